This design comes from an exercise in tuning for small area on the open sky130 flow, not from production work. Function was checked by simulation only, so behaviour that the tests miss may differ from the original. Runs are listed by start time; runs that overlapped did not see each other's results, and the first one shown may already differ from the original design. Not every run is shown, and edits may drop behaviour that the tests do not exercise.

==> design/flow/design.v <==
module IG(
	clk,
	rst,
	mode_w,
	datain,
	dataout,
	DCT_out,
	IDCT_out,
	state
);
input clk,rst,mode_w;
input [21:0] datain;
output [21:0] dataout;
output [11:0] DCT_out;
output [7:0] IDCT_out;
output [5:0] state;
wire [5:0] state_trans;      
wire [21:0] dataout_trans;   
wire [22:0] add_dru,sub_dru,MUXC_dru,MUXD_dru;  
wire [21:0] acfout,bdegout;   
wire [21:0] idruout,dataout_temp;  
reg mode;
assign state=state_trans;
assign dataout=dataout_temp;
assign DCT_out=dataout_temp[20:9]+dataout_temp[8];
assign IDCT_out=dataout_temp[13:6]+dataout_temp[5];
dru mydru(
	datain,
	dataout_trans,
	rst,
	clk,
	state_trans[2:0],
	add_dru,
	sub_dru,
	MUXC_dru,
	MUXD_dru
);
acf myacf(
	MUXC_dru,
	add_dru,
	clk,
	rst,
	mode,  
	state_trans[2:0],
	acfout
);
bdeg mybdeg(
	MUXD_dru,
	sub_dru,
	clk,
	rst,
	mode,  
	state_trans[2:0],
	bdegout
);
idru myidru(
	acfout,
	bdegout,
	rst,
	clk,
	mode,  
	state_trans[2:0],
	idruout,
	dataout_temp
);
transpose mytrans(
	clk,
	rst,
	state_trans,
	idruout,
	dataout_trans
);
state_counter mystate_counter(
	clk,
	rst,
	state_trans
);
always@(posedge clk or negedge rst)begin
	if (!rst)begin
		mode<=0;
	end
	else begin
		mode<=mode_w;
	end
end
endmodule
module state_counter(
	clk,
	rst,
	state
);
input clk,rst;
output [5:0] state;
reg [5:0] state;
wire [5:0] state_w;
assign state_w=state+6'b000001;
always@(posedge clk or negedge rst)begin
	if(!rst)begin
		state<=6'b000000;
	end
	else begin
		state<=state_w;
	end
end
endmodule
module transpose(
	clk,
	rst,
	state,
	datain,
	dataout
);
input clk,rst;
input [5:0] state;
input [21:0] datain;
output [21:0]dataout;
reg [21:0] dataout;
reg mode_in_w,mode_in_r,mode_out_w,mode_out_r;
wire [2:0] index_x_in,index_y_in,index_x_out,index_y_out;
wire [5:0] innum,outnum;
reg [21:0] register_w [7:0][7:0];
reg [21:0] register_r [7:0][7:0];
integer i,j;
assign innum=state-6'b001011;
assign outnum=state-6'b000011;
assign index_x_in=mode_in_r?innum[5:3]:innum[2:0];
assign index_y_in=mode_in_r?innum[2:0]:innum[5:3];
assign index_x_out=mode_out_r?outnum[5:3]:outnum[2:0];
assign index_y_out=mode_out_r?outnum[2:0]:outnum[5:3];
always@(*)begin
	mode_in_w=(state==6'b001011)?!mode_in_r:mode_in_r;
	mode_out_w=(state==6'b000011)?!mode_out_r:mode_out_r;
	for(i=0;i<8;i=i+1)begin
		for(j=0;j<8;j=j+1)begin
			register_w[i][j]=register_r[i][j];
		end
	end
	register_w[index_x_in][index_y_in]=datain;
end
always@ (posedge clk or negedge rst)begin
	if(!rst)begin
		for(i=0;i<8;i=i+1)begin
			for(j=0;j<8;j=j+1)begin
				register_r[i][j]<=22'b0000000000000000000000;
			end
		end
		mode_in_r<=1'b1;
		mode_out_r<=1'b1;
		dataout<=22'b0000000000000000000000;
	end
	else begin
		for(i=0;i<8;i=i+1)begin
			for(j=0;j<8;j=j+1)begin
				register_r[i][j]<=register_w[i][j];
			end
		end
		mode_in_r<=mode_in_w;
		mode_out_r<=mode_out_w;
		dataout<=register_r[index_x_out][index_y_out];
	end
end
endmodule
module idru(
	MUXA,
	MUXB,
	rst,
	clk,
	mode,  
	state,
	out_2_trans,
	out_2_port
);
input [21:0] MUXA,MUXB;
input clk,rst,mode;
input [2:0] state;
output [21:0] out_2_trans,out_2_port;
reg [21:0] out_2_trans,out_2_port;
reg [21:0] temp_w [7:0];
reg [21:0] temp_r [7:0];
wire [21:0] add,sub;
wire [2:0] state_fit;
assign state_fit=state-3'b011;
assign add=MUXA+MUXB;
assign sub=MUXA-MUXB;
parameter n0=3'b000;
parameter n1=3'b001;
parameter n2=3'b010;
parameter n3=3'b011;
parameter n4=3'b100;
parameter n5=3'b101;
parameter n6=3'b110;
parameter n7=3'b111;
always@(*)begin
	if(mode)begin
		out_2_trans=(state_fit==3'b000)?temp_w[0]:
						 (state_fit==3'b001)?temp_w[1]:
						 (state_fit==3'b010)?temp_w[2]:
						 (state_fit==3'b011)?temp_w[3]:
						 (state_fit==3'b100)?temp_r[4]:
						 (state_fit==3'b101)?temp_r[5]:
						 (state_fit==3'b110)?temp_r[6]:
						 temp_r[7];
		out_2_port=(state_fit==3'b100)?temp_w[3]:
						(state_fit==3'b101)?temp_w[2]:
						(state_fit==3'b110)?temp_w[1]:
						(state_fit==3'b111)?temp_w[0]:
						(state_fit==3'b000)?temp_r[7]:
						(state_fit==3'b001)?temp_r[6]:
						(state_fit==3'b010)?temp_r[5]:
						temp_r[4];
	end
	else begin
		out_2_trans=(state_fit==3'b000)?temp_w[0]:
						 (state_fit==3'b001)?temp_r[1]:
						 (state_fit==3'b010)?temp_r[2]:
						 (state_fit==3'b011)?temp_r[3]:
						 (state_fit==3'b100)?temp_r[4]:
						 (state_fit==3'b101)?temp_r[5]:
						 (state_fit==3'b110)?temp_r[6]:
						 temp_r[7];
		out_2_port=(state_fit==3'b100)?temp_w[0]:
						(state_fit==3'b101)?temp_r[1]:
						(state_fit==3'b110)?temp_r[2]:
						(state_fit==3'b111)?temp_r[3]:
						(state_fit==3'b000)?temp_r[4]:
						(state_fit==3'b001)?temp_r[5]:
						(state_fit==3'b010)?temp_r[6]:
						temp_r[7];
	end
end
always@(*)begin
	temp_w[0]=temp_r[0];
	temp_w[1]=temp_r[1];
	temp_w[2]=temp_r[2];
	temp_w[3]=temp_r[3];
	temp_w[4]=temp_r[4];
	temp_w[5]=temp_r[5];
	temp_w[6]=temp_r[6];
	temp_w[7]=temp_r[7];
	if(mode)begin
		case(state_fit)
			n0:begin
				temp_w[0]=add;
				temp_w[7]=sub;
			end
			n1:begin
				temp_w[1]=add;
				temp_w[6]=sub;
			end
			n2:begin
				temp_w[2]=add;
				temp_w[5]=sub;
			end
			n3:begin
				temp_w[3]=add;
				temp_w[4]=sub;
			end
			n4:begin
				temp_w[3]=add;
				temp_w[4]=sub;
			end
			n5:begin
				temp_w[2]=add;
				temp_w[5]=sub;
			end
			n6:begin
				temp_w[1]=add;
				temp_w[6]=sub;
			end
			n7:begin
				temp_w[0]=add;
				temp_w[7]=sub;
			end
		endcase
	end
	else begin
		case(state_fit)
			n0:begin
				temp_w[0]=MUXA;
				temp_w[1]=MUXB;
			end
			n1:begin
				temp_w[2]=MUXA;
				temp_w[3]=MUXB;
			end
			n2:begin
				temp_w[4]=MUXA;
				temp_w[5]=MUXB;
			end
			n3:begin
				temp_w[6]=MUXA;
				temp_w[7]=MUXB;
			end
			n4:begin
				temp_w[0]=MUXA;
				temp_w[1]=MUXB;
			end
			n5:begin
				temp_w[2]=MUXA;
				temp_w[3]=MUXB;
			end
			n6:begin
				temp_w[4]=MUXA;
				temp_w[5]=MUXB;
			end
			n7:begin
				temp_w[6]=MUXA;
				temp_w[7]=MUXB;
			end
		endcase
	end
end
always@(posedge clk or negedge rst)begin
	if(!rst)begin
		temp_r[0]<=22'b0000000000000000000000;
		temp_r[1]<=22'b0000000000000000000000;
		temp_r[2]<=22'b0000000000000000000000;
		temp_r[3]<=22'b0000000000000000000000;
		temp_r[4]<=22'b0000000000000000000000;
		temp_r[5]<=22'b0000000000000000000000;
		temp_r[6]<=22'b0000000000000000000000;
		temp_r[7]<=22'b0000000000000000000000;
	end
	else begin
		temp_r[0]<=temp_w[0];
		temp_r[1]<=temp_w[1];
		temp_r[2]<=temp_w[2];
		temp_r[3]<=temp_w[3];
		temp_r[4]<=temp_w[4];
		temp_r[5]<=temp_w[5];
		temp_r[6]<=temp_w[6];
		temp_r[7]<=temp_w[7];
	end
end
endmodule
module dru(
	datain,
	datain_trans,
	rst,
	clk,
	state,
	add,
	sub,
	MUXC,
	MUXD
);
input [21:0] datain,datain_trans;
input clk,rst;
input [2:0] state;
output [22:0] add,sub;
output [22:0] MUXC,MUXD;
reg [21:0] datain_r,datain_trans_r;
reg [22:0] add_w,sub_w,add_r,sub_r;
reg [22:0] MUXC_w,MUXD_w,MUXC_r,MUXD_r;
reg [21:0] lifo_w [3:0];
reg [21:0] lifo_r [3:0];
wire [2:0] state_fit;
wire [21:0] MUXA,MUXB;
wire [22:0] lifo_out_sign_ext, MUXB_ext;
assign state_fit=state-1;
assign MUXA=state_fit[2]?datain_trans_r:datain_r;
assign MUXB=state_fit[2]?datain_r:datain_trans_r;
assign lifo_out_sign_ext={lifo_r[3][21],lifo_r[3]};
assign MUXB_ext={MUXB[21],MUXB};
assign add=add_r;
assign sub=sub_r;
assign MUXC=MUXC_r;
assign MUXD=MUXD_r;
always@(*)begin
	case(state_fit[1:0])
		2'b00: begin
			lifo_w[0]=MUXA;
			lifo_w[1]=lifo_r[0];
			lifo_w[2]=lifo_r[1];
			lifo_w[3]=lifo_r[2];
		end
		2'b01: begin
			lifo_w[0]=lifo_r[0];
			lifo_w[1]=MUXA;
			lifo_w[2]=lifo_r[1];
			lifo_w[3]=lifo_r[2];
		end
		2'b10: begin
			lifo_w[0]=lifo_r[0];
			lifo_w[1]=lifo_r[1];
			lifo_w[2]=MUXA;
			lifo_w[3]=lifo_r[2];
		end
		2'b11: begin
			lifo_w[0]=lifo_r[0];
			lifo_w[1]=lifo_r[1];
			lifo_w[2]=lifo_r[2];
			lifo_w[3]=MUXA;
		end
	endcase
	MUXC_w=state_fit[0]? {{lifo_r[3][21]},lifo_r[3]}:{{MUXB[21]},MUXB};
	MUXD_w=state_fit[0]? {{MUXB[21]},MUXB}:{{lifo_r[3][21]},lifo_r[3]};
	add_w=lifo_out_sign_ext+MUXB_ext;
	sub_w=lifo_out_sign_ext-MUXB_ext;
end
always@(posedge clk or negedge rst)begin
	if(!rst)begin
		lifo_r[0]<=22'b0000000000000000000000;
		lifo_r[1]<=22'b0000000000000000000000;
		lifo_r[2]<=22'b0000000000000000000000;
		lifo_r[3]<=22'b0000000000000000000000;
		add_r<=23'b00000000000000000000000;
		sub_r<=23'b00000000000000000000000;
		MUXC_r<=23'b00000000000000000000000;
		MUXD_r<=23'b00000000000000000000000;
		datain_r<=22'b0000000000000000000000;
		datain_trans_r<=22'b0000000000000000000000;
	end
	else begin
		lifo_r[0]<=lifo_w[0];
		lifo_r[1]<=lifo_w[1];
		lifo_r[2]<=lifo_w[2];
		lifo_r[3]<=lifo_w[3];
		add_r<=add_w;
		sub_r<=sub_w;
		MUXC_r<=MUXC_w;
		MUXD_r<=MUXD_w;
		datain_r<=datain;
		datain_trans_r<=datain_trans;
	end
end
endmodule
module acf(
	MUXC_in,
	add_in,
	clk,
	rst,
	mode,  
	state,
	dataout
);
input [22:0] MUXC_in,add_in;
input clk,rst,mode;
input [2:0] state;
output [21:0] dataout;
wire [23:0] a,c,f;
acf_mult mymult(
	.rst(rst),
	.clk(clk),
	.mode(mode),
	.add_in(add_in),
	.MUXC_in(MUXC_in),
	.multa(a),
	.multc(c),
	.multf(f)
);
acf_acc myacc(
	.axdata(a),
	.cxdata(c),
	.fxdata(f),
	.clk(clk),
	.rst(rst),
	.mode(mode),  
	.state(state),
	.dataout(dataout)
);
endmodule
module acf_acc(
	axdata,
	cxdata,
	fxdata,
	clk,
	rst,
	mode,  
	state,
	dataout
);
input [23:0] axdata,cxdata,fxdata;
input clk,rst,mode;
input[2:0] state;
output [21:0] dataout;
wire [2:0] state_fit;
reg [21:0] datastore_w [3:0];
reg [21:0] datastore_r [3:0];
reg [23:0] acc0_w,acc0_r,acc1_w,acc1_r, acc2_w,acc2_r, acc3_w,acc3_r;
reg [23:0] acc0_out_temp,acc1_out_temp,acc2_out_temp,acc3_out_temp;
assign state_fit=state-3'b011;
assign dataout=datastore_r[state_fit[1:0]];
always@(*)begin
	datastore_w[0]=datastore_r[0];
	datastore_w[1]=datastore_r[1];
	datastore_w[2]=datastore_r[2];
	datastore_w[3]=datastore_r[3];
	acc0_out_temp=mode?(acc0_r+axdata):(acc0_r+axdata);
	acc1_out_temp=mode?(acc1_r+axdata):(acc1_r+cxdata);
	acc2_out_temp=mode?(acc2_r+axdata):(acc2_r+axdata);
	acc3_out_temp=mode?(acc3_r+axdata):(acc3_r+fxdata);
	if (mode) begin
		case(state_fit)
			3'b000:begin
				acc0_w=acc0_r+axdata;
				acc1_w=acc1_r-axdata;
				acc2_w=acc2_r-axdata;
				acc3_w=acc3_r+axdata;
			end
			3'b001:begin
				acc0_w=acc0_r+cxdata;
				acc1_w=acc1_r+fxdata;
				acc2_w=acc2_r-fxdata;
				acc3_w=acc3_r-cxdata;
			end
			3'b010:begin
				acc0_w=acc0_r+fxdata;
				acc1_w=acc1_r-cxdata;
				acc2_w=acc2_r+cxdata;
				acc3_w=acc3_r-fxdata;
			end
			3'b011:begin
				acc0_w=24'h00;
				acc1_w=24'h00;
				acc2_w=24'h00;
				acc3_w=24'h00;
				datastore_w[0]=(acc0_out_temp>>>2)+acc0_out_temp[1];
				datastore_w[1]=(acc1_out_temp>>>2)+acc1_out_temp[1];
				datastore_w[2]=(acc2_out_temp>>>2)+acc2_out_temp[1];
				datastore_w[3]=(acc3_out_temp>>>2)+acc3_out_temp[1];
			end
			3'b100:begin
				acc0_w=acc0_r+axdata;
				acc1_w=acc1_r-axdata;
				acc2_w=acc2_r-axdata;
				acc3_w=acc3_r+axdata;
			end
			3'b101:begin
				acc0_w=acc0_r+cxdata;
				acc1_w=acc1_r+fxdata;
				acc2_w=acc2_r-fxdata;
				acc3_w=acc3_r-cxdata;
			end
			3'b110:begin
				acc0_w=acc0_r+fxdata;
				acc1_w=acc1_r-cxdata;
				acc2_w=acc2_r+cxdata;
				acc3_w=acc3_r-fxdata;
			end
			3'b111:begin
				acc0_w=24'h00;
				acc1_w=24'h00;
				acc2_w=24'h00;
				acc3_w=24'h00;
				datastore_w[0]=(acc0_out_temp>>>2)+acc0_out_temp[1];
				datastore_w[1]=(acc1_out_temp>>>2)+acc1_out_temp[1];
				datastore_w[2]=(acc2_out_temp>>>2)+acc2_out_temp[1];
				datastore_w[3]=(acc3_out_temp>>>2)+acc3_out_temp[1];
			end
		endcase
	end
	else begin
		case(state_fit)
			3'b000:begin
				acc0_w=acc0_r+axdata;
				acc1_w=acc1_r-cxdata;
				acc2_w=acc2_r+axdata;
				acc3_w=acc3_r-fxdata;
			end
			3'b001:begin
				acc0_w=acc0_r+axdata;
				acc1_w=acc1_r-fxdata;
				acc2_w=acc2_r-axdata;
				acc3_w=acc3_r+cxdata;
			end
			3'b010:begin
				acc0_w=acc0_r+axdata;
				acc1_w=acc1_r+fxdata;
				acc2_w=acc2_r-axdata;
				acc3_w=acc3_r-cxdata;
			end
			3'b011:begin
				acc0_w=24'h00;
				acc1_w=24'h00;
				acc2_w=24'h00;
				acc3_w=24'h00;
				datastore_w[0]=(acc0_out_temp>>>2)+acc0_out_temp[1];
				datastore_w[1]=(acc1_out_temp>>>2)+acc1_out_temp[1];
				datastore_w[2]=(acc2_out_temp>>>2)+acc2_out_temp[1];
				datastore_w[3]=(acc3_out_temp>>>2)+acc3_out_temp[1];
			end
			3'b100:begin
				acc0_w=acc0_r+axdata;
				acc1_w=acc1_r-cxdata;
				acc2_w=acc2_r+axdata;
				acc3_w=acc3_r-fxdata;
			end
			3'b101:begin
				acc0_w=acc0_r+axdata;
				acc1_w=acc1_r-fxdata;
				acc2_w=acc2_r-axdata;
				acc3_w=acc3_r+cxdata;
			end
			3'b110:begin
				acc0_w=acc0_r+axdata;
				acc1_w=acc1_r+fxdata;
				acc2_w=acc2_r-axdata;
				acc3_w=acc3_r-cxdata;
			end
			3'b111:begin
				acc0_w=24'h00;
				acc1_w=24'h00;
				acc2_w=24'h00;
				acc3_w=24'h00;
				datastore_w[0]=(acc0_out_temp>>>2)+acc0_out_temp[1];
				datastore_w[1]=(acc1_out_temp>>>2)+acc1_out_temp[1];
				datastore_w[2]=(acc2_out_temp>>>2)+acc2_out_temp[1];
				datastore_w[3]=(acc3_out_temp>>>2)+acc3_out_temp[1];
			end
		endcase
	end
end
always@(posedge clk or negedge rst)begin
	if(!rst)begin
		datastore_r[0]<=22'h00;
		datastore_r[1]<=22'h00;
		datastore_r[2]<=22'h00;
		datastore_r[3]<=22'h00;
		acc0_r<=24'h00;
		acc1_r<=24'h00;
		acc2_r<=24'h00;
		acc3_r<=24'h00;
	end
	else begin
		acc0_r<=acc0_w;
		acc1_r<=acc1_w;
		acc2_r<=acc2_w;
		acc3_r<=acc3_w;
		datastore_r[0]<=datastore_w[0];
		datastore_r[1]<=datastore_w[1];
		datastore_r[2]<=datastore_w[2];
		datastore_r[3]<=datastore_w[3];
	end
end
endmodule
module acf_mult(
	rst,
	clk,
	mode,
	add_in,
	MUXC_in,
	multa,
	multc,
	multf
);
input rst,clk,mode;
input [22:0] add_in,MUXC_in;
output [23:0] multa,multc,multf;
wire [22:0] datain;
wire [23:0] temp1,temp2,temp3,temp4,temp5,temp7,temp8,temp9,temp10,temp14;
wire [23:0] multa_w,multc_w,multf_w;
reg [23:0] multa,multc,multf;
assign datain=mode?MUXC_in:add_in;
assign temp1={{2{datain[22]}},datain[22:1]};
assign temp2={{3{datain[22]}},datain[22:2]};
assign temp3={{4{datain[22]}},datain[22:3]};
assign temp4={{5{datain[22]}},datain[22:4]};
assign temp5={{6{datain[22]}},datain[22:5]};
assign temp7={{8{datain[22]}},datain[22:7]};
assign temp8={{9{datain[22]}},datain[22:8]};
assign temp9={{10{datain[22]}},datain[22:9]};
assign temp10={{11{datain[22]}},datain[22:10]};
assign temp14={{15{datain[22]}},datain[22:14]};
assign multa_w=temp2+temp4+temp5+temp7+temp9;
assign multc_w=temp1-temp5-temp7+temp10;
assign multf_w=temp3+temp4+temp8-temp14;
always@(posedge clk or negedge rst)begin
	if(!rst)begin
		multa<=24'h00;
		multc<=24'h00;
		multf<=24'h00;
	end
	else begin
		multa<=multa_w;
		multc<=multc_w;
		multf<=multf_w;
	end
end
endmodule
module bdeg(
	MUXD_in,
	sub_in,
	clk,
	rst,
	mode,  
	state,
	dataout
);
input [22:0] MUXD_in,sub_in;
input clk,rst,mode;
input [2:0] state;
output [21:0] dataout;
wire [23:0] b,d,e,g;
bdeg_mult mymult(
	.MUXD_in(MUXD_in),
	.sub_in(sub_in),
	.clk(clk),
	.rst(rst),
	.mode(mode),
	.multb(b),
	.multd(d),
	.multe(e),
	.multg(g)
);
bdeg_acc myacc(
	.bxdata(b),
	.dxdata(d),
	.exdata(e),
	.gxdata(g),
	.clk(clk),
	.rst(rst),
	.mode(mode),  
	.state(state),
	.dataout(dataout)
);
endmodule
module bdeg_acc(
	bxdata,
	dxdata,
	exdata,
	gxdata,
	clk,
	rst,
	mode,  
	state,
	dataout
);
input [23:0] bxdata,dxdata,exdata,gxdata;
input clk,rst,mode;
output [21:0] dataout;
input [2:0] state;
wire [2:0] state_fit;
reg [21:0] datastore_w [3:0];
reg [21:0] datastore_r [3:0];
reg [23:0] acc0_w,acc0_r,acc1_w,acc1_r, acc2_w,acc2_r, acc3_w,acc3_r;
reg [23:0] acc0_out_temp,acc1_out_temp,acc2_out_temp,acc3_out_temp;
assign state_fit=state-3'b011;
assign dataout=datastore_r[state_fit[1:0]];
always@(*)begin
	datastore_w[0]=datastore_r[0];
	datastore_w[1]=datastore_r[1];
	datastore_w[2]=datastore_r[2];
	datastore_w[3]=datastore_r[3];
	acc0_out_temp=mode?(acc0_r+gxdata):(acc0_r+bxdata);
	acc1_out_temp=mode?(acc1_r-exdata):(acc1_r+dxdata);
	acc2_out_temp=mode?(acc2_r+dxdata):(acc2_r+exdata);
	acc3_out_temp=mode?(acc3_r-bxdata):(acc3_r+gxdata);
	if (mode) begin
		case(state_fit)
			3'b000:begin
				acc0_w=acc0_r+dxdata;
				acc1_w=acc1_r-gxdata;
				acc2_w=acc2_r-bxdata;
				acc3_w=acc3_r-exdata;
			end
			3'b001:begin
				acc0_w=acc0_r+exdata;
				acc1_w=acc1_r-bxdata;
				acc2_w=acc2_r+gxdata;
				acc3_w=acc3_r+dxdata;
			end
			3'b010:begin
				acc0_w=acc0_r+bxdata;
				acc1_w=acc1_r+dxdata;
				acc2_w=acc2_r+exdata;
				acc3_w=acc3_r+gxdata;
			end
			3'b011:begin
				acc0_w=24'h00;
				acc1_w=24'h00;
				acc2_w=24'h00;
				acc3_w=24'h00;
				datastore_w[0]=(acc0_out_temp>>>2)+acc0_out_temp[1];
				datastore_w[1]=(acc1_out_temp>>>2)+acc1_out_temp[1];
				datastore_w[2]=(acc2_out_temp>>>2)+acc2_out_temp[1];
				datastore_w[3]=(acc3_out_temp>>>2)+acc3_out_temp[1];
			end
			3'b100:begin
				acc0_w=acc0_r+dxdata;
				acc1_w=acc1_r-gxdata;
				acc2_w=acc2_r-bxdata;
				acc3_w=acc3_r-exdata;
			end
			3'b101:begin
				acc0_w=acc0_r+exdata;
				acc1_w=acc1_r-bxdata;
				acc2_w=acc2_r+gxdata;
				acc3_w=acc3_r+dxdata;
			end
			3'b110:begin
				acc0_w=acc0_r+bxdata;
				acc1_w=acc1_r+dxdata;
				acc2_w=acc2_r+exdata;
				acc3_w=acc3_r+gxdata;
			end
			3'b111:begin
				acc0_w=24'h00;
				acc1_w=24'h00;
				acc2_w=24'h00;
				acc3_w=24'h00;
				datastore_w[0]=(acc0_out_temp>>>2)+acc0_out_temp[1];
				datastore_w[1]=(acc1_out_temp>>>2)+acc1_out_temp[1];
				datastore_w[2]=(acc2_out_temp>>>2)+acc2_out_temp[1];
				datastore_w[3]=(acc3_out_temp>>>2)+acc3_out_temp[1];
			end
		endcase
	end
	else begin
		case(state_fit)
			3'b000:begin
				acc0_w=acc0_r+gxdata;
				acc1_w=acc1_r-exdata;
				acc2_w=acc2_r+dxdata;
				acc3_w=acc3_r-bxdata;
			end
			3'b001:begin
				acc0_w=acc0_r+exdata;
				acc1_w=acc1_r-bxdata;
				acc2_w=acc2_r+gxdata;
				acc3_w=acc3_r+dxdata;
			end
			3'b010:begin
				acc0_w=acc0_r+dxdata;
				acc1_w=acc1_r-gxdata;
				acc2_w=acc2_r-bxdata;
				acc3_w=acc3_r-exdata;
			end
			3'b011:begin
				acc0_w=24'h00;
				acc1_w=24'h00;
				acc2_w=24'h00;
				acc3_w=24'h00;
				datastore_w[0]=(acc0_out_temp>>>2)+acc0_out_temp[1];
				datastore_w[1]=(acc1_out_temp>>>2)+acc1_out_temp[1];
				datastore_w[2]=(acc2_out_temp>>>2)+acc2_out_temp[1];
				datastore_w[3]=(acc3_out_temp>>>2)+acc3_out_temp[1];
			end
			3'b100:begin
				acc0_w=acc0_r+gxdata;
				acc1_w=acc1_r-exdata;
				acc2_w=acc2_r+dxdata;
				acc3_w=acc3_r-bxdata;
			end
			3'b101:begin
				acc0_w=acc0_r+exdata;
				acc1_w=acc1_r-bxdata;
				acc2_w=acc2_r+gxdata;
				acc3_w=acc3_r+dxdata;
			end
			3'b110:begin
				acc0_w=acc0_r+dxdata;
				acc1_w=acc1_r-gxdata;
				acc2_w=acc2_r-bxdata;
				acc3_w=acc3_r-exdata;
			end
			3'b111:begin
				acc0_w=24'h00;
				acc1_w=24'h00;
				acc2_w=24'h00;
				acc3_w=24'h00;
				datastore_w[0]=(acc0_out_temp>>>2)+acc0_out_temp[1];
				datastore_w[1]=(acc1_out_temp>>>2)+acc1_out_temp[1];
				datastore_w[2]=(acc2_out_temp>>>2)+acc2_out_temp[1];
				datastore_w[3]=(acc3_out_temp>>>2)+acc3_out_temp[1];
			end
		endcase
	end
end
always@(posedge clk or negedge rst)begin
	if(!rst)begin
		datastore_r[0]<=22'h00;
		datastore_r[1]<=22'h00;
		datastore_r[2]<=22'h00;
		datastore_r[3]<=22'h00;
		acc0_r<=24'h00;
		acc1_r<=24'h00;
		acc2_r<=24'h00;
		acc3_r<=24'h00;
	end
	else begin
		acc0_r<=acc0_w;
		acc1_r<=acc1_w;
		acc2_r<=acc2_w;
		acc3_r<=acc3_w;
		datastore_r[0]<=datastore_w[0];
		datastore_r[1]<=datastore_w[1];
		datastore_r[2]<=datastore_w[2];
		datastore_r[3]<=datastore_w[3];
	end
end
endmodule
module bdeg_mult(
	MUXD_in,
	sub_in,
	clk,
	rst,
	mode,
	multb,
	multd,
	multe,
	multg
);
input clk,rst,mode;
input [22:0] MUXD_in,sub_in;
output [23:0] multb,multd,multe,multg;
wire [22:0] datain;
wire [23:0] temp1,temp2,temp3,temp4,temp5,temp7,temp8,temp9,temp11,temp12,temp13;
wire [23:0] multb_w,multd_w,multe_w,multg_w;
reg [23:0] multb,multd,multe,multg;
assign datain=mode?MUXD_in:sub_in;
assign temp1={{2{datain[22]}},datain[22:1]};
assign temp2={{3{datain[22]}},datain[22:2]};
assign temp3={{4{datain[22]}},datain[22:3]};
assign temp4={{5{datain[22]}},datain[22:4]};
assign temp5={{6{datain[22]}},datain[22:5]};
assign temp7={{8{datain[22]}},datain[22:7]};
assign temp8={{9{datain[22]}},datain[22:8]};
assign temp9={{10{datain[22]}},datain[22:9]};
assign temp11={{12{datain[22]}},datain[22:11]};
assign temp12={{13{datain[22]}},datain[22:12]};
assign temp13={{14{datain[22]}},datain[22:13]};
assign multb_w=temp1-temp7-temp9+temp13;
assign multd_w=temp2+temp3+temp5+temp7+temp9-temp12;
assign multe_w=temp2+temp5-temp8+temp11;
assign multg_w=temp4+temp5+temp8-temp13;
always@(posedge clk or negedge rst)begin
	if(!rst)begin
		multb<=24'h00;
		multd<=24'h00;
		multe<=24'h00;
		multg<=24'h00;
	end
	else begin
		multb<=multb_w;
		multd<=multd_w;
		multe<=multe_w;
		multg<=multg_w;
	end
end
endmodule
==> design/flow/run.sh <==
#!/bin/bash
# synth_recipe.tcl (not shown) runs the flow's synth.tcl, then flattens the netlist and writes it again
# the make line also repeats each setting of config.mk as NAME=value (left out here)
make -C /OpenROAD-flow-scripts/flow DESIGN_CONFIG=/design/flow/config.mk WORK_HOME=/design/flow/orfs CLKGATE_MAP_FILE= SYNTH_SCRIPT=/design/flow/synth_recipe.tcl finish
==> design/flow/config.mk <==
export PLATFORM = sky130hd
export DESIGN_NAME = IG
export DESIGN_NICKNAME = IG
export VERILOG_FILES = /design/flow/design.v
export SDC_FILE = /design/flow/constraint.sdc
export NUM_CORES = 4
export LEC_CHECK = 0
export CAP_MARGIN = 20
export CORE_MARGIN = 2
export CORE_UTILIZATION = 30
export SLEW_MARGIN = 20
==> design/flow/constraint.sdc <==
create_clock -name core_clock -period 10.0 [get_ports {clk}]
set_input_delay 2.0000 -clock core_clock [delete_from_list [all_inputs] [get_ports {clk}]]
set_output_delay 2.0000 -clock core_clock [all_outputs]
set_load 0.01 [all_outputs]
==> results.ini, run 1 <==
[floorplanning]
core_um2 = 525500
die_area_um2 = 534100
num_rows = 266
initial_core_util_pct = 30.16
die_y_um = 730.8
die_w_um = 730.8
ios = 73

[timing]
skew_ps = 83.91
hold_violations = 0
fmax_ghz = 0.1039
hold_ws_ps = 348.6
finalSetupViolations = 0
slew_headroom_pct = 5.677
drv_slew = 0
fin_crit_sh_pct = 96.25
fin_crit_ps = 9625
setup_ws_ps = 375.1
worst_slew_pin_slew_ps = 1415

[logic_synthesis]
synth.area.top_cells = dfrtp_1 (37%), ha_1 (7.9%), o21ai_0 (6.0%)
syn-cell-area_um2 = 158500
ys_async_sr_fraction_pct = 100.0
ys_ff_latch = 2366
seq_area_frac_synth_pct = 37.36
syn_inst = 17950
synth_most_common_cell = nand2_1
netlist.top_cell.by_area = dfrtp_1
synth_commonest_cells = nand2_1 (2379), dfrtp_1 (2364), o21ai_0 (1904)
ys_types = 109
yosysTopAreaCellShare_pct = 37.33
synth_warnings = 19
synth_flop_cell = dfrtp_1
synth-edff-count = 0
syn_area_per_cell_um2 = 8.829

[setup_path]
required_ps = 8000
cp_data_arrival_time_ps = 7620
worstSetupPathType = register to primary output
slowest_delay_ps = 640
crit_buf_inv = 5
cp_top_family = buffers and inverters
crit_path_end_kind = primary output
crit_chain = buf_4 > ha_4 > inv_8 > buf_6 > mux2i_1 > inv_1 > ha_1 > nor2b_1 > nand3_1 > nor3_1 > a21oi_1 > nand2_1 > or4b_1 > nand2_1 > o221ai_1 > o221a_2 > o21ai_0 > nor2b_1 > nand3_1 > xnor2_1 > clkdlybuf4s50_1
cp-start-kind = register
crit_fanout = 87
slowest_stage = mux2i_1

[cells_and_area]
drive_above_1_share_pct = 8.168
nets = 18920
area_growth_pct = 12.02
fillCellCount = 53750
design_area_um2 = 177500

[min_path]
hold_path_class = register to register

[clocking]
clockBufferDepth = 4
ctsRootBufferMaster = clkbuf_16
hold_buffers = 0
cts.htree.levels = 5
clkTransAtPathRegs_ps = 60
cts_buffers = 278
clock_sinks = 2366
clock_latency_ps = 980
tritoncts = done

[place]
port_buffers = 72
hpwlAfterDp_um = 440200
place_area_um2 = 167600
place_ws_ps = 822.4
place_congestion = 0.9718

[global_routing]
grt_pass1_vias = 132900
grt_max_degree = 179
grt_pass1_wl_um = 933000
antenna_found_initial = 32
grt_overflow = 0
gr-usage-all-layers_pct = 23.33

[routing]
num_vias = 140900
ant_nets = 0
drc = 0
drtIter0Drc = 16580
routed_wl_um = 642700
via_per_inst = 5.684
dr.pass1.iters = 10
wl_per_cell_um = 25.93

[run_status]
status = complete, no violations

[run]
cap_violations = 0

cell type report:
class	instances	area, um2	share of cell area, %
antenna	27	67.56	0.03806
clock buffer	390	8018	4.517
clock inverter	101	1649	0.9290
inverter	784	2959	1.667
multi-input combinational	13690	92980	52.37
sequential	2366	59210	33.36
tap	6968	8718	4.911
timing repair buffer	455	3918	2.207
layout by cell type (no fill, tap or decap), drive strengths merged, types with 142 or more instances in the layout:
cell | synthesis | layout
mux2 | 280 | 280
buf | 244 | 383
nand3 | 277 | 277
mux2i | 193 | 193
o21a | 151 | 151
xor2 | 307 | 307
a21o | 244 | 244
inv | 780 | 793
a22o | 169 | 169
ha | 998 | 998
a21oi | 1232 | 1232
a211oi | 160 | 160
nor2 | 1322 | 1322
nor3 | 264 | 264
a22oi | 382 | 382
o21ai | 2078 | 2078
nor2b | 142 | 142
fa | 316 | 316
a221oi | 321 | 321
nand2 | 2380 | 2380
xnor2 | 682 | 682
dfrtp | 2364 | 2364
clkbuf | 863 | 391
worst paths after layout:
| check | from | endpoint | slack (ps) | depth (start not counted) |
|---|---|---|---|---|
| worst max-delay path | mystate_counter.state[1]$_DFF_PN0_ | DCT_out[11] | 380 | 21 |
| worst min register to register | mytrans.dataout[8]$_DFF_PN0_ | mydru.datain_trans_r[8]$_DFF_PN0_ | 350 | 0 |
| max in group asynchronous | rst | mytrans.register_r[23][20]$_DFFE_PN0N_ | 6720 | 3 |
| worst min-delay path | mytrans.dataout[8]$_DFF_PN0_ | mydru.datain_trans_r[8]$_DFF_PN0_ | 350 | 0 |
| min in group asynchronous | rst | mybdeg.mymult.multd[1]$_DFF_PN0_ | 980 | 1 |
| worst max register to register | mode$_DFF_PN0_ | myacf.mymult.multa[21]$_DFF_PN0_ | 2200 | 20 |
sequential cells by signal (all words and copies together), names as in the netlist, 88 cells and up:
register / flops
myacf.myacc.datastore_r: 88
mybdeg.myacc.datastore_r: 88
mydru.lifo_r: 88
myidru.temp_r: 176
mytrans.register_r: 1408
routing by layer:
metal  track usage, %  up-vias  wire [um]
met5                0        -         72
met3            4.496     1536      57600
met1            30.99    69410     266500
met4            12.11       10      40820
met2            35.99     6527     277700
li1                 -    63380          -
metrics by stage:
step | util, % | cells | TNS, ps
CTS | 33.73 | 24750 | 0
global route | 33.77 | 24770 | -16.25
global placement | 31.88 | 24260 | 0
floorplan | - | 17950 | 0
detailed placement | 31.89 | 24260 | 0
finish | 33.78 | 24780 | 0
repair_timing:
action | 4_1_cts | 5_1_grt
pin swaps | 0 | 3
endpoints found under the setup margin | 2 | 13
buffers inserted | 0 | 5
gates resized for setup | 2 | 11
logic make-up after synthesis:
group                    after synthesis  share of synthesized area, %
AO/OA/AOI/OAI                       5840                         23.38
XOR/XNOR                             989                         5.475
adder cells (fa/ha/maj)             1314                         11.87
buffers and inverters               1891                         4.605
flip-flops                          2366                         37.36
multiplexers                         493                         3.493
AND/OR/NAND/NOR                     5056                         13.81
Power of run 1 is not shown: the default activity estimate is doubtful for this run.
==> inputs of run 2 (changes only) <==
==> design/flow/design.v (replaced) <==
module IG(
	clk,
	rst,
	mode_w,
	datain,
	dataout,
	DCT_out,
	IDCT_out,
	state
);
input clk,rst,mode_w;
input [21:0] datain;
output [21:0] dataout;
output [11:0] DCT_out;
output [7:0] IDCT_out;
output [5:0] state;
wire [5:0] state_trans;      
wire [21:0] dataout_trans;   
wire [22:0] even_dru,odd_dru;  
wire [21:0] acfout,bdegout;   
wire [21:0] idruout,dataout_temp;  
reg mode;
assign state=state_trans;
assign dataout=dataout_temp;
assign DCT_out=dataout_temp[20:9]+dataout_temp[8];
assign IDCT_out=dataout_temp[13:6]+dataout_temp[5];
dru mydru(
	.datain(datain[21:10]),
	.datain_trans(dataout_trans),
	.rst(rst),
	.clk(clk),
	.mode(mode),
	.state(state_trans[2:0]),
	.even(even_dru),
	.odd(odd_dru)
);
acf myacf(
	.datain(even_dru),
	.clk(clk),
	.rst(rst),
	.mode(mode),
	.state(state_trans[2:0]),
	.dataout(acfout)
);
bdeg mybdeg(
	.datain(odd_dru),
	.clk(clk),
	.rst(rst),
	.mode(mode),
	.state(state_trans[2:0]),
	.dataout(bdegout)
);
idru myidru(
	.MUXA(acfout),
	.MUXB(bdegout),
	.rst(rst),
	.clk(clk),
	.mode(mode),
	.state(state_trans[2:0]),
	.out_2_trans(idruout),
	.out_2_port(dataout_temp)
);
transpose mytrans(
	clk,
	rst,
	state_trans,
	idruout,
	dataout_trans
);
state_counter mystate_counter(
	clk,
	rst,
	state_trans
);
always@(posedge clk or negedge rst)begin
	if (!rst)begin
		mode<=0;
	end
	else begin
		mode<=mode_w;
	end
end
endmodule
module state_counter(
	clk,
	rst,
	state
);
input clk,rst;
output [5:0] state;
reg [5:0] state;
wire [5:0] state_w;
assign state_w=state+6'b000001;
always@(posedge clk or negedge rst)begin
	if(!rst)begin
		state<=6'b000000;
	end
	else begin
		state<=state_w;
	end
end
endmodule
module transpose(
	clk,
	rst,
	state,
	datain,
	dataout
);
input clk,rst;
input [5:0] state;
input [21:0] datain;
output [21:0] dataout;
reg [21:0] dataout;
reg [21:0] pre [6:0];
reg [21:0] dl1 [6:0];
reg [21:0] dl2 [13:0];
reg [21:0] dl3 [27:0];
reg f64,f128;
wire [5:0] p1,p2,p3,ko,ki;
wire s1,s2,s3;
wire [21:0] x1,y1,y2,y3;
wire [6:0] d;
wire valid;
integer i;
assign p1=state-6'd18;
assign p2=state-6'd25;
assign p3=state-6'd39;
assign s1=!p1[0]&p1[3];
assign s2=!p2[1]&p2[4];
assign s3=!p3[2]&p3[5];
assign x1=pre[6];
assign y1=s1?x1:dl1[6];
assign y2=s2?y1:dl2[13];
assign y3=s3?y2:dl3[27];
assign ko=state-6'd3;
assign ki={ko[2:0],ko[5:3]};
assign d=7'd56+{1'b0,ko}-{1'b0,ki};
assign valid=f128|(f64?({1'b1,state}>=d):({1'b0,state}>=d));
always@(posedge clk)begin
	pre[0]<=datain;
	for(i=1;i<7;i=i+1) pre[i]<=pre[i-1];
	dl1[0]<=s1?dl1[6]:x1;
	for(i=1;i<7;i=i+1) dl1[i]<=dl1[i-1];
	dl2[0]<=s2?dl2[13]:y1;
	for(i=1;i<14;i=i+1) dl2[i]<=dl2[i-1];
	dl3[0]<=s3?dl3[27]:y2;
	for(i=1;i<28;i=i+1) dl3[i]<=dl3[i-1];
end
always@(posedge clk or negedge rst)begin
	if(!rst)begin
		f64<=1'b0;
		f128<=1'b0;
		dataout<=22'b0;
	end
	else begin
		f64<=f64|(state==6'd63);
		f128<=f128|(f64&(state==6'd63));
		dataout<=valid?y3:22'b0;
	end
end
endmodule
module dru(
	datain,
	datain_trans,
	rst,
	clk,
	mode,
	state,
	even,
	odd
);
input [11:0] datain;
input [21:0] datain_trans;
input clk,rst,mode;
input [2:0] state;
output [22:0] even,odd;
reg [11:0] datain_r;
reg [21:0] datain_trans_r;
reg [22:0] even,odd;
reg [21:0] lifo0,lifo1,lifo2,lifo3;
wire [2:0] state_fit;
wire [21:0] din,MUXA,MUXB;
wire [22:0] l3,mb,add,sub;
assign state_fit=state-3'b001;
assign din={datain_r,10'b0};
assign MUXA=state_fit[2]?datain_trans_r:din;
assign MUXB=state_fit[2]?din:datain_trans_r;
assign l3={lifo3[21],lifo3};
assign mb={MUXB[21],MUXB};
assign add=l3+mb;
assign sub=l3-mb;
always@(posedge clk or negedge rst)begin
	if(!rst)begin
		lifo0<=22'b0;
		lifo1<=22'b0;
		lifo2<=22'b0;
		lifo3<=22'b0;
		even<=23'b0;
		odd<=23'b0;
		datain_r<=12'b0;
		datain_trans_r<=22'b0;
	end
	else begin
		if(state_fit[1:0]==2'b00) lifo0<=MUXA;
		case(state_fit[1:0])
			2'b00: lifo1<=lifo0;
			2'b01: lifo1<=MUXA;
			default: ;
		endcase
		case(state_fit[1:0])
			2'b10: lifo2<=MUXA;
			2'b11: ;
			default: lifo2<=lifo1;
		endcase
		lifo3<=(state_fit[1:0]==2'b11)?MUXA:lifo2;
		if(mode)begin
			even<=state_fit[0]?l3:mb;
			odd<=state_fit[0]?mb:l3;
		end
		else begin
			even<=add;
			odd<=sub;
		end
		datain_r<=datain;
		datain_trans_r<=datain_trans;
	end
end
endmodule
module acf(
	datain,
	clk,
	rst,
	mode,  
	state,
	dataout
);
input [22:0] datain;
input clk,rst,mode;
input [2:0] state;
output [21:0] dataout;
wire [23:0] temp1,temp2,temp3,temp4,temp5,temp7,temp8,temp9,temp10,temp14;
reg [23:0] multa,multc,multf;
wire [2:0] state_fit;
wire [1:0] g;
reg [23:0] acc0_r,acc1_r,acc2_r,acc3_r;
reg [22:0] ds0,ds1,ds2,ds3;
reg [1:0] s0,s1,s2,s3;
reg n0,n1,n2,n3;
reg [23:0] o0,o1,o2,o3;
wire [23:0] sum0,sum1,sum2,sum3;
assign temp1={{2{datain[22]}},datain[22:1]};
assign temp2={{3{datain[22]}},datain[22:2]};
assign temp3={{4{datain[22]}},datain[22:3]};
assign temp4={{5{datain[22]}},datain[22:4]};
assign temp5={{6{datain[22]}},datain[22:5]};
assign temp7={{8{datain[22]}},datain[22:7]};
assign temp8={{9{datain[22]}},datain[22:8]};
assign temp9={{10{datain[22]}},datain[22:9]};
assign temp10={{11{datain[22]}},datain[22:10]};
assign temp14={{15{datain[22]}},datain[22:14]};
assign state_fit=state-3'b011;
assign g=state_fit[1:0];
always@(*)begin
	if(mode)begin
		case(g)
			2'd0: begin s0=0;n0=0; s1=0;n1=1; s2=0;n2=1; s3=0;n3=0; end
			2'd1: begin s0=1;n0=0; s1=2;n1=0; s2=2;n2=1; s3=1;n3=1; end
			2'd2: begin s0=2;n0=0; s1=1;n1=1; s2=1;n2=0; s3=2;n3=1; end
			default: begin s0=0;n0=0; s1=0;n1=0; s2=0;n2=0; s3=0;n3=0; end
		endcase
	end
	else begin
		case(g)
			2'd0: begin s0=0;n0=0; s1=1;n1=1; s2=0;n2=0; s3=2;n3=1; end
			2'd1: begin s0=0;n0=0; s1=2;n1=1; s2=0;n2=1; s3=1;n3=0; end
			2'd2: begin s0=0;n0=0; s1=2;n1=0; s2=0;n2=1; s3=1;n3=1; end
			default: begin s0=0;n0=0; s1=1;n1=0; s2=0;n2=0; s3=2;n3=0; end
		endcase
	end
	o0=(s0==2'd0)?multa:(s0==2'd1)?multc:multf;
	o1=(s1==2'd0)?multa:(s1==2'd1)?multc:multf;
	o2=(s2==2'd0)?multa:(s2==2'd1)?multc:multf;
	o3=(s3==2'd0)?multa:(s3==2'd1)?multc:multf;
end
assign sum0=acc0_r+(o0^{24{n0}})+n0;
assign sum1=acc1_r+(o1^{24{n1}})+n1;
assign sum2=acc2_r+(o2^{24{n2}})+n2;
assign sum3=acc3_r+(o3^{24{n3}})+n3;
assign dataout=ds0[22:1]+ds0[0];
always@(posedge clk or negedge rst)begin
	if(!rst)begin
		multa<=24'h0;
		multc<=24'h0;
		multf<=24'h0;
		acc0_r<=24'h0;
		acc1_r<=24'h0;
		acc2_r<=24'h0;
		acc3_r<=24'h0;
		ds0<=23'h0;
		ds1<=23'h0;
		ds2<=23'h0;
	end
	else begin
		multa<=temp2+temp4+temp5+temp7+temp9;
		multc<=temp1-temp5-temp7+temp10;
		multf<=temp3+temp4+temp8-temp14;
		if(g==2'd3)begin
			acc0_r<=24'h0;
			acc1_r<=24'h0;
			acc2_r<=24'h0;
			acc3_r<=24'h0;
			ds0<=sum0[23:1];
			ds1<=sum1[23:1];
			ds2<=sum2[23:1];
		end
		else begin
			acc0_r<=sum0;
			acc1_r<=sum1;
			acc2_r<=sum2;
			acc3_r<=sum3;
			ds0<=ds1;
			ds1<=ds2;
			ds2<=ds3;
		end
	end
end
always@(posedge clk)begin
	ds3<=sum3[23:1];
end
endmodule
module bdeg(
	datain,
	clk,
	rst,
	mode,  
	state,
	dataout
);
input [22:0] datain;
input clk,rst,mode;
input [2:0] state;
output [21:0] dataout;
wire [23:0] temp1,temp2,temp3,temp4,temp5,temp7,temp8,temp9,temp11,temp12,temp13;
reg [23:0] multb,multd,multe,multg;
wire [2:0] state_fit;
wire [1:0] g;
reg [23:0] acc0_r,acc1_r,acc2_r,acc3_r;
reg [22:0] ds0,ds1,ds2,ds3;
reg [1:0] s0,s1,s2,s3;
reg n0,n1,n2,n3;
reg [23:0] o0,o1,o2,o3;
wire [23:0] sum0,sum1,sum2,sum3;
assign temp1={{2{datain[22]}},datain[22:1]};
assign temp2={{3{datain[22]}},datain[22:2]};
assign temp3={{4{datain[22]}},datain[22:3]};
assign temp4={{5{datain[22]}},datain[22:4]};
assign temp5={{6{datain[22]}},datain[22:5]};
assign temp7={{8{datain[22]}},datain[22:7]};
assign temp8={{9{datain[22]}},datain[22:8]};
assign temp9={{10{datain[22]}},datain[22:9]};
assign temp11={{12{datain[22]}},datain[22:11]};
assign temp12={{13{datain[22]}},datain[22:12]};
assign temp13={{14{datain[22]}},datain[22:13]};
assign state_fit=state-3'b011;
assign g=state_fit[1:0];
always@(*)begin
	if(mode)begin
		case(g)
			2'd0: begin s0=1;n0=0; s1=3;n1=1; s2=0;n2=1; s3=2;n3=1; end
			2'd1: begin s0=2;n0=0; s1=0;n1=1; s2=3;n2=0; s3=1;n3=0; end
			2'd2: begin s0=0;n0=0; s1=1;n1=0; s2=2;n2=0; s3=3;n3=0; end
			default: begin s0=3;n0=0; s1=2;n1=1; s2=1;n2=0; s3=0;n3=1; end
		endcase
	end
	else begin
		case(g)
			2'd0: begin s0=3;n0=0; s1=2;n1=1; s2=1;n2=0; s3=0;n3=1; end
			2'd1: begin s0=2;n0=0; s1=0;n1=1; s2=3;n2=0; s3=1;n3=0; end
			2'd2: begin s0=1;n0=0; s1=3;n1=1; s2=0;n2=1; s3=2;n3=1; end
			default: begin s0=0;n0=0; s1=1;n1=0; s2=2;n2=0; s3=3;n3=0; end
		endcase
	end
	o0=(s0==2'd0)?multb:(s0==2'd1)?multd:(s0==2'd2)?multe:multg;
	o1=(s1==2'd0)?multb:(s1==2'd1)?multd:(s1==2'd2)?multe:multg;
	o2=(s2==2'd0)?multb:(s2==2'd1)?multd:(s2==2'd2)?multe:multg;
	o3=(s3==2'd0)?multb:(s3==2'd1)?multd:(s3==2'd2)?multe:multg;
end
assign sum0=acc0_r+(o0^{24{n0}})+n0;
assign sum1=acc1_r+(o1^{24{n1}})+n1;
assign sum2=acc2_r+(o2^{24{n2}})+n2;
assign sum3=acc3_r+(o3^{24{n3}})+n3;
assign dataout=ds0[22:1]+ds0[0];
always@(posedge clk or negedge rst)begin
	if(!rst)begin
		multb<=24'h0;
		multd<=24'h0;
		multe<=24'h0;
		multg<=24'h0;
		acc0_r<=24'h0;
		acc1_r<=24'h0;
		acc2_r<=24'h0;
		acc3_r<=24'h0;
		ds0<=23'h0;
		ds1<=23'h0;
		ds2<=23'h0;
	end
	else begin
		multb<=temp1-temp7-temp9+temp13;
		multd<=temp2+temp3+temp5+temp7+temp9-temp12;
		multe<=temp2+temp5-temp8+temp11;
		multg<=temp4+temp5+temp8-temp13;
		if(g==2'd3)begin
			acc0_r<=24'h0;
			acc1_r<=24'h0;
			acc2_r<=24'h0;
			acc3_r<=24'h0;
			ds0<=sum0[23:1];
			ds1<=sum1[23:1];
			ds2<=sum2[23:1];
		end
		else begin
			acc0_r<=sum0;
			acc1_r<=sum1;
			acc2_r<=sum2;
			acc3_r<=sum3;
			ds0<=ds1;
			ds1<=ds2;
			ds2<=ds3;
		end
	end
end
always@(posedge clk)begin
	ds3<=sum3[23:1];
end
endmodule
module idru(
	MUXA,
	MUXB,
	rst,
	clk,
	mode,  
	state,
	out_2_trans,
	out_2_port
);
input [21:0] MUXA,MUXB;
input clk,rst,mode;
input [2:0] state;
output [21:0] out_2_trans,out_2_port;
reg [21:0] q0,q1,q2,q3;
wire [21:0] add,sub,v,w,outnew;
wire [2:0] state_fit;
wire [1:0] g;
assign state_fit=state-3'b011;
assign g=state_fit[1:0];
assign add=MUXA+MUXB;
assign sub=MUXA-MUXB;
assign v=mode?sub:MUXA;
assign w=mode?sub:MUXB;
assign outnew=mode?add:(g==2'd0)?MUXA:(g==2'd2)?q1:q0;
assign out_2_trans=state_fit[2]?q3:outnew;
assign out_2_port=state_fit[2]?outnew:q3;
always@(posedge clk or negedge rst)begin
	if(!rst)begin
		q0<=22'b0;
		q1<=22'b0;
		q2<=22'b0;
		q3<=22'b0;
	end
	else begin
		q3<=(mode&&g==2'd3)?v:q2;
		if(g==2'd2) q2<=v;
		else if(!(mode&&g==2'd3)) q2<=q1;
		if(mode)begin
			if(g==2'd0) q1<=q0;
			else if(g==2'd1) q1<=v;
		end
		else begin
			case(g)
				2'd0: q1<=q0;
				2'd2: q1<=w;
				default: q1<=v;
			endcase
		end
		if(mode?(g==2'd0):(g!=2'd2)) q0<=w;
	end
end
endmodule
==> results.ini, run 2 <==
[run_status]
status = complete, no violations

[place]
place_ws_ps = 2577
place_area_um2 = 93620
port_buffers = 62
hpwlAfterDp_um = 151500
place_congestion = 0.8941

[setup_path]
slowest_delay_ps = 640
crit_chain = ha_1 > ha_1 > nand2_1 > nor2_1 > xor2_1 > ha_1 > inv_1 > nor2_1 > nor2_1 > a2111oi_4 > o211ai_2 > a211oi_2 > o21ai_1 > a22oi_1 > a21oi_1 > or4_1 > and3_1 > o21ai_1 > clkdlybuf4s50_1
cp_data_arrival_time_ps = 6360
cp-start-kind = register
worstSetupPathType = register to primary output
required_ps = 8000
crit_fanout = 4
slowest_stage = clkdlybuf4s50_1
crit_path_end_kind = primary output

[cells_and_area]
design_area_um2 = 100800
drive_above_1_share_pct = 8.116
area_growth_pct = 13.91
top_regs = mytrans.dl3 x616, mytrans.dl2 x308
layout_common_cells = dfxtp_1 (1278), dfrtp_1 (776), nand2_1 (699), nor2_1 (560), inv_1 (541)
largest_register_ffs = 616
layout_commonest_cell = dfxtp_1
final_core_utilization_pct = 34.32
max_flop_register = mytrans.dl3
nets = 9127

[logic_synthesis]
seq_area_frac_synth_pct = 50.99
synth_most_common_cell = dfxtp_1
synth_flop_cell = dfxtp_1
syn-cell-area_um2 = 88450
ys_ff_latch = 2058
syn_inst = 8293
yosysTopAreaCellShare_pct = 28.93
syn_area_per_cell_um2 = 10.67
synth_commonest_cells = dfxtp_1 (1278), dfrtp_1 (780), nand2_1 (701)
synth-edff-count = 0
synth.area.top_cells = dfxtp_1 (29%), dfrtp_1 (22%), ha_1 (6.8%)
ys_types = 97
netlist.top_cell.by_area = dfxtp_1
ys_async_sr_fraction_pct = 37.90
synth_warnings = 11

[timing]
fmax_ghz = 0.1196
finalSetupViolations = 0
drv_slew = 0
setup_ws_ps = 1642
slew_headroom_pct = 25.69
fin_crit_ps = 8358
hold_violations = 0
rsz0062_at_grt = false
skew_ps = 98.54
fin_tns_setup_ps = 0
fin_crit_sh_pct = 83.58
worst_slew_pin_slew_ps = 1112

[clocking]
clock_latency_ps = 880
cts.htree.levels = 4
ctsRootBufferMaster = clkbuf_16
clockBufferDepth = 4
hold_buffers = 0
cts_setup_buffers = 0
ctsResizeCount = 0
cts_buffers = 204
tritoncts = done
clkTransAtPathRegs_ps = 70
clock_sinks = 2058

[routing]
via_per_inst = 4.733
top_layer = met5
drtIter0Drc = 4446
wl_met1_um = 99300
wl_per_cell_um = 17.16
dr.pass1.iters = 6
drc = 0
wl_met2_um = 97420
met3_length_um = 8828
routed_wl_um = 213000
ant_nets = 0
num_vias = 58740

[floorplanning]
num_rows = 199
die_y_um = 547.0
core_um2 = 293600
die_w_um = 547.0
initial_core_util_pct = 30.13
die_area_um2 = 299200
ios = 73

[run]
cap_violations = 0

[global_routing]
grt_max_degree = 176
grt_pass1_vias = 59080
gr-usage-all-layers_pct = 14.06
grt_overflow = 0
grt_pass1_wl_um = 337100
antenna_found_initial = 7

[min_path]
hold_path_class = register to register

## run 2: worst max-delay path, delay by kind of cell (launching register included)
family / cells / cell delay (ps)
XOR/XNOR: 1 / 450
flip-flops: 1 / 370
AND/OR/NAND/NOR: 6 / 1120
AO/OA/AOI/OAI: 7 / 2150
adder cells (fa/ha/maj): 3 / 710
buffers and inverters: 2 / 740
## run 2: layout make-up
class                           count  area, um2
Fill cell                       28780     192800
Sequential cell                  2058      45110
Multi-Input combinational cell   5380      40310
Clock buffer                      287       6047
Tap cell                         3919       4903
Inverter                          548       2059
Timing Repair Buffer              135       1236
Clock inverter                     81       1071
Antenna cell                        3      7.507
## run 2: worst paths after layout
path / startpoint / endpoint / slack (ps) / cells after the start
worst max register to register: mystate_counter.state[1]$_DFF_PN0_ / mybdeg.ds1[21]$_DFF_PN0_ / 2870 / 24
worst min-delay path: mytrans.pre[3][5]$_DFF_P_ / mytrans.pre[4][5]$_DFF_P_ / 270 / 0
worst max-delay path: mybdeg.ds0[0]$_DFF_PN0_ / dataout[21] / 1640 / 19
worst min register to register: mytrans.pre[3][5]$_DFF_P_ / mytrans.pre[4][5]$_DFF_P_ / 270 / 0
min in group asynchronous: rst / mydru.datain_trans_r[19]$_DFF_PN0_ / 1100 / 1
max in group asynchronous: rst / myacf.multa[8]$_DFF_PN0_ / 6710 / 3
## run 2: metal layers
metal,track usage (%),up-vias
met4,5.006,2
li1,-,28060
met1,19.30,28900
met3,1.737,346
met2,22.73,1436
met5,0,-
## run 2: metrics by stage
stage | hold slack, ps | instances
2_1_floorplan | 309.6 | 8293
3_3_place_gp | 310.0 | 12040
3_5_place_dp | 312.1 | 12040
4_1_cts | 260.1 | 12410
5_1_grt | 268.1 | 12410
6_report | 272.8 | 12410
## run 2: kinds of logic after synthesis
group | count (synthesis) | share of synthesized area (%)
buf+inv | 855 | 3.644
compound gates | 1700 | 11.97
fa+ha+maj | 775 | 13.46
simple gates | 2051 | 10.72
flops | 2058 | 50.99
xor+xnor | 525 | 5.216
mux | 329 | 4.003
Power of run 2 is not shown: the default activity estimate is doubtful for this run.
==> inputs of run 3 (changes only) <==
--- a/design/flow/design.v
+++ b/design/flow/design.v
@@ -188,8 +188,8 @@
 assign MUXB=state_fit[2]?din:datain_trans_r;
 assign l3={lifo3[21],lifo3};
 assign mb={MUXB[21],MUXB};
-assign add=l3+mb;
-assign sub=l3-mb;
+cia #(.W(23),.B(8)) uadd(.a(l3),.b(mb),.ci(1'b0),.s(add));
+cia #(.W(23),.B(8)) usub(.a(l3),.b(~mb),.ci(1'b1),.s(sub));
 always@(posedge clk or negedge rst)begin
 	if(!rst)begin
 		lifo0<=22'b0;
@@ -244,7 +244,7 @@
 wire [2:0] state_fit;
 wire [1:0] g;
 reg [23:0] acc0_r,acc1_r,acc2_r,acc3_r;
-reg [22:0] ds0,ds1,ds2,ds3;
+reg [21:0] ds0,ds1,ds2,ds3;
 reg [1:0] s0,s1,s2,s3;
 reg n0,n1,n2,n3;
 reg [23:0] o0,o1,o2,o3;
@@ -259,6 +259,17 @@
 assign temp9={{10{datain[22]}},datain[22:9]};
 assign temp10={{11{datain[22]}},datain[22:10]};
 assign temp14={{15{datain[22]}},datain[22:14]};
+wire [23:0] ma,mc,mf,as1,ac1,as2,ac2,as3,ac3,cs1,cc1,cs2,cc2,fs1,fc1,fs2,fc2;
+csa ua1(.x(temp2),.y(temp4),.z(temp5),.cin(1'b0),.s(as1),.c(ac1));
+csa ua2(.x(as1),.y(ac1),.z(temp7),.cin(1'b0),.s(as2),.c(ac2));
+csa ua3(.x(as2),.y(ac2),.z(temp9),.cin(1'b0),.s(as3),.c(ac3));
+cia #(.W(24),.B(8)) uma(.a(as3),.b(ac3),.ci(1'b0),.s(ma));
+csa uc1(.x(temp1),.y(~temp5),.z(~temp7),.cin(1'b1),.s(cs1),.c(cc1));
+csa uc2(.x(cs1),.y(cc1),.z(temp10),.cin(1'b0),.s(cs2),.c(cc2));
+cia #(.W(24),.B(8)) umc(.a(cs2),.b(cc2),.ci(1'b1),.s(mc));
+csa uf1(.x(temp3),.y(temp4),.z(temp8),.cin(1'b0),.s(fs1),.c(fc1));
+csa uf2(.x(fs1),.y(fc1),.z(~temp14),.cin(1'b0),.s(fs2),.c(fc2));
+cia #(.W(24),.B(8)) umf(.a(fs2),.b(fc2),.ci(1'b1),.s(mf));
 assign state_fit=state-3'b011;
 assign g=state_fit[1:0];
 always@(*)begin
@@ -283,36 +294,36 @@
 	o2=(s2==2'd0)?multa:(s2==2'd1)?multc:multf;
 	o3=(s3==2'd0)?multa:(s3==2'd1)?multc:multf;
 end
-assign sum0=acc0_r+(o0^{24{n0}})+n0;
-assign sum1=acc1_r+(o1^{24{n1}})+n1;
-assign sum2=acc2_r+(o2^{24{n2}})+n2;
-assign sum3=acc3_r+(o3^{24{n3}})+n3;
-assign dataout=ds0[22:1]+ds0[0];
+cia #(.W(24),.B(6)) uacc0(.a(acc0_r),.b(o0^{24{n0}}),.ci(n0),.s(sum0));
+cia #(.W(24),.B(6)) uacc1(.a(acc1_r),.b(o1^{24{n1}}),.ci(n1),.s(sum1));
+cia #(.W(24),.B(6)) uacc2(.a(acc2_r),.b(o2^{24{n2}}),.ci(n2),.s(sum2));
+cia #(.W(24),.B(6)) uacc3(.a(acc3_r),.b(o3^{24{n3}}),.ci(n3),.s(sum3));
+assign dataout=ds0;
 always@(posedge clk or negedge rst)begin
 	if(!rst)begin
 		multa<=24'h0;
 		multc<=24'h0;
 		multf<=24'h0;
-		acc0_r<=24'h0;
-		acc1_r<=24'h0;
-		acc2_r<=24'h0;
-		acc3_r<=24'h0;
-		ds0<=23'h0;
-		ds1<=23'h0;
-		ds2<=23'h0;
+		acc0_r<=24'h2;
+		acc1_r<=24'h2;
+		acc2_r<=24'h2;
+		acc3_r<=24'h2;
+		ds0<=22'h0;
+		ds1<=22'h0;
+		ds2<=22'h0;
 	end
 	else begin
-		multa<=temp2+temp4+temp5+temp7+temp9;
-		multc<=temp1-temp5-temp7+temp10;
-		multf<=temp3+temp4+temp8-temp14;
+		multa<=ma;
+		multc<=mc;
+		multf<=mf;
 		if(g==2'd3)begin
-			acc0_r<=24'h0;
-			acc1_r<=24'h0;
-			acc2_r<=24'h0;
-			acc3_r<=24'h0;
-			ds0<=sum0[23:1];
-			ds1<=sum1[23:1];
-			ds2<=sum2[23:1];
+			acc0_r<=24'h2;
+			acc1_r<=24'h2;
+			acc2_r<=24'h2;
+			acc3_r<=24'h2;
+			ds0<=sum0[23:2];
+			ds1<=sum1[23:2];
+			ds2<=sum2[23:2];
 		end
 		else begin
 			acc0_r<=sum0;
@@ -326,7 +337,7 @@
 	end
 end
 always@(posedge clk)begin
-	ds3<=sum3[23:1];
+	ds3<=sum3[23:2];
 end
 endmodule
 module bdeg(
@@ -346,7 +357,7 @@
 wire [2:0] state_fit;
 wire [1:0] g;
 reg [23:0] acc0_r,acc1_r,acc2_r,acc3_r;
-reg [22:0] ds0,ds1,ds2,ds3;
+reg [21:0] ds0,ds1,ds2,ds3;
 reg [1:0] s0,s1,s2,s3;
 reg n0,n1,n2,n3;
 reg [23:0] o0,o1,o2,o3;
@@ -362,6 +373,21 @@
 assign temp11={{12{datain[22]}},datain[22:11]};
 assign temp12={{13{datain[22]}},datain[22:12]};
 assign temp13={{14{datain[22]}},datain[22:13]};
+wire [23:0] mb,md,me,mg,bs1,bc1,bs2,bc2,ds1_,dc1_,ds2_,dc2_,ds3_,dc3_,ds4_,dc4_,es1,ec1,es2,ec2,gs1,gc1,gs2,gc2;
+csa ub1(.x(temp1),.y(~temp7),.z(~temp9),.cin(1'b1),.s(bs1),.c(bc1));
+csa ub2(.x(bs1),.y(bc1),.z(temp13),.cin(1'b0),.s(bs2),.c(bc2));
+cia #(.W(24),.B(8)) umb(.a(bs2),.b(bc2),.ci(1'b1),.s(mb));
+csa ud1(.x(temp2),.y(temp3),.z(temp5),.cin(1'b0),.s(ds1_),.c(dc1_));
+csa ud2(.x(temp7),.y(temp9),.z(~temp12),.cin(1'b0),.s(ds2_),.c(dc2_));
+csa ud3(.x(ds1_),.y(dc1_),.z(ds2_),.cin(1'b0),.s(ds3_),.c(dc3_));
+csa ud4(.x(ds3_),.y(dc3_),.z(dc2_),.cin(1'b0),.s(ds4_),.c(dc4_));
+cia #(.W(24),.B(8)) umd(.a(ds4_),.b(dc4_),.ci(1'b1),.s(md));
+csa ue1(.x(temp2),.y(temp5),.z(~temp8),.cin(1'b0),.s(es1),.c(ec1));
+csa ue2(.x(es1),.y(ec1),.z(temp11),.cin(1'b0),.s(es2),.c(ec2));
+cia #(.W(24),.B(8)) ume(.a(es2),.b(ec2),.ci(1'b1),.s(me));
+csa ug1(.x(temp4),.y(temp5),.z(temp8),.cin(1'b0),.s(gs1),.c(gc1));
+csa ug2(.x(gs1),.y(gc1),.z(~temp13),.cin(1'b0),.s(gs2),.c(gc2));
+cia #(.W(24),.B(8)) umg(.a(gs2),.b(gc2),.ci(1'b1),.s(mg));
 assign state_fit=state-3'b011;
 assign g=state_fit[1:0];
 always@(*)begin
@@ -386,38 +412,38 @@
 	o2=(s2==2'd0)?multb:(s2==2'd1)?multd:(s2==2'd2)?multe:multg;
 	o3=(s3==2'd0)?multb:(s3==2'd1)?multd:(s3==2'd2)?multe:multg;
 end
-assign sum0=acc0_r+(o0^{24{n0}})+n0;
-assign sum1=acc1_r+(o1^{24{n1}})+n1;
-assign sum2=acc2_r+(o2^{24{n2}})+n2;
-assign sum3=acc3_r+(o3^{24{n3}})+n3;
-assign dataout=ds0[22:1]+ds0[0];
+cia #(.W(24),.B(6)) uacc0(.a(acc0_r),.b(o0^{24{n0}}),.ci(n0),.s(sum0));
+cia #(.W(24),.B(6)) uacc1(.a(acc1_r),.b(o1^{24{n1}}),.ci(n1),.s(sum1));
+cia #(.W(24),.B(6)) uacc2(.a(acc2_r),.b(o2^{24{n2}}),.ci(n2),.s(sum2));
+cia #(.W(24),.B(6)) uacc3(.a(acc3_r),.b(o3^{24{n3}}),.ci(n3),.s(sum3));
+assign dataout=ds0;
 always@(posedge clk or negedge rst)begin
 	if(!rst)begin
 		multb<=24'h0;
 		multd<=24'h0;
 		multe<=24'h0;
 		multg<=24'h0;
-		acc0_r<=24'h0;
-		acc1_r<=24'h0;
-		acc2_r<=24'h0;
-		acc3_r<=24'h0;
-		ds0<=23'h0;
-		ds1<=23'h0;
-		ds2<=23'h0;
+		acc0_r<=24'h2;
+		acc1_r<=24'h2;
+		acc2_r<=24'h2;
+		acc3_r<=24'h2;
+		ds0<=22'h0;
+		ds1<=22'h0;
+		ds2<=22'h0;
 	end
 	else begin
-		multb<=temp1-temp7-temp9+temp13;
-		multd<=temp2+temp3+temp5+temp7+temp9-temp12;
-		multe<=temp2+temp5-temp8+temp11;
-		multg<=temp4+temp5+temp8-temp13;
+		multb<=mb;
+		multd<=md;
+		multe<=me;
+		multg<=mg;
 		if(g==2'd3)begin
-			acc0_r<=24'h0;
-			acc1_r<=24'h0;
-			acc2_r<=24'h0;
-			acc3_r<=24'h0;
-			ds0<=sum0[23:1];
-			ds1<=sum1[23:1];
-			ds2<=sum2[23:1];
+			acc0_r<=24'h2;
+			acc1_r<=24'h2;
+			acc2_r<=24'h2;
+			acc3_r<=24'h2;
+			ds0<=sum0[23:2];
+			ds1<=sum1[23:2];
+			ds2<=sum2[23:2];
 		end
 		else begin
 			acc0_r<=sum0;
@@ -431,7 +457,7 @@
 	end
 end
 always@(posedge clk)begin
-	ds3<=sum3[23:1];
+	ds3<=sum3[23:2];
 end
 endmodule
 module idru(
@@ -487,3 +513,60 @@
 	end
 end
 endmodule
+module cia #(parameter W=24, parameter B=6) (
+	input [W-1:0] a,
+	input [W-1:0] b,
+	input ci,
+	output [W-1:0] s
+);
+localparam N=(W+B-1)/B;
+wire [W-1:0] t;
+wire [W-1:0] cin;    
+wire [W-1:0] cout;
+wire [W-1:0] iin;    
+wire [N:0] cb;       
+genvar i,k;
+generate
+	for(i=0;i<W;i=i+1)begin: bits
+		if(i==0) begin: b0
+			assign cin[i]=ci;
+			assign iin[i]=1'b0;
+		end
+		else if(i%B==0) begin: first
+			assign cin[i]=1'b0;
+			assign iin[i]=cb[i/B];
+		end
+		else begin: rest
+			assign cin[i]=cout[i-1];
+			assign iin[i]=iin[i-1]&t[i-1];
+		end
+		assign t[i]=a[i]^b[i]^cin[i];
+		assign cout[i]=(a[i]&b[i])|(cin[i]&(a[i]^b[i]));
+		assign s[i]=t[i]^iin[i];
+	end
+	assign cb[0]=ci;
+	for(k=0;k<N;k=k+1)begin: blocks
+		localparam LO=k*B;
+		localparam HI=(k*B+B>W)?W:k*B+B;
+		if(k==0) begin: bk0
+			assign cb[1]=cout[HI-1];
+		end
+		else begin: bk
+			assign cb[k+1]=cout[HI-1]|(cb[k]&(&t[HI-1:LO]));
+		end
+	end
+endgenerate
+endmodule
+module csa #(parameter W=24) (
+	input [W-1:0] x,
+	input [W-1:0] y,
+	input [W-1:0] z,
+	input cin,
+	output [W-1:0] s,
+	output [W-1:0] c
+);
+wire [W-1:0] m;
+assign s=x^y^z;
+assign m=(x&y)|(x&z)|(y&z);
+assign c={m[W-2:0],cin};
+endmodule
==> results.ini, run 3 <==
[logic_synthesis]
syn-cell-area_um2 = 84480
netlist.top_cell.by_area = dfxtp_1
synth.area.top_cells = dfxtp_1 (30%), dfrtp_1 (23%), fa_1 (14%)
ys_types = 93
synth_flop_cell = dfxtp_1
seq_area_frac_synth_pct = 53.18
ys_async_sr_fraction_pct = 37.76
syn_area_per_cell_um2 = 11.97
synth-edff-count = 0
synth_most_common_cell = dfxtp_1
syn_inst = 7057
synth_commonest_cells = dfxtp_1 (1276), dfrtp_1 (766), fa_1 (580)
synth_warnings = 11
yosysTopAreaCellShare_pct = 30.24
ys_ff_latch = 2050

[global_routing]
grt_max_degree = 182
grt_pass1_wl_um = 304100
antenna_found_initial = 7
gr-usage-all-layers_pct = 13.50
grt_overflow = 0
grt_pass1_vias = 51920

[timing]
fin_crit_sh_pct = 82.96
drv_slew = 0
rsz0062_at_grt = false
skew_ps = 104.7
worst_slew_pin_slew_ps = 1033
hold_violations = 0
fmax_ghz = 0.1205
fin_tns_setup_ps = 0
finalSetupViolations = 0
slew_headroom_pct = 30.37
fin_crit_ps = 8296
setup_ws_ps = 1704

[place]
hpwlAfterDp_um = 134700
place_ws_ps = 1675
place_congestion = 0.8960
port_buffers = 62

[routing]
routed_wl_um = 191400
ant_nets = 0
dr.pass1.iters = 8
num_vias = 49710
drtIter0Drc = 3685
via_per_inst = 4.522
wl_per_cell_um = 17.41
drc = 0

[setup_path]
crit_fanout = 9
crit_path_end_kind = register
slowest_delay_ps = 670
required_ps = 10760
cp-start-kind = register
rrSetupSlack_ps = 1700
rr_worst_depth = 27
cp_data_arrival_time_ps = 9060
timing.rr.end = mybdeg.multd[23]$_DFF_PN0_
reg2reg_from = mydru.odd[11]$_DFF_PN0_
crit_path_end = mybdeg.multd[23]$_DFF_PN0_
path_common_cell = fa_1
worstSetupPathType = register to register
crit_start = mydru.odd[11]$_DFF_PN0_
slowest_stage = dfrtp_1

[cells_and_area]
top_regs = mytrans.dl3 x616, mytrans.dl2 x308
nets = 8107
layout_commonest_cell = dfxtp_1
fillCellCount = 27220
layout_common_cells = dfxtp_1 (1276), dfrtp_1 (762), fa_1 (580), inv_1 (573), nand2_1 (504)
area_growth_pct = 14.30
drive_above_1_share_pct = 9.828
largest_register_ffs = 616
max_flop_register = mytrans.dl3

[clocking]
tritoncts = done
hold_buffers = 0
clkTransAtPathRegs_ps = 60
cts_buffers = 195
ctsRootBufferMaster = clkbuf_16
clockBufferDepth = 3
clock_sinks = 2050
ctsResizeCount = 0
cts_setup_buffers = 0
clock_latency_ps = 870
cts.htree.levels = 4

[floorplanning]
ios = 73
die_y_um = 534.7
die_w_um = 534.7
initial_core_util_pct = 30.21
num_rows = 194
core_um2 = 279600
die_area_um2 = 285900

[min_path]
hold_path_class = register to register
hold_depth = 0

[run_status]
status = complete, no violations

[run]
cap_violations = 0

run 3: changes by cell type in the layout (fill, tap and decap cells not counted), sizes merged, moves of 50 or more:
cell | previous run | this run
o21a | 55 | 4
xnor2 | 384 | 225
a31oi | 123 | 73
and2 | 197 | 22
fa | 294 | 580
a21oi | 517 | 391
xor2 | 141 | 71
nand2 | 701 | 508
a21o | 112 | 22
ha | 481 | 409
nor3 | 124 | 48
o21ai | 386 | 272
nor2b | 78 | 197
nor2 | 563 | 371
run 3: cell families (layout without fill, tap and decap cells):
family | Yosys count | count (layout) | synth area share, %
adder cells (fa/ha/maj) | 989 | 989 | 19.80
AO/OA/AOI/OAI | 1055 | 1055 | 7.367
multiplexers | 410 | 410 | 5.212
other | 2 | 6 | 0.008890
XOR/XNOR | 296 | 296 | 3.069
buffers and inverters | 904 | 1111 | 4.060
AND/OR/NAND/NOR | 1351 | 1351 | 7.306
flip-flops | 2050 | 2050 | 53.18
run 3: worst max-delay path, delay by kind of cell (launching register included):
| family | cells | cell delay (ps) |
|---|---|---|
| adders and majority gates | 18 | 5850 |
| buffers and inverters | 5 | 740 |
| DFF | 1 | 670 |
| and+or+nand+nor | 2 | 430 |
| AOI/OAI and AO/OA | 1 | 370 |
| xor gates and xnor gates | 1 | 160 |
run 3: per-layer routing:
metal / GRT usage [%] / routed length, um / share of wire [%]
met1: 18.63 / 87680 / 46
met2: 21.54 / 88190 / 46
met3: 2.062 / 9219 / 4.8
met4: 4.656 / 6295 / 3.3
met5: 0 / 13 / 0.0068
run 3: cell type report:
class                   count  area (um2)  share of cell area [%]
multi-input cells        4104       36290                   37.58
clock inverters            91        1351                   1.399
well taps                3724        4659                   4.825
clock buffers             278        5717                   5.920
flip-flops and latches   2050       44930                   46.53
inverters                 582        2186                   2.264
diodes                      3       7.507                0.007775
repair buffers            160        1415                   1.466
run 3: metrics by stage:
step | hold slack, ps | utilization (%) | instances | instance area [um2]
after floorplan | 309.6 | - | 7058 | 84480
after global placement | 309.8 | 32.00 | 10620 | 89480
after detailed placement | 312.1 | 32.00 | 10620 | 89480
after CTS | 250.5 | 34.53 | 10990 | 96550
after global routing | 253.5 | 34.53 | 10990 | 96550
final | 260.6 | 34.53 | 10990 | 96560
run 3: worst min path at each step:
stage / from / end / slack [ps]
2_1_floorplan: mytrans.dl1[0][0]$_DFF_P_ / mytrans.dl1[1][0]$_DFF_P_ / 310
3_5_place_dp: mytrans.dl1[5][20]$_DFF_P_ / mytrans.dl1[6][20]$_DFF_P_ / 310
3_3_place_gp: mytrans.dl3[25][2]$_DFF_P_ / mytrans.dl3[26][2]$_DFF_P_ / 310
6_report: mytrans.dl3[15][2]$_DFF_P_ / mytrans.dl3[16][2]$_DFF_P_ / 260
4_1_cts: mytrans.dl3[15][2]$_DFF_P_ / mytrans.dl3[16][2]$_DFF_P_ / 250
5_1_grt: mytrans.dl3[15][2]$_DFF_P_ / mytrans.dl3[16][2]$_DFF_P_ / 250
Power of run 3 is not shown: the default activity estimate is doubtful for this run.
==> inputs of run 4 (changes only) <==
--- a/design/flow/config.mk
+++ b/design/flow/config.mk
@@ -7,5 +7,7 @@
 export LEC_CHECK = 0
 export CAP_MARGIN = 20
 export CORE_MARGIN = 2
-export CORE_UTILIZATION = 30
+export CORE_UTILIZATION = 45
+export CTS_BUF_LIST = sky130_fd_sc_hd__clkbuf_8
+export CTS_CLUSTER_SIZE = 30
 export SLEW_MARGIN = 20
==> results.ini, run 4 <==
[run_status]
status = complete, no violations

[cells_and_area]
largest_register_ffs = 616
top_regs = mytrans.dl3 x616, mytrans.dl2 x308
area_growth_pct = 12.21
drive_above_1_share_pct = 11.35
nets = 8238
layout_common_cells = dfxtp_1 (1276), dfrtp_1 (763), inv_1 (678), fa_1 (580), nand2_1 (504)
layout_commonest_cell = dfxtp_1
max_flop_register = mytrans.dl3

[global_routing]
antenna_found_initial = 12
grt_pass1_wl_um = 305400
grt_max_degree = 162
gr-usage-all-layers_pct = 20.72
grt_overflow = 0
grt_pass1_vias = 50960

[timing]
fin_crit_sh_pct = 88.04
finalSetupViolations = 0
fin_crit_ps = 8804
slew_headroom_pct = 20.92
hold_violations = 0
fmax_ghz = 0.1136
rsz0062_at_grt = false
worst_slew_pin_slew_ps = 1183
fin_tns_setup_ps = 0
drv_slew = 0
hold_ws_ps = 253.4
skew_ps = 112.1

[setup_path]
cp-start-kind = register
timing.rr.end = myacf.ds1[21]$_DFF_PN0_
worstSetupPathType = register to primary output
rr_worst_depth = 28
rrSetupSlack_ps = 1270
crit_fanout = 64
required_ps = 8000
reg2reg_from = mystate_counter.state[0]$_DFF_PN0_
cp_data_arrival_time_ps = 6800
crit_path_end_kind = primary output

[clocking]
hold_buffers = 0
cts_buffers = 333
clkTransAtPathRegs_ps = 60
ctsResizeCount = 0
clock_sinks = 2050
clockBufferDepth = 4
clock_latency_ps = 1020
tritoncts = done
ctsRootBufferMaster = clkbuf_8
cts_setup_buffers = 0
cts.htree.levels = 5

[logic_synthesis]
syn_inst = 7057
synth_commonest_cells = dfxtp_1 (1276), dfrtp_1 (766), fa_1 (580)
synth_warnings = 11
synth.area.top_cells = dfxtp_1 (30%), dfrtp_1 (23%), fa_1 (14%)
ys_types = 93
synth_most_common_cell = dfxtp_1
ys_async_sr_fraction_pct = 37.76
seq_area_frac_synth_pct = 53.18
syn-cell-area_um2 = 84480
syn_area_per_cell_um2 = 11.97
synth_flop_cell = dfxtp_1
netlist.top_cell.by_area = dfxtp_1
ys_ff_latch = 2050
synth-edff-count = 0
yosysTopAreaCellShare_pct = 30.24

[min_path]
hold_path_class = register to register
hp-start = mytrans.dl1[5][10]$_DFF_P_
hold_depth = 0
hold_end = mytrans.dl1[6][10]$_DFF_P_

[routing]
wl_per_cell_um = 19.58
num_vias = 50050
via_per_inst = 5.017
dr.pass1.iters = 6
drtIter0Drc = 3763
drc = 0
ant_nets = 0
routed_wl_um = 195300

[floorplanning]
die_y_um = 437.3
ios = 73
die_w_um = 437.3
die_area_um2 = 191200
num_rows = 159
initial_core_util_pct = 45.13
core_um2 = 187200

[place]
place_congestion = 0.8958
port_buffers = 62
hpwlAfterDp_um = 138200

[run]
cap_violations = 0

==> run 4: cell counts after synthesis <==
Identical to the previous run, type by type.
==> run 4: critical path: stages, from the launching register on <==
cell and delay (ps):
dfrtp_2 550, buf_4 640, ha_2 340, xnor2_2 230, buf_4 310, inv_2 80
buf_4 540, a221o_1 440, ha_1 250, ha_1 190, nor3b_1 670, nand3_1 480
nand4b_1 350, xnor2_1 150, clkdlybuf4s50_1 550
==> run 4: through the flow <==
stage	worst slack (ps)	cells	util, %	area [um2]
CTS	913.6	9965	50.62	94770
global placement	1382	9384	46.95	87890
floorplan	2354	7058	-	84480
detailed placement	1372	9384	46.95	87890
finish	1196	9975	50.64	94800
global route	803.9	9968	50.63	94780
==> run 4: kinds of logic (layout without fill, tap and decap cells) <==
kind of cell | Yosys count | count (layout) | synth area share, %
adder cells (fa/ha/maj) | 989 | 989 | 19.80
other | 2 | 13 | 0.008890
AO/OA/AOI/OAI | 1055 | 1055 | 7.367
AND/OR/NAND/NOR | 1351 | 1351 | 7.306
flip-flops | 2050 | 2050 | 53.18
multiplexers | 410 | 410 | 5.212
buffers and inverters | 904 | 1316 | 4.060
XOR/XNOR | 296 | 296 | 3.069
==> run 4: final cells by class <==
| cell class | instances | area [um2] |
|---|---|---|
| Tap cell | 2495 | 3122 |
| Clock buffer | 418 | 5753 |
| Sequential cell | 2050 | 44930 |
| Inverter | 582 | 2187 |
| Timing Repair Buffer | 153 | 1363 |
| Fill cell | 16280 | 92400 |
| Antenna cell | 10 | 25.02 |
| Multi-Input combinational cell | 4104 | 36290 |
| Clock inverter | 163 | 1130 |
==> run 4: routing by layer <==
layer  up-vias  global-route usage, %  routed length, um
li1      23480                      -                  -
met1     25010                  29.92              91300
met2      1247                  32.03              89420
met3       305                  3.592               9709
met4         6                  6.051               4829
met5         -                      0                 41
==> run 4: how the worst max path moves through the flow <==
stage,from,to,cells past startpoint
after floorplan,mystate_counter.state[0]$_DFF_PN0_,mybdeg.ds2[21]$_DFF_PN0_,32
after global placement,mystate_counter.state[0]$_DFF_PN0_,myacf.ds1[21]$_DFF_PN0_,28
after detailed placement,mystate_counter.state[0]$_DFF_PN0_,myacf.ds1[21]$_DFF_PN0_,28
after CTS,mystate_counter.state[0]$_DFF_PN0_,DCT_out[10],14
after global routing,mystate_counter.state[0]$_DFF_PN0_,DCT_out[10],14
final,mystate_counter.state[0]$_DFF_PN0_,DCT_out[10],14
Power of run 4 is not shown: the default activity estimate is doubtful for this run.
==> inputs of run 5 (changes only) <==
--- a/design/flow/design.v
+++ b/design/flow/design.v
@@ -19,12 +19,17 @@
 wire [22:0] even_dru,odd_dru;  
 wire [21:0] acfout,bdegout;   
 wire [21:0] idruout,dataout_temp;  
+wire [21:0] addsum,subsum;   
 reg mode;
 assign state=state_trans;
 assign dataout=dataout_temp;
 assign DCT_out=dataout_temp[20:9]+dataout_temp[8];
 assign IDCT_out=dataout_temp[13:6]+dataout_temp[5];
 dru mydru(
+	.opa(acfout),
+	.opb(bdegout),
+	.addsum(addsum),
+	.subsum(subsum),
 	.datain(datain[21:10]),
 	.datain_trans(dataout_trans),
 	.rst(rst),
@@ -53,6 +58,8 @@
 idru myidru(
 	.MUXA(acfout),
 	.MUXB(bdegout),
+	.add(addsum),
+	.sub(subsum),
 	.rst(rst),
 	.clk(clk),
 	.mode(mode),
@@ -161,6 +168,10 @@
 end
 endmodule
 module dru(
+	opa,
+	opb,
+	addsum,
+	subsum,
 	datain,
 	datain_trans,
 	rst,
@@ -170,6 +181,8 @@
 	even,
 	odd
 );
+input [21:0] opa,opb;
+output [21:0] addsum,subsum;
 input [11:0] datain;
 input [21:0] datain_trans;
 input clk,rst,mode;
@@ -181,15 +194,19 @@
 reg [21:0] lifo0,lifo1,lifo2,lifo3;
 wire [2:0] state_fit;
 wire [21:0] din,MUXA,MUXB;
-wire [22:0] l3,mb,add,sub;
+wire [22:0] l3,mb,add,sub,x,y;
 assign state_fit=state-3'b001;
 assign din={datain_r,10'b0};
 assign MUXA=state_fit[2]?datain_trans_r:din;
 assign MUXB=state_fit[2]?din:datain_trans_r;
 assign l3={lifo3[21],lifo3};
 assign mb={MUXB[21],MUXB};
-cia #(.W(23),.B(8)) uadd(.a(l3),.b(mb),.ci(1'b0),.s(add));
-cia #(.W(23),.B(8)) usub(.a(l3),.b(~mb),.ci(1'b1),.s(sub));
+assign x=mode?{opa[21],opa}:l3;
+assign y=mode?{opb[21],opb}:mb;
+cia #(.W(23),.B(6)) uadd(.a(x),.b(y),.ci(1'b0),.s(add));
+cia #(.W(23),.B(6)) usub(.a(x),.b(~y),.ci(1'b1),.s(sub));
+assign addsum=add[21:0];
+assign subsum=sub[21:0];
 always@(posedge clk or negedge rst)begin
 	if(!rst)begin
 		lifo0<=22'b0;
@@ -199,7 +216,6 @@
 		even<=23'b0;
 		odd<=23'b0;
 		datain_r<=12'b0;
-		datain_trans_r<=22'b0;
 	end
 	else begin
 		if(state_fit[1:0]==2'b00) lifo0<=MUXA;
@@ -223,9 +239,11 @@
 			odd<=sub;
 		end
 		datain_r<=datain;
-		datain_trans_r<=datain_trans;
 	end
 end
+always@(posedge clk)begin
+	datain_trans_r<=datain_trans;
+end
 endmodule
 module acf(
 	datain,
@@ -245,9 +263,7 @@
 wire [1:0] g;
 reg [23:0] acc0_r,acc1_r,acc2_r,acc3_r;
 reg [21:0] ds0,ds1,ds2,ds3;
-reg [1:0] s0,s1,s2,s3;
-reg n0,n1,n2,n3;
-reg [23:0] o0,o1,o2,o3;
+wire [23:0] o0,o1,o2,o3;
 wire [23:0] sum0,sum1,sum2,sum3;
 assign temp1={{2{datain[22]}},datain[22:1]};
 assign temp2={{3{datain[22]}},datain[22:2]};
@@ -272,27 +288,35 @@
 cia #(.W(24),.B(8)) umf(.a(fs2),.b(fc2),.ci(1'b1),.s(mf));
 assign state_fit=state-3'b011;
 assign g=state_fit[1:0];
+reg n0,n1,n2,n3;
+wire swap,sa0,sa1;
+wire [23:0] x,y;
+assign swap=mode?(g==2'd2):(g==2'd0||g==2'd3);
+assign x=swap?multf:multc;
+assign y=swap?multc:multf;
+assign sa0=!(mode&&(g==2'd1||g==2'd2));
+assign sa1=mode&&(g==2'd0||g==2'd3);
+assign o0=sa0?multa:x;
+assign o1=sa1?multa:y;
+assign o2=sa0?multa:y;
+assign o3=sa1?multa:x;
 always@(*)begin
 	if(mode)begin
 		case(g)
-			2'd0: begin s0=0;n0=0; s1=0;n1=1; s2=0;n2=1; s3=0;n3=0; end
-			2'd1: begin s0=1;n0=0; s1=2;n1=0; s2=2;n2=1; s3=1;n3=1; end
-			2'd2: begin s0=2;n0=0; s1=1;n1=1; s2=1;n2=0; s3=2;n3=1; end
-			default: begin s0=0;n0=0; s1=0;n1=0; s2=0;n2=0; s3=0;n3=0; end
+			2'd0: begin n0=0; n1=1; n2=1; n3=0; end
+			2'd1: begin n0=0; n1=0; n2=1; n3=1; end
+			2'd2: begin n0=0; n1=1; n2=0; n3=1; end
+			default: begin n0=0; n1=0; n2=0; n3=0; end
 		endcase
 	end
 	else begin
 		case(g)
-			2'd0: begin s0=0;n0=0; s1=1;n1=1; s2=0;n2=0; s3=2;n3=1; end
-			2'd1: begin s0=0;n0=0; s1=2;n1=1; s2=0;n2=1; s3=1;n3=0; end
-			2'd2: begin s0=0;n0=0; s1=2;n1=0; s2=0;n2=1; s3=1;n3=1; end
-			default: begin s0=0;n0=0; s1=1;n1=0; s2=0;n2=0; s3=2;n3=0; end
+			2'd0: begin n0=0; n1=1; n2=0; n3=1; end
+			2'd1: begin n0=0; n1=1; n2=1; n3=0; end
+			2'd2: begin n0=0; n1=0; n2=1; n3=1; end
+			default: begin n0=0; n1=0; n2=0; n3=0; end
 		endcase
 	end
-	o0=(s0==2'd0)?multa:(s0==2'd1)?multc:multf;
-	o1=(s1==2'd0)?multa:(s1==2'd1)?multc:multf;
-	o2=(s2==2'd0)?multa:(s2==2'd1)?multc:multf;
-	o3=(s3==2'd0)?multa:(s3==2'd1)?multc:multf;
 end
 cia #(.W(24),.B(6)) uacc0(.a(acc0_r),.b(o0^{24{n0}}),.ci(n0),.s(sum0));
 cia #(.W(24),.B(6)) uacc1(.a(acc1_r),.b(o1^{24{n1}}),.ci(n1),.s(sum1));
@@ -301,9 +325,6 @@
 assign dataout=ds0;
 always@(posedge clk or negedge rst)begin
 	if(!rst)begin
-		multa<=24'h0;
-		multc<=24'h0;
-		multf<=24'h0;
 		acc0_r<=24'h2;
 		acc1_r<=24'h2;
 		acc2_r<=24'h2;
@@ -313,9 +334,6 @@
 		ds2<=22'h0;
 	end
 	else begin
-		multa<=ma;
-		multc<=mc;
-		multf<=mf;
 		if(g==2'd3)begin
 			acc0_r<=24'h2;
 			acc1_r<=24'h2;
@@ -338,6 +356,9 @@
 end
 always@(posedge clk)begin
 	ds3<=sum3[23:2];
+	multa<=ma;
+	multc<=mc;
+	multf<=mf;
 end
 endmodule
 module bdeg(
@@ -358,9 +379,7 @@
 wire [1:0] g;
 reg [23:0] acc0_r,acc1_r,acc2_r,acc3_r;
 reg [21:0] ds0,ds1,ds2,ds3;
-reg [1:0] s0,s1,s2,s3;
-reg n0,n1,n2,n3;
-reg [23:0] o0,o1,o2,o3;
+wire [23:0] o0,o1,o2,o3;
 wire [23:0] sum0,sum1,sum2,sum3;
 assign temp1={{2{datain[22]}},datain[22:1]};
 assign temp2={{3{datain[22]}},datain[22:2]};
@@ -390,27 +409,38 @@
 cia #(.W(24),.B(8)) umg(.a(gs2),.b(gc2),.ci(1'b1),.s(mg));
 assign state_fit=state-3'b011;
 assign g=state_fit[1:0];
+reg n0,n1,n2,n3;
+reg [1:0] k;
+wire [23:0] u0,u1,u2,u3,r0,r1,r2,r3;
+assign u0=k[1]?multg:multb;
+assign u1=k[1]?multd:multe;
+assign u2=k[1]?multb:multg;
+assign u3=k[1]?multe:multd;
+assign r0=k[0]?u1:u0;
+assign r1=k[0]?u2:u1;
+assign r2=k[0]?u3:u2;
+assign r3=k[0]?u0:u3;
+assign o0=r0;
+assign o1=r3;
+assign o2=r1;
+assign o3=r2;
 always@(*)begin
 	if(mode)begin
 		case(g)
-			2'd0: begin s0=1;n0=0; s1=3;n1=1; s2=0;n2=1; s3=2;n3=1; end
-			2'd1: begin s0=2;n0=0; s1=0;n1=1; s2=3;n2=0; s3=1;n3=0; end
-			2'd2: begin s0=0;n0=0; s1=1;n1=0; s2=2;n2=0; s3=3;n3=0; end
-			default: begin s0=3;n0=0; s1=2;n1=1; s2=1;n2=0; s3=0;n3=1; end
+			2'd0: begin k=2'd3; n0=0; n1=1; n2=1; n3=1; end
+			2'd1: begin k=2'd1; n0=0; n1=1; n2=0; n3=0; end
+			2'd2: begin k=2'd0; n0=0; n1=0; n2=0; n3=0; end
+			default: begin k=2'd2; n0=0; n1=1; n2=0; n3=1; end
 		endcase
 	end
 	else begin
 		case(g)
-			2'd0: begin s0=3;n0=0; s1=2;n1=1; s2=1;n2=0; s3=0;n3=1; end
-			2'd1: begin s0=2;n0=0; s1=0;n1=1; s2=3;n2=0; s3=1;n3=0; end
-			2'd2: begin s0=1;n0=0; s1=3;n1=1; s2=0;n2=1; s3=2;n3=1; end
-			default: begin s0=0;n0=0; s1=1;n1=0; s2=2;n2=0; s3=3;n3=0; end
+			2'd0: begin k=2'd2; n0=0; n1=1; n2=0; n3=1; end
+			2'd1: begin k=2'd1; n0=0; n1=1; n2=0; n3=0; end
+			2'd2: begin k=2'd3; n0=0; n1=1; n2=1; n3=1; end
+			default: begin k=2'd0; n0=0; n1=0; n2=0; n3=0; end
 		endcase
 	end
-	o0=(s0==2'd0)?multb:(s0==2'd1)?multd:(s0==2'd2)?multe:multg;
-	o1=(s1==2'd0)?multb:(s1==2'd1)?multd:(s1==2'd2)?multe:multg;
-	o2=(s2==2'd0)?multb:(s2==2'd1)?multd:(s2==2'd2)?multe:multg;
-	o3=(s3==2'd0)?multb:(s3==2'd1)?multd:(s3==2'd2)?multe:multg;
 end
 cia #(.W(24),.B(6)) uacc0(.a(acc0_r),.b(o0^{24{n0}}),.ci(n0),.s(sum0));
 cia #(.W(24),.B(6)) uacc1(.a(acc1_r),.b(o1^{24{n1}}),.ci(n1),.s(sum1));
@@ -419,10 +449,6 @@
 assign dataout=ds0;
 always@(posedge clk or negedge rst)begin
 	if(!rst)begin
-		multb<=24'h0;
-		multd<=24'h0;
-		multe<=24'h0;
-		multg<=24'h0;
 		acc0_r<=24'h2;
 		acc1_r<=24'h2;
 		acc2_r<=24'h2;
@@ -432,10 +458,6 @@
 		ds2<=22'h0;
 	end
 	else begin
-		multb<=mb;
-		multd<=md;
-		multe<=me;
-		multg<=mg;
 		if(g==2'd3)begin
 			acc0_r<=24'h2;
 			acc1_r<=24'h2;
@@ -458,11 +480,17 @@
 end
 always@(posedge clk)begin
 	ds3<=sum3[23:2];
+	multb<=mb;
+	multd<=md;
+	multe<=me;
+	multg<=mg;
 end
 endmodule
 module idru(
 	MUXA,
 	MUXB,
+	add,
+	sub,
 	rst,
 	clk,
 	mode,  
@@ -470,18 +498,16 @@
 	out_2_trans,
 	out_2_port
 );
-input [21:0] MUXA,MUXB;
+input [21:0] MUXA,MUXB,add,sub;
 input clk,rst,mode;
 input [2:0] state;
 output [21:0] out_2_trans,out_2_port;
 reg [21:0] q0,q1,q2,q3;
-wire [21:0] add,sub,v,w,outnew;
+wire [21:0] v,w,outnew;
 wire [2:0] state_fit;
 wire [1:0] g;
 assign state_fit=state-3'b011;
 assign g=state_fit[1:0];
-assign add=MUXA+MUXB;
-assign sub=MUXA-MUXB;
 assign v=mode?sub:MUXA;
 assign w=mode?sub:MUXB;
 assign outnew=mode?add:(g==2'd0)?MUXA:(g==2'd2)?q1:q0;
--- a/design/flow/config.mk
+++ b/design/flow/config.mk
@@ -8,6 +8,7 @@
 export CAP_MARGIN = 20
 export CORE_MARGIN = 2
 export CORE_UTILIZATION = 45
-export CTS_BUF_LIST = sky130_fd_sc_hd__clkbuf_8
-export CTS_CLUSTER_SIZE = 30
+export CTS_BUF_LIST = sky130_fd_sc_hd__clkbuf_16
+export CTS_CLUSTER_DIAMETER = 100
+export CTS_CLUSTER_SIZE = 25
 export SLEW_MARGIN = 20
==> results.ini, run 5 <==
[clocking]
clock_latency_ps = 790
ctsRootBufferMaster = clkbuf_16
clock_sinks = 2050
tritoncts = done
clockBufferDepth = 3
cts.htree.levels = 3
hold_buffers = 0
clkTransAtPathRegs_ps = 100
cts_buffers = 95

[setup_path]
path_common_cell = ha_1
timing.rr.end = mybdeg.multd[23]$_DFF_P_
crit_fanout = 4
crit_path_end_kind = primary output
slowest_stage = clkdlybuf4s50_1
worstSetupPathType = register to primary output
cp_data_arrival_time_ps = 7550
cp-start-kind = register
rrSetupSlack_ps = 1800
rr_worst_depth = 27
reg2reg_from = mydru.odd[11]$_DFF_PN0_
slowest_delay_ps = 550
crit_start = mystate_counter.state[0]$_DFF_PN0_
required_ps = 8000

[timing]
fin_tns_setup_ps = 0
hold_violations = 0
fin_crit_ps = 9548
rsz0062_at_grt = false
finalSetupViolations = 0
skew_ps = 73.96
worst_slew_pin_slew_ps = 1165
fmax_ghz = 0.1047
fin_crit_sh_pct = 95.48
drv_slew = 0
slew_headroom_pct = 22.17

[cells_and_area]
drive_above_1_share_pct = 8.317
top_regs = mytrans.dl3 x616, mytrans.dl2 x308
layout_commonest_cell = dfxtp_1
area_growth_pct = 7.758
layout_common_cells = dfxtp_1 (1463), dfrtp_1 (576), fa_1 (575), inv_1 (534), ha_1 (367)
multiInputGateArea_um2 = 33400
fillCellCount = 15450
regArea_um2 = 43990
max_flop_register = mytrans.dl3
largest_register_ffs = 616
nets = 7222

[logic_synthesis]
netlist.top_cell.by_area = dfxtp_1
syn_area_per_cell_um2 = 12.86
synth_commonest_cells = dfxtp_1 (1463), dfrtp_1 (579), fa_1 (575)
syn_inst = 6242
synth.area.top_cells = dfxtp_1 (36%), dfrtp_1 (18%), fa_1 (14%)
synth_most_common_cell = dfxtp_1
syn-cell-area_um2 = 80250
synth-edff-count = 0
seq_area_frac_synth_pct = 54.81
yosysTopAreaCellShare_pct = 36.49
ys_async_sr_fraction_pct = 28.63
synth_flop_cell = dfxtp_1
synth_warnings = 11
ys_ff_latch = 2050
ys_types = 80

[routing]
routed_wl_um = 169300
drc = 0
drtIter0Drc = 2806
ant_nets = 0
dr.pass1.iters = 8
via_per_inst = 4.913
num_vias = 42460
wl_per_cell_um = 19.59

[floorplanning]
die_w_um = 426.3
die_y_um = 426.3
core_um2 = 176700
num_rows = 154
ios = 73
die_area_um2 = 181700
initial_core_util_pct = 45.42

[min_path]
hold_depth = 0
hp-start = mytrans.dl1[4][12]$_DFF_P_
hold_end = mytrans.dl1[5][12]$_DFF_P_
hold_path_class = register to register

[global_routing]
gr-usage-all-layers_pct = 19.13
grt_max_degree = 134
grt_pass1_wl_um = 264700
antenna_found_initial = 10
grt_overflow = 0
grt_pass1_vias = 44140

[place]
place_congestion = 0.9342
port_buffers = 62
hpwlAfterDp_um = 122900

[run]
cap_violations = 0

[run_status]
status = complete, no violations

==> run 5: routing by layer <==
metal / part of all wire [%] / vias up / wire (um) / GRT usage, %
met3: 3.8 / 222 / 6365 / 2.457
met2: 46 / 670 / 78300 / 30.54
met5: 0.014 / - / 23 / 0
met4: 3.3 / 4 / 5601 / 6.278
met1: 47 / 21340 / 79030 / 27.04
li1: - / 20220 / - / -
==> run 5: worst max-delay path by stage <==
stage                     cells after the start     endpoint
final                                        28  DCT_out[11]
after global routing                         28  DCT_out[11]
after CTS                                    25  DCT_out[11]
after detailed placement                     24  DCT_out[11]
after global placement                       29  DCT_out[11]
after floorplan                              28  DCT_out[11]
==> run 5: final cells by class <==
| type | instances | area share [%] |
|---|---|---|
| Antenna cell | 2 | 0.005787 |
| Clock buffer | 96 | 2.778 |
| Timing Repair Buffer | 160 | 1.646 |
| Inverter | 507 | 2.202 |
| Sequential cell | 2050 | 50.87 |
| Clock inverter | 52 | 0.4847 |
| Tap cell | 2340 | 3.386 |
| Multi-Input combinational cell | 3435 | 38.63 |
==> run 5: per-stage QoR <==
| step | util [%] | setup WS, ps | cell area (um2) | cells | hold WS, ps |
|---|---|---|---|---|---|
| after global routing | 48.94 | 1.926 | 86480 | 8640 | 283.0 |
| after floorplan | - | 828.7 | 80260 | 6243 | 309.6 |
| after CTS | 48.90 | 35.75 | 86410 | 8636 | 271.1 |
| after global placement | 47.30 | 894.5 | 83580 | 8488 | 309.6 |
| after detailed placement | 47.30 | 832.4 | 83580 | 8488 | 312.1 |
| final | 48.94 | 452.1 | 86480 | 8642 | 288.0 |
==> run 5: cell families after synthesis <==
kind of cell             after synthesis  share of synthesized area (%)
AO/OA/AOI/OAI                        756                          5.650
XOR/XNOR                             263                          2.880
adder cells (fa/ha/maj)              948                          20.16
buffers and inverters                758                          3.827
flip-flops                          2050                          54.81
multiplexers                         503                          7.011
other                                  2                       0.009358
AND/OR/NAND/NOR                      962                          5.655
==> run 5: timing repair <==
action,CTS,global route
pin swaps,0,2
endpoints found under the setup margin,1,5
gates resized for setup,1,4
setup buffers,0,4
endpoints found under the hold margin,0,0
gates cloned,0,0
==> run 5: critical path: cells and delay by family, from the launching register on <==
| kind | cells | cell delay, ps |
|---|---|---|
| AOI/OAI and AO/OA | 4 | 1040 |
| xor gates and xnor gates | 3 | 660 |
| buffers and inverters | 6 | 1070 |
| and+or+nand+nor | 3 | 550 |
| DFF | 1 | 370 |
| adders and majority gates | 12 | 3090 |
Power of run 5 is not shown: default switching activity piles up to over one toggle a cycle in this logic, so the estimate is an artifact.
==> inputs of run 6 (changes only) <==
--- a/design/flow/design.v
+++ b/design/flow/design.v
@@ -258,12 +258,13 @@
 input [2:0] state;
 output [21:0] dataout;
 wire [23:0] temp1,temp2,temp3,temp4,temp5,temp7,temp8,temp9,temp10,temp14;
-reg [23:0] multa,multc,multf;
+reg [21:0] multa,multc,multf;
 wire [2:0] state_fit;
 wire [1:0] g;
 reg [23:0] acc0_r,acc1_r,acc2_r,acc3_r;
 reg [21:0] ds0,ds1,ds2,ds3;
 wire [23:0] o0,o1,o2,o3;
+wire [21:0] p0,p1,p2,p3;
 wire [23:0] sum0,sum1,sum2,sum3;
 assign temp1={{2{datain[22]}},datain[22:1]};
 assign temp2={{3{datain[22]}},datain[22:2]};
@@ -275,31 +276,35 @@
 assign temp9={{10{datain[22]}},datain[22:9]};
 assign temp10={{11{datain[22]}},datain[22:10]};
 assign temp14={{15{datain[22]}},datain[22:14]};
-wire [23:0] ma,mc,mf,as1,ac1,as2,ac2,as3,ac3,cs1,cc1,cs2,cc2,fs1,fc1,fs2,fc2;
-csa ua1(.x(temp2),.y(temp4),.z(temp5),.cin(1'b0),.s(as1),.c(ac1));
-csa ua2(.x(as1),.y(ac1),.z(temp7),.cin(1'b0),.s(as2),.c(ac2));
-csa ua3(.x(as2),.y(ac2),.z(temp9),.cin(1'b0),.s(as3),.c(ac3));
-cia #(.W(24),.B(8)) uma(.a(as3),.b(ac3),.ci(1'b0),.s(ma));
-csa uc1(.x(temp1),.y(~temp5),.z(~temp7),.cin(1'b1),.s(cs1),.c(cc1));
-csa uc2(.x(cs1),.y(cc1),.z(temp10),.cin(1'b0),.s(cs2),.c(cc2));
-cia #(.W(24),.B(8)) umc(.a(cs2),.b(cc2),.ci(1'b1),.s(mc));
-csa uf1(.x(temp3),.y(temp4),.z(temp8),.cin(1'b0),.s(fs1),.c(fc1));
-csa uf2(.x(fs1),.y(fc1),.z(~temp14),.cin(1'b0),.s(fs2),.c(fc2));
-cia #(.W(24),.B(8)) umf(.a(fs2),.b(fc2),.ci(1'b1),.s(mf));
+wire [21:0] ma,mc,mf,as1,ac1,as2,ac2,as3,ac3,cs1,cc1,cs2,cc2,fs1,fc1,fs2,fc2;
+csa #(.W(22)) ua1(.x(temp2[21:0]),.y(temp4[21:0]),.z(temp5[21:0]),.cin(1'b0),.s(as1),.c(ac1));
+csa #(.W(22)) ua2(.x(as1),.y(ac1),.z(temp7[21:0]),.cin(1'b0),.s(as2),.c(ac2));
+csa #(.W(22)) ua3(.x(as2),.y(ac2),.z(temp9[21:0]),.cin(1'b0),.s(as3),.c(ac3));
+cia #(.W(22),.B(8)) uma(.a(as3),.b(ac3),.ci(1'b0),.s(ma));
+csa #(.W(22)) uc1(.x(temp1[21:0]),.y(~temp5[21:0]),.z(~temp7[21:0]),.cin(1'b1),.s(cs1),.c(cc1));
+csa #(.W(22)) uc2(.x(cs1),.y(cc1),.z(temp10[21:0]),.cin(1'b0),.s(cs2),.c(cc2));
+cia #(.W(22),.B(8)) umc(.a(cs2),.b(cc2),.ci(1'b1),.s(mc));
+csa #(.W(22)) uf1(.x(temp3[21:0]),.y(temp4[21:0]),.z(temp8[21:0]),.cin(1'b0),.s(fs1),.c(fc1));
+csa #(.W(22)) uf2(.x(fs1),.y(fc1),.z(~temp14[21:0]),.cin(1'b0),.s(fs2),.c(fc2));
+cia #(.W(22),.B(8)) umf(.a(fs2),.b(fc2),.ci(1'b1),.s(mf));
 assign state_fit=state-3'b011;
 assign g=state_fit[1:0];
 reg n0,n1,n2,n3;
 wire swap,sa0,sa1;
-wire [23:0] x,y;
+wire [21:0] x,y;
 assign swap=mode?(g==2'd2):(g==2'd0||g==2'd3);
 assign x=swap?multf:multc;
 assign y=swap?multc:multf;
 assign sa0=!(mode&&(g==2'd1||g==2'd2));
 assign sa1=mode&&(g==2'd0||g==2'd3);
-assign o0=sa0?multa:x;
-assign o1=sa1?multa:y;
-assign o2=sa0?multa:y;
-assign o3=sa1?multa:x;
+assign o0={{2{p0[21]}},p0};
+assign p0=sa0?multa:x;
+assign o1={{2{p1[21]}},p1};
+assign p1=sa1?multa:y;
+assign o2={{2{p2[21]}},p2};
+assign p2=sa0?multa:y;
+assign o3={{2{p3[21]}},p3};
+assign p3=sa1?multa:x;
 always@(*)begin
 	if(mode)begin
 		case(g)
@@ -374,7 +379,7 @@
 input [2:0] state;
 output [21:0] dataout;
 wire [23:0] temp1,temp2,temp3,temp4,temp5,temp7,temp8,temp9,temp11,temp12,temp13;
-reg [23:0] multb,multd,multe,multg;
+reg [21:0] multb,multd,multe,multg;
 wire [2:0] state_fit;
 wire [1:0] g;
 reg [23:0] acc0_r,acc1_r,acc2_r,acc3_r;
@@ -392,26 +397,26 @@
 assign temp11={{12{datain[22]}},datain[22:11]};
 assign temp12={{13{datain[22]}},datain[22:12]};
 assign temp13={{14{datain[22]}},datain[22:13]};
-wire [23:0] mb,md,me,mg,bs1,bc1,bs2,bc2,ds1_,dc1_,ds2_,dc2_,ds3_,dc3_,ds4_,dc4_,es1,ec1,es2,ec2,gs1,gc1,gs2,gc2;
-csa ub1(.x(temp1),.y(~temp7),.z(~temp9),.cin(1'b1),.s(bs1),.c(bc1));
-csa ub2(.x(bs1),.y(bc1),.z(temp13),.cin(1'b0),.s(bs2),.c(bc2));
-cia #(.W(24),.B(8)) umb(.a(bs2),.b(bc2),.ci(1'b1),.s(mb));
-csa ud1(.x(temp2),.y(temp3),.z(temp5),.cin(1'b0),.s(ds1_),.c(dc1_));
-csa ud2(.x(temp7),.y(temp9),.z(~temp12),.cin(1'b0),.s(ds2_),.c(dc2_));
-csa ud3(.x(ds1_),.y(dc1_),.z(ds2_),.cin(1'b0),.s(ds3_),.c(dc3_));
-csa ud4(.x(ds3_),.y(dc3_),.z(dc2_),.cin(1'b0),.s(ds4_),.c(dc4_));
-cia #(.W(24),.B(8)) umd(.a(ds4_),.b(dc4_),.ci(1'b1),.s(md));
-csa ue1(.x(temp2),.y(temp5),.z(~temp8),.cin(1'b0),.s(es1),.c(ec1));
-csa ue2(.x(es1),.y(ec1),.z(temp11),.cin(1'b0),.s(es2),.c(ec2));
-cia #(.W(24),.B(8)) ume(.a(es2),.b(ec2),.ci(1'b1),.s(me));
-csa ug1(.x(temp4),.y(temp5),.z(temp8),.cin(1'b0),.s(gs1),.c(gc1));
-csa ug2(.x(gs1),.y(gc1),.z(~temp13),.cin(1'b0),.s(gs2),.c(gc2));
-cia #(.W(24),.B(8)) umg(.a(gs2),.b(gc2),.ci(1'b1),.s(mg));
+wire [21:0] mb,md,me,mg,bs1,bc1,bs2,bc2,ds1_,dc1_,ds2_,dc2_,ds3_,dc3_,ds4_,dc4_,es1,ec1,es2,ec2,gs1,gc1,gs2,gc2;
+csa #(.W(22)) ub1(.x(temp1[21:0]),.y(~temp7[21:0]),.z(~temp9[21:0]),.cin(1'b1),.s(bs1),.c(bc1));
+csa #(.W(22)) ub2(.x(bs1),.y(bc1),.z(temp13[21:0]),.cin(1'b0),.s(bs2),.c(bc2));
+cia #(.W(22),.B(8)) umb(.a(bs2),.b(bc2),.ci(1'b1),.s(mb));
+csa #(.W(22)) ud1(.x(temp2[21:0]),.y(temp3[21:0]),.z(temp5[21:0]),.cin(1'b0),.s(ds1_),.c(dc1_));
+csa #(.W(22)) ud2(.x(temp7[21:0]),.y(temp9[21:0]),.z(~temp12[21:0]),.cin(1'b0),.s(ds2_),.c(dc2_));
+csa #(.W(22)) ud3(.x(ds1_),.y(dc1_),.z(ds2_),.cin(1'b0),.s(ds3_),.c(dc3_));
+csa #(.W(22)) ud4(.x(ds3_),.y(dc3_),.z(dc2_),.cin(1'b0),.s(ds4_),.c(dc4_));
+cia #(.W(22),.B(8)) umd(.a(ds4_),.b(dc4_),.ci(1'b1),.s(md));
+csa #(.W(22)) ue1(.x(temp2[21:0]),.y(temp5[21:0]),.z(~temp8[21:0]),.cin(1'b0),.s(es1),.c(ec1));
+csa #(.W(22)) ue2(.x(es1),.y(ec1),.z(temp11[21:0]),.cin(1'b0),.s(es2),.c(ec2));
+cia #(.W(22),.B(8)) ume(.a(es2),.b(ec2),.ci(1'b1),.s(me));
+csa #(.W(22)) ug1(.x(temp4[21:0]),.y(temp5[21:0]),.z(temp8[21:0]),.cin(1'b0),.s(gs1),.c(gc1));
+csa #(.W(22)) ug2(.x(gs1),.y(gc1),.z(~temp13[21:0]),.cin(1'b0),.s(gs2),.c(gc2));
+cia #(.W(22),.B(8)) umg(.a(gs2),.b(gc2),.ci(1'b1),.s(mg));
 assign state_fit=state-3'b011;
 assign g=state_fit[1:0];
 reg n0,n1,n2,n3;
 reg [1:0] k;
-wire [23:0] u0,u1,u2,u3,r0,r1,r2,r3;
+wire [21:0] u0,u1,u2,u3,r0,r1,r2,r3;
 assign u0=k[1]?multg:multb;
 assign u1=k[1]?multd:multe;
 assign u2=k[1]?multb:multg;
@@ -420,10 +425,10 @@
 assign r1=k[0]?u2:u1;
 assign r2=k[0]?u3:u2;
 assign r3=k[0]?u0:u3;
-assign o0=r0;
-assign o1=r3;
-assign o2=r1;
-assign o3=r2;
+assign o0={{2{r0[21]}},r0};
+assign o1={{2{r3[21]}},r3};
+assign o2={{2{r1[21]}},r1};
+assign o3={{2{r2[21]}},r2};
 always@(*)begin
 	if(mode)begin
 		case(g)
==> results.ini, run 6 <==
[logic_synthesis]
yosysTopAreaCellShare_pct = 36.77
seq_area_frac_synth_pct = 55.36
synth_warnings = 11
ys_types = 60
synth_most_common_cell = dfxtp_1
synth-edff-count = 0
synth.area.top_cells = dfxtp_1 (37%), dfrtp_1 (18%), fa_1 (14%)
ys_async_sr_fraction_pct = 28.79
ys_ff_latch = 2039
syn_inst = 6183
syn-cell-area_um2 = 79050
netlist.top_cell.by_area = dfxtp_1
syn_area_per_cell_um2 = 12.79
synth_flop_cell = dfxtp_1
synth_commonest_cells = dfxtp_1 (1452), dfrtp_1 (579), fa_1 (572)

[setup_path]
rr_worst_depth = 26
crit_path_end_kind = primary output
reg2reg_from = mydru.odd[15]$_DFF_PN0_
rrSetupSlack_ps = 1810
worstSetupPathType = register to primary output
crit_fanout = 17
cp-start-kind = register
required_ps = 8000
cp_data_arrival_time_ps = 7590
timing.rr.end = mybdeg.multd[21]$_DFF_P_

[routing]
wl_per_cell_um = 19.28
drc = 0
ant_nets = 0
dr.pass1.iters = 6
routed_wl_um = 165200
drtIter0Drc = 2547
num_vias = 41700
via_per_inst = 4.866

[cells_and_area]
area_growth_pct = 7.906
largest_register_ffs = 616
fillCellCount = 15320
drive_above_1_share_pct = 7.956
max_flop_register = mytrans.dl3
design_area_um2 = 85300
nets = 7132
top_regs = mytrans.dl3 x616, mytrans.dl2 x308
layout_commonest_cell = dfxtp_1
layout_common_cells = dfxtp_1 (1452), dfrtp_1 (575), fa_1 (572), inv_1 (542), ha_1 (348)

[clocking]
clkTransAtPathRegs_ps = 100
hold_buffers = 0
clock_sinks = 2039
ctsRootBufferMaster = clkbuf_16
clockBufferDepth = 3
cts.htree.levels = 3
cts_buffers = 94
tritoncts = done
clock_latency_ps = 770

[floorplanning]
die_area_um2 = 179000
die_w_um = 423.1
die_y_um = 423.1
core_um2 = 174200
initial_core_util_pct = 45.38
num_rows = 153
ios = 73

[timing]
fin_tns_setup_ps = 0
skew_ps = 45.41
hold_ws_ps = 306.8
fmax_ghz = 0.1043
drv_slew = 0
finalSetupViolations = 0
fin_crit_sh_pct = 95.91
hold_violations = 0
slew_headroom_pct = 24.07
rsz0062_at_grt = false
worst_slew_pin_slew_ps = 1127
fin_crit_ps = 9591

[min_path]
hold_end = mytrans.pre[2][13]$_DFF_P_
hold_depth = 0
hold_path_class = register to register
hp-start = mytrans.pre[1][13]$_DFF_P_

[global_routing]
grt_pass1_vias = 42920
antenna_found_initial = 9
gr-usage-all-layers_pct = 18.73
grt_overflow = 0
grt_pass1_wl_um = 257600
grt_max_degree = 169

[place]
port_buffers = 62
hpwlAfterDp_um = 119500
place_area_um2 = 82380
place_congestion = 0.9108

[run_status]
status = complete, no violations

[run]
cap_violations = 0

run 6: per-layer routing:
metal,global-route usage (%),up-vias,wire length (um)
li1,-,19870,-
met1,26.81,20910,78200
met2,29.36,701,75750
met3,2.091,218,5294
met4,6.999,0,5994
met5,0,-,0
run 6: metrics by stage:
| step | utilization (%) | setup slack, ps | cells |
|---|---|---|---|
| after floorplan | - | 475.8 | 6183 |
| after global placement | 47.29 | 537.1 | 8401 |
| after detailed placement | 47.29 | 475.7 | 8401 |
| after CTS | 48.91 | 55.68 | 8556 |
| after global routing | 48.96 | 8.481 | 8565 |
| final | 48.97 | 408.7 | 8569 |
run 6: cell type report:
cell class / instances / area (um2) / area share (%)
flip-flops and latches: 2039 / 43770 / 51.32
multi-input cells: 3388 / 32540 / 38.15
well taps: 2325 / 2909 / 3.410
clock buffers: 96 / 2402 / 2.816
inverters: 510 / 1914 / 2.244
repair buffers: 148 / 1373 / 1.609
clock inverters: 53 / 366.6 / 0.4298
diodes: 10 / 25.02 / 0.02933
run 6: worst max path at each step:
stage	to	cells past startpoint	startpoint	slack, ps
after floorplan	DCT_out[11]	29	mystate_counter.state[0]$_DFF_PN0_	480
after global placement	DCT_out[11]	27	mystate_counter.state[1]$_DFF_PN0_	540
after detailed placement	DCT_out[11]	27	mystate_counter.state[1]$_DFF_PN0_	480
after CTS	DCT_out[10]	28	mystate_counter.state[1]$_DFF_PN0_	60
after global routing	DCT_out[10]	33	mystate_counter.state[0]$_DFF_PN0_	8
final	dataout[21]	24	mystate_counter.state[0]$_DFF_PN0_	410
run 6: logic make-up after synthesis:
family	synth area share, %
xor gates and xnor gates	2.906
DFF	55.36
adders and majority gates	20.09
buffers and inverters	3.718
and+or+nand+nor	5.739
AOI/OAI and AO/OA	5.179
muxes	7.008
run 6: what timing repair did:
item                       4_1_cts  5_1_grt
pin swaps                        1        3
buffers inserted                 6        2
resized for setup                3       10
setup endpoints to repair        7       11
run 6: worst max-delay path, cell delays in order, from the launching register on:
cell	delay, ps
dfrtp_2	420
inv_1	110
ha_4	180
xnor2_4	140
buf_12	140
buf_4	120
buf_4	150
buf_4	290
mux2i_1	580
a21oi_1	250
fa_1	460
fa_1	420
inv_1	80
fa_1	200
fa_1	180
inv_1	60
fa_1	500
a41o_1	240
ha_1	190
ha_1	220
ha_1	210
ha_1	290
a21oi_1	100
o21ai_0	590
clkdlybuf4s50_1	680
Power of run 6 is left out for the same reason.
==> inputs of run 7 (changes only) <==
--- a/design/flow/design.v
+++ b/design/flow/design.v
@@ -258,7 +258,9 @@
 input [2:0] state;
 output [21:0] dataout;
 wire [23:0] temp1,temp2,temp3,temp4,temp5,temp7,temp8,temp9,temp10,temp14;
-reg [21:0] multa,multc,multf;
+reg [21:0] multa,multc;
+reg [20:0] multf_r;
+wire [21:0] multf={multf_r[20],multf_r};
 wire [2:0] state_fit;
 wire [1:0] g;
 reg [23:0] acc0_r,acc1_r,acc2_r,acc3_r;
@@ -276,17 +278,18 @@
 assign temp9={{10{datain[22]}},datain[22:9]};
 assign temp10={{11{datain[22]}},datain[22:10]};
 assign temp14={{15{datain[22]}},datain[22:14]};
-wire [21:0] ma,mc,mf,as1,ac1,as2,ac2,as3,ac3,cs1,cc1,cs2,cc2,fs1,fc1,fs2,fc2;
+wire [21:0] ma,mc,as1,ac1,as2,ac2,as3,ac3,cs1,cc1,cs2,cc2;
+wire [20:0] mf_n,fs1,fc1,fs2,fc2;
 csa #(.W(22)) ua1(.x(temp2[21:0]),.y(temp4[21:0]),.z(temp5[21:0]),.cin(1'b0),.s(as1),.c(ac1));
 csa #(.W(22)) ua2(.x(as1),.y(ac1),.z(temp7[21:0]),.cin(1'b0),.s(as2),.c(ac2));
 csa #(.W(22)) ua3(.x(as2),.y(ac2),.z(temp9[21:0]),.cin(1'b0),.s(as3),.c(ac3));
-cia #(.W(22),.B(8)) uma(.a(as3),.b(ac3),.ci(1'b0),.s(ma));
+cia #(.W(22),.B(11)) uma(.a(as3),.b(ac3),.ci(1'b0),.s(ma));
 csa #(.W(22)) uc1(.x(temp1[21:0]),.y(~temp5[21:0]),.z(~temp7[21:0]),.cin(1'b1),.s(cs1),.c(cc1));
 csa #(.W(22)) uc2(.x(cs1),.y(cc1),.z(temp10[21:0]),.cin(1'b0),.s(cs2),.c(cc2));
-cia #(.W(22),.B(8)) umc(.a(cs2),.b(cc2),.ci(1'b1),.s(mc));
-csa #(.W(22)) uf1(.x(temp3[21:0]),.y(temp4[21:0]),.z(temp8[21:0]),.cin(1'b0),.s(fs1),.c(fc1));
-csa #(.W(22)) uf2(.x(fs1),.y(fc1),.z(~temp14[21:0]),.cin(1'b0),.s(fs2),.c(fc2));
-cia #(.W(22),.B(8)) umf(.a(fs2),.b(fc2),.ci(1'b1),.s(mf));
+cia #(.W(22),.B(11)) umc(.a(cs2),.b(cc2),.ci(1'b1),.s(mc));
+csa #(.W(21)) uf1(.x(temp3[20:0]),.y(temp4[20:0]),.z(temp8[20:0]),.cin(1'b0),.s(fs1),.c(fc1));
+csa #(.W(21)) uf2(.x(fs1),.y(fc1),.z(~temp14[20:0]),.cin(1'b0),.s(fs2),.c(fc2));
+cia #(.W(21),.B(11)) umf(.a(fs2),.b(fc2),.ci(1'b1),.s(mf_n));
 assign state_fit=state-3'b011;
 assign g=state_fit[1:0];
 reg n0,n1,n2,n3;
@@ -323,10 +326,10 @@
 		endcase
 	end
 end
-cia #(.W(24),.B(6)) uacc0(.a(acc0_r),.b(o0^{24{n0}}),.ci(n0),.s(sum0));
-cia #(.W(24),.B(6)) uacc1(.a(acc1_r),.b(o1^{24{n1}}),.ci(n1),.s(sum1));
-cia #(.W(24),.B(6)) uacc2(.a(acc2_r),.b(o2^{24{n2}}),.ci(n2),.s(sum2));
-cia #(.W(24),.B(6)) uacc3(.a(acc3_r),.b(o3^{24{n3}}),.ci(n3),.s(sum3));
+cia #(.W(24),.B(8)) uacc0(.a(acc0_r),.b(o0^{24{n0}}),.ci(n0),.s(sum0));
+cia #(.W(24),.B(8)) uacc1(.a(acc1_r),.b(o1^{24{n1}}),.ci(n1),.s(sum1));
+cia #(.W(24),.B(8)) uacc2(.a(acc2_r),.b(o2^{24{n2}}),.ci(n2),.s(sum2));
+cia #(.W(24),.B(8)) uacc3(.a(acc3_r),.b(o3^{24{n3}}),.ci(n3),.s(sum3));
 assign dataout=ds0;
 always@(posedge clk or negedge rst)begin
 	if(!rst)begin
@@ -363,7 +366,7 @@
 	ds3<=sum3[23:2];
 	multa<=ma;
 	multc<=mc;
-	multf<=mf;
+	multf_r<=mf_n;
 end
 endmodule
 module bdeg(
@@ -379,7 +382,9 @@
 input [2:0] state;
 output [21:0] dataout;
 wire [23:0] temp1,temp2,temp3,temp4,temp5,temp7,temp8,temp9,temp11,temp12,temp13;
-reg [21:0] multb,multd,multe,multg;
+reg [21:0] multb,multd,multe;
+reg [19:0] multg_r;
+wire [21:0] multg={{2{multg_r[19]}},multg_r};
 wire [2:0] state_fit;
 wire [1:0] g;
 reg [23:0] acc0_r,acc1_r,acc2_r,acc3_r;
@@ -397,21 +402,22 @@
 assign temp11={{12{datain[22]}},datain[22:11]};
 assign temp12={{13{datain[22]}},datain[22:12]};
 assign temp13={{14{datain[22]}},datain[22:13]};
-wire [21:0] mb,md,me,mg,bs1,bc1,bs2,bc2,ds1_,dc1_,ds2_,dc2_,ds3_,dc3_,ds4_,dc4_,es1,ec1,es2,ec2,gs1,gc1,gs2,gc2;
+wire [21:0] mb,md,me,bs1,bc1,bs2,bc2,ds1_,dc1_,ds2_,dc2_,ds3_,dc3_,ds4_,dc4_,es1,ec1,es2,ec2;
+wire [19:0] mg_n,gs1,gc1,gs2,gc2;
 csa #(.W(22)) ub1(.x(temp1[21:0]),.y(~temp7[21:0]),.z(~temp9[21:0]),.cin(1'b1),.s(bs1),.c(bc1));
 csa #(.W(22)) ub2(.x(bs1),.y(bc1),.z(temp13[21:0]),.cin(1'b0),.s(bs2),.c(bc2));
-cia #(.W(22),.B(8)) umb(.a(bs2),.b(bc2),.ci(1'b1),.s(mb));
+cia #(.W(22),.B(11)) umb(.a(bs2),.b(bc2),.ci(1'b1),.s(mb));
 csa #(.W(22)) ud1(.x(temp2[21:0]),.y(temp3[21:0]),.z(temp5[21:0]),.cin(1'b0),.s(ds1_),.c(dc1_));
 csa #(.W(22)) ud2(.x(temp7[21:0]),.y(temp9[21:0]),.z(~temp12[21:0]),.cin(1'b0),.s(ds2_),.c(dc2_));
 csa #(.W(22)) ud3(.x(ds1_),.y(dc1_),.z(ds2_),.cin(1'b0),.s(ds3_),.c(dc3_));
 csa #(.W(22)) ud4(.x(ds3_),.y(dc3_),.z(dc2_),.cin(1'b0),.s(ds4_),.c(dc4_));
-cia #(.W(22),.B(8)) umd(.a(ds4_),.b(dc4_),.ci(1'b1),.s(md));
+cia #(.W(22),.B(11)) umd(.a(ds4_),.b(dc4_),.ci(1'b1),.s(md));
 csa #(.W(22)) ue1(.x(temp2[21:0]),.y(temp5[21:0]),.z(~temp8[21:0]),.cin(1'b0),.s(es1),.c(ec1));
 csa #(.W(22)) ue2(.x(es1),.y(ec1),.z(temp11[21:0]),.cin(1'b0),.s(es2),.c(ec2));
-cia #(.W(22),.B(8)) ume(.a(es2),.b(ec2),.ci(1'b1),.s(me));
-csa #(.W(22)) ug1(.x(temp4[21:0]),.y(temp5[21:0]),.z(temp8[21:0]),.cin(1'b0),.s(gs1),.c(gc1));
-csa #(.W(22)) ug2(.x(gs1),.y(gc1),.z(~temp13[21:0]),.cin(1'b0),.s(gs2),.c(gc2));
-cia #(.W(22),.B(8)) umg(.a(gs2),.b(gc2),.ci(1'b1),.s(mg));
+cia #(.W(22),.B(11)) ume(.a(es2),.b(ec2),.ci(1'b1),.s(me));
+csa #(.W(20)) ug1(.x(temp4[19:0]),.y(temp5[19:0]),.z(temp8[19:0]),.cin(1'b0),.s(gs1),.c(gc1));
+csa #(.W(20)) ug2(.x(gs1),.y(gc1),.z(~temp13[19:0]),.cin(1'b0),.s(gs2),.c(gc2));
+cia #(.W(20),.B(11)) umg(.a(gs2),.b(gc2),.ci(1'b1),.s(mg_n));
 assign state_fit=state-3'b011;
 assign g=state_fit[1:0];
 reg n0,n1,n2,n3;
@@ -447,10 +453,10 @@
 		endcase
 	end
 end
-cia #(.W(24),.B(6)) uacc0(.a(acc0_r),.b(o0^{24{n0}}),.ci(n0),.s(sum0));
-cia #(.W(24),.B(6)) uacc1(.a(acc1_r),.b(o1^{24{n1}}),.ci(n1),.s(sum1));
-cia #(.W(24),.B(6)) uacc2(.a(acc2_r),.b(o2^{24{n2}}),.ci(n2),.s(sum2));
-cia #(.W(24),.B(6)) uacc3(.a(acc3_r),.b(o3^{24{n3}}),.ci(n3),.s(sum3));
+cia #(.W(24),.B(8)) uacc0(.a(acc0_r),.b(o0^{24{n0}}),.ci(n0),.s(sum0));
+cia #(.W(24),.B(8)) uacc1(.a(acc1_r),.b(o1^{24{n1}}),.ci(n1),.s(sum1));
+cia #(.W(24),.B(8)) uacc2(.a(acc2_r),.b(o2^{24{n2}}),.ci(n2),.s(sum2));
+cia #(.W(24),.B(8)) uacc3(.a(acc3_r),.b(o3^{24{n3}}),.ci(n3),.s(sum3));
 assign dataout=ds0;
 always@(posedge clk or negedge rst)begin
 	if(!rst)begin
@@ -488,7 +494,7 @@
 	multb<=mb;
 	multd<=md;
 	multe<=me;
-	multg<=mg;
+	multg_r<=mg_n;
 end
 endmodule
 module idru(
==> results.ini, run 7 <==
[run_status]
status = complete, no violations

[timing]
worst_slew_pin_slew_ps = 1092
fin_crit_sh_pct = 94.82
fin_tns_setup_ps = 0
finalSetupViolations = 0
fmax_ghz = 0.1055
hold_violations = 0
skew_ps = 79.61
drv_slew = 0
fin_crit_ps = 9482
slew_headroom_pct = 26.43
rsz0062_at_grt = false
hold_ws_ps = 295.3

[global_routing]
gr-usage-all-layers_pct = 18.27
antenna_found_initial = 5
grt_pass1_vias = 41640
grt_max_degree = 160
grt_pass1_wl_um = 250500
grt_overflow = 0

[floorplanning]
num_rows = 153
die_w_um = 421.1
ios = 73
die_y_um = 421.1
die_area_um2 = 177300
core_um2 = 173400
initial_core_util_pct = 45.14

[cells_and_area]
stdcell_count = 8281
nets = 6830
drive_above_1_share_pct = 9.355
layout_commonest_cell = dfxtp_1
fillCellCount = 15320
top_regs = mytrans.dl3 x616, mytrans.dl2 x308
largest_register_ffs = 616
multiInputGateArea_um2 = 32160
regArea_um2 = 43710
max_flop_register = mytrans.dl3
final_core_utilization_pct = 48.83
layout_common_cells = dfxtp_1 (1449), fa_1 (587), dfrtp_1 (576), inv_1 (479), mux2i_1 (342)
area_growth_pct = 8.193

[place]
port_buffers = 62
place_congestion = 0.8976
hpwlAfterDp_um = 114700
placed_cells = 8129

[clocking]
clockBufferDepth = 3
ctsRootBufferMaster = clkbuf_16
tritoncts = done
clock_latency_ps = 790
hold_buffers = 0
clkTransAtPathRegs_ps = 110
cts.htree.levels = 3
clock_sinks = 2036
cts_buffers = 95

[logic_synthesis]
synth_most_common_cell = dfxtp_1
yosysTopAreaCellShare_pct = 37.05
synth.area.top_cells = dfxtp_1 (37%), dfrtp_1 (19%), fa_1 (15%)
seq_area_frac_synth_pct = 55.83
syn_area_per_cell_um2 = 13.29
syn-cell-area_um2 = 78280
netlist.top_cell.by_area = dfxtp_1
ys_types = 61
synth_warnings = 11
ys_async_sr_fraction_pct = 28.83
syn_inst = 5891
synth_commonest_cells = dfxtp_1 (1449), fa_1 (587), dfrtp_1 (579)
synth-edff-count = 0
synth_flop_cell = dfxtp_1
ys_ff_latch = 2036

[setup_path]
rr_worst_depth = 27
rrSetupSlack_ps = 1190
path_common_cell = ha_1
crit_path_end_kind = primary output
slowest_delay_ps = 550
worstSetupPathType = register to primary output
crit_buf_inv = 9
required_ps = 8000
cp_data_arrival_time_ps = 7480
crit_fanout = 7
cp.depth = 32
slowest_stage = clkdlybuf4s50_1
cp-start-kind = register
cp_top_family = adder cells

[routing]
dr.pass1.iters = 6
drc = 0
wl_per_cell_um = 19.22
ant_nets = 0
drtIter0Drc = 2458
routed_wl_um = 159100
num_vias = 40020
via_per_inst = 4.833

[run]
cap_violations = 0

[min_path]
hold_path_class = register to register
hold_depth = 0

## run 7: cell families after synthesis
group / Yosys count / share of synthesized area [%]
AOI/OAI and AO/OA: 598 / 4.504
xor gates and xnor gates: 249 / 2.855
and+or+nand+nor: 776 / 4.677
DFF: 2036 / 55.83
buffers and inverters: 687 / 3.392
adders and majority gates: 899 / 20.00
muxes: 646 / 8.744
## run 7: routing by layer
| metal | track usage, % | wire length [um] |
|---|---|---|
| met1 | 26.20 | 74800 |
| met3 | 2.107 | 5536 |
| met5 | 0 | 13 |
| met4 | 4.086 | 3477 |
| met2 | 29.84 | 75310 |
## run 7: worst reg2reg max path: cells and delay by family, from the launching register on
family / cells / cell delay (ps)
flip-flops: 1 / 410
XOR/XNOR: 5 / 1480
adder cells (fa/ha/maj): 14 / 4360
multiplexers: 3 / 730
AO/OA/AOI/OAI: 1 / 440
buffers and inverters: 4 / 1230
## run 7: final timing paths
path / startpoint / endpoint
min in group asynchronous: rst / myacf.acc3_r[6]$_DFF_PN0_
hold / removal: mytrans.dl3[7][12]$_DFF_P_ / mytrans.dl3[8][12]$_DFF_P_
hold reg to reg: mytrans.dl3[7][12]$_DFF_P_ / mytrans.dl3[8][12]$_DFF_P_
max in group asynchronous: rst / mybdeg.ds0[18]$_DFF_PN0_
setup reg to reg: mystate_counter.state[0]$_DFF_PN0_ / mybdeg.ds1[21]$_DFF_PN0_
setup / recovery: mystate_counter.state[0]$_DFF_PN0_ / DCT_out[8]
## run 7: through the flow
step	area [um2]	setup slack [ps]
after floorplan	78280	783.0
after global placement	81730	943.5
after detailed placement	81730	896.4
after CTS	84580	105.6
after global routing	84690	44.46
final	84700	517.8
## run 7: layout make-up
type                            count  area share, %
Antenna cell                        2       0.005909
Clock buffer                       95          2.807
Clock inverter                     50         0.5599
Inverter                          450          1.994
Multi-Input combinational cell   3168          37.97
Sequential cell                  2036          51.61
Tap cell                         2325          3.435
Timing Repair Buffer              155          1.622
## run 7: repair_timing
| action | in CTS | in global routing |
|---|---|---|
| setup buffers | 0 | 4 |
| setup endpoints to repair | 1 | 6 |
| pin swaps | 0 | 4 |
| gates cloned | 0 | 1 |
| gates resized for setup | 1 | 15 |
| hold endpoints to repair | 0 | 0 |
Power of run 7 is left out for the same reason.
==> inputs of run 8 (changes only) <==
==> design/flow/config.mk (replaced) <==
export PLATFORM = sky130hd
export DESIGN_NAME = IG
export DESIGN_NICKNAME = IG
export VERILOG_FILES = /design/flow/design.v
export SDC_FILE = /design/flow/constraint.sdc
export NUM_CORES = 4
export LEC_CHECK = 0
export CAP_MARGIN = 10
export CORE_MARGIN = 2
export CORE_UTILIZATION = 45
export CTS_BUF_LIST = sky130_fd_sc_hd__clkbuf_16
export CTS_CLUSTER_DIAMETER = 100
export CTS_CLUSTER_SIZE = 25
export SLEW_MARGIN = 10
==> results.ini, run 8 <==
[timing]
fin_tns_setup_ps = 0
fmax_ghz = 0.1055
worst_slew_pin_slew_ps = 1092
fin_crit_sh_pct = 94.82
slew_headroom_pct = 26.43
fin_crit_ps = 9482
setup_ws_ps = 517.8
hold_violations = 0
rsz0062_at_grt = false
drv_slew = 0
finalSetupViolations = 0
skew_ps = 79.61

[logic_synthesis]
ys_ff_latch = 2036
synth.area.top_cells = dfxtp_1 (37%), dfrtp_1 (19%), fa_1 (15%)
synth_warnings = 11
syn-cell-area_um2 = 78280
seq_area_frac_synth_pct = 55.83
synth_commonest_cells = dfxtp_1 (1449), fa_1 (587), dfrtp_1 (579)
syn_inst = 5891
synth_most_common_cell = dfxtp_1
syn_area_per_cell_um2 = 13.29
synthXorXnorAreaFrac_pct = 2.855
yosys.area_share.simple_pct = 4.677
synth-edff-count = 0
synth_top_family_by_area = adder cells
synth_flop_cell = dfxtp_1
ys_types = 61
yosysTopAreaCellShare_pct = 37.05
synth_compound_area_share_pct = 4.504
synthAdderAreaFrac_pct = 20.00
netlist.top_cell.by_area = dfxtp_1
ys_async_sr_fraction_pct = 28.83
synthMuxAreaShare_pct = 8.744

[place]
place_ws_ps = 896.4
port_buffers = 62
place_area_um2 = 81730
placed_cells = 8129
hpwlAfterDp_um = 114700
place_congestion = 0.8976

[cells_and_area]
design_area_um2 = 84700
largest_register_ffs = 616
layout_commonest_cell = dfxtp_1
max_flop_register = mytrans.dl3
top_regs = mytrans.dl3 x616, mytrans.dl2 x308
layout_common_cells = dfxtp_1 (1449), fa_1 (587), dfrtp_1 (576), inv_1 (479), mux2i_1 (342)
fillCellCount = 15320
nets = 6830
stdcell_count = 8281
drive_above_1_share_pct = 9.355
area_growth_pct = 8.193

[routing]
num_vias = 40020
dr.pass1.iters = 6
wl_met2_um = 75310
ant_nets = 0
met3_length_um = 5536
wl_met1_um = 74800
wl_per_cell_um = 19.22
drc = 0
via_per_inst = 4.833
top_layer = met5
drtIter0Drc = 2458
routed_wl_um = 159100

[clocking]
tritoncts = done
clkTransAtPathRegs_ps = 110
cts_buffers = 95
hold_buffers = 0
clock_latency_ps = 790
clockBufferDepth = 3
ctsRootBufferMaster = clkbuf_16
cts.htree.levels = 3
clock_sinks = 2036

[run]
cap_violations = 0

[run_status]
status = complete, no violations

[min_path]
hold_path_class = register to register

[setup_path]
worstSetupPathType = register to primary output
cp_data_arrival_time_ps = 7480
cp-start-kind = register
slowest_stage = clkdlybuf4s50_1
path_common_cell = ha_1
crit_path_end_kind = primary output
crit_fanout = 7
slowest_delay_ps = 550
required_ps = 8000

[floorplanning]
die_area_um2 = 177300
initial_core_util_pct = 45.14
die_y_um = 421.1
num_rows = 153
die_w_um = 421.1
ios = 73
core_um2 = 173400

[global_routing]
gr-usage-all-layers_pct = 18.27
grt_overflow = 0
grt_pass1_vias = 41640
grt_max_degree = 160
antenna_found_initial = 5
grt_pass1_wl_um = 250500

run 8: cell counts after synthesis:
Identical to the previous run, type by type.
run 8: cells by family after synthesis:
family / after synthesis
AO/OA/AOI/OAI: 598
XOR/XNOR: 249
adder cells (fa/ha/maj): 899
buffers and inverters: 687
flip-flops: 2036
multiplexers: 646
AND/OR/NAND/NOR: 776
run 8: final cells by class:
| type | count | area [um2] | area share, % |
|---|---|---|---|
| antenna | 2 | 5.005 | 0.005909 |
| clock buffer | 95 | 2377 | 2.807 |
| clock inverter | 50 | 474.2 | 0.5599 |
| inverter | 450 | 1689 | 1.994 |
| multi-input combinational | 3168 | 32160 | 37.97 |
| sequential | 2036 | 43710 | 51.61 |
| tap | 2325 | 2909 | 3.435 |
| timing repair buffer | 155 | 1374 | 1.622 |
run 8: repair_timing:
item                                    CTS  global route
gates cloned                              0             1
buffers inserted                          0             4
endpoints found under the setup margin    1             6
gates resized for setup                   1            15
pin swaps                                 0             4
endpoints found under the hold margin     0             0
run 8: layer usage:
layer	global-route usage, %	vias to the layer above
li1	-	19020
met1	26.20	20210
met2	29.84	621
met3	2.107	166
met4	4.086	2
met5	0	-
run 8: critical path: cells and delay by family (launching register included):
| family | cells | cell delay, ps |
|---|---|---|
| adder cells (fa/ha/maj) | 12 | 2930 |
| buffers and inverters | 9 | 1530 |
| XOR/XNOR | 2 | 280 |
| AND/OR/NAND/NOR | 5 | 610 |
| AO/OA/AOI/OAI | 4 | 920 |
| flip-flops | 1 | 410 |
run 8: path summary, 6_finish.rpt:
kind                                                     from  depth (start not counted)  slack [ps]                         end
max                        mystate_counter.state[0]$_DFF_PN0_                         32         520                  DCT_out[8]
min reg2reg                        mytrans.dl3[7][12]$_DFF_P_                          0         300  mytrans.dl3[8][12]$_DFF_P_
min                                mytrans.dl3[7][12]$_DFF_P_                          0         300  mytrans.dl3[8][12]$_DFF_P_
max in group asynchronous                                 rst                          3        6520    mybdeg.ds0[18]$_DFF_PN0_
min in group asynchronous                                 rst                          1        1260   myacf.acc3_r[6]$_DFF_PN0_
max reg2reg                mystate_counter.state[0]$_DFF_PN0_                         27        1190    mybdeg.ds1[21]$_DFF_PN0_
run 8: through the flow:
step / util (%) / hold WS (ps)
5_1_grt: 48.83 / 308.7
2_1_floorplan: - / 309.6
3_5_place_dp: 47.12 / 312.1
6_report: 48.83 / 295.3
4_1_cts: 48.77 / 295.9
3_3_place_gp: 47.12 / 309.6
Power of run 8 is left out for the same reason.
==> inputs of run 9 (changes only) <==
==> design/flow/config.mk (replaced) <==
export PLATFORM = sky130hd
export DESIGN_NAME = IG
export DESIGN_NICKNAME = IG
export VERILOG_FILES = /design/flow/design.v
export SDC_FILE = /design/flow/constraint.sdc
export NUM_CORES = 4
export LEC_CHECK = 0
export CAP_MARGIN = 20
export CORE_MARGIN = 2
export CORE_UTILIZATION = 45
export CTS_BUF_LIST = sky130_fd_sc_hd__clkbuf_16
export CTS_CLUSTER_DIAMETER = 80
export CTS_CLUSTER_SIZE = 25
export GPL_TIMING_DRIVEN = 0
export PLACE_DENSITY = 0.7
export SLEW_MARGIN = 20
==> results.ini, run 9 <==
[run_status]
status = complete, no violations

[clocking]
clkTransAtPathRegs_ps = 100
hold_buffers = 0
tritoncts = done
ctsRootBufferMaster = clkbuf_16
clock_latency_ps = 790
clockBufferDepth = 3
cts.htree.levels = 3
clock_sinks = 2036
cts_buffers = 103

[logic_synthesis]
yosysTopAreaCellShare_pct = 37.05
ys_ff_latch = 2036
ys_types = 61
syn_area_per_cell_um2 = 13.29
synth_flop_cell = dfxtp_1
synth.area.top_cells = dfxtp_1 (37%), dfrtp_1 (19%), fa_1 (15%)
netlist.top_cell.by_area = dfxtp_1
syn-cell-area_um2 = 78280
syn_inst = 5891
ys_async_sr_fraction_pct = 28.83
seq_area_frac_synth_pct = 55.83
synth-edff-count = 0
synth_commonest_cells = dfxtp_1 (1449), fa_1 (587), dfrtp_1 (579)
synth_most_common_cell = dfxtp_1
synth_warnings = 11

[timing]
fin_tns_setup_ps = 0
setup_ws_ps = 185.5
rsz0062_at_grt = false
drv_slew = 0
fin_crit_ps = 9815
fin_crit_sh_pct = 98.15
hold_violations = 0
slew_headroom_pct = 16.26
skew_ps = 65.23
finalSetupViolations = 0
worst_slew_pin_slew_ps = 1243
hold_ws_ps = 312.5
fmax_ghz = 0.1019

[setup_path]
crit_path_end_kind = primary output
crit_start = mystate_counter.state[0]$_DFF_PN0_
cp_top_family = adder cells
slowest_delay_ps = 840
cp_data_arrival_time_ps = 7810
path_common_cell = fa_1
crit_buf_inv = 10
required_ps = 8000
worstSetupPathType = register to primary output
slowest_stage = o21ai_0
cp-start-kind = register
crit_fanout = 15
reg2reg_from = mystate_counter.state[0]$_DFF_PN0_

[global_routing]
gr-usage-all-layers_pct = 21.85
grt_max_degree = 101
grt_pass1_vias = 45220
grt_overflow = 0
antenna_found_initial = 7
grt_pass1_wl_um = 290600

[routing]
routed_wl_um = 192400
drtIter0Drc = 3486
num_vias = 42930
drc = 0
wl_per_cell_um = 22.74
dr.pass1.iters = 6
ant_nets = 0
via_per_inst = 5.074

[cells_and_area]
final_core_utilization_pct = 49.39
nets = 6999
area_growth_pct = 9.428
max_flop_register = mytrans.dl3
layout_common_cells = dfxtp_1 (1449), fa_1 (586), dfrtp_1 (576), inv_1 (465), mux2i_1 (341)
layout_commonest_cell = dfxtp_1
top_regs = mytrans.dl3 x616, mytrans.dl2 x308
largest_register_ffs = 616
drive_above_1_share_pct = 9.442

[min_path]
hold_path_class = register to register
hp-start = mytrans.dl3[13][19]$_DFF_P_

[place]
place_congestion = 0.9786
port_buffers = 62
place_ws_ps = -1967
hpwlAfterDp_um = 147300

[floorplanning]
die_w_um = 421.1
ios = 73
initial_core_util_pct = 45.14
core_um2 = 173400
die_y_um = 421.1
num_rows = 153
die_area_um2 = 177300

[run]
cap_violations = 0

[run 9: cell types whose count changed in the layout (fill, tap and decap cells not counted), moves of 7 or more]
cell       delta
clkbuf_16     +9
clkinv_8      +7
buf_4        -70
clkbuf_1    +132
inv_6         +7
inv_1        -14
buf_2        +48
buf_1        +28
clkbuf_2      +7
[run 9: cells by family after synthesis]
| kind of cell | synth area share [%] |
|---|---|
| xor+xnor | 2.855 |
| compound gates | 4.504 |
| buf+inv | 3.392 |
| simple gates | 4.677 |
| flops | 55.83 |
| fa+ha+maj | 20.00 |
| mux | 8.744 |
[run 9: area by class of cell]
type	instances	area, um2
diodes	4	10.01
plain buffers	233	1080
clock buffers	103	2577
clock inverters	59	655.6
fillers	14950	87770
inverters	450	1697
multi-input cells	3168	32080
flip-flops and latches	2036	43710
well taps	2325	2909
repair buffers	83	938.4
[run 9: per-layer routing]
| metal | vias up | global-route usage [%] | wire length (um) |
|---|---|---|---|
| met4 | 2 | 7.443 | 6542 |
| met3 | 272 | 3.543 | 11740 |
| met5 | - | 0 | 13 |
| met1 | 22010 | 31.65 | 87990 |
| met2 | 1269 | 33.41 | 86080 |
| li1 | 19380 | - | - |
[run 9: timing repair]
item	CTS	global route
pin swaps	3	6
resized for setup	71	14
setup buffers	8	5
gates cloned	0	0
setup endpoints to repair	74	8
[run 9: worst paths after layout]
check                                              end  slack, ps  depth (start not counted)
hold reg to reg            mytrans.dl3[14][19]$_DFF_P_        310                          0
max in group asynchronous     myidru.q2[9]$_DFFE_PN0P_       7150                          4
hold / removal             mytrans.dl3[14][19]$_DFF_P_        310                          0
setup reg to reg               myacf.ds1[21]$_DFF_PN0_        430                         30
setup / recovery                           IDCT_out[6]        190                         27
min in group asynchronous      myacf.ds2[21]$_DFF_PN0_       1120                          1
[run 9: worst register-to-register path, delay by kind of cell (launching register included)]
| family | cells | cell delay, ps |
|---|---|---|
| xor+xnor | 4 | 690 |
| compound gates | 1 | 590 |
| fa+ha+maj | 16 | 4810 |
| buf+inv | 7 | 2150 |
| mux | 2 | 840 |
| flops | 1 | 380 |
[run 9: metrics by stage]
| stage | std cells | area (um2) |
|---|---|---|
| final | 8461 | 85660 |
| after global routing | 8457 | 85650 |
| after CTS | 8452 | 85570 |
| after detailed placement | 8286 | 82030 |
| after global placement | 8278 | 81810 |
| after floorplan | 5891 | 78280 |
Power of run 9 is left out for the same reason.
==> inputs of run 10 (changes only) <==
--- a/design/flow/config.mk
+++ b/design/flow/config.mk
@@ -9,8 +9,6 @@
 export CORE_MARGIN = 2
 export CORE_UTILIZATION = 45
 export CTS_BUF_LIST = sky130_fd_sc_hd__clkbuf_16
-export CTS_CLUSTER_DIAMETER = 80
-export CTS_CLUSTER_SIZE = 25
-export GPL_TIMING_DRIVEN = 0
-export PLACE_DENSITY = 0.7
+export CTS_CLUSTER_DIAMETER = 100
+export CTS_CLUSTER_SIZE = 27
 export SLEW_MARGIN = 20
==> results.ini, run 10 <==
[run_status]
status = complete, no violations

[timing]
worst_slew_pin_slew_ps = 1086
finalSetupViolations = 0
skew_ps = 60.03
slew_headroom_pct = 26.86
fmax_ghz = 0.1046
fin_crit_ps = 9556
hold_ws_ps = 302.2
fin_crit_sh_pct = 95.56
hold_violations = 0
drv_slew = 0

[global_routing]
grt_pass1_wl_um = 249400
grt.busiest_layer = met2
met3_usage_pct = 2.020
antenna_found_initial = 3
gr-usage-met1_pct = 26.08
grt_max_degree = 160
gr-usage-all-layers_pct = 18.18
grt_use_met2_pct = 29.69
grt_overflow = 0
grt_pass1_vias = 41560

[setup_path]
cp_data_arrival_time_ps = 7560
crit_fanout = 7
crit_path_end_kind = primary output
cp-start-kind = register
path_common_cell = ha_1
required_ps = 8000
slowest_delay_ps = 550
worstSetupPathType = register to primary output
slowest_stage = clkdlybuf4s50_1

[floorplanning]
initial_core_util_pct = 45.14
die_y_um = 421.1
die_area_um2 = 177300
ios = 73
die_w_um = 421.1
num_rows = 153
core_um2 = 173400

[clocking]
clock_latency_ps = 770
hold_buffers = 0
clockBufferDepth = 3
tritoncts = done
clkTransAtPathRegs_ps = 120
cts.htree.levels = 3
cts_buffers = 87
clock_sinks = 2036
ctsRootBufferMaster = clkbuf_16

[cells_and_area]
largest_register_ffs = 616
regArea_um2 = 43710
layout_commonest_cell = dfxtp_1
max_flop_register = mytrans.dl3
top_regs = mytrans.dl3 x616, mytrans.dl2 x308
area_growth_pct = 7.828
fillCellCount = 15310
layout_common_cells = dfxtp_1 (1449), fa_1 (587), dfrtp_1 (576), inv_1 (476), mux2i_1 (342)
multiInputGateArea_um2 = 32150
final_core_utilization_pct = 48.67
drive_above_1_share_pct = 9.219
nets = 6822

[routing]
ant_nets = 0
wl_per_cell_um = 19.13
via_per_inst = 4.830
routed_wl_um = 158200
drc = 0
num_vias = 39960
dr.pass1.iters = 5
drtIter0Drc = 2365

[logic_synthesis]
netlist.top_cell.by_area = dfxtp_1
seq_area_frac_synth_pct = 55.83
synth_flop_cell = dfxtp_1
synth_most_common_cell = dfxtp_1
ys_async_sr_fraction_pct = 28.83
yosysTopAreaCellShare_pct = 37.05
synth.area.top_cells = dfxtp_1 (37%), dfrtp_1 (19%), fa_1 (15%)
syn-cell-area_um2 = 78280
syn_area_per_cell_um2 = 13.29
ys_ff_latch = 2036
synth_commonest_cells = dfxtp_1 (1449), fa_1 (587), dfrtp_1 (579)
syn_inst = 5891
synth_warnings = 11
ys_types = 61
synth-edff-count = 0

[place]
hpwlAfterDp_um = 114700
port_buffers = 62
place_congestion = 0.8976

[min_path]
hold_path_class = register to register

[run]
cap_violations = 0

run 10: path summary, 6_finish.rpt:
kind	from	endpoint	slack, ps	cells after the start
max	mystate_counter.state[0]$_DFF_PN0_	DCT_out[8]	440	32
min	mytrans.dl2[12][1]$_DFF_P_	mytrans.dl2[13][1]$_DFF_P_	300	0
max reg2reg	mystate_counter.state[0]$_DFF_PN0_	mybdeg.ds0[21]$_DFF_PN0_	1210	26
min reg2reg	mytrans.dl2[12][1]$_DFF_P_	mytrans.dl2[13][1]$_DFF_P_	300	0
max in group asynchronous	rst	mybdeg.ds0[20]$_DFF_PN0_	6500	3
min in group asynchronous	rst	mybdeg.acc3_r[5]$_DFF_PN0_	1270	1
run 10: what timing repair did:
item | CTS | global route
resized for setup | 1 | 14
pin swaps | 0 | 4
buffers inserted | 0 | 4
setup endpoints to repair | 1 | 6
gates cloned | 0 | 1
run 10: cell families after synthesis:
| logic type | count (synthesis) | synth area share (%) |
|---|---|---|
| DFF | 2036 | 55.83 |
| AOI/OAI and AO/OA | 598 | 4.504 |
| buffers and inverters | 687 | 3.392 |
| muxes | 646 | 8.744 |
| and+or+nand+nor | 776 | 4.677 |
| adders and majority gates | 899 | 20.00 |
| xor gates and xnor gates | 249 | 2.855 |
run 10: worst max-delay path: cells and delay by family (launching register included):
family          cells  cell delay, ps
flops               1             420
fa+ha+maj          12            2910
xor+xnor            2             290
simple gates        5             630
buf+inv             9            1510
compound gates      4            1020
run 10: final cells by class:
cell class,count,area share [%]
clock buffer,88,2.609
multi-input combinational,3168,38.08
tap,2325,3.446
timing repair buffer,155,1.628
antenna,4,0.01186
sequential,2036,51.79
clock inverter,47,0.4343
inverter,450,2.001
run 10: layer usage:
layer,routed length [um],share of wire (%)
met5,0,0
met3,5113,3.2
met2,74930,47
met1,74810,47
met4,3383,2.1
run 10: stage by stage:
step                      instance area [um2]  std cells  setup WS (ps)  TNS [ps]
after global placement                  81730       8129          943.5         0
final                                   84410       8273          444.2         0
after CTS                               84300       8264          113.3         0
after global routing                    84400       8270         -48.32    -48.32
after detailed placement                81730       8129          896.4         0
after floorplan                         78280       5891          783.0         0
Power of run 10 is left out for the same reason.
==> inputs of run 11 (changes only) <==
--- a/design/flow/config.mk
+++ b/design/flow/config.mk
@@ -9,6 +9,6 @@
 export CORE_MARGIN = 2
 export CORE_UTILIZATION = 45
 export CTS_BUF_LIST = sky130_fd_sc_hd__clkbuf_16
-export CTS_CLUSTER_DIAMETER = 100
-export CTS_CLUSTER_SIZE = 27
+export CTS_CLUSTER_DIAMETER = 60
+export CTS_CLUSTER_SIZE = 30
 export SLEW_MARGIN = 20
==> results.ini, run 11 <==
[cells_and_area]
nets = 6867
layout_commonest_cell = dfxtp_1
area_growth_pct = 10.46
layout_common_cells = dfxtp_1 (1449), fa_1 (587), dfrtp_1 (576), inv_1 (461), mux2i_1 (342)
top_regs = mytrans.dl3 x616, mytrans.dl2 x308
largest_register_ffs = 616
drive_above_1_share_pct = 10.90
design_area_um2 = 86470
max_flop_register = mytrans.dl3

[clocking]
cts.htree.levels = 4
ctsRootBufferMaster = clkbuf_16
clockBufferDepth = 3
clock_latency_ps = 800
cts_buffers = 132
clkTransAtPathRegs_ps = 100
clock_sinks = 2036
tritoncts = done

[global_routing]
grt_pass1_vias = 42040
grt_overflow = 0
antenna_found_initial = 0
gr-usage-all-layers_pct = 18.38
grt_max_degree = 160
grt_pass1_wl_um = 251100

[timing]
fin_crit_sh_pct = 96.02
slew_headroom_pct = 23.38
fmax_ghz = 0.1041
skew_ps = 49.95
hold_violations = 0
worst_slew_pin_slew_ps = 1137
drv_slew = 0
fin_crit_ps = 9602
finalSetupViolations = 0

[routing]
drtIter0Drc = 2449
drc = 0
routed_wl_um = 159200
ant_nets = 0
wl_per_cell_um = 19.01
num_vias = 40360
dr.pass1.iters = 5
via_per_inst = 4.819

[place]
hpwlAfterDp_um = 114700
place_congestion = 0.8976
port_buffers = 62
place_area_um2 = 81730

[logic_synthesis]
yosysTopAreaCellShare_pct = 37.05
syn_inst = 5891
synth.area.top_cells = dfxtp_1 (37%), dfrtp_1 (19%), fa_1 (15%)
syn-cell-area_um2 = 78280
netlist.top_cell.by_area = dfxtp_1
ys_ff_latch = 2036
synth_flop_cell = dfxtp_1
ys_types = 61
synth_commonest_cells = dfxtp_1 (1449), fa_1 (587), dfrtp_1 (579)
syn_area_per_cell_um2 = 13.29
synth_most_common_cell = dfxtp_1
synth_warnings = 11
synth-edff-count = 0
ys_async_sr_fraction_pct = 28.83
seq_area_frac_synth_pct = 55.83

[setup_path]
cp_data_arrival_time_ps = 7600
cp-start-kind = register
worstSetupPathType = register to primary output
path_common_cell = ha_1
cp.depth = 32
slowest_delay_ps = 550
crit_start = mystate_counter.state[0]$_DFF_PN0_
rr_worst_depth = 26
crit_path_end = DCT_out[8]
reg2reg_from = mystate_counter.state[0]$_DFF_PN0_
crit_path_end_kind = primary output
crit_buf_inv = 9
crit_fanout = 7
required_ps = 8000
slowest_stage = clkdlybuf4s50_1
cp_top_family = adder cells
timing.rr.end = mybdeg.ds0[21]$_DFF_PN0_
rrSetupSlack_ps = 1210

[floorplanning]
core_um2 = 173400
die_y_um = 421.1
ios = 73
initial_core_util_pct = 45.14
num_rows = 153
die_area_um2 = 177300
die_w_um = 421.1

[min_path]
hold_path_class = register to register

[run]
cap_violations = 0

[run_status]
status = complete, no violations

[run 11: cell count changes in the layout (fill, tap and decap cells not counted), moves of 6 or more]
| cell | before | now |
|---|---|---|
| clkbuf_16 | 88 | 140 |
| inv_1 | 476 | 461 |
| clkinv_8 | 2 | 15 |
| inv_6 | 1 | 14 |
| inv_12 | 0 | 9 |
| inv_16 | 0 | 8 |
| clkinv_4 | 2 | 8 |
[run 11: stage by stage]
stage               instances  hold slack, ps  utilization, %  setup WS, ps  setup TNS, ps
finish                   8375           310.6           49.86         397.7              0
global route             8370           314.0           49.85        -56.20         -56.20
CTS                      8365           307.2           49.79         86.60              0
detailed placement       8129           312.1           47.12         896.4              0
global placement         8129           309.6           47.12         943.5              0
floorplan                5891           309.6               -         783.0              0
[run 11: worst min path at each step]
| stage | end | from | cells after the start |
|---|---|---|---|
| 6_report | mytrans.dl3[12][21]$_DFF_P_ | mytrans.dl3[11][21]$_DFF_P_ | 0 |
| 5_1_grt | mytrans.dl3[8][21]$_DFF_P_ | mytrans.dl3[7][21]$_DFF_P_ | 0 |
| 4_1_cts | mytrans.dl3[8][21]$_DFF_P_ | mytrans.dl3[7][21]$_DFF_P_ | 0 |
| 3_5_place_dp | mytrans.dl1[2][12]$_DFF_P_ | mytrans.dl1[1][12]$_DFF_P_ | 0 |
| 3_3_place_gp | mytrans.dl2[11][2]$_DFF_P_ | mytrans.dl2[10][2]$_DFF_P_ | 0 |
| 2_1_floorplan | mytrans.dl1[1][0]$_DFF_P_ | mytrans.dl1[0][0]$_DFF_P_ | 0 |
[run 11: cell families (layout without fill, tap and decap cells)]
logic type                 count (synthesis)  count (layout)  share of synthesized area [%]
AOI/OAI and AO/OA                        598             598                          4.504
xor gates and xnor gates                 249             249                          2.855
adders and majority gates                899             899                          20.00
buffers and inverters                    687             841                          3.392
DFF                                     2036            2036                          55.83
muxes                                    646             646                          8.744
other                                      0               5                              0
and+or+nand+nor                          776             776                          4.677
[run 11: layout make-up]
| class | count | area [um2] |
|---|---|---|
| Timing Repair Buffer | 155 | 1374 |
| Clock buffer | 140 | 3503 |
| Antenna cell | 5 | 12.51 |
| Sequential cell | 2036 | 43710 |
| Fill cell | 15160 | 86970 |
| Inverter | 450 | 1689 |
| Tap cell | 2325 | 2909 |
| Clock inverter | 96 | 1124 |
| Multi-Input combinational cell | 3168 | 32150 |
[run 11: metal layers]
metal,share of wire [%],vias up,track usage [%]
met2,47,607,29.54
li1,-,19190,-
met3,3.3,206,2.323
met5,0,-,0
met1,47,20350,26.17
met4,2.5,0,5.311
[run 11: repair_timing]
action,4_1_cts,5_1_grt
setup buffers,0,4
gates cloned,0,1
resized for setup,1,14
pin swaps,0,4
hold buffers,0,0
setup endpoints to repair,2,6
Power of run 11 is left out for the same reason.
==> inputs of run 12 (changes only) <==
--- a/design/flow/config.mk
+++ b/design/flow/config.mk
@@ -7,8 +7,8 @@
 export LEC_CHECK = 0
 export CAP_MARGIN = 20
 export CORE_MARGIN = 2
-export CORE_UTILIZATION = 45
+export CORE_UTILIZATION = 55
 export CTS_BUF_LIST = sky130_fd_sc_hd__clkbuf_16
-export CTS_CLUSTER_DIAMETER = 60
-export CTS_CLUSTER_SIZE = 30
+export CTS_CLUSTER_DIAMETER = 100
+export CTS_CLUSTER_SIZE = 27
 export SLEW_MARGIN = 20
==> results.ini, run 12 <==
[timing]
finalSetupViolations = 0
rsz0062_at_grt = false
hold_violations = 0
fin_crit_ps = 9536
setup_ws_ps = 463.5
hold_ws_ps = 279.5
drv_slew = 0
slew_headroom_pct = 21.89
fmax_ghz = 0.1049
skew_ps = 78.03
fin_crit_sh_pct = 95.36
fin_tns_setup_ps = 0
worst_slew_pin_slew_ps = 1170

[floorplanning]
core_um2 = 141400
initial_core_util_pct = 55.36
die_y_um = 381.3
num_rows = 138
die_w_um = 381.3
ios = 73
die_area_um2 = 145400

[cells_and_area]
top_regs = mytrans.dl3 x616, mytrans.dl2 x308
largest_register_ffs = 616
layout_common_cells = dfxtp_1 (1449), fa_1 (587), dfrtp_1 (576), inv_1 (480), mux2i_1 (342)
stdcell_count = 7838
drive_above_1_share_pct = 9.180
nets = 6820
max_flop_register = mytrans.dl3
antennaDiodeCount = 0
area_growth_pct = 7.309
layout_commonest_cell = dfxtp_1
fillCellCount = 11310

[logic_synthesis]
ys_async_sr_fraction_pct = 28.83
syn_area_per_cell_um2 = 13.29
synth_warnings = 11
ys_types = 61
seq_area_frac_synth_pct = 55.83
yosysTopAreaCellShare_pct = 37.05
synth_most_common_cell = dfxtp_1
syn-cell-area_um2 = 78280
netlist.top_cell.by_area = dfxtp_1
synth.area.top_cells = dfxtp_1 (37%), dfrtp_1 (19%), fa_1 (15%)
syn_inst = 5891
synth_commonest_cells = dfxtp_1 (1449), fa_1 (587), dfrtp_1 (579)
synth_flop_cell = dfxtp_1
ys_ff_latch = 2036
synth-edff-count = 0

[setup_path]
slowest_stage = fa_1
crit_fanout = 11
timing.rr.end = mybdeg.multd[21]$_DFF_P_
slowest_delay_ps = 620
cp-start-kind = register
reg2reg_from = mydru.odd[9]$_DFF_PN0_
required_ps = 8000
crit_path_end_kind = primary output
rr_worst_depth = 28
worstSetupPathType = register to primary output
path_common_cell = ha_1
rrSetupSlack_ps = 1280
cp_data_arrival_time_ps = 7540

[min_path]
hold_path_class = register to register
hold_end = mytrans.pre[4][20]$_DFF_P_
hold_depth = 0
hp-start = mytrans.pre[3][20]$_DFF_P_

[global_routing]
grt_pass1_wl_um = 246400
antenna_found_initial = 9
grt_max_degree = 169
grt_pass1_vias = 41360
gr-usage-all-layers_pct = 22.29
grt_overflow = 0

[clocking]
clkTransAtPathRegs_ps = 110
hold_buffers = 0
cts_buffers = 89
ctsRootBufferMaster = clkbuf_16
tritoncts = done
clock_sinks = 2036
clockBufferDepth = 3
cts.htree.levels = 3
clock_latency_ps = 780

[routing]
via_per_inst = 5.079
routed_wl_um = 156800
wl_per_cell_um = 20.01
drc = 0
ant_nets = 0
dr.pass1.iters = 5
num_vias = 39810
drtIter0Drc = 2465

[run]
cap_violations = 0

[place]
place_congestion = 0.8946
hpwlAfterDp_um = 112100
placed_cells = 7694
port_buffers = 62
place_ws_ps = 647.9

[run_status]
status = complete, no violations

[run 12: cell counts after synthesis]
No cell type changed its count.
[run 12: worst max path at each step]
| stage | startpoint | slack [ps] | to | depth (start not counted) |
|---|---|---|---|---|
| final | mystate_counter.state[1]$_DFF_PN0_ | 460 | DCT_out[9] | 28 |
| after global routing | mystate_counter.state[1]$_DFF_PN0_ | 20 | DCT_out[10] | 28 |
| after CTS | mystate_counter.state[1]$_DFF_PN0_ | 20 | DCT_out[10] | 28 |
| after detailed placement | mystate_counter.state[1]$_DFF_PN0_ | 650 | DCT_out[9] | 26 |
| after global placement | mystate_counter.state[1]$_DFF_PN0_ | 690 | DCT_out[9] | 26 |
| after floorplan | mystate_counter.state[0]$_DFF_PN0_ | 780 | DCT_out[9] | 28 |
[run 12: repair_timing]
action                     CTS  global route
pin swaps                    0             1
setup buffers                0             1
setup endpoints to repair    5             5
gates resized for setup      4             5
[run 12: per-layer routing]
| layer | global-route usage (%) | wire [um] | share of wire [%] | vias up |
|---|---|---|---|---|
| met3 | 3.646 | 6706 | 4.3 | 252 |
| li1 | - | - | - | 19010 |
| met2 | 34.03 | 70010 | 45 | 648 |
| met5 | 0 | 23 | 0.015 | - |
| met1 | 31.68 | 72360 | 46 | 19890 |
| met4 | 9.515 | 7708 | 4.9 | 4 |
[run 12: kinds of logic (layout without fill, tap and decap cells)]
kind of cell	after synthesis	after routing	synth area share, %
AND/OR/NAND/NOR	776	776	4.677
XOR/XNOR	249	249	2.855
AO/OA/AOI/OAI	598	598	4.504
flip-flops	2036	2036	55.83
multiplexers	646	646	8.744
adder cells (fa/ha/maj)	899	899	20.00
buffers and inverters	687	744	3.392
[run 12: worst max-delay path, delay by kind of cell, from the launching register on]
family,cells,cell delay [ps]
buffers and inverters,6,1190
xor gates and xnor gates,3,540
DFF,1,410
AOI/OAI and AO/OA,4,790
adders and majority gates,12,3350
and+or+nand+nor,3,460
[run 12: cell type report]
cell class	instances	area [um2]	area share (%)
flip-flops and latches	2036	43710	52.04
multi-input cells	3168	32150	38.27
well taps	1890	2365	2.815
clock buffers	90	2252	2.681
inverters	450	1689	2.011
repair buffers	151	1360	1.619
clock inverters	53	476.7	0.5675
[run 12: stage by stage]
step / cell area [um2] / util, %
2_1_floorplan: 78280 / -
3_3_place_gp: 81230 / 57.44
3_5_place_dp: 81230 / 57.44
4_1_cts: 83980 / 59.38
5_1_grt: 84010 / 59.40
6_report: 84010 / 59.40
Power of run 12 is left out for the same reason.
==> inputs of run 13 (changes only) <==
--- a/design/flow/design.v
+++ b/design/flow/design.v
@@ -264,7 +264,9 @@
 wire [2:0] state_fit;
 wire [1:0] g;
 reg [23:0] acc0_r,acc1_r,acc2_r,acc3_r;
-reg [21:0] ds0,ds1,ds2,ds3;
+reg [21:0] ds0,ds1,ds2;
+wire [23:0] acc3_in;
+assign acc3_in=(g==2'd0)?24'h2:acc3_r;
 wire [23:0] o0,o1,o2,o3;
 wire [21:0] p0,p1,p2,p3;
 wire [23:0] sum0,sum1,sum2,sum3;
@@ -329,7 +331,7 @@
 cia #(.W(24),.B(8)) uacc0(.a(acc0_r),.b(o0^{24{n0}}),.ci(n0),.s(sum0));
 cia #(.W(24),.B(8)) uacc1(.a(acc1_r),.b(o1^{24{n1}}),.ci(n1),.s(sum1));
 cia #(.W(24),.B(8)) uacc2(.a(acc2_r),.b(o2^{24{n2}}),.ci(n2),.s(sum2));
-cia #(.W(24),.B(8)) uacc3(.a(acc3_r),.b(o3^{24{n3}}),.ci(n3),.s(sum3));
+cia #(.W(24),.B(8)) uacc3(.a(acc3_in),.b(o3^{24{n3}}),.ci(n3),.s(sum3));
 assign dataout=ds0;
 always@(posedge clk or negedge rst)begin
 	if(!rst)begin
@@ -342,11 +344,11 @@
 		ds2<=22'h0;
 	end
 	else begin
+		acc3_r<=sum3;
 		if(g==2'd3)begin
 			acc0_r<=24'h2;
 			acc1_r<=24'h2;
 			acc2_r<=24'h2;
-			acc3_r<=24'h2;
 			ds0<=sum0[23:2];
 			ds1<=sum1[23:2];
 			ds2<=sum2[23:2];
@@ -355,15 +357,13 @@
 			acc0_r<=sum0;
 			acc1_r<=sum1;
 			acc2_r<=sum2;
-			acc3_r<=sum3;
 			ds0<=ds1;
 			ds1<=ds2;
-			ds2<=ds3;
+			ds2<=acc3_r[23:2];
 		end
 	end
 end
 always@(posedge clk)begin
-	ds3<=sum3[23:2];
 	multa<=ma;
 	multc<=mc;
 	multf_r<=mf_n;
@@ -388,7 +388,9 @@
 wire [2:0] state_fit;
 wire [1:0] g;
 reg [23:0] acc0_r,acc1_r,acc2_r,acc3_r;
-reg [21:0] ds0,ds1,ds2,ds3;
+reg [21:0] ds0,ds1,ds2;
+wire [23:0] acc3_in;
+assign acc3_in=(g==2'd0)?24'h2:acc3_r;
 wire [23:0] o0,o1,o2,o3;
 wire [23:0] sum0,sum1,sum2,sum3;
 assign temp1={{2{datain[22]}},datain[22:1]};
@@ -456,7 +458,7 @@
 cia #(.W(24),.B(8)) uacc0(.a(acc0_r),.b(o0^{24{n0}}),.ci(n0),.s(sum0));
 cia #(.W(24),.B(8)) uacc1(.a(acc1_r),.b(o1^{24{n1}}),.ci(n1),.s(sum1));
 cia #(.W(24),.B(8)) uacc2(.a(acc2_r),.b(o2^{24{n2}}),.ci(n2),.s(sum2));
-cia #(.W(24),.B(8)) uacc3(.a(acc3_r),.b(o3^{24{n3}}),.ci(n3),.s(sum3));
+cia #(.W(24),.B(8)) uacc3(.a(acc3_in),.b(o3^{24{n3}}),.ci(n3),.s(sum3));
 assign dataout=ds0;
 always@(posedge clk or negedge rst)begin
 	if(!rst)begin
@@ -469,11 +471,11 @@
 		ds2<=22'h0;
 	end
 	else begin
+		acc3_r<=sum3;
 		if(g==2'd3)begin
 			acc0_r<=24'h2;
 			acc1_r<=24'h2;
 			acc2_r<=24'h2;
-			acc3_r<=24'h2;
 			ds0<=sum0[23:2];
 			ds1<=sum1[23:2];
 			ds2<=sum2[23:2];
@@ -482,15 +484,13 @@
 			acc0_r<=sum0;
 			acc1_r<=sum1;
 			acc2_r<=sum2;
-			acc3_r<=sum3;
 			ds0<=ds1;
 			ds1<=ds2;
-			ds2<=ds3;
+			ds2<=acc3_r[23:2];
 		end
 	end
 end
 always@(posedge clk)begin
-	ds3<=sum3[23:2];
 	multb<=mb;
 	multd<=md;
 	multe<=me;
--- a/design/flow/config.mk
+++ b/design/flow/config.mk
@@ -7,7 +7,7 @@
 export LEC_CHECK = 0
 export CAP_MARGIN = 20
 export CORE_MARGIN = 2
-export CORE_UTILIZATION = 55
+export CORE_UTILIZATION = 45
 export CTS_BUF_LIST = sky130_fd_sc_hd__clkbuf_16
 export CTS_CLUSTER_DIAMETER = 100
 export CTS_CLUSTER_SIZE = 27
==> results.ini, run 13 <==
[clocking]
clockBufferDepth = 3
clkTransAtPathRegs_ps = 110
clock_sinks = 1992
ctsRootBufferMaster = clkbuf_16
cts_buffers = 88
tritoncts = done
clock_latency_ps = 760
cts.htree.levels = 3

[routing]
dr.pass1.iters = 5
ant_nets = 0
drtIter0Drc = 2653
routed_wl_um = 157100
drc = 0
via_per_inst = 4.857
wl_per_cell_um = 18.89
num_vias = 40390

[place]
place_congestion = 0.8689
place_area_um2 = 81350
hpwlAfterDp_um = 113700
port_buffers = 62

[global_routing]
antenna_found_initial = 14
grt_overflow = 0
grt_pass1_wl_um = 247900
gr-usage-all-layers_pct = 18.26
grt_pass1_vias = 41510
grt_max_degree = 139

[floorplanning]
die_area_um2 = 177100
initial_core_util_pct = 45.43
die_w_um = 420.9
die_y_um = 420.9
ios = 73
core_um2 = 172100
num_rows = 152

[cells_and_area]
drive_above_1_share_pct = 9.667
layout_common_cells = dfxtp_1 (1405), fa_1 (587), dfrtp_1 (576), inv_1 (487), ha_1 (305)
largest_register_ffs = 616
design_area_um2 = 84100
nets = 6876
max_flop_register = mytrans.dl3
layout_commonest_cell = dfxtp_1
top_regs = mytrans.dl3 x616, mytrans.dl2 x308
area_growth_pct = 7.554

[logic_synthesis]
ys_ff_latch = 1992
yosysTopAreaCellShare_pct = 35.97
seq_area_frac_synth_pct = 54.77
ys_types = 76
netlist.top_cell.by_area = dfxtp_1
ys_async_sr_fraction_pct = 29.47
synth.area.top_cells = dfxtp_1 (36%), dfrtp_1 (19%), fa_1 (15%)
synth_warnings = 11
syn-cell-area_um2 = 78190
synth-edff-count = 0
syn_area_per_cell_um2 = 13.12
synth_flop_cell = dfxtp_1
synth_commonest_cells = dfxtp_1 (1405), fa_1 (587), dfrtp_1 (579)
syn_inst = 5961
synth_most_common_cell = dfxtp_1

[setup_path]
crit_path_end_kind = primary output
cp-start-kind = register
required_ps = 8000
crit_fanout = 50
worstSetupPathType = register to primary output
cp_data_arrival_time_ps = 7600

[timing]
hold_violations = 0
finalSetupViolations = 0
worst_slew_pin_slew_ps = 1119
fin_crit_sh_pct = 96.04
hold_ws_ps = 302.8
fin_crit_ps = 9604
skew_ps = 66.15
drv_slew = 0
fmax_ghz = 0.1041
slew_headroom_pct = 25.42

[run_status]
status = complete, no violations

[run]
cap_violations = 0

[min_path]
hold_path_class = register to register

==> run 13: path summary, 6_finish.rpt <==
| check | from | to | slack (ps) | depth (start not counted) |
|---|---|---|---|---|
| setup / recovery | mode$_DFF_PN0_ | dataout[21] | 400 | 20 |
| min in group asynchronous | rst | mybdeg.acc2_r[22]$_DFF_PN0_ | 1280 | 1 |
| max in group asynchronous | rst | mydru.lifo0[17]$_DFFE_PN0N_ | 6580 | 3 |
| hold / removal | mytrans.pre[0][20]$_DFF_P_ | mytrans.pre[1][20]$_DFF_P_ | 300 | 0 |
| setup reg to reg | mode$_DFF_PN0_ | mybdeg.ds1[21]$_DFF_PN0_ | 1010 | 29 |
| hold reg to reg | mytrans.pre[0][20]$_DFF_P_ | mytrans.pre[1][20]$_DFF_P_ | 300 | 0 |
==> run 13: cell type report <==
cell class,instances,area [um2]
diodes,6,15.01
repair buffers,153,1338
flip-flops and latches,1992,42830
well taps,2310,2890
multi-input cells,3257,32630
inverters,460,1727
clock buffers,90,2252
fillers,15000,88010
clock inverters,48,416.7
==> run 13: what timing repair did <==
action | 4_1_cts | 5_1_grt
pin swaps | 1 | 2
hold buffers | 0 | 0
setup endpoints to repair | 2 | 7
gates resized for setup | 2 | 6
buffers inserted | 1 | 3
==> run 13: logic make-up (layout without fill, tap and decap cells) <==
family          after synthesis  count (layout)  share of synthesized area, %
fa+ha+maj                   899             899                         20.02
buf+inv                     712             751                         3.752
compound gates              670             670                         5.176
simple gates                845             845                         5.228
mux                         595             595                         8.228
flops                      1992            1992                         54.77
xor+xnor                    248             248                         2.826
other cells                   0               6                             0
==> run 13: critical path, stage by stage (launching register included) <==
cell             delay [ps]
dfrtp_4                 810
buf_4                   560
inv_2                   350
o21ai_0                 330
inv_1                    80
ha_1                    230
fa_1                    460
fa_1                    420
inv_1                    90
fa_1                    210
fa_1                    190
inv_1                    60
fa_1                    510
a41o_1                  250
ha_1                    190
ha_1                    190
ha_1                    200
ha_1                    290
a21oi_1                 160
o21ai_0                 510
clkdlybuf4s50_1         720
==> run 13: layer usage <==
metal	GRT usage, %	vias up	wire length, um
met4	4.793	4	3892
met2	28.81	629	72340
met3	2.135	176	5180
li1	-	19250	-
met5	0	-	22
met1	26.75	20330	75660
==> run 13: stage by stage <==
step,std cells,setup TNS (ps),worst slack [ps],util (%)
final,8316,0,396.1,48.86
after global routing,8312,-5.364,-5.364,48.86
after CTS,8307,0,76.41,48.83
after detailed placement,8168,0,502.9,47.26
after floorplan,5961,0,826.0,-
after global placement,8168,0,536.9,47.26
Power of run 13 is left out for the same reason.
==> inputs of run 14 (changes only) <==
--- a/design/flow/config.mk
+++ b/design/flow/config.mk
@@ -10,5 +10,5 @@
 export CORE_UTILIZATION = 45
 export CTS_BUF_LIST = sky130_fd_sc_hd__clkbuf_16
 export CTS_CLUSTER_DIAMETER = 100
-export CTS_CLUSTER_SIZE = 27
+export CTS_CLUSTER_SIZE = 28
 export SLEW_MARGIN = 20
==> results.ini, run 14 <==
[timing]
skew_ps = 76.15
drv_slew = 0
worst_slew_pin_slew_ps = 1115
fin_crit_ps = 9716
slew_headroom_pct = 25.64
fmax_ghz = 0.1029
hold_violations = 0
finalSetupViolations = 0
fin_crit_sh_pct = 97.16
setup_ws_ps = 283.8

[floorplanning]
initial_core_util_pct = 45.43
ios = 73
die_w_um = 420.9
num_rows = 152
core_um2 = 172100
die_y_um = 420.9
die_area_um2 = 177100

[logic_synthesis]
synth.area.top_cells = dfxtp_1 (36%), dfrtp_1 (19%), fa_1 (15%)
synth_warnings = 11
ys_async_sr_fraction_pct = 29.47
syn_inst = 5961
yosysTopAreaCellShare_pct = 35.97
synth-edff-count = 0
synthMuxAreaShare_pct = 8.228
synth_flop_cell = dfxtp_1
yosys.area_share.simple_pct = 5.228
ys_types = 76
synth_compound_area_share_pct = 5.176
synthAdderAreaFrac_pct = 20.02
syn_area_per_cell_um2 = 13.12
seq_area_frac_synth_pct = 54.77
ys_ff_latch = 1992
syn-cell-area_um2 = 78190
synthXorXnorAreaFrac_pct = 2.826
synth_top_family_by_area = adder cells
netlist.top_cell.by_area = dfxtp_1
synth_most_common_cell = dfxtp_1
synth_commonest_cells = dfxtp_1 (1405), fa_1 (587), dfrtp_1 (579)

[routing]
wl_met2_um = 72190
wl_met1_um = 75860
drtIter0Drc = 2704
routed_wl_um = 157000
top_layer = met5
met3_length_um = 4867
num_vias = 40330
wl_per_cell_um = 18.89
dr.pass1.iters = 5
via_per_inst = 4.852
ant_nets = 0
drc = 0

[place]
placed_cells = 8168
place_ws_ps = 502.9
port_buffers = 62
hpwlAfterDp_um = 113700
place_congestion = 0.8689

[global_routing]
grt_max_degree = 139
grt_pass1_vias = 41500
gr-usage-all-layers_pct = 18.26
grt_overflow = 0
antenna_found_initial = 12
grt_pass1_wl_um = 247900

[clocking]
ctsRootBufferMaster = clkbuf_16
tritoncts = done
clockBufferDepth = 3
clock_sinks = 1992
clkTransAtPathRegs_ps = 110
cts.htree.levels = 3
clock_latency_ps = 760
cts_buffers = 86

[run_status]
status = complete, no violations

[setup_path]
cp-start-kind = register
required_ps = 8000
cp_data_arrival_time_ps = 7720
worstSetupPathType = register to primary output
crit_fanout = 22
crit_path_end_kind = primary output

[cells_and_area]
stdcell_count = 8312
largest_register_ffs = 616
area_growth_pct = 7.521
drive_above_1_share_pct = 9.675
layout_common_cells = dfxtp_1 (1405), fa_1 (587), dfrtp_1 (576), inv_1 (482), ha_1 (305)
top_regs = mytrans.dl3 x616, mytrans.dl2 x308
nets = 6874
max_flop_register = mytrans.dl3
layout_commonest_cell = dfxtp_1

[min_path]
hold_path_class = register to register

[run]
cap_violations = 0

-- run 14: cell counts after synthesis --
No cell type changed its count.
-- run 14: cells by family after synthesis --
| family | count (synthesis) |
|---|---|
| DFF | 1992 |
| adders and majority gates | 899 |
| and+or+nand+nor | 845 |
| buffers and inverters | 712 |
| AOI/OAI and AO/OA | 670 |
| muxes | 595 |
| xor gates and xnor gates | 248 |
-- run 14: area by class of cell --
class / count / area, um2
fillers: 15000 / 88040
flip-flops and latches: 1992 / 42830
multi-input cells: 3257 / 32630
well taps: 2310 / 2890
clock buffers: 87 / 2177
inverters: 460 / 1727
repair buffers: 153 / 1341
clock inverters: 46 / 459.2
diodes: 7 / 17.52
-- run 14: what timing repair did --
item / in CTS / in global routing
setup buffers: 1 / 3
gates resized for setup: 2 / 7
setup endpoints to repair: 2 / 8
hold buffers: 0 / 0
endpoints found under the hold margin: 0 / 0
cloned: 0 / 0
pin swaps: 1 / 2
-- run 14: layer usage --
metal | vias to the layer above | GRT usage [%]
met5 | - | 0
met4 | 2 | 4.945
met3 | 171 | 1.955
met2 | 611 | 28.77
met1 | 20320 | 26.85
li1 | 19230 | -
-- run 14: critical path: stages (launching register included) --
cell	delay [ps]
dfrtp_2	420
inv_1	70
ha_1	200
buf_4	230
xor2_2	180
buf_4	370
mux2i_1	710
a21oi_1	270
fa_1	480
fa_1	420
inv_1	80
fa_1	210
fa_1	190
inv_1	60
fa_1	510
a41o_1	250
ha_1	190
ha_1	190
ha_1	200
ha_1	290
a21oi_1	160
o21ai_0	530
clkdlybuf4s50_1	730
-- run 14: worst paths after layout --
check                                                    from                           to  slack [ps]  cells after the start
setup reg to reg           mystate_counter.state[0]$_DFF_PN0_   myacf.acc3_r[23]$_DFF_PN0_        1030                     32
hold reg to reg                     mytrans.pre[0][5]$_DFF_P_    mytrans.pre[1][5]$_DFF_P_         310                      0
setup / recovery           mystate_counter.state[0]$_DFF_PN0_                  dataout[21]         280                     22
min in group asynchronous                                 rst  mybdeg.acc2_r[22]$_DFF_PN0_        1250                      1
max in group asynchronous                                 rst  mydru.lifo0[17]$_DFFE_PN0N_        6610                      3
hold / removal                      mytrans.pre[0][5]$_DFF_P_    mytrans.pre[1][5]$_DFF_P_         310                      0
-- run 14: per-stage QoR --
step	util (%)	instance area [um2]	TNS (ps)	hold slack, ps
floorplan	-	78190	0	309.6
global placement	47.26	81350	0	309.7
detailed placement	47.26	81350	0	312.1
CTS	48.81	84010	0	311.0
global route	48.84	84060	-6.762	325.7
finish	48.85	84070	0	311.4
Power of run 14 is left out for the same reason.

## re-timing with driven ports
The flow's constraints put no driver on any port. The routed layouts listed below were extracted and timed again, unchanged, in two steps.
Step 1, drivers: a clkbuf_16 drives clk and a buf_2 each remaining input, both assumed.
Step 2, shift: input delay + t, output delay - t, t = (earliest + latest rising clock arrival at the registers) / 2. This alone moves slack from input paths to output paths.
a / b / c = no drivers / after step 1 / after step 2; a / b = the first two.
run | shift t [ns] | setup slack, ns | worst setup path after step 2 | worst data-port slew with drivers (ns)
run 1 | 1.040 | 0.375 / 0.274 / 1.315 | register to output | 0.20
run 2 | 0.917 | 1.642 / 1.551 / 2.468 | register to output | 0.15
run 3 | 0.914 | 1.704 / 1.704 / 1.704 | register to register | 0.05
run 4 | 1.049 | 1.196 / 1.118 / 1.271 | register to register | 0.05
run 5 | 0.836 | 0.452 / 0.365 / 1.201 | register to output | 0.07
run 6 | 0.832 | 0.409 / 0.326 / 1.158 | register to output | 0.08
run 7 | 0.834 | 0.518 / 0.432 / 1.188 | register to register | 0.07
run 8 | 0.834 | 0.518 / 0.432 / 1.188 | register to register | 0.07
run 9 | 0.832 | 0.185 / 0.109 / 0.428 | register to register | 0.07
run 10 | 0.821 | 0.444 / 0.361 / 1.182 | register to output | 0.07
run 11 | 0.867 | 0.398 / 0.314 / 1.181 | register to output | 0.07
run 12 | 0.819 | 0.464 / 0.384 / 1.203 | register to output | 0.05
run 13 | 0.806 | 0.396 / 0.312 / 1.011 | register to register | 0.07
run 14 | 0.808 | 0.284 / 0.201 / 1.009 | register to output | 0.07
After both steps setup and hold are still met in every run listed.
